This is an optimization exercise on Yosys and OpenROAD, whose aim is small area and a short achievable clock period, not a production implementation. RTL that was checked went through simulation tests only; none was proved equivalent to the original. Runs are listed by start time; runs that overlapped did not see each other's results, and the first one shown may already differ from the original design. Not every run is shown, and edits may drop behaviour that the tests do not exercise. Function not checked in run 5: the RTL went through the layout flow alone.

==> flow/design.v <==
module Mul12_CS (
    input  [11:0] a,
    input  [11:0] b,
    output [23:0] x,
    output [23:0] y
);
    wire s1, c1, s2, c2, s3, c3, s4, c4, s5, c5, s6, c6, s7, c7, s8, c8;
    wire s9, c9, s10, c10, s11, c11, s12, c12, s13, c13, s14, c14, s15, c15, s16, c16;
    wire s17, c17, s18, c18, s19, c19, s20, c20, s21, c21, s22, c22, s23, c23, s24, c24;
    wire s25, c25, s26, c26, s27, c27, s28, c28, s29, c29, s30, c30, s31, c31, s32, c32;
    wire s33, c33, s34, c34, s35, c35, s36, c36, s37, c37, s38, c38, s39, c39, s40, c40;
    wire s41, c41, s42, c42, s43, c43, s44, c44, s45, c45, s46, c46, s47, c47, s48, c48;
    wire s49, c49, s50, c50, s51, c51, s52, c52, s53, c53, s54, c54, s55, c55, s56, c56;
    wire s57, c57, s58, c58, s59, c59, s60, c60, s61, c61, s62, c62, s63, c63, s64, c64;
    wire s65, c65, s66, c66, s67, c67, s68, c68, s69, c69, s70, c70, s71, c71, s72, c72;
    wire s73, c73, s74, c74, s75, c75, s76, c76, s77, c77, s78, c78, s79, c79, s80, c80;
    wire s81, c81, s82, c82, s83, c83, s84, c84, s85, c85, s86, c86, s87, c87, s88, c88;
    wire s89, c89, s90, c90, s91, c91, s92, c92, s93, c93, s94, c94, s95, c95, s96, c96;
    wire s97, c97, s98, c98, s99, c99, s100, c100, s101, c101, s102, c102, s103, c103, s104, c104;
    wire s105, c105, s106, c106, s107, c107, s108, c108, s109, c109, s110, c110;
    assign s1 = ~((~(a[0] & b[9])) ^ (~(a[1] & b[8])));
    assign c1 = (~(a[0] & b[9])) | (~(a[1] & b[8]));
    assign {c2, s2} = {1'b0, (~(a[0] & b[10]))} + {1'b0, (~(a[1] & b[9]))} + {1'b0, (~(a[2] & b[8]))};
    assign s3 = ~((~(a[3] & b[7])) ^ (~(a[4] & b[6])));
    assign c3 = (~(a[3] & b[7])) | (~(a[4] & b[6]));
    assign {c4, s4} = {1'b0, (~(a[0] & b[11]))} + {1'b0, (~(a[1] & b[10]))} + {1'b0, (~(a[2] & b[9]))};
    assign {c5, s5} = {1'b0, (~(a[3] & b[8]))} + {1'b0, (~(a[4] & b[7]))} + {1'b0, (~(a[5] & b[6]))};
    assign s6 = ~((~(a[6] & b[5])) ^ (~(a[7] & b[4])));
    assign c6 = (~(a[6] & b[5])) | (~(a[7] & b[4]));
    assign {c7, s7} = {1'b0, (~(a[1] & b[11]))} + {1'b0, (~(a[2] & b[10]))} + {1'b0, (~(a[3] & b[9]))};
    assign {c8, s8} = {1'b0, (~(a[4] & b[8]))} + {1'b0, (~(a[5] & b[7]))} + {1'b0, (~(a[6] & b[6]))};
    assign s9 = ~((~(a[7] & b[5])) ^ (~(a[8] & b[4])));
    assign c9 = (~(a[7] & b[5])) | (~(a[8] & b[4]));
    assign {c10, s10} = {1'b0, (~(a[2] & b[11]))} + {1'b0, (~(a[3] & b[10]))} + {1'b0, (~(a[4] & b[9]))};
    assign {c11, s11} = {1'b0, (~(a[5] & b[8]))} + {1'b0, (~(a[6] & b[7]))} + {1'b0, (~(a[7] & b[6]))};
    assign {c12, s12} = {1'b0, (~(a[3] & b[11]))} + {1'b0, (~(a[4] & b[10]))} + {1'b0, (~(a[5] & b[9]))};
    assign s13 = ~((~(a[0] & b[6])) ^ (~(a[1] & b[5])));
    assign c13 = (~(a[0] & b[6])) | (~(a[1] & b[5]));
    assign {c14, s14} = {1'b0, (~(a[0] & b[7]))} + {1'b0, (~(a[1] & b[6]))} + {1'b0, (~(a[2] & b[5]))};
    assign s15 = ~((~(a[3] & b[4])) ^ (~(a[4] & b[3])));
    assign c15 = (~(a[3] & b[4])) | (~(a[4] & b[3]));
    assign {c16, s16} = {1'b0, (~(a[0] & b[8]))} + {1'b0, (~(a[1] & b[7]))} + {1'b0, (~(a[2] & b[6]))};
    assign {c17, s17} = {1'b0, (~(a[3] & b[5]))} + {1'b0, (~(a[4] & b[4]))} + {1'b0, (~(a[5] & b[3]))};
    assign s18 = ~((~(a[6] & b[2])) ^ (~(a[7] & b[1])));
    assign c18 = (~(a[6] & b[2])) | (~(a[7] & b[1]));
    assign {c19, s19} = {1'b0, s1} + {1'b0, (~(a[2] & b[7]))} + {1'b0, (~(a[3] & b[6]))};
    assign {c20, s20} = {1'b0, (~(a[4] & b[5]))} + {1'b0, (~(a[5] & b[4]))} + {1'b0, (~(a[6] & b[3]))};
    assign {c21, s21} = {1'b0, (~(a[7] & b[2]))} + {1'b0, (~(a[8] & b[1]))} + {1'b0, (~(a[9] & b[0]))};
    assign {c22, s22} = {1'b0, s2} + {1'b0, s3} + {1'b0, (~(a[5] & b[5]))};
    assign {c23, s23} = {1'b0, (~(a[6] & b[4]))} + {1'b0, (~(a[7] & b[3]))} + {1'b0, (~(a[8] & b[2]))};
    assign {c24, s24} = {1'b0, (~(a[9] & b[1]))} + {1'b0, (~(a[10] & b[0]))} + {1'b0, c1};
    assign {c25, s25} = {1'b0, s4} + {1'b0, s5} + {1'b0, s6};
    assign {c26, s26} = {1'b0, (~(a[8] & b[3]))} + {1'b0, (~(a[9] & b[2]))} + {1'b0, (~(a[10] & b[1]))};
    assign {c27, s27} = {1'b0, (~(a[11] & b[0]))} + {1'b0, c2} + {1'b0, c3};
    assign {c28, s28} = {1'b0, s7} + {1'b0, s8} + {1'b0, s9};
    assign {c29, s29} = {1'b0, (~(a[9] & b[3]))} + {1'b0, (~(a[10] & b[2]))} + {1'b0, (~(a[11] & b[1]))};
    assign {c30, s30} = {1'b0, c4} + {1'b0, c5} + {1'b0, c6};
    assign {c31, s31} = {1'b0, s10} + {1'b0, s11} + {1'b0, (~(a[8] & b[5]))};
    assign {c32, s32} = {1'b0, (~(a[9] & b[4]))} + {1'b0, (~(a[10] & b[3]))} + {1'b0, (~(a[11] & b[2]))};
    assign {c33, s33} = {1'b0, c7} + {1'b0, c8} + {1'b0, c9};
    assign {c34, s34} = {1'b0, s12} + {1'b0, (~(a[6] & b[8]))} + {1'b0, (~(a[7] & b[7]))};
    assign {c35, s35} = {1'b0, (~(a[8] & b[6]))} + {1'b0, (~(a[9] & b[5]))} + {1'b0, (~(a[10] & b[4]))};
    assign {c36, s36} = {1'b0, (~(a[11] & b[3]))} + {1'b0, c10} + {1'b0, c11};
    assign {c37, s37} = {1'b0, (~(a[4] & b[11]))} + {1'b0, (~(a[5] & b[10]))} + {1'b0, (~(a[6] & b[9]))};
    assign {c38, s38} = {1'b0, (~(a[7] & b[8]))} + {1'b0, (~(a[8] & b[7]))} + {1'b0, (~(a[9] & b[6]))};
    assign {c39, s39} = {1'b0, (~(a[10] & b[5]))} + {1'b0, (~(a[11] & b[4]))} + {1'b0, c12};
    assign {c40, s40} = {1'b0, (~(a[5] & b[11]))} + {1'b0, (~(a[6] & b[10]))} + {1'b0, (~(a[7] & b[9]))};
    assign {c41, s41} = {1'b0, (~(a[8] & b[8]))} + {1'b0, (~(a[9] & b[7]))} + {1'b0, (~(a[10] & b[6]))};
    assign {c42, s42} = {1'b0, (~(a[6] & b[11]))} + {1'b0, (~(a[7] & b[10]))} + {1'b0, (~(a[8] & b[9]))};
    assign s43 = ~((~(a[0] & b[4])) ^ (~(a[1] & b[3])));
    assign c43 = (~(a[0] & b[4])) | (~(a[1] & b[3]));
    assign {c44, s44} = {1'b0, (~(a[0] & b[5]))} + {1'b0, (~(a[1] & b[4]))} + {1'b0, (~(a[2] & b[3]))};
    assign s45 = ~((~(a[3] & b[2])) ^ (~(a[4] & b[1])));
    assign c45 = (~(a[3] & b[2])) | (~(a[4] & b[1]));
    assign {c46, s46} = {1'b0, s13} + {1'b0, (~(a[2] & b[4]))} + {1'b0, (~(a[3] & b[3]))};
    assign {c47, s47} = {1'b0, (~(a[4] & b[2]))} + {1'b0, (~(a[5] & b[1]))} + {1'b0, (~(a[6] & b[0]))};
    assign {c48, s48} = {1'b0, s14} + {1'b0, s15} + {1'b0, (~(a[5] & b[2]))};
    assign {c49, s49} = {1'b0, (~(a[6] & b[1]))} + {1'b0, (~(a[7] & b[0]))} + {1'b0, c13};
    assign {c50, s50} = {1'b0, s16} + {1'b0, s17} + {1'b0, s18};
    assign {c51, s51} = {1'b0, (~(a[8] & b[0]))} + {1'b0, c14} + {1'b0, c15};
    assign {c52, s52} = {1'b0, s19} + {1'b0, s20} + {1'b0, s21};
    assign {c53, s53} = {1'b0, c16} + {1'b0, c17} + {1'b0, c18};
    assign {c54, s54} = {1'b0, s22} + {1'b0, s23} + {1'b0, s24};
    assign {c55, s55} = {1'b0, c19} + {1'b0, c20} + {1'b0, c21};
    assign {c56, s56} = {1'b0, s25} + {1'b0, s26} + {1'b0, s27};
    assign {c57, s57} = {1'b0, c22} + {1'b0, c23} + {1'b0, c24};
    assign {c58, s58} = {1'b0, s28} + {1'b0, s29} + {1'b0, s30};
    assign {c59, s59} = {1'b0, c25} + {1'b0, c26} + {1'b0, c27};
    assign {c60, s60} = {1'b0, s31} + {1'b0, s32} + {1'b0, s33};
    assign {c61, s61} = {1'b0, c28} + {1'b0, c29} + {1'b0, c30};
    assign {c62, s62} = {1'b0, s34} + {1'b0, s35} + {1'b0, s36};
    assign {c63, s63} = {1'b0, c31} + {1'b0, c32} + {1'b0, c33};
    assign {c64, s64} = {1'b0, s37} + {1'b0, s38} + {1'b0, s39};
    assign {c65, s65} = {1'b0, c34} + {1'b0, c35} + {1'b0, c36};
    assign {c66, s66} = {1'b0, s40} + {1'b0, s41} + {1'b0, (~(a[11] & b[5]))};
    assign {c67, s67} = {1'b0, c37} + {1'b0, c38} + {1'b0, c39};
    assign {c68, s68} = {1'b0, s42} + {1'b0, (~(a[9] & b[8]))} + {1'b0, (~(a[10] & b[7]))};
    assign {c69, s69} = {1'b0, (~(a[11] & b[6]))} + {1'b0, c40} + {1'b0, c41};
    assign {c70, s70} = {1'b0, (~(a[7] & b[11]))} + {1'b0, (~(a[8] & b[10]))} + {1'b0, (~(a[9] & b[9]))};
    assign {c71, s71} = {1'b0, (~(a[10] & b[8]))} + {1'b0, (~(a[11] & b[7]))} + {1'b0, c42};
    assign {c72, s72} = {1'b0, (~(a[8] & b[11]))} + {1'b0, (~(a[9] & b[10]))} + {1'b0, (~(a[10] & b[9]))};
    assign s73 = ~((~(a[0] & b[3])) ^ (~(a[1] & b[2])));
    assign c73 = (~(a[0] & b[3])) | (~(a[1] & b[2]));
    assign {c74, s74} = {1'b0, s43} + {1'b0, (~(a[2] & b[2]))} + {1'b0, (~(a[3] & b[1]))};
    assign {c75, s75} = {1'b0, s44} + {1'b0, s45} + {1'b0, (~(a[5] & b[0]))};
    assign {c76, s76} = {1'b0, s46} + {1'b0, s47} + {1'b0, c44};
    assign {c77, s77} = {1'b0, s48} + {1'b0, s49} + {1'b0, c46};
    assign {c78, s78} = {1'b0, s50} + {1'b0, s51} + {1'b0, c48};
    assign {c79, s79} = {1'b0, s52} + {1'b0, s53} + {1'b0, c50};
    assign {c80, s80} = {1'b0, s54} + {1'b0, s55} + {1'b0, c52};
    assign {c81, s81} = {1'b0, s56} + {1'b0, s57} + {1'b0, c54};
    assign {c82, s82} = {1'b0, s58} + {1'b0, s59} + {1'b0, c56};
    assign {c83, s83} = {1'b0, s60} + {1'b0, s61} + {1'b0, c58};
    assign {c84, s84} = {1'b0, s62} + {1'b0, s63} + {1'b0, c60};
    assign {c85, s85} = {1'b0, s64} + {1'b0, s65} + {1'b0, c62};
    assign {c86, s86} = {1'b0, s66} + {1'b0, s67} + {1'b0, c64};
    assign {c87, s87} = {1'b0, s68} + {1'b0, s69} + {1'b0, c66};
    assign {c88, s88} = {1'b0, s70} + {1'b0, s71} + {1'b0, c68};
    assign {c89, s89} = {1'b0, s72} + {1'b0, (~(a[11] & b[8]))} + {1'b0, c70};
    assign {c90, s90} = {1'b0, (~(a[9] & b[11]))} + {1'b0, (~(a[10] & b[10]))} + {1'b0, (~(a[11] & b[9]))};
    assign s91 = ~((~(a[0] & b[2])) ^ (~(a[1] & b[1])));
    assign c91 = (~(a[0] & b[2])) | (~(a[1] & b[1]));
    assign {c92, s92} = {1'b0, s73} + {1'b0, (~(a[2] & b[1]))} + {1'b0, (~(a[3] & b[0]))};
    assign {c93, s93} = {1'b0, s74} + {1'b0, (~(a[4] & b[0]))} + {1'b0, c73};
    assign {c94, s94} = {1'b0, s75} + {1'b0, c43} + {1'b0, c74};
    assign {c95, s95} = {1'b0, s76} + {1'b0, c45} + {1'b0, c75};
    assign {c96, s96} = {1'b0, s77} + {1'b0, c47} + {1'b0, c76};
    assign {c97, s97} = {1'b0, s78} + {1'b0, c49} + {1'b0, c77};
    assign {c98, s98} = {1'b0, s79} + {1'b0, c51} + {1'b0, c78};
    assign {c99, s99} = {1'b0, s80} + {1'b0, c53} + {1'b0, c79};
    assign {c100, s100} = {1'b0, s81} + {1'b0, c55} + {1'b0, c80};
    assign {c101, s101} = {1'b0, s82} + {1'b0, c57} + {1'b0, c81};
    assign {c102, s102} = {1'b0, s83} + {1'b0, c59} + {1'b0, c82};
    assign {c103, s103} = {1'b0, s84} + {1'b0, c61} + {1'b0, c83};
    assign {c104, s104} = {1'b0, s85} + {1'b0, c63} + {1'b0, c84};
    assign {c105, s105} = {1'b0, s86} + {1'b0, c65} + {1'b0, c85};
    assign {c106, s106} = {1'b0, s87} + {1'b0, c67} + {1'b0, c86};
    assign {c107, s107} = {1'b0, s88} + {1'b0, c69} + {1'b0, c87};
    assign {c108, s108} = {1'b0, s89} + {1'b0, c71} + {1'b0, c88};
    assign {c109, s109} = {1'b0, s90} + {1'b0, c72} + {1'b0, c89};
    assign {c110, s110} = {1'b0, (~(a[10] & b[11]))} + {1'b0, (~(a[11] & b[10]))} + {1'b0, c90};
    assign x = ~{1'b1, (~(a[11] & b[11])), s110, s109, s108, s107, s106, s105, s104, s103, s102, s101, s100, s99, s98, s97, s96, s95, s94, s93, s92, s91, (~(a[0] & b[1])), (~(a[0] & b[0]))};
    assign y = ~{1'b1, c110, c109, c108, c107, c106, c105, c104, c103, c102, c101, c100, c99, c98, c97, c96, c95, c94, c93, c92, c91, (~(a[2] & b[0])), (~(a[1] & b[0])), 1'b1};
endmodule
module Tab_P12 (input [3:0] h, output [12:0] t);
    assign t[0] = (~h[3] & ~h[2] & ~h[1] & ~h[0]) | (~h[3] & ~h[2] & h[1] & h[0]) | (~h[3] & h[2] & ~h[1] & h[0]) | (~h[3] & h[2] & h[1] & ~h[0]) | (h[3] & ~h[2] & ~h[1] & ~h[0]) | (h[3] & ~h[2] & h[1] & ~h[0]) | (h[3] & ~h[2] & h[1] & h[0]) | (h[3] & h[2] & ~h[1] & h[0]);
    assign t[1] = (~h[3] & ~h[2] & h[1] & ~h[0]) | (~h[3] & h[2] & ~h[1] & h[0]) | (h[3] & ~h[2] & ~h[1] & ~h[0]) | (h[3] & ~h[2] & ~h[1] & h[0]) | (h[3] & ~h[2] & h[1] & h[0]) | (h[3] & h[2] & ~h[1] & ~h[0]) | (h[3] & h[2] & h[1] & h[0]);
    assign t[2] = (~h[3] & ~h[2] & h[1] & ~h[0]) | (~h[3] & ~h[2] & h[1] & h[0]) | (~h[3] & h[2] & ~h[1] & ~h[0]) | (h[3] & ~h[2] & ~h[1] & ~h[0]) | (h[3] & ~h[2] & ~h[1] & h[0]) | (h[3] & ~h[2] & h[1] & ~h[0]) | (h[3] & h[2] & h[1] & h[0]);
    assign t[3] = (~h[3] & ~h[2] & h[1] & ~h[0]) | (~h[3] & ~h[2] & h[1] & h[0]) | (~h[3] & h[2] & ~h[1] & ~h[0]) | (~h[3] & h[2] & ~h[1] & h[0]) | (~h[3] & h[2] & h[1] & ~h[0]) | (~h[3] & h[2] & h[1] & h[0]) | (h[3] & h[2] & h[1] & h[0]);
    assign t[4] = (~h[3] & ~h[2] & h[1] & ~h[0]) | (~h[3] & ~h[2] & h[1] & h[0]) | (~h[3] & h[2] & ~h[1] & ~h[0]) | (~h[3] & h[2] & ~h[1] & h[0]) | (~h[3] & h[2] & h[1] & ~h[0]) | (~h[3] & h[2] & h[1] & h[0]) | (h[3] & ~h[2] & ~h[1] & ~h[0]) | (h[3] & ~h[2] & ~h[1] & h[0]) | (h[3] & ~h[2] & h[1] & ~h[0]) | (h[3] & ~h[2] & h[1] & h[0]) | (h[3] & h[2] & ~h[1] & ~h[0]) | (h[3] & h[2] & ~h[1] & h[0]) | (h[3] & h[2] & h[1] & ~h[0]);
    assign t[5] = (~h[3] & ~h[2] & h[1] & ~h[0]) | (~h[3] & ~h[2] & h[1] & h[0]) | (~h[3] & h[2] & ~h[1] & ~h[0]) | (~h[3] & h[2] & ~h[1] & h[0]) | (~h[3] & h[2] & h[1] & ~h[0]) | (~h[3] & h[2] & h[1] & h[0]) | (h[3] & ~h[2] & ~h[1] & ~h[0]) | (h[3] & ~h[2] & ~h[1] & h[0]) | (h[3] & ~h[2] & h[1] & ~h[0]) | (h[3] & ~h[2] & h[1] & h[0]) | (h[3] & h[2] & ~h[1] & ~h[0]) | (h[3] & h[2] & ~h[1] & h[0]) | (h[3] & h[2] & h[1] & ~h[0]) | (h[3] & h[2] & h[1] & h[0]);
    assign t[6] = (~h[3] & ~h[2] & h[1] & ~h[0]) | (~h[3] & ~h[2] & h[1] & h[0]) | (~h[3] & h[2] & ~h[1] & ~h[0]) | (~h[3] & h[2] & ~h[1] & h[0]) | (~h[3] & h[2] & h[1] & ~h[0]) | (~h[3] & h[2] & h[1] & h[0]) | (h[3] & ~h[2] & ~h[1] & ~h[0]) | (h[3] & ~h[2] & ~h[1] & h[0]) | (h[3] & ~h[2] & h[1] & ~h[0]) | (h[3] & ~h[2] & h[1] & h[0]) | (h[3] & h[2] & ~h[1] & ~h[0]) | (h[3] & h[2] & ~h[1] & h[0]) | (h[3] & h[2] & h[1] & ~h[0]) | (h[3] & h[2] & h[1] & h[0]);
    assign t[7] = (~h[3] & ~h[2] & h[1] & ~h[0]) | (~h[3] & ~h[2] & h[1] & h[0]) | (~h[3] & h[2] & ~h[1] & ~h[0]) | (~h[3] & h[2] & ~h[1] & h[0]) | (~h[3] & h[2] & h[1] & ~h[0]) | (~h[3] & h[2] & h[1] & h[0]) | (h[3] & ~h[2] & ~h[1] & ~h[0]) | (h[3] & ~h[2] & ~h[1] & h[0]) | (h[3] & ~h[2] & h[1] & ~h[0]) | (h[3] & ~h[2] & h[1] & h[0]) | (h[3] & h[2] & ~h[1] & ~h[0]) | (h[3] & h[2] & ~h[1] & h[0]) | (h[3] & h[2] & h[1] & ~h[0]) | (h[3] & h[2] & h[1] & h[0]);
    assign t[8] = (~h[3] & ~h[2] & ~h[1] & ~h[0]) | (~h[3] & ~h[2] & h[1] & ~h[0]) | (~h[3] & h[2] & ~h[1] & ~h[0]) | (~h[3] & h[2] & h[1] & h[0]) | (h[3] & ~h[2] & ~h[1] & h[0]) | (h[3] & h[2] & ~h[1] & ~h[0]) | (h[3] & h[2] & h[1] & ~h[0]) | (h[3] & h[2] & h[1] & h[0]);
    assign t[9] = (~h[3] & h[2] & ~h[1] & ~h[0]) | (~h[3] & h[2] & ~h[1] & h[0]) | (~h[3] & h[2] & h[1] & h[0]) | (h[3] & ~h[2] & ~h[1] & ~h[0]) | (h[3] & ~h[2] & h[1] & h[0]) | (h[3] & h[2] & h[1] & ~h[0]);
    assign t[10] = (~h[3] & ~h[2] & ~h[1] & ~h[0]) | (~h[3] & ~h[2] & h[1] & ~h[0]) | (~h[3] & h[2] & ~h[1] & h[0]) | (~h[3] & h[2] & h[1] & ~h[0]) | (~h[3] & h[2] & h[1] & h[0]) | (h[3] & ~h[2] & ~h[1] & h[0]) | (h[3] & ~h[2] & h[1] & h[0]) | (h[3] & h[2] & ~h[1] & h[0]) | (h[3] & h[2] & h[1] & ~h[0]) | (h[3] & h[2] & h[1] & h[0]);
    assign t[11] = (~h[3] & ~h[2] & ~h[1] & ~h[0]) | (~h[3] & ~h[2] & h[1] & h[0]) | (~h[3] & h[2] & ~h[1] & ~h[0]) | (~h[3] & h[2] & ~h[1] & h[0]) | (h[3] & ~h[2] & ~h[1] & ~h[0]) | (h[3] & ~h[2] & ~h[1] & h[0]) | (h[3] & h[2] & ~h[1] & ~h[0]) | (h[3] & h[2] & ~h[1] & h[0]) | (h[3] & h[2] & h[1] & ~h[0]);
    assign t[12] = (~h[3] & ~h[2] & ~h[1] & h[0]) | (h[3] & ~h[2] & h[1] & ~h[0]);
endmodule
module Tab_P16 (input [3:0] h, output [11:0] t);
    assign t[0] = (~h[3] & ~h[2] & ~h[1] & h[0]) | (~h[3] & ~h[2] & h[1] & ~h[0]) | (~h[3] & ~h[2] & h[1] & h[0]) | (~h[3] & h[2] & h[1] & h[0]) | (h[3] & ~h[2] & ~h[1] & ~h[0]) | (h[3] & ~h[2] & ~h[1] & h[0]) | (h[3] & h[2] & ~h[1] & h[0]) | (h[3] & h[2] & h[1] & ~h[0]) | (h[3] & h[2] & h[1] & h[0]);
    assign t[1] = (~h[3] & h[2] & ~h[1] & ~h[0]) | (~h[3] & h[2] & ~h[1] & h[0]) | (~h[3] & h[2] & h[1] & ~h[0]) | (~h[3] & h[2] & h[1] & h[0]) | (h[3] & ~h[2] & ~h[1] & ~h[0]) | (h[3] & ~h[2] & ~h[1] & h[0]);
    assign t[2] = (~h[3] & ~h[2] & ~h[1] & h[0]) | (~h[3] & ~h[2] & h[1] & h[0]) | (~h[3] & h[2] & ~h[1] & h[0]) | (~h[3] & h[2] & h[1] & h[0]) | (h[3] & ~h[2] & ~h[1] & h[0]) | (h[3] & ~h[2] & h[1] & ~h[0]) | (h[3] & h[2] & ~h[1] & ~h[0]) | (h[3] & h[2] & h[1] & ~h[0]);
    assign t[3] = (~h[3] & ~h[2] & ~h[1] & h[0]) | (~h[3] & ~h[2] & h[1] & ~h[0]) | (~h[3] & h[2] & ~h[1] & h[0]) | (~h[3] & h[2] & h[1] & ~h[0]) | (h[3] & ~h[2] & ~h[1] & h[0]) | (h[3] & ~h[2] & h[1] & ~h[0]) | (h[3] & ~h[2] & h[1] & h[0]) | (h[3] & h[2] & h[1] & ~h[0]) | (h[3] & h[2] & h[1] & h[0]);
    assign t[4] = (~h[3] & ~h[2] & h[1] & ~h[0]) | (~h[3] & h[2] & ~h[1] & ~h[0]) | (~h[3] & h[2] & ~h[1] & h[0]) | (~h[3] & h[2] & h[1] & h[0]) | (h[3] & ~h[2] & h[1] & ~h[0]) | (h[3] & h[2] & ~h[1] & ~h[0]) | (h[3] & h[2] & h[1] & h[0]);
    assign t[5] = (~h[3] & ~h[2] & ~h[1] & h[0]) | (~h[3] & h[2] & ~h[1] & ~h[0]) | (~h[3] & h[2] & h[1] & h[0]) | (h[3] & ~h[2] & ~h[1] & ~h[0]) | (h[3] & ~h[2] & h[1] & ~h[0]) | (h[3] & ~h[2] & h[1] & h[0]) | (h[3] & h[2] & h[1] & ~h[0]);
    assign t[6] = (~h[3] & ~h[2] & ~h[1] & h[0]) | (~h[3] & ~h[2] & h[1] & ~h[0]) | (~h[3] & ~h[2] & h[1] & h[0]) | (~h[3] & h[2] & h[1] & h[0]) | (h[3] & ~h[2] & ~h[1] & ~h[0]) | (h[3] & ~h[2] & ~h[1] & h[0]) | (h[3] & h[2] & h[1] & ~h[0]) | (h[3] & h[2] & h[1] & h[0]);
    assign t[7] = (~h[3] & ~h[2] & ~h[1] & h[0]) | (~h[3] & ~h[2] & h[1] & ~h[0]) | (~h[3] & ~h[2] & h[1] & h[0]) | (~h[3] & h[2] & ~h[1] & ~h[0]) | (~h[3] & h[2] & ~h[1] & h[0]) | (~h[3] & h[2] & h[1] & ~h[0]) | (h[3] & h[2] & h[1] & ~h[0]) | (h[3] & h[2] & h[1] & h[0]);
    assign t[8] = (~h[3] & h[2] & ~h[1] & ~h[0]) | (~h[3] & h[2] & ~h[1] & h[0]) | (~h[3] & h[2] & h[1] & ~h[0]) | (h[3] & ~h[2] & h[1] & ~h[0]) | (h[3] & ~h[2] & h[1] & h[0]) | (h[3] & h[2] & ~h[1] & ~h[0]) | (h[3] & h[2] & h[1] & ~h[0]) | (h[3] & h[2] & h[1] & h[0]);
    assign t[9] = (~h[3] & h[2] & h[1] & h[0]) | (h[3] & ~h[2] & ~h[1] & ~h[0]) | (h[3] & ~h[2] & ~h[1] & h[0]) | (h[3] & ~h[2] & h[1] & ~h[0]) | (h[3] & ~h[2] & h[1] & h[0]) | (h[3] & h[2] & ~h[1] & ~h[0]) | (h[3] & h[2] & h[1] & ~h[0]) | (h[3] & h[2] & h[1] & h[0]);
    assign t[10] = (~h[3] & ~h[2] & h[1] & ~h[0]) | (~h[3] & h[2] & ~h[1] & h[0]) | (h[3] & ~h[2] & ~h[1] & ~h[0]) | (h[3] & ~h[2] & h[1] & h[0]) | (h[3] & h[2] & ~h[1] & h[0]) | (h[3] & h[2] & h[1] & ~h[0]);
    assign t[11] = (~h[3] & ~h[2] & ~h[1] & h[0]) | (~h[3] & h[2] & ~h[1] & ~h[0]) | (~h[3] & h[2] & h[1] & h[0]) | (h[3] & ~h[2] & h[1] & ~h[0]) | (h[3] & h[2] & ~h[1] & h[0]);
endmodule
module Tab_P20 (input [3:0] h, output [14:0] t);
    assign t[0] = (~h[3] & ~h[2] & ~h[1] & h[0]) | (~h[3] & ~h[2] & h[1] & h[0]) | (~h[3] & h[2] & ~h[1] & h[0]) | (~h[3] & h[2] & h[1] & h[0]) | (h[3] & ~h[2] & ~h[1] & h[0]) | (h[3] & ~h[2] & h[1] & h[0]) | (h[3] & h[2] & ~h[1] & h[0]) | (h[3] & h[2] & h[1] & h[0]);
    assign t[1] = (~h[3] & ~h[2] & h[1] & ~h[0]) | (~h[3] & ~h[2] & h[1] & h[0]) | (~h[3] & h[2] & h[1] & ~h[0]) | (~h[3] & h[2] & h[1] & h[0]) | (h[3] & ~h[2] & h[1] & ~h[0]) | (h[3] & ~h[2] & h[1] & h[0]) | (h[3] & h[2] & h[1] & ~h[0]) | (h[3] & h[2] & h[1] & h[0]);
    assign t[2] = (~h[3] & ~h[2] & ~h[1] & h[0]) | (~h[3] & ~h[2] & h[1] & h[0]) | (~h[3] & h[2] & ~h[1] & ~h[0]) | (~h[3] & h[2] & h[1] & ~h[0]) | (h[3] & ~h[2] & ~h[1] & h[0]) | (h[3] & ~h[2] & h[1] & h[0]) | (h[3] & h[2] & ~h[1] & ~h[0]) | (h[3] & h[2] & h[1] & ~h[0]);
    assign t[3] = (~h[3] & ~h[2] & h[1] & ~h[0]) | (~h[3] & ~h[2] & h[1] & h[0]) | (~h[3] & h[2] & ~h[1] & h[0]) | (~h[3] & h[2] & h[1] & ~h[0]) | (h[3] & ~h[2] & ~h[1] & ~h[0]) | (h[3] & ~h[2] & ~h[1] & h[0]) | (h[3] & h[2] & ~h[1] & ~h[0]) | (h[3] & h[2] & h[1] & h[0]);
    assign t[4] = (~h[3] & h[2] & ~h[1] & ~h[0]) | (~h[3] & h[2] & ~h[1] & h[0]) | (~h[3] & h[2] & h[1] & ~h[0]) | (h[3] & ~h[2] & h[1] & ~h[0]) | (h[3] & ~h[2] & h[1] & h[0]) | (h[3] & h[2] & ~h[1] & ~h[0]);
    assign t[5] = (~h[3] & h[2] & h[1] & h[0]) | (h[3] & ~h[2] & ~h[1] & ~h[0]) | (h[3] & ~h[2] & ~h[1] & h[0]) | (h[3] & ~h[2] & h[1] & ~h[0]) | (h[3] & ~h[2] & h[1] & h[0]) | (h[3] & h[2] & ~h[1] & ~h[0]);
    assign t[6] = (~h[3] & ~h[2] & ~h[1] & h[0]) | (~h[3] & ~h[2] & h[1] & h[0]) | (~h[3] & h[2] & ~h[1] & h[0]) | (~h[3] & h[2] & h[1] & h[0]) | (h[3] & ~h[2] & ~h[1] & h[0]) | (h[3] & ~h[2] & h[1] & h[0]) | (h[3] & h[2] & h[1] & ~h[0]);
    assign t[7] = (~h[3] & ~h[2] & ~h[1] & h[0]) | (~h[3] & ~h[2] & h[1] & ~h[0]) | (~h[3] & h[2] & ~h[1] & h[0]) | (~h[3] & h[2] & h[1] & ~h[0]) | (h[3] & ~h[2] & ~h[1] & h[0]) | (h[3] & ~h[2] & h[1] & ~h[0]) | (h[3] & h[2] & h[1] & ~h[0]) | (h[3] & h[2] & h[1] & h[0]);
    assign t[8] = (~h[3] & ~h[2] & ~h[1] & h[0]) | (~h[3] & ~h[2] & h[1] & ~h[0]) | (~h[3] & ~h[2] & h[1] & h[0]) | (~h[3] & h[2] & ~h[1] & ~h[0]) | (h[3] & ~h[2] & ~h[1] & h[0]) | (h[3] & ~h[2] & h[1] & ~h[0]) | (h[3] & ~h[2] & h[1] & h[0]) | (h[3] & h[2] & ~h[1] & ~h[0]) | (h[3] & h[2] & ~h[1] & h[0]);
    assign t[9] = (~h[3] & ~h[2] & ~h[1] & h[0]) | (~h[3] & ~h[2] & h[1] & ~h[0]) | (~h[3] & ~h[2] & h[1] & h[0]) | (~h[3] & h[2] & ~h[1] & ~h[0]) | (~h[3] & h[2] & ~h[1] & h[0]) | (~h[3] & h[2] & h[1] & ~h[0]) | (~h[3] & h[2] & h[1] & h[0]) | (h[3] & ~h[2] & ~h[1] & ~h[0]);
    assign t[10] = (~h[3] & ~h[2] & ~h[1] & h[0]) | (~h[3] & ~h[2] & h[1] & ~h[0]) | (~h[3] & ~h[2] & h[1] & h[0]) | (~h[3] & h[2] & ~h[1] & ~h[0]) | (~h[3] & h[2] & ~h[1] & h[0]) | (~h[3] & h[2] & h[1] & ~h[0]) | (~h[3] & h[2] & h[1] & h[0]) | (h[3] & ~h[2] & ~h[1] & ~h[0]) | (h[3] & ~h[2] & ~h[1] & h[0]) | (h[3] & ~h[2] & h[1] & ~h[0]) | (h[3] & ~h[2] & h[1] & h[0]) | (h[3] & h[2] & ~h[1] & ~h[0]) | (h[3] & h[2] & ~h[1] & h[0]) | (h[3] & h[2] & h[1] & ~h[0]) | (h[3] & h[2] & h[1] & h[0]);
    assign t[11] = (~h[3] & ~h[2] & ~h[1] & h[0]) | (~h[3] & ~h[2] & h[1] & ~h[0]) | (~h[3] & ~h[2] & h[1] & h[0]) | (~h[3] & h[2] & ~h[1] & ~h[0]) | (~h[3] & h[2] & ~h[1] & h[0]) | (~h[3] & h[2] & h[1] & ~h[0]) | (~h[3] & h[2] & h[1] & h[0]) | (h[3] & ~h[2] & ~h[1] & ~h[0]) | (h[3] & ~h[2] & ~h[1] & h[0]) | (h[3] & ~h[2] & h[1] & ~h[0]) | (h[3] & ~h[2] & h[1] & h[0]) | (h[3] & h[2] & ~h[1] & ~h[0]) | (h[3] & h[2] & ~h[1] & h[0]) | (h[3] & h[2] & h[1] & ~h[0]) | (h[3] & h[2] & h[1] & h[0]);
    assign t[12] = (~h[3] & ~h[2] & ~h[1] & h[0]) | (~h[3] & ~h[2] & h[1] & ~h[0]) | (~h[3] & ~h[2] & h[1] & h[0]) | (~h[3] & h[2] & ~h[1] & ~h[0]) | (~h[3] & h[2] & ~h[1] & h[0]) | (~h[3] & h[2] & h[1] & ~h[0]) | (~h[3] & h[2] & h[1] & h[0]) | (h[3] & ~h[2] & ~h[1] & ~h[0]) | (h[3] & ~h[2] & ~h[1] & h[0]) | (h[3] & ~h[2] & h[1] & ~h[0]) | (h[3] & ~h[2] & h[1] & h[0]) | (h[3] & h[2] & ~h[1] & ~h[0]) | (h[3] & h[2] & ~h[1] & h[0]) | (h[3] & h[2] & h[1] & ~h[0]) | (h[3] & h[2] & h[1] & h[0]);
    assign t[13] = (~h[3] & ~h[2] & ~h[1] & h[0]) | (~h[3] & ~h[2] & h[1] & ~h[0]) | (~h[3] & ~h[2] & h[1] & h[0]) | (~h[3] & h[2] & ~h[1] & ~h[0]) | (~h[3] & h[2] & ~h[1] & h[0]) | (~h[3] & h[2] & h[1] & ~h[0]) | (~h[3] & h[2] & h[1] & h[0]) | (h[3] & ~h[2] & ~h[1] & ~h[0]) | (h[3] & ~h[2] & ~h[1] & h[0]) | (h[3] & ~h[2] & h[1] & ~h[0]) | (h[3] & ~h[2] & h[1] & h[0]) | (h[3] & h[2] & ~h[1] & ~h[0]) | (h[3] & h[2] & ~h[1] & h[0]) | (h[3] & h[2] & h[1] & ~h[0]) | (h[3] & h[2] & h[1] & h[0]);
    assign t[14] = (~h[3] & ~h[2] & ~h[1] & h[0]) | (~h[3] & ~h[2] & h[1] & ~h[0]) | (~h[3] & ~h[2] & h[1] & h[0]) | (~h[3] & h[2] & ~h[1] & ~h[0]) | (~h[3] & h[2] & ~h[1] & h[0]) | (~h[3] & h[2] & h[1] & ~h[0]) | (~h[3] & h[2] & h[1] & h[0]) | (h[3] & ~h[2] & ~h[1] & ~h[0]) | (h[3] & ~h[2] & ~h[1] & h[0]) | (h[3] & ~h[2] & h[1] & ~h[0]) | (h[3] & ~h[2] & h[1] & h[0]) | (h[3] & h[2] & ~h[1] & ~h[0]) | (h[3] & h[2] & ~h[1] & h[0]) | (h[3] & h[2] & h[1] & ~h[0]) | (h[3] & h[2] & h[1] & h[0]);
endmodule
module CSA #(parameter W = 8) (
    input  [W-1:0] a,
    input  [W-1:0] b,
    input  [W-1:0] c,
    output [W-1:0] s,
    output [W-1:0] y       
);
    wire [W-1:0] maj;
    genvar i;
    generate
        for (i = 0; i < W; i = i + 1) begin : bit_
            assign {maj[i], s[i]} = {1'b0, a[i]} + {1'b0, b[i]} + {1'b0, c[i]};
        end
    endgenerate
    assign y = {maj[W-2:0], 1'b0};
endmodule
module Butterfly_Unit (
    input clk,
    input reset,
    input [1:0] operation,   
    input valid_in,
    input [11:0] a_in,
    input [11:0] b_in,
    input [11:0] zeta,
    output reg [11:0] a_out,
    output reg [11:0] b_out,
    output reg valid_out
);
    localparam [12:0] Q = 13'd3329;
    wire        intt0 = operation[0];
    wire        zero0 = operation[1];
    wire [12:0] d0    = {1'b0, a_in} - {1'b0, b_in};
    wire [12:0] ds0, dc0;
    CSA #(13) csa_d (.a({1'b0, a_in}), .b({1'b1, ~b_in}), .c(13'd3330), .s(ds0), .y(dc0));
    wire [12:0] dq0   = ds0 + dc0;                                   
    wire [11:0] m0    = !intt0 ? b_in : (d0[12] ? dq0[11:0] : d0[11:0]);
    wire [12:0] s0    = {1'b0, a_in & {12{~zero0}}} + {1'b0, b_in & {12{intt0 & ~zero0}}};
    reg [11:0] m1, z1;
    reg [12:0] s1;
    reg        op1;
    reg        v1;
    always @(posedge clk) begin
        m1  <= m0;
        s1  <= s0;
        z1  <= zeta & {12{~zero0}};
        op1 <= intt0;
    end
    wire [23:0] px1, py1;
    Mul12_CS mul (.a(z1), .b(m1), .x(px1), .y(py1));
    reg [23:0] px2, py2;
    reg [12:0] s2;
    reg        op2;
    reg        v2;
    always @(posedge clk) begin
        px2 <= px1;
        py2 <= py1;
        s2  <= s1;
        op2 <= op1;
    end
    wire [11:0] h2 = px2[23:12] + py2[23:12];
    wire [12:0] t0;
    wire [11:0] t1;
    wire [14:0] t2;
    Tab_P12 tab0 (.h(h2[3:0]),  .t(t0));
    Tab_P16 tab1 (.h(h2[7:4]),  .t(t1));
    Tab_P20 tab2 (.h(h2[11:8]), .t(t2));
    wire [14:0] sa, ca, sb, cb, sc, cc;
    CSA #(15) csa_a (.a({3'b000, px2[11:0]}), .b({3'b000, py2[11:0]}), .c({2'b00, t0}), .s(sa), .y(ca));
    CSA #(15) csa_b (.a(sa), .b(ca), .c({3'b000, t1}), .s(sb), .y(cb));
    CSA #(15) csa_c (.a(sb), .b(cb), .c(t2), .s(sc), .y(cc));
    reg [14:0] xs3, xc3;
    reg [12:0] s3;
    reg        op3;
    reg        v3;
    always @(posedge clk) begin
        xs3 <= sc;
        xc3 <= cc;
        s3  <= s2;
        op3 <= op2;
    end
    wire [14:0] x3  = xs3 + xc3;
    wire        ge1 = x3 >= 15'd3329;
    wire        ge2 = x3 >= 15'd6658;
    wire        ge3 = x3 >= 15'd9987;
    wire        ge4 = x3 >= 15'd13316;
    wire [11:0] x31 = x3[11:0] + 12'd767;
    wire [11:0] x32 = x3[11:0] + 12'd1534;
    wire [11:0] x33 = x3[11:0] + 12'd2301;
    wire [11:0] x34 = x3[11:0] + 12'd3068;
    wire [11:0] r3  = ge4 ? x34 : ge3 ? x33 : ge2 ? x32 : ge1 ? x31 : x3[11:0];
    reg [11:0] r4;
    reg [12:0] s4;
    reg        op4;
    reg        v4;
    always @(posedge clk) begin
        r4  <= r3;
        s4  <= s3;
        op4 <= op3;
    end
    wire [11:0] rn4 = r4 & {12{~op4}};
    wire [12:0] t4  = s4 + {1'b0, rn4};                            
    wire        tg4 = t4 >= 13'd3329;
    wire [11:0] tm4 = t4[11:0] + 12'd767;
    wire [11:0] ao4 = tg4 ? tm4 : t4[11:0];
    wire [12:0] u4  = {1'b0, s4[11:0]} - {1'b0, r4};
    wire [11:0] uq4 = u4[11:0] + 12'd3329;
    wire [11:0] bo4 = op4 ? r4 : (u4[12] ? uq4 : u4[11:0]);
    always @(posedge clk) begin
        a_out <= ao4;
        b_out <= bo4;
    end
    always @(posedge clk) begin
        if (reset) begin
            v1 <= 1'b0; v2 <= 1'b0; v3 <= 1'b0; v4 <= 1'b0; valid_out <= 1'b0;
        end else begin
            v1 <= valid_in; v2 <= v1; v3 <= v2; v4 <= v3; valid_out <= v4;
        end
    end
endmodule
==> flow/run.sh <==
#!/bin/bash
# synth_recipe.tcl (not shown) runs the flow's synth.tcl, then flattens the netlist and writes it again
# the make line also repeats each setting of config.mk as NAME=value (left out here)
make -C /OpenROAD-flow-scripts/flow DESIGN_CONFIG=/design/flow/config.mk WORK_HOME=/design/flow/orfs CLKGATE_MAP_FILE= SYNTH_SCRIPT=/design/flow/synth_recipe.tcl finish
==> flow/config.mk <==
export PLATFORM = sky130hd
export DESIGN_NAME = Butterfly_Unit
export DESIGN_NICKNAME = Butterfly_Unit
export VERILOG_FILES = /design/flow/design.v
export SDC_FILE = /design/flow/constraint.sdc
export NUM_CORES = 4
export LEC_CHECK = 0
export CAP_MARGIN = 20
export CELL_PAD_IN_SITES_DETAIL_PLACEMENT = 0
export CELL_PAD_IN_SITES_GLOBAL_PLACEMENT = 0
export CORE_MARGIN = 2
export CORE_UTILIZATION = 55
export SETUP_SLACK_MARGIN = 3.15
export SLEW_MARGIN = 20
export TNS_END_PERCENT = 0
==> flow/constraint.sdc <==
create_clock -name core_clock -period 6.5 [get_ports {clk}]
set_input_delay 1.3000 -clock core_clock [delete_from_list [all_inputs] [get_ports {clk}]]
set_output_delay 1.3000 -clock core_clock [all_outputs]
set_load 0.01 [all_outputs]
==> flow_metrics.tcl, run 1 <==
set metrics [dict create \
    synth_compound_area_share_pct 15.0 \
    synthAdderAreaFrac_pct 29.9 \
    route.detailed.drc 0 \
    port_buffers 65 \
    syn_area_per_cell_um2 9.49 \
    synth-simple-area-share_pct 15.6 \
    synth_flop_cell "dfxtp_1" \
    antenna_found_initial 0 \
    cts_buffers 17 \
    use_met2_pct 42.9 \
    use_met3_pct 3.40 \
    synth-edff-count 0 \
    rr_worst_depth 13 \
    gr-total-overflow 0 \
    groute.usage.overall_pct 24.4 \
    synth_seq_cells 195 \
    worst_pin_slew_ns 1.01 \
    htreeDepth 4 \
    drtAntennaViolNets 0 \
    min_period_ns 3.66 \
    gp_congestion 0.851 \
    ff2ff_setup_slack_ns 2.84 \
    finalWirelength_um 33400 \
    final_cell_mix "dfxtp_1 (189), inv_1 (148), and2_1 (144)" \
    hp-class "reg -> reg" \
    hold_end "s2[9]$_DFF_P_" \
    io-pin-count 66 \
    use_met1_pct 31.8 \
    critPathLaunchType "flip-flop" \
    critical_path_class "reg -> reg" \
    layout_commonest_cell "dfxtp_1" \
    viasPerCell 5.54 \
    final-setup-viol-count 0 \
    drive_gt1_share_pct 15.2 \
    status "no timing/DRC/antenna violations" \
    grt_pass1_wl_um 54800 \
    max_freq_ghz 0.273 \
    clock_skew_ns 0.0135 \
    rsz0062_at_grt "yes" \
    critPathArrivalTime_ns 4.01 \
    crit_path_end_kind "flip-flop" \
    clockRootBuffer "clkbuf_16" \
    syn_inst 1546 \
    die_h_um 167 \
    first_iter_violations 660 \
    ys_seq_area_share_pct 26.6 \
    num_vias 11000 \
    yosys.cell_types.count 78 \
    ys.warnings.count 1 \
    syn_nets 1849 \
    dp_hpwl_um 24500 \
    finalCritPeriodShare_pct 56.3 \
    clk_path_buf_depth 2 \
    core_um2 26100 \
    r2r-start "xs3[1]$_DFF_P_" \
    maxSlewViolCount 0 \
    cts_hold_buffers 0 \
    muxShareOfSynthArea_pct 1.01 \
    grt_busiest_layer "met2" \
    dr.pass1.iters 16 \
    insertedDiodeCount 0 \
    synthToLayoutAreaGrowth_pct 20.3 \
    start_util_pct 56.2 \
    clock_sinks 195 \
    max_cap_violations 0 \
    die_area_um2 28000 \
    cts_tree "done" \
    netlist_area_um2 14700 \
    reg2reg_to "r4[4]$_DFF_P_" \
    synthArstFlopShare_pct 0 \
    cp_max_fo 6 \
    clk_pin_slew_ns 0.09 \
    die_w_um 167 \
    fin_nets 1948 \
    synth_top_family_by_area "adder cells" \
    synth_xor_xnor_area_share_pct 6.15 \
    worstPathRequired_ns 6.85 \
    rows 59 \
    relSlewSlack_pct 31.9 \
    routedWlPerCell_um 16.8 \
    grt_pass1_vias 11000 \
    min_from "s1[9]$_DFF_P_" \
    final_hold_viol_count 0 \
    tns_ns 0 \
    hold_path_depth 0 \
    grt_max_degree 22 \
    clkLatencyLatePin_ns 0.44 \
]
[metal layers]
metal,vias up,wire [um]
met5,-,0
met4,0,551
met3,51,1140
met2,236,16700
met1,5393,15000
li1,5368,-
[metrics by stage]
stage | std cells | hold WS [ns] | util, % | setup slack (ns) | cell area, um^2
CTS | 1969 | 0.318 | 65.4 | 2.91 | 17100
detailed placement | 1890 | 0.312 | 60.2 | 1.98 | 15700
global placement | 1890 | 0.311 | 60.2 | 2.04 | 15700
global route | 1993 | 0.326 | 67.6 | 2.76 | 17700
floorplan | 1546 | 0.310 | - | 3.01 | 14900
finish | 1993 | 0.318 | 67.6 | 2.84 | 17700
[worst max-delay path by stage]
| stage | slack (ns) | from | cells after the start | endpoint |
|---|---|---|---|---|
| detailed placement | 1.98 | operation[0] | 15 | s1[11]$_DFF_P_ |
| floorplan | 3.01 | xc3[1]$_DFF_P_ | 14 | r4[3]$_DFF_P_ |
| global placement | 2.04 | operation[0] | 15 | s1[11]$_DFF_P_ |
| CTS | 2.91 | xs3[1]$_DFF_P_ | 13 | r4[2]$_DFF_P_ |
| finish | 2.84 | xs3[1]$_DFF_P_ | 13 | r4[4]$_DFF_P_ |
| global route | 2.76 | xc3[1]$_DFF_P_ | 13 | r4[4]$_DFF_P_ |
[flip-flops by register name, summed over array words and instances (netlist names), 13 cells and up]
register  count
px2          23
py2          22
xs3          15
xc3          14
s1           13
s2           13
s3           13
s4           13
[synthesized netlist by cell type, types with 14 or more instances]
| library cell | instances | area share [%] |
|---|---|---|
| dfxtp_1 | 195 | 27 |
| inv_1 | 155 | 4.0 |
| fa_1 | 147 | 20 |
| and2_1 | 144 | 6.1 |
| ha_1 | 115 | 9.8 |
| nand2_1 | 89 | 2.3 |
| a21oi_1 | 79 | 2.7 |
| nor2_1 | 76 | 1.9 |
| o21ai_0 | 70 | 2.4 |
| xnor2_1 | 61 | 3.6 |
| clkbuf_1 | 48 | 1.2 |
| xor2_1 | 42 | 2.5 |
| a21o_1 | 28 | 1.4 |
| nor2b_1 | 27 | 1.2 |
| nor3_1 | 26 | 0.89 |
| nand3_1 | 18 | 0.61 |
| o21bai_1 | 16 | 0.82 |
| o211ai_1 | 15 | 0.77 |
| and3_1 | 14 | 0.60 |
[logic make-up (layout without fill, tap and decap cells)]
family          Yosys count  after routing
compound gates          322            324
xor+xnor                103            103
fa+ha+maj               263            263
buf+inv                 214            324
flops                   195            195
mux                      14             14
simple gates            435            435
[layout make-up]
cell class / count / area [um^2]
Inverter: 155 / 591
Clock inverter: 14 / 206
Fill cell: 2097 / 8470
Clock buffer: 18 / 439
Tap cell: 335 / 419
Multi-Input combinational cell: 1139 / 10800
Timing Repair Buffer: 137 / 1320
Sequential cell: 195 / 3910
[critical path, stage by stage, from the launching register on]
cell	delay (ns)
dfxtp_2	0.33
ha_4	0.16
buf_6	0.11
a211o_1	0.33
a2111o_1	0.54
and3b_1	0.23
or4_4	0.58
a211oi_4	0.31
a21oi_4	0.14
buf_6	0.14
buf_4	0.13
a211oi_1	0.23
o21ai_1	0.13
xnor2_1	0.20
[what timing repair did]
item                                   in CTS  in global routing
gates resized for setup                    75                 76
gates cloned                                5                  1
endpoints found under the hold margin       0                  0
setup buffers                              42                 23
setup endpoints to repair                  96                 95
pin swaps                                  35                 48
Power of run 1 is not shown: default switching activity piles up to over one toggle a cycle in this logic, so the estimate is an artifact.
==> inputs of run 2 (changes only) <==
--- a/flow/config.mk
+++ b/flow/config.mk
@@ -10,6 +10,6 @@
 export CELL_PAD_IN_SITES_GLOBAL_PLACEMENT = 0
 export CORE_MARGIN = 2
 export CORE_UTILIZATION = 55
-export SETUP_SLACK_MARGIN = 3.15
+export SETUP_SLACK_MARGIN = 2.85
 export SLEW_MARGIN = 20
 export TNS_END_PERCENT = 0
==> run 2 against run 1 <==
  * Utilization fell by 2.0 points
  * Fmax is 2.6% lower
  * Design area is 2.9% lower
  * Clock skew down 0.0014 ns
  * Clock-buffer cell count unchanged
  * Worst setup slack got worse by 0.096 ns
  * Critical path type unchanged
  * Register-to-register slack got worse by 0.096 ns
  * Area after synthesis did not move
  * Final cell count decreased by 0.85%
  * Sequential cell count stayed put
  * Highest routed layer unchanged
  * Critical path depth decreased by 1
  * Synthesized cell count unchanged
  * Still clean
  * Critical endpoint is now r4[11]$_DFF_P_
==> flow_metrics.tcl, run 2 <==
set metrics [dict create \
    layout_commonest_cell "dfxtp_1" \
    final_cell_mix "dfxtp_1 (194), inv_1 (150), and2_1 (144)" \
    syn_area_per_cell_um2 9.49 \
    cts_tree "done" \
    synth_compound_area_share_pct 15.0 \
    rsz0062_at_grt "yes" \
    synth_xor_xnor_area_share_pct 6.15 \
    finalCritPeriodShare_pct 57.7 \
    fill_cells 2171 \
    hold_end "s2[1]$_DFF_P_" \
    r2r-start "xs3[1]$_DFF_P_" \
    gp_congestion 0.882 \
    status "no timing/DRC/antenna violations" \
    clk_path_buf_depth 2 \
    relSlewSlack_pct 42.1 \
    hold_path_depth 0 \
    grt_max_degree 30 \
    grt_pass1_vias 10800 \
    antenna_found_initial 0 \
    drtAntennaViolNets 0 \
    finalWirelength_um 31800 \
    critical_path_class "reg -> reg" \
    synth-edff-count 0 \
    htreeDepth 4 \
    synth_top_area_cell "dfxtp_1" \
    die_area_um2 28000 \
    final_hold_viol_count 0 \
    clock_skew_ns 0.0121 \
    start_util_pct 56.2 \
    worstPathRequired_ns 6.79 \
    fin_nets 1932 \
    num_vias 10800 \
    netlist_area_um2 14700 \
    yosys.cell_types.count 78 \
    rr_worst_depth 12 \
    groute.usage.overall_pct 23.4 \
    max_cap_violations 0 \
    synth-simple-area-share_pct 15.6 \
    cts_buffers 17 \
    synth_top_cell_area_share_pct 26.6 \
    drive_gt1_share_pct 12.9 \
    ys_seq_area_share_pct 26.6 \
    clockRootBuffer "clkbuf_16" \
    syn_inst 1546 \
    synth_top_cells_by_count "dfxtp_1 (195), inv_1 (155), fa_1 (147), and2_1 (144), ha_1 (115)" \
    maxSlewViolCount 0 \
    top_regs "px2: 23 flops, py2: 22 flops, xs3: 15 flops" \
    routedWlPerCell_um 16.1 \
    synth_top_family_by_area "adder cells" \
    insertedDiodeCount 0 \
    tns_ns 0 \
    die_w_um 167 \
    largest_reg_flops 23 \
    ff2ff_setup_slack_ns 2.75 \
    grt_pass1_wl_um 53000 \
    core_um2 26100 \
    min_period_ns 3.75 \
    synth.most_common_cell "dfxtp_1" \
    route.detailed.drc 0 \
    rows 59 \
    synthArstFlopShare_pct 0 \
    hp-class "reg -> reg" \
    gr-total-overflow 0 \
    max_freq_ghz 0.266 \
    final-setup-viol-count 0 \
    synthAdderAreaFrac_pct 29.9 \
    critPathArrivalTime_ns 4.05 \
    crit_path_end_kind "flip-flop" \
    synth_seq_cells 195 \
    first_iter_violations 526 \
    port_buffers 65 \
    largest_register "px2" \
    reg2reg_to "r4[11]$_DFF_P_" \
    worst_pin_slew_ns 0.862 \
    critPathLaunchType "flip-flop" \
    cp_max_fo 6 \
    muxShareOfSynthArea_pct 1.01 \
    clock_sinks 195 \
    ys.warnings.count 1 \
    synthToLayoutAreaGrowth_pct 16.8 \
    io-pin-count 66 \
    synth.area.top_cells "dfxtp_1 (27%), fa_1 (20%), ha_1 (9.8%)" \
    min_from "s1[1]$_DFF_P_" \
    dr.pass1.iters 16 \
    clk_pin_slew_ns 0.07 \
    viasPerCell 5.48 \
    clkLatencyLatePin_ns 0.43 \
    synth_flop_cell "dfxtp_1" \
    syn_nets 1849 \
    die_h_um 167 \
    critical_path.startpoint "xs3[1]$_DFF_P_" \
    dp_hpwl_um 23900 \
]
## run 2: cell counts after synthesis
Identical to the previous run, type by type.
## run 2: stage by stage
step / util, % / hold slack, ns / area, um^2 / cells / worst slack [ns]
after floorplan: - / 0.310 / 14700 / 1546 / 2.77
after global placement: 59.3 / 0.310 / 15500 / 1889 / 1.37
after detailed placement: 59.3 / 0.312 / 15500 / 1889 / 1.31
after CTS: 63.8 / 0.320 / 16700 / 1953 / 2.80
after global routing: 65.6 / 0.329 / 17100 / 1976 / 2.73
final: 65.6 / 0.323 / 17100 / 1976 / 2.75
## run 2: worst max path at each step
stage / depth (start not counted) / endpoint
6_report: 12 / r4[11]$_DFF_P_
5_1_grt: 14 / s1[11]$_DFF_P_
4_1_cts: 12 / xs3[2]$_DFF_P_
3_5_place_dp: 14 / s1[11]$_DFF_P_
3_3_place_gp: 14 / s1[11]$_DFF_P_
2_1_floorplan: 14 / m1[8]$_DFF_P_
## run 2: what timing repair did
item	CTS	global route
endpoints found under the setup margin	73	79
hold buffers	0	0
pin swaps	25	41
gates cloned	1	0
gates resized for setup	82	76
setup buffers	32	23
## run 2: logic make-up (layout without fill, tap and decap cells)
logic type	Yosys count	count (layout)
fa+ha+maj	263	263
compound gates	322	322
flops	195	195
mux	14	14
buf+inv	214	309
simple gates	435	435
xor+xnor	103	103
## run 2: cell type report
cell class	instances	area (um^2)	area share, %
Sequential cell	195	3910	22.8
Inverter	155	586	3.42
Timing Repair Buffer	123	1120	6.51
Clock buffer	18	429	2.50
Clock inverter	13	141	0.825
Multi-Input combinational cell	1137	10500	61.5
Tap cell	335	419	2.44
## run 2: routing by layer
metal	vias to the layer above	global-route usage, %	share of wire (%)
met5	-	0	0
met4	0	5.82	1.4
met3	39	3.10	2.5
met2	169	40.5	49
met1	5324	31.1	47
li1	5299	-	-
## run 2: critical path, stage by stage (launching register included)
cell and delay (ns):
dfxtp_1 0.31, ha_2 0.21, fa_2 0.40, a211o_4 0.40, a21o_1 0.20, a311oi_4 0.37
o31ai_4 0.15, or4b_4 0.55, a21oi_4 0.24, buf_4 0.16, a211oi_1 0.07, o31ai_1 0.40
xnor2_1 0.17
Power of run 2 is not shown: the default activity estimate is doubtful for this run.
==> inputs of run 3 (changes only) <==
--- a/flow/config.mk
+++ b/flow/config.mk
@@ -10,6 +10,7 @@
 export CELL_PAD_IN_SITES_GLOBAL_PLACEMENT = 0
 export CORE_MARGIN = 2
 export CORE_UTILIZATION = 55
-export SETUP_SLACK_MARGIN = 2.85
+export GPL_TIMING_DRIVEN = 0
+export SETUP_SLACK_MARGIN = 3.0
 export SLEW_MARGIN = 20
 export TNS_END_PERCENT = 0
==> run 3 against run 2 <==
  * Critical path type unchanged
  * Fmax up 2.0%
  * Area after synthesis unchanged
  * Hold slack worse by 0.0015 ns
  * Worst setup slack better by 0.073 ns
  * Critical path depth up 1
  * Still clean on timing, DRC and antenna
  * Synthesized cell count unchanged
  * Via count up 3.4%
  * Routed wire length up 7.3%
  * Sequential cell count unchanged
==> flow_metrics.tcl, run 3 <==
set metrics [dict create \
    grt_max_degree 25 \
    muxShareOfSynthArea_pct 1.01 \
    critPathLaunchType "flip-flop" \
    critical_path_class "reg -> reg" \
    gr-total-overflow 0 \
    grt_pass1_wl_um 56000 \
    netlist_area_um2 14700 \
    tns_ns 0 \
    fin_nets 2004 \
    die_area_um2 28000 \
    drtAntennaViolNets 0 \
    grt_pass1_vias 11500 \
    worst_pin_slew_ns 0.789 \
    start_util_pct 56.2 \
    worstPathRequired_ns 6.84 \
    maxSlewViolCount 0 \
    yosys.cell_types.count 78 \
    hp-class "reg -> reg" \
    synth_compound_area_share_pct 15.0 \
    ys_seq_area_share_pct 26.6 \
    finalCritPeriodShare_pct 56.6 \
    min_period_ns 3.68 \
    die_w_um 167 \
    gp_congestion 0.892 \
    synth-simple-area-share_pct 15.6 \
    synth.most_common_cell "dfxtp_1" \
    critPathArrivalTime_ns 4.02 \
    die_h_um 167 \
    crit_path_cell_trace "ha_4, fa_2, buf_6, a211o_4, a211o_4, a31oi_4, xor2_4, or4b_4, o211ai_4, buf_6, a211oi_2, o31ai_2, xnor2_1" \
    largest_register "px2" \
    synth-edff-count 0 \
    clk_pin_slew_ns 0.09 \
    synthAdderAreaFrac_pct 29.9 \
    route.detailed.drc 0 \
    rsz0062_at_grt "yes" \
    syn_nets 1849 \
    finalWirelength_um 34100 \
    ys.warnings.count 1 \
    num_vias 11200 \
    drive_gt1_share_pct 17.6 \
    synth_flop_cell "dfxtp_1" \
    layout_commonest_cell "dfxtp_1" \
    clock_skew_ns 0.0132 \
    htreeDepth 4 \
    synthToLayoutAreaGrowth_pct 22.1 \
    final_hold_viol_count 0 \
    largest_reg_flops 23 \
    groute.usage.overall_pct 24.9 \
    syn_area_per_cell_um2 9.49 \
    synth_top_family_by_area "adder cells" \
    status "no timing/DRC/antenna violations" \
    first_iter_violations 708 \
    finalWorstSetupSlack_ns 2.82 \
    synth_top_area_cell "dfxtp_1" \
    max_stage_delay_ns 0.51 \
    antenna_found_initial 0 \
    synth.area.top_cells "dfxtp_1 (27%), fa_1 (20%), ha_1 (9.8%)" \
    port_buffers 64 \
    routedWlPerCell_um 16.6 \
    crit_path_end_kind "flip-flop" \
    max_cap_violations 0 \
    max_freq_ghz 0.272 \
    viasPerCell 5.47 \
    place_ws_ns 1.80 \
    syn_inst 1546 \
    synth_top_cells_by_count "dfxtp_1 (195), inv_1 (155), fa_1 (147), and2_1 (144), ha_1 (115)" \
    insertedDiodeCount 0 \
    clkLatencyLatePin_ns 0.44 \
    final-setup-viol-count 0 \
    critPathSlowestCell "or4b_4" \
    io-pin-count 66 \
    dr.pass1.iters 18 \
    dp_hpwl_um 25800 \
    clockRootBuffer "clkbuf_16" \
    core_um2 26100 \
    synthArstFlopShare_pct 0 \
    synth_top_cell_area_share_pct 26.6 \
    cp_max_fo 6 \
    clock_sinks 195 \
    synth_xor_xnor_area_share_pct 6.15 \
    relSlewSlack_pct 47.0 \
    top_regs "px2: 23 flops, py2: 22 flops, xs3: 15 flops" \
    cts_buffers 17 \
    cts_tree "done" \
    final_cell_mix "dfxtp_1 (190), inv_1 (147), and2_1 (144)" \
    rows 59 \
    clk_path_buf_depth 2 \
    synth_seq_cells 195 \
]
-- run 3: cell counts after synthesis --
No cell type changed its count.
-- run 3: what timing repair did --
item,in CTS,in global routing
setup buffers,32,37
endpoints found under the setup margin,92,96
pin swaps,43,81
cloned,3,0
hold buffers,0,0
gates resized for setup,101,157
-- run 3: worst max-delay path, delay by kind of cell (launching register included) --
family | cells | cell delay [ns]
AOI/OAI and AO/OA | 6 | 1.57
adders and majority gates | 2 | 0.51
and+or+nand+nor | 1 | 0.51
DFF | 1 | 0.33
xor gates and xnor gates | 2 | 0.33
buffers and inverters | 2 | 0.31
-- run 3: cell families after synthesis --
family / after synthesis
simple gates: 435
buf+inv: 214
mux: 14
xor+xnor: 103
fa+ha+maj: 263
flops: 195
compound gates: 322
-- run 3: final timing paths --
| path | startpoint | endpoint | slack (ns) | cells after the start |
|---|---|---|---|---|
| max | xs3[1]$_DFF_P_ | r4[11]$_DFF_P_ | 2.82 | 13 |
| min | s1[5]$_DFF_P_ | s2[5]$_DFF_P_ | 0.32 | 0 |
| max reg2reg | xs3[1]$_DFF_P_ | r4[11]$_DFF_P_ | 2.82 | 13 |
| min reg2reg | s1[5]$_DFF_P_ | s2[5]$_DFF_P_ | 0.32 | 0 |
-- run 3: cell type report --
class	count	area, um^2
plain buffers	59	362
clock buffers	17	425
clock inverters	15	225
fillers	2162	8210
inverters	155	582
multi-input cells	1138	10800
flip-flops and latches	195	3910
well taps	335	419
repair buffers	135	1210
-- run 3: layer usage --
layer	vias to the layer above	wire length (um)	GRT usage, %
met1	5441	15400	32.4
met3	61	926	3.24
met5	-	0	0
met4	0	938	8.32
li1	5473	-	-
met2	227	16800	43.2
-- run 3: per-stage QoR --
stage / util [%] / hold WS [ns] / std cells / area [um^2]
2_1_floorplan: - / 0.310 / 1546 / 14700
3_3_place_gp: 60.4 / 0.311 / 1945 / 15800
3_5_place_dp: 60.4 / 0.312 / 1945 / 15800
4_1_cts: 65.7 / 0.322 / 2012 / 17200
5_1_grt: 68.6 / 0.327 / 2049 / 17900
6_report: 68.6 / 0.322 / 2049 / 17900
Power of run 3 is not shown: default switching activity piles up to over one toggle a cycle in this logic, so the estimate is an artifact.
==> inputs of run 4 (changes only) <==
==> flow/config.mk (replaced) <==
export PLATFORM = sky130hd
export DESIGN_NAME = Butterfly_Unit
export DESIGN_NICKNAME = Butterfly_Unit
export VERILOG_FILES = /design/flow/design.v
export SDC_FILE = /design/flow/constraint.sdc
export NUM_CORES = 4
export LEC_CHECK = 0
export CAP_MARGIN = 5
export CELL_PAD_IN_SITES_DETAIL_PLACEMENT = 0
export CELL_PAD_IN_SITES_GLOBAL_PLACEMENT = 0
export CORE_MARGIN = 2
export CORE_UTILIZATION = 55
export SETUP_SLACK_MARGIN = 3.0
export SLEW_MARGIN = 5
export TNS_END_PERCENT = 0
==> run 4 against run 3 <==
  * Area after synthesis unchanged
  * Hold slack improved by 0.0015 ns
  * Register-to-register slack improved by 0.09 ns
  * Critical endpoint unchanged
==> flow_metrics.tcl, run 4 <==
set metrics [dict create \
    clockRootBuffer "clkbuf_16" \
    finalCritPeriodShare_pct 55.2 \
    finalWirelength_um 34400 \
    dp_hpwl_um 24700 \
    top_regs "px2: 23 flops, py2: 22 flops, xs3: 15 flops" \
    route.detailed.drc 0 \
    synth-edff-count 0 \
    fin_nets 1968 \
    layout_commonest_cell "dfxtp_1" \
    fill_cells 2108 \
    crit_path_cell_trace "ha_4, fa_2, a211o_4, a211o_4, a211oi_4, o211ai_1, buf_4, buf_4, buf_6, buf_6, buf_4, buf_4, o211ai_1, o31ai_2, xnor2_1" \
    yosys.cell_types.count 78 \
    rows 59 \
    syn_area_per_cell_um2 9.49 \
    clk_path_buf_depth 2 \
    synth_top_family_by_area "adder cells" \
    port_buffers 65 \
    path_buf_inv 6 \
    critPathLaunchType "flip-flop" \
    grt_pass1_vias 11400 \
    rsz0062_at_grt "yes" \
    synth_flop_cell "dfxtp_1" \
    max_freq_ghz 0.279 \
    cp_max_fo 5 \
    max_stage_delay_ns 0.42 \
    syn_nets 1849 \
    die_area_um2 28000 \
    die_h_um 167 \
    core_um2 26100 \
    wl_met3_um 1330 \
    place_ws_ns 1.89 \
    final_hold_viol_count 0 \
    htreeDepth 4 \
    drive_gt1_share_pct 17.0 \
    clock_sinks 195 \
    largest_register "px2" \
    gr-total-overflow 0 \
    register_area_um2 3920 \
    grt_pass1_wl_um 57000 \
    first_iter_violations 653 \
    min_period_ns 3.59 \
    synth_compound_area_share_pct 15.0 \
    critPathSlowestCell "fa_2" \
    multi_input_area_um2 10800 \
    worstPathRequired_ns 6.84 \
    cts_buffers 17 \
    routedWlPerCell_um 17.1 \
    final-setup-viol-count 0 \
    synth.area.top_cells "dfxtp_1 (27%), fa_1 (20%), ha_1 (9.8%)" \
    syn_inst 1546 \
    critical_path_class "reg -> reg" \
    synth_xor_xnor_area_share_pct 6.15 \
    grt_max_degree 23 \
    m1WireLength_um 15200 \
    synth_top_cell_area_share_pct 26.6 \
    cts_tree "done" \
    gp_congestion 0.890 \
    synth_top_cells_by_count "dfxtp_1 (195), inv_1 (155), fa_1 (147), and2_1 (144), ha_1 (115)" \
    critPathArrivalTime_ns 3.92 \
    clock_skew_ns 0.0210 \
    relSlewSlack_pct 47.4 \
    synthToLayoutAreaGrowth_pct 21.5 \
    synth_top_area_cell "dfxtp_1" \
    synthAdderAreaFrac_pct 29.9 \
    top_layer_used "met4" \
    synthArstFlopShare_pct 0 \
    max_cap_violations 0 \
    hp-class "reg -> reg" \
    num_vias 11100 \
    crit_path_end_kind "flip-flop" \
    clk_pin_slew_ns 0.09 \
    tns_ns 0 \
    met2_length_um 17300 \
    dr.pass1.iters 19 \
    die_w_um 167 \
    cts_hold_buffers 0 \
    viasPerCell 5.54 \
    synth_seq_cells 195 \
    status "no timing/DRC/antenna violations" \
    synth-simple-area-share_pct 15.6 \
    io-pin-count 66 \
    finalWorstSetupSlack_ns 2.91 \
    largest_reg_flops 23 \
    netlist_area_um2 14700 \
    final_cell_mix "dfxtp_1 (188), inv_1 (148), and2_1 (144)" \
    synth.most_common_cell "dfxtp_1" \
    antenna_found_initial 0 \
    clkLatencyLatePin_ns 0.44 \
    maxSlewViolCount 0 \
    insertedDiodeCount 0 \
    ys_seq_area_share_pct 26.6 \
    ys.warnings.count 1 \
    groute.usage.overall_pct 25.3 \
    crit_top_cell "buf_4" \
    worst_pin_slew_ns 0.789 \
    start_util_pct 56.2 \
    crit_family "compound AO/OA/AOI/OAI gates" \
    drtAntennaViolNets 0 \
    muxShareOfSynthArea_pct 1.01 \
]
[run 4: cell counts after synthesis]
Identical to the previous run, type by type.
[run 4: cell families (layout without fill, tap and decap cells)]
kind of cell / after synthesis / in the layout
adder cells (fa/ha/maj): 263 / 263
AND/OR/NAND/NOR: 435 / 435
buffers and inverters: 214 / 345
XOR/XNOR: 103 / 103
flip-flops: 195 / 195
AO/OA/AOI/OAI: 322 / 323
multiplexers: 14 / 14
[run 4: stage by stage]
step | hold WS (ns) | cell area [um^2] | std cells | util [%]
after floorplan | 0.310 | 14700 | 1546 | -
after global placement | 0.310 | 15500 | 1890 | 59.5
after detailed placement | 0.312 | 15500 | 1890 | 59.5
after CTS | 0.324 | 17300 | 1994 | 66.2
after global routing | 0.331 | 17800 | 2013 | 68.3
final | 0.323 | 17800 | 2013 | 68.3
[run 4: timing repair]
| item | in CTS | in global routing |
|---|---|---|
| cloned | 4 | 0 |
| pin swaps | 57 | 70 |
| setup endpoints to repair | 85 | 91 |
| resized for setup | 134 | 89 |
| setup buffers | 68 | 19 |
| endpoints found under the hold margin | 0 | 0 |
[run 4: layout make-up]
class                      instances  share of cell area (%)
timing repair buffer             158                    8.21
clock buffer                      18                    2.41
sequential                       195                    21.9
tap                              335                    2.35
multi-input combinational       1138                    60.7
inverter                         155                    3.28
clock inverter                    14                    1.07
[run 4: worst paths after layout]
check | slack (ns) | start | cells past startpoint | end
max | 2.91 | xc3[1]$_DFF_P_ | 15 | r4[11]$_DFF_P_
min | 0.32 | s2[0]$_DFF_P_ | 0 | s3[0]$_DFF_P_
max reg2reg | 2.91 | xc3[1]$_DFF_P_ | 15 | r4[11]$_DFF_P_
min reg2reg | 0.32 | s2[0]$_DFF_P_ | 0 | s3[0]$_DFF_P_
[run 4: layer usage]
| metal | track usage (%) | up-vias |
|---|---|---|
| li1 | - | 5383 |
| met1 | 32.8 | 5478 |
| met2 | 44.8 | 235 |
| met3 | 3.81 | 51 |
| met4 | 5.75 | 0 |
| met5 | 0 | - |
Power of run 4 is left out for the same reason.
==> inputs of run 5 (changes only) <==
==> flow/design.v (replaced) <==
module Mul12x13s_CS (
    input  [11:0] a,
    input  [12:0] b,
    output [24:0] x,
    output [24:0] y
);
    wire s1, c1, s2, c2, s3, c3, s4, c4, s5, c5, s6, c6, s7, c7, s8, c8;
    wire s9, c9, s10, c10, s11, c11, s12, c12, s13, c13, s14, c14, s15, c15, s16, c16;
    wire s17, c17, s18, c18, s19, c19, s20, c20, s21, c21, s22, c22, s23, c23, s24, c24;
    wire s25, c25, s26, c26, s27, c27, s28, c28, s29, c29, s30, c30, s31, c31, s32, c32;
    wire s33, c33, s34, c34, s35, c35, s36, c36, s37, c37, s38, c38, s39, c39, s40, c40;
    wire s41, c41, s42, c42, s43, c43, s44, c44, s45, c45, s46, c46, s47, c47, s48, c48;
    wire s49, c49, s50, c50, s51, c51, s52, c52, s53, c53, s54, c54, s55, c55, s56, c56;
    wire s57, c57, s58, c58, s59, c59, s60, c60, s61, c61, s62, c62, s63, c63, s64, c64;
    wire s65, c65, s66, c66, s67, c67, s68, c68, s69, c69, s70, c70, s71, c71, s72, c72;
    wire s73, c73, s74, c74, s75, c75, s76, c76, s77, c77, s78, c78, s79, c79, s80, c80;
    wire s81, c81, s82, c82, s83, c83, s84, c84, s85, c85, s86, c86, s87, c87, s88, c88;
    wire s89, c89, s90, c90, s91, c91, s92, c92, s93, c93, s94, c94, s95, c95, s96, c96;
    wire s97, c97, s98, c98, s99, c99, s100, c100, s101, c101, s102, c102, s103, c103, s104, c104;
    wire s105, c105, s106, c106, s107, c107, s108, c108, s109, c109, s110, c110, s111, c111, s112, c112;
    wire s113, c113, s114, c114, s115, c115, s116, c116, s117, c117, s118, c118, s119, c119, s120, c120;
    wire s121, c121;
    assign {c1, s1} = {1'b0, (a[0] & b[9])} + {1'b0, (a[1] & b[8])};
    assign {c2, s2} = {1'b0, (a[0] & b[10])} + {1'b0, (a[1] & b[9])} + {1'b0, (a[2] & b[8])};
    assign {c3, s3} = {1'b0, (a[3] & b[7])} + {1'b0, (a[4] & b[6])};
    assign {c4, s4} = {1'b0, (a[0] & b[11])} + {1'b0, (a[1] & b[10])} + {1'b0, (a[2] & b[9])};
    assign {c5, s5} = {1'b0, (a[3] & b[8])} + {1'b0, (a[4] & b[7])} + {1'b0, (a[5] & b[6])};
    assign {c6, s6} = {1'b0, (a[6] & b[5])} + {1'b0, (a[7] & b[4])};
    assign {c7, s7} = {1'b0, (a[1] & b[11])} + {1'b0, (a[2] & b[10])} + {1'b0, (a[3] & b[9])};
    assign {c8, s8} = {1'b0, (a[4] & b[8])} + {1'b0, (a[5] & b[7])} + {1'b0, (a[6] & b[6])};
    assign {c9, s9} = {1'b0, (a[7] & b[5])} + {1'b0, (a[8] & b[4])} + {1'b0, (a[9] & b[3])};
    assign {c10, s10} = {1'b0, (a[10] & b[2])} + {1'b0, (a[11] & b[1])};
    assign {c11, s11} = {1'b0, (a[2] & b[11])} + {1'b0, (a[3] & b[10])} + {1'b0, (a[4] & b[9])};
    assign {c12, s12} = {1'b0, (a[5] & b[8])} + {1'b0, (a[6] & b[7])} + {1'b0, (a[7] & b[6])};
    assign {c13, s13} = {1'b0, (a[8] & b[5])} + {1'b0, (a[9] & b[4])} + {1'b0, (a[10] & b[3])};
    assign {c14, s14} = {1'b0, (a[3] & b[11])} + {1'b0, (a[4] & b[10])} + {1'b0, (a[5] & b[9])};
    assign {c15, s15} = {1'b0, (a[6] & b[8])} + {1'b0, (a[7] & b[7])} + {1'b0, (a[8] & b[6])};
    assign {c16, s16} = {1'b0, (a[4] & b[11])} + {1'b0, (a[5] & b[10])} + {1'b0, (a[6] & b[9])};
    assign {c17, s17} = {1'b0, (a[0] & b[6])} + {1'b0, (a[1] & b[5])};
    assign {c18, s18} = {1'b0, (a[0] & b[7])} + {1'b0, (a[1] & b[6])} + {1'b0, (a[2] & b[5])};
    assign {c19, s19} = {1'b0, (a[3] & b[4])} + {1'b0, (a[4] & b[3])};
    assign {c20, s20} = {1'b0, (a[0] & b[8])} + {1'b0, (a[1] & b[7])} + {1'b0, (a[2] & b[6])};
    assign {c21, s21} = {1'b0, (a[3] & b[5])} + {1'b0, (a[4] & b[4])} + {1'b0, (a[5] & b[3])};
    assign {c22, s22} = {1'b0, (a[6] & b[2])} + {1'b0, (a[7] & b[1])};
    assign {c23, s23} = {1'b0, s1} + {1'b0, (a[2] & b[7])} + {1'b0, (a[3] & b[6])};
    assign {c24, s24} = {1'b0, (a[4] & b[5])} + {1'b0, (a[5] & b[4])} + {1'b0, (a[6] & b[3])};
    assign {c25, s25} = {1'b0, (a[7] & b[2])} + {1'b0, (a[8] & b[1])} + {1'b0, (a[9] & b[0])};
    assign {c26, s26} = {1'b0, s2} + {1'b0, s3} + {1'b0, (a[5] & b[5])};
    assign {c27, s27} = {1'b0, (a[6] & b[4])} + {1'b0, (a[7] & b[3])} + {1'b0, (a[8] & b[2])};
    assign {c28, s28} = {1'b0, (a[9] & b[1])} + {1'b0, (a[10] & b[0])} + {1'b0, c1};
    assign {c29, s29} = {1'b0, s4} + {1'b0, s5} + {1'b0, s6};
    assign {c30, s30} = {1'b0, (a[8] & b[3])} + {1'b0, (a[9] & b[2])} + {1'b0, (a[10] & b[1])};
    assign {c31, s31} = {1'b0, (a[11] & b[0])} + {1'b0, c2} + {1'b0, c3};
    assign {c32, s32} = {1'b0, s7} + {1'b0, s8} + {1'b0, s9};
    assign {c33, s33} = {1'b0, s10} + {1'b0, (~(a[0] & b[12]))} + {1'b0, 1'b1};
    assign {c34, s34} = {1'b0, c4} + {1'b0, c5} + {1'b0, c6};
    assign {c35, s35} = {1'b0, s11} + {1'b0, s12} + {1'b0, s13};
    assign {c36, s36} = {1'b0, (a[11] & b[2])} + {1'b0, (~(a[1] & b[12]))} + {1'b0, c7};
    assign {c37, s37} = {1'b0, c8} + {1'b0, c9} + {1'b0, c10};
    assign {c38, s38} = {1'b0, s14} + {1'b0, s15} + {1'b0, (a[9] & b[5])};
    assign {c39, s39} = {1'b0, (a[10] & b[4])} + {1'b0, (a[11] & b[3])} + {1'b0, (~(a[2] & b[12]))};
    assign {c40, s40} = {1'b0, c11} + {1'b0, c12} + {1'b0, c13};
    assign {c41, s41} = {1'b0, s16} + {1'b0, (a[7] & b[8])} + {1'b0, (a[8] & b[7])};
    assign {c42, s42} = {1'b0, (a[9] & b[6])} + {1'b0, (a[10] & b[5])} + {1'b0, (a[11] & b[4])};
    assign {c43, s43} = {1'b0, (~(a[3] & b[12]))} + {1'b0, c14} + {1'b0, c15};
    assign {c44, s44} = {1'b0, (a[5] & b[11])} + {1'b0, (a[6] & b[10])} + {1'b0, (a[7] & b[9])};
    assign {c45, s45} = {1'b0, (a[8] & b[8])} + {1'b0, (a[9] & b[7])} + {1'b0, (a[10] & b[6])};
    assign {c46, s46} = {1'b0, (a[11] & b[5])} + {1'b0, (~(a[4] & b[12]))} + {1'b0, c16};
    assign {c47, s47} = {1'b0, (a[6] & b[11])} + {1'b0, (a[7] & b[10])} + {1'b0, (a[8] & b[9])};
    assign {c48, s48} = {1'b0, (a[9] & b[8])} + {1'b0, (a[10] & b[7])} + {1'b0, (a[11] & b[6])};
    assign {c49, s49} = {1'b0, (a[7] & b[11])} + {1'b0, (a[8] & b[10])} + {1'b0, (a[9] & b[9])};
    assign {c50, s50} = {1'b0, (a[0] & b[4])} + {1'b0, (a[1] & b[3])};
    assign {c51, s51} = {1'b0, (a[0] & b[5])} + {1'b0, (a[1] & b[4])} + {1'b0, (a[2] & b[3])};
    assign {c52, s52} = {1'b0, (a[3] & b[2])} + {1'b0, (a[4] & b[1])};
    assign {c53, s53} = {1'b0, s17} + {1'b0, (a[2] & b[4])} + {1'b0, (a[3] & b[3])};
    assign {c54, s54} = {1'b0, (a[4] & b[2])} + {1'b0, (a[5] & b[1])} + {1'b0, (a[6] & b[0])};
    assign {c55, s55} = {1'b0, s18} + {1'b0, s19} + {1'b0, (a[5] & b[2])};
    assign {c56, s56} = {1'b0, (a[6] & b[1])} + {1'b0, (a[7] & b[0])} + {1'b0, c17};
    assign {c57, s57} = {1'b0, s20} + {1'b0, s21} + {1'b0, s22};
    assign {c58, s58} = {1'b0, (a[8] & b[0])} + {1'b0, c18} + {1'b0, c19};
    assign {c59, s59} = {1'b0, s23} + {1'b0, s24} + {1'b0, s25};
    assign {c60, s60} = {1'b0, c20} + {1'b0, c21} + {1'b0, c22};
    assign {c61, s61} = {1'b0, s26} + {1'b0, s27} + {1'b0, s28};
    assign {c62, s62} = {1'b0, c23} + {1'b0, c24} + {1'b0, c25};
    assign {c63, s63} = {1'b0, s29} + {1'b0, s30} + {1'b0, s31};
    assign {c64, s64} = {1'b0, c26} + {1'b0, c27} + {1'b0, c28};
    assign {c65, s65} = {1'b0, s32} + {1'b0, s33} + {1'b0, s34};
    assign {c66, s66} = {1'b0, c29} + {1'b0, c30} + {1'b0, c31};
    assign {c67, s67} = {1'b0, s35} + {1'b0, s36} + {1'b0, s37};
    assign {c68, s68} = {1'b0, c32} + {1'b0, c33} + {1'b0, c34};
    assign {c69, s69} = {1'b0, s38} + {1'b0, s39} + {1'b0, s40};
    assign {c70, s70} = {1'b0, c35} + {1'b0, c36} + {1'b0, c37};
    assign {c71, s71} = {1'b0, s41} + {1'b0, s42} + {1'b0, s43};
    assign {c72, s72} = {1'b0, c38} + {1'b0, c39} + {1'b0, c40};
    assign {c73, s73} = {1'b0, s44} + {1'b0, s45} + {1'b0, s46};
    assign {c74, s74} = {1'b0, c41} + {1'b0, c42} + {1'b0, c43};
    assign {c75, s75} = {1'b0, s47} + {1'b0, s48} + {1'b0, (~(a[5] & b[12]))};
    assign {c76, s76} = {1'b0, c44} + {1'b0, c45} + {1'b0, c46};
    assign {c77, s77} = {1'b0, s49} + {1'b0, (a[10] & b[8])} + {1'b0, (a[11] & b[7])};
    assign {c78, s78} = {1'b0, (~(a[6] & b[12]))} + {1'b0, c47} + {1'b0, c48};
    assign {c79, s79} = {1'b0, (a[8] & b[11])} + {1'b0, (a[9] & b[10])} + {1'b0, (a[10] & b[9])};
    assign {c80, s80} = {1'b0, (a[11] & b[8])} + {1'b0, (~(a[7] & b[12]))} + {1'b0, c49};
    assign {c81, s81} = {1'b0, (a[9] & b[11])} + {1'b0, (a[10] & b[10])} + {1'b0, (a[11] & b[9])};
    assign {c82, s82} = {1'b0, (a[0] & b[3])} + {1'b0, (a[1] & b[2])};
    assign {c83, s83} = {1'b0, s50} + {1'b0, (a[2] & b[2])} + {1'b0, (a[3] & b[1])};
    assign {c84, s84} = {1'b0, s51} + {1'b0, s52} + {1'b0, (a[5] & b[0])};
    assign {c85, s85} = {1'b0, s53} + {1'b0, s54} + {1'b0, c51};
    assign {c86, s86} = {1'b0, s55} + {1'b0, s56} + {1'b0, c53};
    assign {c87, s87} = {1'b0, s57} + {1'b0, s58} + {1'b0, c55};
    assign {c88, s88} = {1'b0, s59} + {1'b0, s60} + {1'b0, c57};
    assign {c89, s89} = {1'b0, s61} + {1'b0, s62} + {1'b0, c59};
    assign {c90, s90} = {1'b0, s63} + {1'b0, s64} + {1'b0, c61};
    assign {c91, s91} = {1'b0, s65} + {1'b0, s66} + {1'b0, c63};
    assign {c92, s92} = {1'b0, s67} + {1'b0, s68} + {1'b0, c65};
    assign {c93, s93} = {1'b0, s69} + {1'b0, s70} + {1'b0, c67};
    assign {c94, s94} = {1'b0, s71} + {1'b0, s72} + {1'b0, c69};
    assign {c95, s95} = {1'b0, s73} + {1'b0, s74} + {1'b0, c71};
    assign {c96, s96} = {1'b0, s75} + {1'b0, s76} + {1'b0, c73};
    assign {c97, s97} = {1'b0, s77} + {1'b0, s78} + {1'b0, c75};
    assign {c98, s98} = {1'b0, s79} + {1'b0, s80} + {1'b0, c77};
    assign {c99, s99} = {1'b0, s81} + {1'b0, (~(a[8] & b[12]))} + {1'b0, c79};
    assign {c100, s100} = {1'b0, (a[10] & b[11])} + {1'b0, (a[11] & b[10])} + {1'b0, (~(a[9] & b[12]))};
    assign {c101, s101} = {1'b0, (a[0] & b[2])} + {1'b0, (a[1] & b[1])};
    assign {c102, s102} = {1'b0, s82} + {1'b0, (a[2] & b[1])} + {1'b0, (a[3] & b[0])};
    assign {c103, s103} = {1'b0, s83} + {1'b0, (a[4] & b[0])} + {1'b0, c82};
    assign {c104, s104} = {1'b0, s84} + {1'b0, c50} + {1'b0, c83};
    assign {c105, s105} = {1'b0, s85} + {1'b0, c52} + {1'b0, c84};
    assign {c106, s106} = {1'b0, s86} + {1'b0, c54} + {1'b0, c85};
    assign {c107, s107} = {1'b0, s87} + {1'b0, c56} + {1'b0, c86};
    assign {c108, s108} = {1'b0, s88} + {1'b0, c58} + {1'b0, c87};
    assign {c109, s109} = {1'b0, s89} + {1'b0, c60} + {1'b0, c88};
    assign {c110, s110} = {1'b0, s90} + {1'b0, c62} + {1'b0, c89};
    assign {c111, s111} = {1'b0, s91} + {1'b0, c64} + {1'b0, c90};
    assign {c112, s112} = {1'b0, s92} + {1'b0, c66} + {1'b0, c91};
    assign {c113, s113} = {1'b0, s93} + {1'b0, c68} + {1'b0, c92};
    assign {c114, s114} = {1'b0, s94} + {1'b0, c70} + {1'b0, c93};
    assign {c115, s115} = {1'b0, s95} + {1'b0, c72} + {1'b0, c94};
    assign {c116, s116} = {1'b0, s96} + {1'b0, c74} + {1'b0, c95};
    assign {c117, s117} = {1'b0, s97} + {1'b0, c76} + {1'b0, c96};
    assign {c118, s118} = {1'b0, s98} + {1'b0, c78} + {1'b0, c97};
    assign {c119, s119} = {1'b0, s99} + {1'b0, c80} + {1'b0, c98};
    assign {c120, s120} = {1'b0, s100} + {1'b0, c81} + {1'b0, c99};
    assign {c121, s121} = {1'b0, (a[11] & b[11])} + {1'b0, (~(a[10] & b[12]))} + {1'b0, c100};
    assign x = {1'b1, (~(a[11] & b[12])), s121, s120, s119, s118, s117, s116, s115, s114, s113, s112, s111, s110, s109, s108, s107, s106, s105, s104, s103, s102, s101, (a[0] & b[1]), (a[0] & b[0])};
    assign y = {1'b0, c121, c120, c119, c118, c117, c116, c115, c114, c113, c112, c111, c110, c109, c108, c107, c106, c105, c104, c103, c102, c101, (a[2] & b[0]), (a[1] & b[0]), 1'b0};
endmodule
module Tab_P12 (input [3:0] h, output [12:0] t);
    assign t[0] = (~h[3] & ~h[2] & ~h[1] & ~h[0]) | (~h[3] & ~h[2] & ~h[1] & h[0]) | (~h[3] & ~h[2] & h[1] & h[0]) | (~h[3] & h[2] & h[1] & ~h[0]) | (h[3] & ~h[2] & ~h[1] & ~h[0]) | (h[3] & ~h[2] & ~h[1] & h[0]) | (h[3] & ~h[2] & h[1] & h[0]) | (h[3] & h[2] & ~h[1] & h[0]) | (h[3] & h[2] & h[1] & ~h[0]);
    assign t[1] = (~h[3] & ~h[2] & ~h[1] & h[0]) | (~h[3] & ~h[2] & h[1] & ~h[0]) | (~h[3] & h[2] & ~h[1] & h[0]) | (h[3] & ~h[2] & ~h[1] & ~h[0]) | (h[3] & ~h[2] & h[1] & h[0]) | (h[3] & h[2] & ~h[1] & ~h[0]) | (h[3] & h[2] & h[1] & ~h[0]) | (h[3] & h[2] & h[1] & h[0]);
    assign t[2] = (~h[3] & ~h[2] & ~h[1] & h[0]) | (~h[3] & ~h[2] & h[1] & ~h[0]) | (~h[3] & ~h[2] & h[1] & h[0]) | (~h[3] & h[2] & ~h[1] & ~h[0]) | (h[3] & ~h[2] & ~h[1] & ~h[0]) | (h[3] & ~h[2] & ~h[1] & h[0]) | (h[3] & ~h[2] & h[1] & ~h[0]) | (h[3] & h[2] & h[1] & ~h[0]) | (h[3] & h[2] & h[1] & h[0]);
    assign t[3] = (~h[3] & ~h[2] & ~h[1] & h[0]) | (~h[3] & ~h[2] & h[1] & ~h[0]) | (~h[3] & ~h[2] & h[1] & h[0]) | (~h[3] & h[2] & ~h[1] & ~h[0]) | (~h[3] & h[2] & ~h[1] & h[0]) | (~h[3] & h[2] & h[1] & ~h[0]) | (~h[3] & h[2] & h[1] & h[0]) | (h[3] & h[2] & h[1] & ~h[0]) | (h[3] & h[2] & h[1] & h[0]);
    assign t[4] = (~h[3] & ~h[2] & ~h[1] & h[0]) | (~h[3] & ~h[2] & h[1] & ~h[0]) | (~h[3] & ~h[2] & h[1] & h[0]) | (~h[3] & h[2] & ~h[1] & ~h[0]) | (~h[3] & h[2] & ~h[1] & h[0]) | (~h[3] & h[2] & h[1] & ~h[0]) | (~h[3] & h[2] & h[1] & h[0]) | (h[3] & ~h[2] & ~h[1] & ~h[0]) | (h[3] & ~h[2] & ~h[1] & h[0]) | (h[3] & ~h[2] & h[1] & ~h[0]) | (h[3] & ~h[2] & h[1] & h[0]) | (h[3] & h[2] & ~h[1] & ~h[0]) | (h[3] & h[2] & ~h[1] & h[0]);
    assign t[5] = (~h[3] & ~h[2] & ~h[1] & h[0]) | (~h[3] & ~h[2] & h[1] & ~h[0]) | (~h[3] & ~h[2] & h[1] & h[0]) | (~h[3] & h[2] & ~h[1] & ~h[0]) | (~h[3] & h[2] & ~h[1] & h[0]) | (~h[3] & h[2] & h[1] & ~h[0]) | (~h[3] & h[2] & h[1] & h[0]) | (h[3] & ~h[2] & ~h[1] & ~h[0]) | (h[3] & ~h[2] & ~h[1] & h[0]) | (h[3] & ~h[2] & h[1] & ~h[0]) | (h[3] & ~h[2] & h[1] & h[0]) | (h[3] & h[2] & ~h[1] & ~h[0]) | (h[3] & h[2] & ~h[1] & h[0]) | (h[3] & h[2] & h[1] & ~h[0]) | (h[3] & h[2] & h[1] & h[0]);
    assign t[6] = (~h[3] & ~h[2] & ~h[1] & h[0]) | (~h[3] & ~h[2] & h[1] & ~h[0]) | (~h[3] & ~h[2] & h[1] & h[0]) | (~h[3] & h[2] & ~h[1] & ~h[0]) | (~h[3] & h[2] & ~h[1] & h[0]) | (~h[3] & h[2] & h[1] & ~h[0]) | (~h[3] & h[2] & h[1] & h[0]) | (h[3] & ~h[2] & ~h[1] & ~h[0]) | (h[3] & ~h[2] & ~h[1] & h[0]) | (h[3] & ~h[2] & h[1] & ~h[0]) | (h[3] & ~h[2] & h[1] & h[0]) | (h[3] & h[2] & ~h[1] & ~h[0]) | (h[3] & h[2] & ~h[1] & h[0]) | (h[3] & h[2] & h[1] & ~h[0]) | (h[3] & h[2] & h[1] & h[0]);
    assign t[7] = (~h[3] & ~h[2] & ~h[1] & h[0]) | (~h[3] & ~h[2] & h[1] & ~h[0]) | (~h[3] & ~h[2] & h[1] & h[0]) | (~h[3] & h[2] & ~h[1] & ~h[0]) | (~h[3] & h[2] & ~h[1] & h[0]) | (~h[3] & h[2] & h[1] & ~h[0]) | (~h[3] & h[2] & h[1] & h[0]) | (h[3] & ~h[2] & ~h[1] & ~h[0]) | (h[3] & ~h[2] & ~h[1] & h[0]) | (h[3] & ~h[2] & h[1] & ~h[0]) | (h[3] & ~h[2] & h[1] & h[0]) | (h[3] & h[2] & ~h[1] & ~h[0]) | (h[3] & h[2] & ~h[1] & h[0]) | (h[3] & h[2] & h[1] & ~h[0]) | (h[3] & h[2] & h[1] & h[0]);
    assign t[8] = (~h[3] & ~h[2] & ~h[1] & ~h[0]) | (~h[3] & ~h[2] & h[1] & ~h[0]) | (~h[3] & h[2] & ~h[1] & ~h[0]) | (~h[3] & h[2] & ~h[1] & h[0]) | (~h[3] & h[2] & h[1] & h[0]) | (h[3] & ~h[2] & h[1] & ~h[0]) | (h[3] & h[2] & ~h[1] & ~h[0]) | (h[3] & h[2] & h[1] & h[0]);
    assign t[9] = (~h[3] & ~h[2] & ~h[1] & h[0]) | (~h[3] & h[2] & ~h[1] & ~h[0]) | (~h[3] & h[2] & h[1] & h[0]) | (h[3] & ~h[2] & ~h[1] & ~h[0]) | (h[3] & ~h[2] & h[1] & ~h[0]) | (h[3] & ~h[2] & h[1] & h[0]) | (h[3] & h[2] & h[1] & ~h[0]);
    assign t[10] = (~h[3] & ~h[2] & ~h[1] & ~h[0]) | (~h[3] & ~h[2] & h[1] & ~h[0]) | (~h[3] & h[2] & h[1] & ~h[0]) | (~h[3] & h[2] & h[1] & h[0]) | (h[3] & ~h[2] & h[1] & h[0]) | (h[3] & h[2] & ~h[1] & h[0]) | (h[3] & h[2] & h[1] & h[0]);
    assign t[11] = (~h[3] & ~h[2] & ~h[1] & ~h[0]) | (~h[3] & ~h[2] & h[1] & h[0]) | (~h[3] & h[2] & ~h[1] & ~h[0]) | (h[3] & ~h[2] & ~h[1] & ~h[0]) | (h[3] & h[2] & ~h[1] & ~h[0]) | (h[3] & h[2] & ~h[1] & h[0]);
    assign t[12] = 1'b0;
endmodule
module Tab_P16 (input [3:0] h, output [11:0] t);
    assign t[0] = (~h[3] & ~h[2] & ~h[1] & ~h[0]) | (~h[3] & ~h[2] & ~h[1] & h[0]) | (~h[3] & ~h[2] & h[1] & ~h[0]) | (~h[3] & h[2] & h[1] & h[0]) | (h[3] & ~h[2] & ~h[1] & ~h[0]) | (h[3] & ~h[2] & ~h[1] & h[0]) | (h[3] & h[2] & ~h[1] & h[0]) | (h[3] & h[2] & h[1] & ~h[0]) | (h[3] & h[2] & h[1] & h[0]);
    assign t[1] = (~h[3] & ~h[2] & h[1] & h[0]) | (~h[3] & h[2] & ~h[1] & ~h[0]) | (~h[3] & h[2] & ~h[1] & h[0]) | (~h[3] & h[2] & h[1] & ~h[0]) | (~h[3] & h[2] & h[1] & h[0]) | (h[3] & ~h[2] & ~h[1] & ~h[0]) | (h[3] & ~h[2] & ~h[1] & h[0]);
    assign t[2] = (~h[3] & ~h[2] & ~h[1] & h[0]) | (~h[3] & ~h[2] & h[1] & h[0]) | (~h[3] & h[2] & ~h[1] & h[0]) | (~h[3] & h[2] & h[1] & h[0]) | (h[3] & ~h[2] & ~h[1] & h[0]) | (h[3] & ~h[2] & h[1] & ~h[0]) | (h[3] & h[2] & ~h[1] & ~h[0]) | (h[3] & h[2] & h[1] & ~h[0]);
    assign t[3] = (~h[3] & ~h[2] & ~h[1] & h[0]) | (~h[3] & ~h[2] & h[1] & ~h[0]) | (~h[3] & h[2] & ~h[1] & h[0]) | (~h[3] & h[2] & h[1] & ~h[0]) | (h[3] & ~h[2] & ~h[1] & h[0]) | (h[3] & ~h[2] & h[1] & ~h[0]) | (h[3] & ~h[2] & h[1] & h[0]) | (h[3] & h[2] & h[1] & ~h[0]) | (h[3] & h[2] & h[1] & h[0]);
    assign t[4] = (~h[3] & ~h[2] & h[1] & ~h[0]) | (~h[3] & h[2] & ~h[1] & ~h[0]) | (~h[3] & h[2] & ~h[1] & h[0]) | (~h[3] & h[2] & h[1] & h[0]) | (h[3] & ~h[2] & h[1] & ~h[0]) | (h[3] & h[2] & ~h[1] & ~h[0]) | (h[3] & h[2] & h[1] & h[0]);
    assign t[5] = (~h[3] & ~h[2] & ~h[1] & h[0]) | (~h[3] & h[2] & ~h[1] & ~h[0]) | (~h[3] & h[2] & h[1] & h[0]) | (h[3] & ~h[2] & ~h[1] & ~h[0]) | (h[3] & ~h[2] & h[1] & ~h[0]) | (h[3] & ~h[2] & h[1] & h[0]) | (h[3] & h[2] & h[1] & ~h[0]);
    assign t[6] = (~h[3] & ~h[2] & ~h[1] & h[0]) | (~h[3] & ~h[2] & h[1] & ~h[0]) | (~h[3] & ~h[2] & h[1] & h[0]) | (~h[3] & h[2] & h[1] & h[0]) | (h[3] & ~h[2] & ~h[1] & ~h[0]) | (h[3] & ~h[2] & ~h[1] & h[0]) | (h[3] & h[2] & h[1] & ~h[0]) | (h[3] & h[2] & h[1] & h[0]);
    assign t[7] = (~h[3] & ~h[2] & ~h[1] & h[0]) | (~h[3] & ~h[2] & h[1] & ~h[0]) | (~h[3] & ~h[2] & h[1] & h[0]) | (~h[3] & h[2] & ~h[1] & ~h[0]) | (~h[3] & h[2] & ~h[1] & h[0]) | (~h[3] & h[2] & h[1] & ~h[0]) | (h[3] & h[2] & h[1] & ~h[0]) | (h[3] & h[2] & h[1] & h[0]);
    assign t[8] = (~h[3] & ~h[2] & ~h[1] & ~h[0]) | (~h[3] & ~h[2] & h[1] & h[0]) | (~h[3] & h[2] & ~h[1] & ~h[0]) | (~h[3] & h[2] & ~h[1] & h[0]) | (~h[3] & h[2] & h[1] & ~h[0]) | (h[3] & ~h[2] & h[1] & ~h[0]) | (h[3] & ~h[2] & h[1] & h[0]) | (h[3] & h[2] & ~h[1] & ~h[0]) | (h[3] & h[2] & h[1] & ~h[0]) | (h[3] & h[2] & h[1] & h[0]);
    assign t[9] = (~h[3] & h[2] & h[1] & h[0]) | (h[3] & ~h[2] & ~h[1] & ~h[0]) | (h[3] & ~h[2] & ~h[1] & h[0]) | (h[3] & ~h[2] & h[1] & ~h[0]) | (h[3] & ~h[2] & h[1] & h[0]) | (h[3] & h[2] & ~h[1] & ~h[0]) | (h[3] & h[2] & h[1] & ~h[0]) | (h[3] & h[2] & h[1] & h[0]);
    assign t[10] = (~h[3] & ~h[2] & ~h[1] & ~h[0]) | (~h[3] & ~h[2] & h[1] & ~h[0]) | (~h[3] & ~h[2] & h[1] & h[0]) | (~h[3] & h[2] & ~h[1] & h[0]) | (h[3] & ~h[2] & ~h[1] & ~h[0]) | (h[3] & ~h[2] & h[1] & h[0]) | (h[3] & h[2] & ~h[1] & h[0]) | (h[3] & h[2] & h[1] & ~h[0]);
    assign t[11] = (~h[3] & ~h[2] & ~h[1] & ~h[0]) | (~h[3] & ~h[2] & ~h[1] & h[0]) | (~h[3] & ~h[2] & h[1] & h[0]) | (~h[3] & h[2] & ~h[1] & ~h[0]) | (~h[3] & h[2] & h[1] & h[0]) | (h[3] & ~h[2] & h[1] & ~h[0]) | (h[3] & h[2] & ~h[1] & h[0]);
endmodule
module Tab_P20 (input [4:0] h, output [14:0] t);
    assign t[0] = (~h[4] & ~h[3] & ~h[2] & ~h[1] & h[0]) | (~h[4] & ~h[3] & ~h[2] & h[1] & h[0]) | (~h[4] & ~h[3] & h[2] & ~h[1] & h[0]) | (~h[4] & ~h[3] & h[2] & h[1] & h[0]) | (~h[4] & h[3] & ~h[2] & ~h[1] & h[0]) | (~h[4] & h[3] & ~h[2] & h[1] & h[0]) | (~h[4] & h[3] & h[2] & ~h[1] & h[0]) | (~h[4] & h[3] & h[2] & h[1] & h[0]) | (h[4] & ~h[3] & ~h[2] & ~h[1] & h[0]) | (h[4] & ~h[3] & ~h[2] & h[1] & h[0]) | (h[4] & ~h[3] & h[2] & ~h[1] & h[0]) | (h[4] & ~h[3] & h[2] & h[1] & h[0]) | (h[4] & h[3] & ~h[2] & ~h[1] & h[0]) | (h[4] & h[3] & ~h[2] & h[1] & h[0]) | (h[4] & h[3] & h[2] & ~h[1] & h[0]) | (h[4] & h[3] & h[2] & h[1] & h[0]);
    assign t[1] = (~h[4] & ~h[3] & ~h[2] & h[1] & ~h[0]) | (~h[4] & ~h[3] & ~h[2] & h[1] & h[0]) | (~h[4] & ~h[3] & h[2] & h[1] & ~h[0]) | (~h[4] & ~h[3] & h[2] & h[1] & h[0]) | (~h[4] & h[3] & ~h[2] & h[1] & ~h[0]) | (~h[4] & h[3] & ~h[2] & h[1] & h[0]) | (~h[4] & h[3] & h[2] & h[1] & ~h[0]) | (~h[4] & h[3] & h[2] & h[1] & h[0]) | (h[4] & ~h[3] & ~h[2] & h[1] & ~h[0]) | (h[4] & ~h[3] & ~h[2] & h[1] & h[0]) | (h[4] & ~h[3] & h[2] & h[1] & ~h[0]) | (h[4] & ~h[3] & h[2] & h[1] & h[0]) | (h[4] & h[3] & ~h[2] & h[1] & ~h[0]) | (h[4] & h[3] & ~h[2] & h[1] & h[0]) | (h[4] & h[3] & h[2] & h[1] & ~h[0]) | (h[4] & h[3] & h[2] & h[1] & h[0]);
    assign t[2] = (~h[4] & ~h[3] & ~h[2] & ~h[1] & h[0]) | (~h[4] & ~h[3] & ~h[2] & h[1] & h[0]) | (~h[4] & ~h[3] & h[2] & ~h[1] & ~h[0]) | (~h[4] & ~h[3] & h[2] & h[1] & ~h[0]) | (~h[4] & h[3] & ~h[2] & ~h[1] & h[0]) | (~h[4] & h[3] & ~h[2] & h[1] & h[0]) | (~h[4] & h[3] & h[2] & ~h[1] & ~h[0]) | (~h[4] & h[3] & h[2] & h[1] & ~h[0]) | (h[4] & ~h[3] & ~h[2] & ~h[1] & h[0]) | (h[4] & ~h[3] & ~h[2] & h[1] & h[0]) | (h[4] & ~h[3] & h[2] & ~h[1] & ~h[0]) | (h[4] & ~h[3] & h[2] & h[1] & ~h[0]) | (h[4] & h[3] & ~h[2] & ~h[1] & h[0]) | (h[4] & h[3] & ~h[2] & h[1] & h[0]) | (h[4] & h[3] & h[2] & ~h[1] & ~h[0]) | (h[4] & h[3] & h[2] & h[1] & ~h[0]);
    assign t[3] = (~h[4] & ~h[3] & ~h[2] & h[1] & ~h[0]) | (~h[4] & ~h[3] & ~h[2] & h[1] & h[0]) | (~h[4] & ~h[3] & h[2] & ~h[1] & h[0]) | (~h[4] & ~h[3] & h[2] & h[1] & ~h[0]) | (~h[4] & h[3] & ~h[2] & ~h[1] & ~h[0]) | (~h[4] & h[3] & ~h[2] & ~h[1] & h[0]) | (~h[4] & h[3] & h[2] & ~h[1] & ~h[0]) | (~h[4] & h[3] & h[2] & h[1] & h[0]) | (h[4] & ~h[3] & ~h[2] & h[1] & ~h[0]) | (h[4] & ~h[3] & ~h[2] & h[1] & h[0]) | (h[4] & ~h[3] & h[2] & ~h[1] & h[0]) | (h[4] & ~h[3] & h[2] & h[1] & ~h[0]) | (h[4] & h[3] & ~h[2] & ~h[1] & ~h[0]) | (h[4] & h[3] & ~h[2] & ~h[1] & h[0]) | (h[4] & h[3] & h[2] & ~h[1] & ~h[0]) | (h[4] & h[3] & h[2] & h[1] & h[0]);
    assign t[4] = (~h[4] & ~h[3] & h[2] & ~h[1] & ~h[0]) | (~h[4] & ~h[3] & h[2] & ~h[1] & h[0]) | (~h[4] & ~h[3] & h[2] & h[1] & ~h[0]) | (~h[4] & h[3] & ~h[2] & h[1] & ~h[0]) | (~h[4] & h[3] & ~h[2] & h[1] & h[0]) | (~h[4] & h[3] & h[2] & ~h[1] & ~h[0]) | (h[4] & ~h[3] & ~h[2] & ~h[1] & ~h[0]) | (h[4] & ~h[3] & ~h[2] & ~h[1] & h[0]) | (h[4] & ~h[3] & ~h[2] & h[1] & ~h[0]) | (h[4] & ~h[3] & ~h[2] & h[1] & h[0]) | (h[4] & ~h[3] & h[2] & h[1] & h[0]) | (h[4] & h[3] & ~h[2] & ~h[1] & ~h[0]) | (h[4] & h[3] & ~h[2] & ~h[1] & h[0]) | (h[4] & h[3] & h[2] & ~h[1] & h[0]) | (h[4] & h[3] & h[2] & h[1] & ~h[0]) | (h[4] & h[3] & h[2] & h[1] & h[0]);
    assign t[5] = (~h[4] & ~h[3] & h[2] & h[1] & h[0]) | (~h[4] & h[3] & ~h[2] & ~h[1] & ~h[0]) | (~h[4] & h[3] & ~h[2] & ~h[1] & h[0]) | (~h[4] & h[3] & ~h[2] & h[1] & ~h[0]) | (~h[4] & h[3] & ~h[2] & h[1] & h[0]) | (~h[4] & h[3] & h[2] & ~h[1] & ~h[0]) | (h[4] & ~h[3] & ~h[2] & ~h[1] & ~h[0]) | (h[4] & ~h[3] & ~h[2] & ~h[1] & h[0]) | (h[4] & ~h[3] & ~h[2] & h[1] & ~h[0]) | (h[4] & ~h[3] & ~h[2] & h[1] & h[0]) | (h[4] & h[3] & ~h[2] & h[1] & ~h[0]) | (h[4] & h[3] & ~h[2] & h[1] & h[0]) | (h[4] & h[3] & h[2] & ~h[1] & ~h[0]) | (h[4] & h[3] & h[2] & ~h[1] & h[0]) | (h[4] & h[3] & h[2] & h[1] & ~h[0]) | (h[4] & h[3] & h[2] & h[1] & h[0]);
    assign t[6] = (~h[4] & ~h[3] & ~h[2] & ~h[1] & h[0]) | (~h[4] & ~h[3] & ~h[2] & h[1] & h[0]) | (~h[4] & ~h[3] & h[2] & ~h[1] & h[0]) | (~h[4] & ~h[3] & h[2] & h[1] & h[0]) | (~h[4] & h[3] & ~h[2] & ~h[1] & h[0]) | (~h[4] & h[3] & ~h[2] & h[1] & h[0]) | (~h[4] & h[3] & h[2] & h[1] & ~h[0]) | (h[4] & ~h[3] & ~h[2] & ~h[1] & h[0]) | (h[4] & ~h[3] & ~h[2] & h[1] & h[0]) | (h[4] & ~h[3] & h[2] & ~h[1] & ~h[0]) | (h[4] & ~h[3] & h[2] & h[1] & ~h[0]) | (h[4] & h[3] & ~h[2] & ~h[1] & ~h[0]) | (h[4] & h[3] & ~h[2] & h[1] & ~h[0]) | (h[4] & h[3] & h[2] & ~h[1] & ~h[0]) | (h[4] & h[3] & h[2] & h[1] & ~h[0]);
    assign t[7] = (~h[4] & ~h[3] & ~h[2] & ~h[1] & h[0]) | (~h[4] & ~h[3] & ~h[2] & h[1] & ~h[0]) | (~h[4] & ~h[3] & h[2] & ~h[1] & h[0]) | (~h[4] & ~h[3] & h[2] & h[1] & ~h[0]) | (~h[4] & h[3] & ~h[2] & ~h[1] & h[0]) | (~h[4] & h[3] & ~h[2] & h[1] & ~h[0]) | (~h[4] & h[3] & h[2] & h[1] & ~h[0]) | (~h[4] & h[3] & h[2] & h[1] & h[0]) | (h[4] & ~h[3] & ~h[2] & ~h[1] & ~h[0]) | (h[4] & ~h[3] & ~h[2] & h[1] & h[0]) | (h[4] & ~h[3] & h[2] & ~h[1] & ~h[0]) | (h[4] & ~h[3] & h[2] & ~h[1] & h[0]) | (h[4] & h[3] & ~h[2] & ~h[1] & ~h[0]) | (h[4] & h[3] & ~h[2] & ~h[1] & h[0]) | (h[4] & h[3] & h[2] & ~h[1] & ~h[0]) | (h[4] & h[3] & h[2] & ~h[1] & h[0]);
    assign t[8] = (~h[4] & ~h[3] & ~h[2] & ~h[1] & h[0]) | (~h[4] & ~h[3] & ~h[2] & h[1] & ~h[0]) | (~h[4] & ~h[3] & ~h[2] & h[1] & h[0]) | (~h[4] & ~h[3] & h[2] & ~h[1] & ~h[0]) | (~h[4] & h[3] & ~h[2] & ~h[1] & h[0]) | (~h[4] & h[3] & ~h[2] & h[1] & ~h[0]) | (~h[4] & h[3] & ~h[2] & h[1] & h[0]) | (~h[4] & h[3] & h[2] & ~h[1] & ~h[0]) | (~h[4] & h[3] & h[2] & ~h[1] & h[0]) | (h[4] & ~h[3] & ~h[2] & ~h[1] & ~h[0]) | (h[4] & ~h[3] & ~h[2] & ~h[1] & h[0]) | (h[4] & ~h[3] & ~h[2] & h[1] & ~h[0]) | (h[4] & h[3] & ~h[2] & ~h[1] & ~h[0]) | (h[4] & h[3] & ~h[2] & ~h[1] & h[0]) | (h[4] & h[3] & ~h[2] & h[1] & ~h[0]) | (h[4] & h[3] & ~h[2] & h[1] & h[0]);
    assign t[9] = (~h[4] & ~h[3] & ~h[2] & ~h[1] & h[0]) | (~h[4] & ~h[3] & ~h[2] & h[1] & ~h[0]) | (~h[4] & ~h[3] & ~h[2] & h[1] & h[0]) | (~h[4] & ~h[3] & h[2] & ~h[1] & ~h[0]) | (~h[4] & ~h[3] & h[2] & ~h[1] & h[0]) | (~h[4] & ~h[3] & h[2] & h[1] & ~h[0]) | (~h[4] & ~h[3] & h[2] & h[1] & h[0]) | (~h[4] & h[3] & ~h[2] & ~h[1] & ~h[0]) | (h[4] & ~h[3] & ~h[2] & ~h[1] & ~h[0]) | (h[4] & ~h[3] & ~h[2] & ~h[1] & h[0]) | (h[4] & ~h[3] & ~h[2] & h[1] & ~h[0]) | (h[4] & ~h[3] & ~h[2] & h[1] & h[0]) | (h[4] & ~h[3] & h[2] & ~h[1] & ~h[0]) | (h[4] & ~h[3] & h[2] & ~h[1] & h[0]) | (h[4] & ~h[3] & h[2] & h[1] & ~h[0]) | (h[4] & ~h[3] & h[2] & h[1] & h[0]);
    assign t[10] = (~h[4] & ~h[3] & ~h[2] & ~h[1] & h[0]) | (~h[4] & ~h[3] & ~h[2] & h[1] & ~h[0]) | (~h[4] & ~h[3] & ~h[2] & h[1] & h[0]) | (~h[4] & ~h[3] & h[2] & ~h[1] & ~h[0]) | (~h[4] & ~h[3] & h[2] & ~h[1] & h[0]) | (~h[4] & ~h[3] & h[2] & h[1] & ~h[0]) | (~h[4] & ~h[3] & h[2] & h[1] & h[0]) | (~h[4] & h[3] & ~h[2] & ~h[1] & ~h[0]) | (~h[4] & h[3] & ~h[2] & ~h[1] & h[0]) | (~h[4] & h[3] & ~h[2] & h[1] & ~h[0]) | (~h[4] & h[3] & ~h[2] & h[1] & h[0]) | (~h[4] & h[3] & h[2] & ~h[1] & ~h[0]) | (~h[4] & h[3] & h[2] & ~h[1] & h[0]) | (~h[4] & h[3] & h[2] & h[1] & ~h[0]) | (~h[4] & h[3] & h[2] & h[1] & h[0]);
    assign t[11] = (~h[4] & ~h[3] & ~h[2] & ~h[1] & h[0]) | (~h[4] & ~h[3] & ~h[2] & h[1] & ~h[0]) | (~h[4] & ~h[3] & ~h[2] & h[1] & h[0]) | (~h[4] & ~h[3] & h[2] & ~h[1] & ~h[0]) | (~h[4] & ~h[3] & h[2] & ~h[1] & h[0]) | (~h[4] & ~h[3] & h[2] & h[1] & ~h[0]) | (~h[4] & ~h[3] & h[2] & h[1] & h[0]) | (~h[4] & h[3] & ~h[2] & ~h[1] & ~h[0]) | (~h[4] & h[3] & ~h[2] & ~h[1] & h[0]) | (~h[4] & h[3] & ~h[2] & h[1] & ~h[0]) | (~h[4] & h[3] & ~h[2] & h[1] & h[0]) | (~h[4] & h[3] & h[2] & ~h[1] & ~h[0]) | (~h[4] & h[3] & h[2] & ~h[1] & h[0]) | (~h[4] & h[3] & h[2] & h[1] & ~h[0]) | (~h[4] & h[3] & h[2] & h[1] & h[0]);
    assign t[12] = (~h[4] & ~h[3] & ~h[2] & ~h[1] & h[0]) | (~h[4] & ~h[3] & ~h[2] & h[1] & ~h[0]) | (~h[4] & ~h[3] & ~h[2] & h[1] & h[0]) | (~h[4] & ~h[3] & h[2] & ~h[1] & ~h[0]) | (~h[4] & ~h[3] & h[2] & ~h[1] & h[0]) | (~h[4] & ~h[3] & h[2] & h[1] & ~h[0]) | (~h[4] & ~h[3] & h[2] & h[1] & h[0]) | (~h[4] & h[3] & ~h[2] & ~h[1] & ~h[0]) | (~h[4] & h[3] & ~h[2] & ~h[1] & h[0]) | (~h[4] & h[3] & ~h[2] & h[1] & ~h[0]) | (~h[4] & h[3] & ~h[2] & h[1] & h[0]) | (~h[4] & h[3] & h[2] & ~h[1] & ~h[0]) | (~h[4] & h[3] & h[2] & ~h[1] & h[0]) | (~h[4] & h[3] & h[2] & h[1] & ~h[0]) | (~h[4] & h[3] & h[2] & h[1] & h[0]);
    assign t[13] = (~h[4] & ~h[3] & ~h[2] & ~h[1] & h[0]) | (~h[4] & ~h[3] & ~h[2] & h[1] & ~h[0]) | (~h[4] & ~h[3] & ~h[2] & h[1] & h[0]) | (~h[4] & ~h[3] & h[2] & ~h[1] & ~h[0]) | (~h[4] & ~h[3] & h[2] & ~h[1] & h[0]) | (~h[4] & ~h[3] & h[2] & h[1] & ~h[0]) | (~h[4] & ~h[3] & h[2] & h[1] & h[0]) | (~h[4] & h[3] & ~h[2] & ~h[1] & ~h[0]) | (~h[4] & h[3] & ~h[2] & ~h[1] & h[0]) | (~h[4] & h[3] & ~h[2] & h[1] & ~h[0]) | (~h[4] & h[3] & ~h[2] & h[1] & h[0]) | (~h[4] & h[3] & h[2] & ~h[1] & ~h[0]) | (~h[4] & h[3] & h[2] & ~h[1] & h[0]) | (~h[4] & h[3] & h[2] & h[1] & ~h[0]) | (~h[4] & h[3] & h[2] & h[1] & h[0]);
    assign t[14] = (~h[4] & ~h[3] & ~h[2] & ~h[1] & h[0]) | (~h[4] & ~h[3] & ~h[2] & h[1] & ~h[0]) | (~h[4] & ~h[3] & ~h[2] & h[1] & h[0]) | (~h[4] & ~h[3] & h[2] & ~h[1] & ~h[0]) | (~h[4] & ~h[3] & h[2] & ~h[1] & h[0]) | (~h[4] & ~h[3] & h[2] & h[1] & ~h[0]) | (~h[4] & ~h[3] & h[2] & h[1] & h[0]) | (~h[4] & h[3] & ~h[2] & ~h[1] & ~h[0]) | (~h[4] & h[3] & ~h[2] & ~h[1] & h[0]) | (~h[4] & h[3] & ~h[2] & h[1] & ~h[0]) | (~h[4] & h[3] & ~h[2] & h[1] & h[0]) | (~h[4] & h[3] & h[2] & ~h[1] & ~h[0]) | (~h[4] & h[3] & h[2] & ~h[1] & h[0]) | (~h[4] & h[3] & h[2] & h[1] & ~h[0]) | (~h[4] & h[3] & h[2] & h[1] & h[0]);
endmodule
module CSA #(parameter W = 8) (
    input  [W-1:0] a,
    input  [W-1:0] b,
    input  [W-1:0] c,
    output [W-1:0] s,
    output [W-1:0] y       
);
    wire [W-1:0] maj;
    genvar i;
    generate
        for (i = 0; i < W; i = i + 1) begin : bit_
            assign {maj[i], s[i]} = {1'b0, a[i]} + {1'b0, b[i]} + {1'b0, c[i]};
        end
    endgenerate
    assign y = {maj[W-2:0], 1'b0};
endmodule
module Butterfly_Unit (
    input clk,
    input reset,
    input [1:0] operation,   
    input valid_in,
    input [11:0] a_in,
    input [11:0] b_in,
    input [11:0] zeta,
    output reg [11:0] a_out,
    output reg [11:0] b_out,
    output reg valid_out
);
    localparam [12:0] Q = 13'd3329;
    wire        intt0 = operation[0];
    wire        zero0 = operation[1];
    wire [12:0] d0    = {1'b0, a_in} - {1'b0, b_in};
    wire [12:0] m0    = intt0 ? d0 : {1'b0, b_in};
    wire [12:0] s0    = {1'b0, a_in & {12{~zero0}}} + {1'b0, b_in & {12{intt0 & ~zero0}}};
    reg [12:0] m1;
    reg [11:0] z1;
    reg [12:0] s1;
    reg        op1;
    reg        v1;
    always @(posedge clk) begin
        m1  <= m0;
        s1  <= s0;
        z1  <= zeta & {12{~zero0}};
        op1 <= intt0;
    end
    wire [24:0] px1, py1;
    Mul12x13s_CS mul (.a(z1), .b(m1), .x(px1), .y(py1));
    reg [24:0] px2, py2;
    reg [12:0] s2;
    reg        op2;
    reg        v2;
    always @(posedge clk) begin
        px2 <= px1;
        py2 <= py1;
        s2  <= s1;
        op2 <= op1;
    end
    wire [12:0] h2 = px2[24:12] + py2[24:12];
    wire [12:0] t0;
    wire [11:0] t1;
    wire [14:0] t2;
    Tab_P12 tab0 (.h(h2[3:0]),  .t(t0));
    Tab_P16 tab1 (.h(h2[7:4]),  .t(t1));
    Tab_P20 tab2 (.h(h2[12:8]), .t(t2));
    wire [14:0] sa, ca, sb, cb, sc, cc;
    CSA #(15) csa_a (.a({3'b000, px2[11:0]}), .b({3'b000, py2[11:0]}), .c({2'b00, t0}), .s(sa), .y(ca));
    CSA #(15) csa_b (.a(sa), .b(ca), .c({3'b000, t1}), .s(sb), .y(cb));
    CSA #(15) csa_c (.a(sb), .b(cb), .c(t2), .s(sc), .y(cc));
    reg [14:0] xs3, xc3;
    reg [12:0] s3;
    reg        op3;
    reg        v3;
    always @(posedge clk) begin
        xs3 <= sc;
        xc3 <= cc;
        s3  <= s2;
        op3 <= op2;
    end
    wire [14:0] x3  = xs3 + xc3;
    wire        ge1 = x3 >= 15'd3329;
    wire        ge2 = x3 >= 15'd6658;
    wire        ge3 = x3 >= 15'd9987;
    wire        ge4 = x3 >= 15'd13316;
    wire [11:0] x31 = x3[11:0] + 12'd767;
    wire [11:0] x32 = x3[11:0] + 12'd1534;
    wire [11:0] x33 = x3[11:0] + 12'd2301;
    wire [11:0] x34 = x3[11:0] + 12'd3068;
    wire [11:0] r3  = ge4 ? x34 : ge3 ? x33 : ge2 ? x32 : ge1 ? x31 : x3[11:0];
    reg [11:0] r4;
    reg [12:0] s4;
    reg        op4;
    reg        v4;
    always @(posedge clk) begin
        r4  <= r3;
        s4  <= s3;
        op4 <= op3;
    end
    wire [11:0] rn4 = r4 & {12{~op4}};
    wire [12:0] t4  = s4 + {1'b0, rn4};                            
    wire        tg4 = t4 >= 13'd3329;
    wire [11:0] tm4 = t4[11:0] + 12'd767;
    wire [11:0] ao4 = tg4 ? tm4 : t4[11:0];
    wire [12:0] u4  = {1'b0, s4[11:0]} - {1'b0, r4};
    wire [11:0] uq4 = u4[11:0] + 12'd3329;
    wire [11:0] bo4 = op4 ? r4 : (u4[12] ? uq4 : u4[11:0]);
    always @(posedge clk) begin
        a_out <= ao4;
        b_out <= bo4;
    end
    always @(posedge clk) begin
        if (reset) begin
            v1 <= 1'b0; v2 <= 1'b0; v3 <= 1'b0; v4 <= 1'b0; valid_out <= 1'b0;
        end else begin
            v1 <= valid_in; v2 <= v1; v3 <= v2; v4 <= v3; valid_out <= v4;
        end
    end
endmodule
--- a/flow/config.mk
+++ b/flow/config.mk
@@ -5,11 +5,11 @@
 export SDC_FILE = /design/flow/constraint.sdc
 export NUM_CORES = 4
 export LEC_CHECK = 0
-export CAP_MARGIN = 5
+export CAP_MARGIN = 20
 export CELL_PAD_IN_SITES_DETAIL_PLACEMENT = 0
 export CELL_PAD_IN_SITES_GLOBAL_PLACEMENT = 0
 export CORE_MARGIN = 2
 export CORE_UTILIZATION = 55
 export SETUP_SLACK_MARGIN = 3.0
-export SLEW_MARGIN = 5
+export SLEW_MARGIN = 20
 export TNS_END_PERCENT = 0
==> run 5 against run 4 <==
  * Critical path type unchanged
  * Synthesized cell count up 4.7%
  * Sequential cell count up 1
  * Die area is 1.1% higher
  * Highest routed layer unchanged
  * First-iteration DRC count is 15% lower
  * Critical path depth decreased by 2
  * Clock-buffer cell count fell by 1
  * Critical endpoint is now r4[7]$_DFF_P_
  * Largest cell class unchanged
==> flow_metrics.tcl, run 5 <==
set metrics [dict create \
    finalCritPeriodShare_pct 55.6 \
    cp_max_fo 4 \
    grt_pass1_vias 10900 \
    synth_top_cells_by_count "inv_1 (232), dfxtp_1 (196), fa_1 (149), and2_1 (147), nand2_1 (110)" \
    ys.warnings.count 1 \
    clock_sinks 196 \
    maxSlewViolCount 0 \
    fin_nets 2001 \
    synth_seq_cells 196 \
    top_regs "px2: 24 flops, xs3: 14 flops" \
    critical_path_class "reg -> reg" \
    path_buf_inv 2 \
    grt_max_degree 35 \
    critPathSlowestCell "a2111oi_0" \
    yosys.cell_types.count 90 \
    largest_register "px2" \
    max_stage_delay_ns 0.62 \
    worstPathRequired_ns 6.85 \
    synthArstFlopShare_pct 0 \
    gr-total-overflow 0 \
    routedWlPerCell_um 16.2 \
    dr.pass1.iters 6 \
    clock_skew_ns 0.0125 \
    clk_path_buf_depth 2 \
    io-pin-count 66 \
    max_freq_ghz 0.277 \
    final_cell_mix "inv_1 (226), dfxtp_1 (177), and2_1 (147)" \
    final_hold_viol_count 0 \
    syn_nets 1909 \
    die_w_um 168 \
    viasPerCell 5.38 \
    synth_flop_cell "dfxtp_1" \
    min_period_ns 3.61 \
    critPathArrivalTime_ns 3.96 \
    fin_cells 2064 \
    port_buffers 65 \
    grt_pass1_wl_um 54300 \
    synth.most_common_cell "inv_1" \
    worst_pin_slew_ns 0.729 \
    synthToLayoutAreaGrowth_pct 18.6 \
    route.detailed.drc 0 \
    crit_path_end_kind "flip-flop" \
    critPathLaunchType "flip-flop" \
    htreeDepth 4 \
    finalWirelength_um 33400 \
    crit_top_cell "buf_4" \
    dp_hpwl_um 24800 \
    crit_path_cell_trace "ha_1, a21o_1, a2111oi_0, o311ai_2, a2111oi_2, o2111ai_1, a31oi_2, buf_4, buf_4, a221oi_1, o32ai_1, nand2_1, xnor2_1" \
    cts_tree "done" \
    crit_family "compound AO/OA/AOI/OAI gates" \
    antenna_found_initial 0 \
    synth.area.top_cells "dfxtp_1 (26%), fa_1 (20%), ha_1 (8.5%)" \
    clkLatencyLatePin_ns 0.44 \
    clockRootBuffer "clkbuf_16" \
    finalWorstSetupSlack_ns 2.89 \
    final-setup-viol-count 0 \
    hold_slack_ns 0.324 \
    gp_congestion 0.891 \
    syn_inst 1618 \
    drive_gt1_share_pct 14.3 \
    synth_top_area_cell "dfxtp_1" \
    clk_pin_slew_ns 0.08 \
    first_iter_violations 554 \
    ys_seq_area_share_pct 26.4 \
    tns_ns 0 \
    max_cap_violations 0 \
    syn_area_per_cell_um2 9.17 \
    synth-edff-count 0 \
    rsz0062_at_grt "yes" \
    rows 60 \
    relSlewSlack_pct 51.0 \
    netlist_area_um2 14800 \
    insertedDiodeCount 0 \
    largest_reg_flops 24 \
    synth_top_cell_area_share_pct 26.4 \
    die_area_um2 28300 \
    dpl.cell_count 1973 \
    status "no timing/DRC/antenna violations" \
    num_vias 11100 \
    drtAntennaViolNets 0 \
    core_um2 26700 \
    cts_hold_buffers 0 \
    hp-class "reg -> reg" \
    layout_commonest_cell "inv_1" \
    place_ws_ns 1.59 \
    groute.usage.overall_pct 24.0 \
    cts_buffers 17 \
    start_util_pct 55.5 \
    die_h_um 168 \
]
[run 5: worst paths after layout]
path	from	to	slack (ns)	cells after the start
setup / recovery	xc3[2]$_DFF_P_	r4[7]$_DFF_P_	2.89	13
hold / removal	s3[4]$_DFF_P_	s4[4]$_DFF_P_	0.32	0
setup reg to reg	xc3[2]$_DFF_P_	r4[7]$_DFF_P_	2.89	13
hold reg to reg	s3[4]$_DFF_P_	s4[4]$_DFF_P_	0.32	0
[run 5: what timing repair did]
item / 4_1_cts / 5_1_grt
gates cloned: 1 / 2
setup endpoints to repair: 67 / 85
buffers inserted: 14 / 42
gates resized for setup: 42 / 138
pin swaps: 10 / 70
[run 5: through the flow]
| step | util (%) | cell area [um^2] |
|---|---|---|
| floorplan | - | 14800 |
| global placement | 58.8 | 15700 |
| detailed placement | 58.8 | 15700 |
| CTS | 62.4 | 16700 |
| global route | 65.9 | 17600 |
| finish | 65.9 | 17600 |
[run 5: cell families after synthesis]
logic type | synth area share (%)
and+or+nand+nor | 16.8
xor gates and xnor gates | 5.36
adders and majority gates | 28.7
muxes | 0.717
DFF | 26.4
buffers and inverters | 7.55
AOI/OAI and AO/OA | 14.4
[run 5: final cells by class]
| type | count | area (um^2) |
|---|---|---|
| Multi-Input combinational cell | 1136 | 10500 |
| Clock buffer | 17 | 425 |
| Inverter | 232 | 871 |
| Clock inverter | 15 | 211 |
| Sequential cell | 196 | 3950 |
| Tap cell | 341 | 427 |
| Fill cell | 2186 | 9120 |
| Timing Repair Buffer | 127 | 1210 |
[run 5: routing by layer]
layer / part of all wire, % / GRT usage, % / up-vias / wire length (um)
met5: 0 / 0 / - / 0
met4: 2.2 / 7.27 / 0 / 729
met3: 3.4 / 3.08 / 60 / 1140
met2: 50 / 41.5 / 261 / 16600
met1: 45 / 31.6 / 5295 / 14900
li1: - / - / 5479 / -
Power of run 5 is left out for the same reason.
==> inputs of run 6 (changes only) <==
==> flow/design.v (replaced) <==
module Mul12_CS (
    input  [11:0] a,
    input  [11:0] b,
    output [23:0] x,
    output [23:0] y
);
    wire s1, c1, s2, c2, s3, c3, s4, c4, s5, c5, s6, c6, s7, c7, s8, c8;
    wire s9, c9, s10, c10, s11, c11, s12, c12, s13, c13, s14, c14, s15, c15, s16, c16;
    wire s17, c17, s18, c18, s19, c19, s20, c20, s21, c21, s22, c22, s23, c23, s24, c24;
    wire s25, c25, s26, c26, s27, c27, s28, c28, s29, c29, s30, c30, s31, c31, s32, c32;
    wire s33, c33, s34, c34, s35, c35, s36, c36, s37, c37, s38, c38, s39, c39, s40, c40;
    wire s41, c41, s42, c42, s43, c43, s44, c44, s45, c45, s46, c46, s47, c47, s48, c48;
    wire s49, c49, s50, c50, s51, c51, s52, c52, s53, c53, s54, c54, s55, c55, s56, c56;
    wire s57, c57, s58, c58, s59, c59, s60, c60, s61, c61, s62, c62, s63, c63, s64, c64;
    wire s65, c65, s66, c66, s67, c67, s68, c68, s69, c69, s70, c70, s71, c71, s72, c72;
    wire s73, c73, s74, c74, s75, c75, s76, c76, s77, c77, s78, c78, s79, c79, s80, c80;
    wire s81, c81, s82, c82, s83, c83, s84, c84, s85, c85, s86, c86, s87, c87, s88, c88;
    wire s89, c89, s90, c90, s91, c91, s92, c92, s93, c93, s94, c94, s95, c95, s96, c96;
    wire s97, c97, s98, c98, s99, c99, s100, c100, s101, c101, s102, c102, s103, c103, s104, c104;
    wire s105, c105, s106, c106, s107, c107, s108, c108, s109, c109, s110, c110;
    assign s1 = ~((~(a[0] & b[9])) ^ (~(a[1] & b[8])));
    assign c1 = (~(a[0] & b[9])) | (~(a[1] & b[8]));
    assign {c2, s2} = {1'b0, (~(a[0] & b[10]))} + {1'b0, (~(a[1] & b[9]))} + {1'b0, (~(a[2] & b[8]))};
    assign s3 = ~((~(a[3] & b[7])) ^ (~(a[4] & b[6])));
    assign c3 = (~(a[3] & b[7])) | (~(a[4] & b[6]));
    assign {c4, s4} = {1'b0, (~(a[0] & b[11]))} + {1'b0, (~(a[1] & b[10]))} + {1'b0, (~(a[2] & b[9]))};
    assign {c5, s5} = {1'b0, (~(a[3] & b[8]))} + {1'b0, (~(a[4] & b[7]))} + {1'b0, (~(a[5] & b[6]))};
    assign s6 = ~((~(a[6] & b[5])) ^ (~(a[7] & b[4])));
    assign c6 = (~(a[6] & b[5])) | (~(a[7] & b[4]));
    assign {c7, s7} = {1'b0, (~(a[1] & b[11]))} + {1'b0, (~(a[2] & b[10]))} + {1'b0, (~(a[3] & b[9]))};
    assign {c8, s8} = {1'b0, (~(a[4] & b[8]))} + {1'b0, (~(a[5] & b[7]))} + {1'b0, (~(a[6] & b[6]))};
    assign s9 = ~((~(a[7] & b[5])) ^ (~(a[8] & b[4])));
    assign c9 = (~(a[7] & b[5])) | (~(a[8] & b[4]));
    assign {c10, s10} = {1'b0, (~(a[2] & b[11]))} + {1'b0, (~(a[3] & b[10]))} + {1'b0, (~(a[4] & b[9]))};
    assign {c11, s11} = {1'b0, (~(a[5] & b[8]))} + {1'b0, (~(a[6] & b[7]))} + {1'b0, (~(a[7] & b[6]))};
    assign {c12, s12} = {1'b0, (~(a[3] & b[11]))} + {1'b0, (~(a[4] & b[10]))} + {1'b0, (~(a[5] & b[9]))};
    assign s13 = ~((~(a[0] & b[6])) ^ (~(a[1] & b[5])));
    assign c13 = (~(a[0] & b[6])) | (~(a[1] & b[5]));
    assign {c14, s14} = {1'b0, (~(a[0] & b[7]))} + {1'b0, (~(a[1] & b[6]))} + {1'b0, (~(a[2] & b[5]))};
    assign s15 = ~((~(a[3] & b[4])) ^ (~(a[4] & b[3])));
    assign c15 = (~(a[3] & b[4])) | (~(a[4] & b[3]));
    assign {c16, s16} = {1'b0, (~(a[0] & b[8]))} + {1'b0, (~(a[1] & b[7]))} + {1'b0, (~(a[2] & b[6]))};
    assign {c17, s17} = {1'b0, (~(a[3] & b[5]))} + {1'b0, (~(a[4] & b[4]))} + {1'b0, (~(a[5] & b[3]))};
    assign s18 = ~((~(a[6] & b[2])) ^ (~(a[7] & b[1])));
    assign c18 = (~(a[6] & b[2])) | (~(a[7] & b[1]));
    assign {c19, s19} = {1'b0, s1} + {1'b0, (~(a[2] & b[7]))} + {1'b0, (~(a[3] & b[6]))};
    assign {c20, s20} = {1'b0, (~(a[4] & b[5]))} + {1'b0, (~(a[5] & b[4]))} + {1'b0, (~(a[6] & b[3]))};
    assign {c21, s21} = {1'b0, (~(a[7] & b[2]))} + {1'b0, (~(a[8] & b[1]))} + {1'b0, (~(a[9] & b[0]))};
    assign {c22, s22} = {1'b0, s2} + {1'b0, s3} + {1'b0, (~(a[5] & b[5]))};
    assign {c23, s23} = {1'b0, (~(a[6] & b[4]))} + {1'b0, (~(a[7] & b[3]))} + {1'b0, (~(a[8] & b[2]))};
    assign {c24, s24} = {1'b0, (~(a[9] & b[1]))} + {1'b0, (~(a[10] & b[0]))} + {1'b0, c1};
    assign {c25, s25} = {1'b0, s4} + {1'b0, s5} + {1'b0, s6};
    assign {c26, s26} = {1'b0, (~(a[8] & b[3]))} + {1'b0, (~(a[9] & b[2]))} + {1'b0, (~(a[10] & b[1]))};
    assign {c27, s27} = {1'b0, (~(a[11] & b[0]))} + {1'b0, c2} + {1'b0, c3};
    assign {c28, s28} = {1'b0, s7} + {1'b0, s8} + {1'b0, s9};
    assign {c29, s29} = {1'b0, (~(a[9] & b[3]))} + {1'b0, (~(a[10] & b[2]))} + {1'b0, (~(a[11] & b[1]))};
    assign {c30, s30} = {1'b0, c4} + {1'b0, c5} + {1'b0, c6};
    assign {c31, s31} = {1'b0, s10} + {1'b0, s11} + {1'b0, (~(a[8] & b[5]))};
    assign {c32, s32} = {1'b0, (~(a[9] & b[4]))} + {1'b0, (~(a[10] & b[3]))} + {1'b0, (~(a[11] & b[2]))};
    assign {c33, s33} = {1'b0, c7} + {1'b0, c8} + {1'b0, c9};
    assign {c34, s34} = {1'b0, s12} + {1'b0, (~(a[6] & b[8]))} + {1'b0, (~(a[7] & b[7]))};
    assign {c35, s35} = {1'b0, (~(a[8] & b[6]))} + {1'b0, (~(a[9] & b[5]))} + {1'b0, (~(a[10] & b[4]))};
    assign {c36, s36} = {1'b0, (~(a[11] & b[3]))} + {1'b0, c10} + {1'b0, c11};
    assign {c37, s37} = {1'b0, (~(a[4] & b[11]))} + {1'b0, (~(a[5] & b[10]))} + {1'b0, (~(a[6] & b[9]))};
    assign {c38, s38} = {1'b0, (~(a[7] & b[8]))} + {1'b0, (~(a[8] & b[7]))} + {1'b0, (~(a[9] & b[6]))};
    assign {c39, s39} = {1'b0, (~(a[10] & b[5]))} + {1'b0, (~(a[11] & b[4]))} + {1'b0, c12};
    assign {c40, s40} = {1'b0, (~(a[5] & b[11]))} + {1'b0, (~(a[6] & b[10]))} + {1'b0, (~(a[7] & b[9]))};
    assign {c41, s41} = {1'b0, (~(a[8] & b[8]))} + {1'b0, (~(a[9] & b[7]))} + {1'b0, (~(a[10] & b[6]))};
    assign {c42, s42} = {1'b0, (~(a[6] & b[11]))} + {1'b0, (~(a[7] & b[10]))} + {1'b0, (~(a[8] & b[9]))};
    assign s43 = ~((~(a[0] & b[4])) ^ (~(a[1] & b[3])));
    assign c43 = (~(a[0] & b[4])) | (~(a[1] & b[3]));
    assign {c44, s44} = {1'b0, (~(a[0] & b[5]))} + {1'b0, (~(a[1] & b[4]))} + {1'b0, (~(a[2] & b[3]))};
    assign s45 = ~((~(a[3] & b[2])) ^ (~(a[4] & b[1])));
    assign c45 = (~(a[3] & b[2])) | (~(a[4] & b[1]));
    assign {c46, s46} = {1'b0, s13} + {1'b0, (~(a[2] & b[4]))} + {1'b0, (~(a[3] & b[3]))};
    assign {c47, s47} = {1'b0, (~(a[4] & b[2]))} + {1'b0, (~(a[5] & b[1]))} + {1'b0, (~(a[6] & b[0]))};
    assign {c48, s48} = {1'b0, s14} + {1'b0, s15} + {1'b0, (~(a[5] & b[2]))};
    assign {c49, s49} = {1'b0, (~(a[6] & b[1]))} + {1'b0, (~(a[7] & b[0]))} + {1'b0, c13};
    assign {c50, s50} = {1'b0, s16} + {1'b0, s17} + {1'b0, s18};
    assign {c51, s51} = {1'b0, (~(a[8] & b[0]))} + {1'b0, c14} + {1'b0, c15};
    assign {c52, s52} = {1'b0, s19} + {1'b0, s20} + {1'b0, s21};
    assign {c53, s53} = {1'b0, c16} + {1'b0, c17} + {1'b0, c18};
    assign {c54, s54} = {1'b0, s22} + {1'b0, s23} + {1'b0, s24};
    assign {c55, s55} = {1'b0, c19} + {1'b0, c20} + {1'b0, c21};
    assign {c56, s56} = {1'b0, s25} + {1'b0, s26} + {1'b0, s27};
    assign {c57, s57} = {1'b0, c22} + {1'b0, c23} + {1'b0, c24};
    assign {c58, s58} = {1'b0, s28} + {1'b0, s29} + {1'b0, s30};
    assign {c59, s59} = {1'b0, c25} + {1'b0, c26} + {1'b0, c27};
    assign {c60, s60} = {1'b0, s31} + {1'b0, s32} + {1'b0, s33};
    assign {c61, s61} = {1'b0, c28} + {1'b0, c29} + {1'b0, c30};
    assign {c62, s62} = {1'b0, s34} + {1'b0, s35} + {1'b0, s36};
    assign {c63, s63} = {1'b0, c31} + {1'b0, c32} + {1'b0, c33};
    assign {c64, s64} = {1'b0, s37} + {1'b0, s38} + {1'b0, s39};
    assign {c65, s65} = {1'b0, c34} + {1'b0, c35} + {1'b0, c36};
    assign {c66, s66} = {1'b0, s40} + {1'b0, s41} + {1'b0, (~(a[11] & b[5]))};
    assign {c67, s67} = {1'b0, c37} + {1'b0, c38} + {1'b0, c39};
    assign {c68, s68} = {1'b0, s42} + {1'b0, (~(a[9] & b[8]))} + {1'b0, (~(a[10] & b[7]))};
    assign {c69, s69} = {1'b0, (~(a[11] & b[6]))} + {1'b0, c40} + {1'b0, c41};
    assign {c70, s70} = {1'b0, (~(a[7] & b[11]))} + {1'b0, (~(a[8] & b[10]))} + {1'b0, (~(a[9] & b[9]))};
    assign {c71, s71} = {1'b0, (~(a[10] & b[8]))} + {1'b0, (~(a[11] & b[7]))} + {1'b0, c42};
    assign {c72, s72} = {1'b0, (~(a[8] & b[11]))} + {1'b0, (~(a[9] & b[10]))} + {1'b0, (~(a[10] & b[9]))};
    assign s73 = ~((~(a[0] & b[3])) ^ (~(a[1] & b[2])));
    assign c73 = (~(a[0] & b[3])) | (~(a[1] & b[2]));
    assign {c74, s74} = {1'b0, s43} + {1'b0, (~(a[2] & b[2]))} + {1'b0, (~(a[3] & b[1]))};
    assign {c75, s75} = {1'b0, s44} + {1'b0, s45} + {1'b0, (~(a[5] & b[0]))};
    assign {c76, s76} = {1'b0, s46} + {1'b0, s47} + {1'b0, c44};
    assign {c77, s77} = {1'b0, s48} + {1'b0, s49} + {1'b0, c46};
    assign {c78, s78} = {1'b0, s50} + {1'b0, s51} + {1'b0, c48};
    assign {c79, s79} = {1'b0, s52} + {1'b0, s53} + {1'b0, c50};
    assign {c80, s80} = {1'b0, s54} + {1'b0, s55} + {1'b0, c52};
    assign {c81, s81} = {1'b0, s56} + {1'b0, s57} + {1'b0, c54};
    assign {c82, s82} = {1'b0, s58} + {1'b0, s59} + {1'b0, c56};
    assign {c83, s83} = {1'b0, s60} + {1'b0, s61} + {1'b0, c58};
    assign {c84, s84} = {1'b0, s62} + {1'b0, s63} + {1'b0, c60};
    assign {c85, s85} = {1'b0, s64} + {1'b0, s65} + {1'b0, c62};
    assign {c86, s86} = {1'b0, s66} + {1'b0, s67} + {1'b0, c64};
    assign {c87, s87} = {1'b0, s68} + {1'b0, s69} + {1'b0, c66};
    assign {c88, s88} = {1'b0, s70} + {1'b0, s71} + {1'b0, c68};
    assign {c89, s89} = {1'b0, s72} + {1'b0, (~(a[11] & b[8]))} + {1'b0, c70};
    assign {c90, s90} = {1'b0, (~(a[9] & b[11]))} + {1'b0, (~(a[10] & b[10]))} + {1'b0, (~(a[11] & b[9]))};
    assign s91 = ~((~(a[0] & b[2])) ^ (~(a[1] & b[1])));
    assign c91 = (~(a[0] & b[2])) | (~(a[1] & b[1]));
    assign {c92, s92} = {1'b0, s73} + {1'b0, (~(a[2] & b[1]))} + {1'b0, (~(a[3] & b[0]))};
    assign {c93, s93} = {1'b0, s74} + {1'b0, (~(a[4] & b[0]))} + {1'b0, c73};
    assign {c94, s94} = {1'b0, s75} + {1'b0, c43} + {1'b0, c74};
    assign {c95, s95} = {1'b0, s76} + {1'b0, c45} + {1'b0, c75};
    assign {c96, s96} = {1'b0, s77} + {1'b0, c47} + {1'b0, c76};
    assign {c97, s97} = {1'b0, s78} + {1'b0, c49} + {1'b0, c77};
    assign {c98, s98} = {1'b0, s79} + {1'b0, c51} + {1'b0, c78};
    assign {c99, s99} = {1'b0, s80} + {1'b0, c53} + {1'b0, c79};
    assign {c100, s100} = {1'b0, s81} + {1'b0, c55} + {1'b0, c80};
    assign {c101, s101} = {1'b0, s82} + {1'b0, c57} + {1'b0, c81};
    assign {c102, s102} = {1'b0, s83} + {1'b0, c59} + {1'b0, c82};
    assign {c103, s103} = {1'b0, s84} + {1'b0, c61} + {1'b0, c83};
    assign {c104, s104} = {1'b0, s85} + {1'b0, c63} + {1'b0, c84};
    assign {c105, s105} = {1'b0, s86} + {1'b0, c65} + {1'b0, c85};
    assign {c106, s106} = {1'b0, s87} + {1'b0, c67} + {1'b0, c86};
    assign {c107, s107} = {1'b0, s88} + {1'b0, c69} + {1'b0, c87};
    assign {c108, s108} = {1'b0, s89} + {1'b0, c71} + {1'b0, c88};
    assign {c109, s109} = {1'b0, s90} + {1'b0, c72} + {1'b0, c89};
    assign {c110, s110} = {1'b0, (~(a[10] & b[11]))} + {1'b0, (~(a[11] & b[10]))} + {1'b0, c90};
    assign x = ~{1'b1, (~(a[11] & b[11])), s110, s109, s108, s107, s106, s105, s104, s103, s102, s101, s100, s99, s98, s97, s96, s95, s94, s93, s92, s91, (~(a[0] & b[1])), (~(a[0] & b[0]))};
    assign y = ~{1'b1, c110, c109, c108, c107, c106, c105, c104, c103, c102, c101, c100, c99, c98, c97, c96, c95, c94, c93, c92, c91, (~(a[2] & b[0])), (~(a[1] & b[0])), 1'b1};
endmodule
module Tab_P11 (input [3:0] h, output [12:0] t);
    assign t[0] = (~h[3] & ~h[2] & ~h[1] & ~h[0]) | (~h[3] & ~h[2] & ~h[1] & h[0]) | (~h[3] & ~h[2] & h[1] & h[0]) | (~h[3] & h[2] & ~h[1] & ~h[0]) | (~h[3] & h[2] & h[1] & h[0]) | (h[3] & ~h[2] & h[1] & ~h[0]) | (h[3] & ~h[2] & h[1] & h[0]) | (h[3] & h[2] & ~h[1] & h[0]) | (h[3] & h[2] & h[1] & ~h[0]);
    assign t[1] = (~h[3] & ~h[2] & h[1] & h[0]) | (~h[3] & h[2] & ~h[1] & ~h[0]) | (~h[3] & h[2] & ~h[1] & h[0]) | (~h[3] & h[2] & h[1] & ~h[0]) | (h[3] & ~h[2] & h[1] & ~h[0]) | (h[3] & ~h[2] & h[1] & h[0]) | (h[3] & h[2] & ~h[1] & ~h[0]);
    assign t[2] = (~h[3] & ~h[2] & h[1] & h[0]) | (~h[3] & h[2] & ~h[1] & ~h[0]) | (~h[3] & h[2] & ~h[1] & h[0]) | (~h[3] & h[2] & h[1] & ~h[0]) | (~h[3] & h[2] & h[1] & h[0]) | (h[3] & ~h[2] & ~h[1] & ~h[0]) | (h[3] & ~h[2] & ~h[1] & h[0]);
    assign t[3] = (~h[3] & ~h[2] & h[1] & h[0]) | (~h[3] & h[2] & ~h[1] & ~h[0]) | (~h[3] & h[2] & ~h[1] & h[0]) | (~h[3] & h[2] & h[1] & ~h[0]) | (~h[3] & h[2] & h[1] & h[0]) | (h[3] & ~h[2] & ~h[1] & ~h[0]) | (h[3] & ~h[2] & ~h[1] & h[0]) | (h[3] & ~h[2] & h[1] & ~h[0]) | (h[3] & ~h[2] & h[1] & h[0]) | (h[3] & h[2] & ~h[1] & ~h[0]) | (h[3] & h[2] & ~h[1] & h[0]) | (h[3] & h[2] & h[1] & ~h[0]) | (h[3] & h[2] & h[1] & h[0]);
    assign t[4] = (~h[3] & ~h[2] & h[1] & h[0]) | (~h[3] & h[2] & ~h[1] & ~h[0]) | (~h[3] & h[2] & ~h[1] & h[0]) | (~h[3] & h[2] & h[1] & ~h[0]) | (~h[3] & h[2] & h[1] & h[0]) | (h[3] & ~h[2] & ~h[1] & ~h[0]) | (h[3] & ~h[2] & ~h[1] & h[0]) | (h[3] & ~h[2] & h[1] & ~h[0]) | (h[3] & ~h[2] & h[1] & h[0]) | (h[3] & h[2] & ~h[1] & ~h[0]) | (h[3] & h[2] & ~h[1] & h[0]) | (h[3] & h[2] & h[1] & ~h[0]) | (h[3] & h[2] & h[1] & h[0]);
    assign t[5] = (~h[3] & ~h[2] & h[1] & h[0]) | (~h[3] & h[2] & ~h[1] & ~h[0]) | (~h[3] & h[2] & ~h[1] & h[0]) | (~h[3] & h[2] & h[1] & ~h[0]) | (~h[3] & h[2] & h[1] & h[0]) | (h[3] & ~h[2] & ~h[1] & ~h[0]) | (h[3] & ~h[2] & ~h[1] & h[0]) | (h[3] & ~h[2] & h[1] & ~h[0]) | (h[3] & ~h[2] & h[1] & h[0]) | (h[3] & h[2] & ~h[1] & ~h[0]) | (h[3] & h[2] & ~h[1] & h[0]) | (h[3] & h[2] & h[1] & ~h[0]) | (h[3] & h[2] & h[1] & h[0]);
    assign t[6] = (~h[3] & ~h[2] & h[1] & h[0]) | (~h[3] & h[2] & ~h[1] & ~h[0]) | (~h[3] & h[2] & ~h[1] & h[0]) | (~h[3] & h[2] & h[1] & ~h[0]) | (~h[3] & h[2] & h[1] & h[0]) | (h[3] & ~h[2] & ~h[1] & ~h[0]) | (h[3] & ~h[2] & ~h[1] & h[0]) | (h[3] & ~h[2] & h[1] & ~h[0]) | (h[3] & ~h[2] & h[1] & h[0]) | (h[3] & h[2] & ~h[1] & ~h[0]) | (h[3] & h[2] & ~h[1] & h[0]) | (h[3] & h[2] & h[1] & ~h[0]) | (h[3] & h[2] & h[1] & h[0]);
    assign t[7] = (~h[3] & ~h[2] & h[1] & h[0]) | (~h[3] & h[2] & ~h[1] & ~h[0]) | (~h[3] & h[2] & ~h[1] & h[0]) | (~h[3] & h[2] & h[1] & ~h[0]) | (~h[3] & h[2] & h[1] & h[0]) | (h[3] & ~h[2] & ~h[1] & ~h[0]) | (h[3] & ~h[2] & ~h[1] & h[0]) | (h[3] & ~h[2] & h[1] & ~h[0]) | (h[3] & ~h[2] & h[1] & h[0]) | (h[3] & h[2] & ~h[1] & ~h[0]) | (h[3] & h[2] & ~h[1] & h[0]) | (h[3] & h[2] & h[1] & ~h[0]) | (h[3] & h[2] & h[1] & h[0]);
    assign t[8] = (~h[3] & ~h[2] & ~h[1] & ~h[0]) | (~h[3] & ~h[2] & ~h[1] & h[0]) | (~h[3] & h[2] & ~h[1] & h[0]) | (~h[3] & h[2] & h[1] & ~h[0]) | (h[3] & ~h[2] & ~h[1] & ~h[0]) | (h[3] & ~h[2] & ~h[1] & h[0]) | (h[3] & h[2] & ~h[1] & ~h[0]) | (h[3] & h[2] & h[1] & h[0]);
    assign t[9] = (~h[3] & ~h[2] & h[1] & h[0]) | (~h[3] & h[2] & ~h[1] & ~h[0]) | (h[3] & ~h[2] & ~h[1] & ~h[0]) | (h[3] & ~h[2] & ~h[1] & h[0]) | (h[3] & ~h[2] & h[1] & ~h[0]) | (h[3] & ~h[2] & h[1] & h[0]) | (h[3] & h[2] & h[1] & h[0]);
    assign t[10] = (~h[3] & ~h[2] & ~h[1] & ~h[0]) | (~h[3] & ~h[2] & ~h[1] & h[0]) | (~h[3] & h[2] & ~h[1] & h[0]) | (~h[3] & h[2] & h[1] & ~h[0]) | (h[3] & ~h[2] & h[1] & ~h[0]) | (h[3] & ~h[2] & h[1] & h[0]) | (h[3] & h[2] & ~h[1] & h[0]) | (h[3] & h[2] & h[1] & ~h[0]) | (h[3] & h[2] & h[1] & h[0]);
    assign t[11] = (~h[3] & ~h[2] & ~h[1] & ~h[0]) | (~h[3] & ~h[2] & h[1] & h[0]) | (~h[3] & h[2] & ~h[1] & h[0]) | (h[3] & ~h[2] & ~h[1] & ~h[0]) | (h[3] & ~h[2] & h[1] & ~h[0]) | (h[3] & h[2] & ~h[1] & h[0]) | (h[3] & h[2] & h[1] & h[0]);
    assign t[12] = (~h[3] & ~h[2] & ~h[1] & h[0]) | (~h[3] & ~h[2] & h[1] & ~h[0]) | (~h[3] & h[2] & ~h[1] & ~h[0]) | (~h[3] & h[2] & h[1] & ~h[0]) | (~h[3] & h[2] & h[1] & h[0]) | (h[3] & ~h[2] & ~h[1] & h[0]) | (h[3] & ~h[2] & h[1] & h[0]) | (h[3] & h[2] & ~h[1] & ~h[0]) | (h[3] & h[2] & h[1] & ~h[0]);
endmodule
module Tab_P15 (input [3:0] h, output [12:0] t);
    assign t[0] = (~h[3] & ~h[2] & ~h[1] & ~h[0]) | (~h[3] & ~h[2] & ~h[1] & h[0]) | (~h[3] & ~h[2] & h[1] & ~h[0]) | (~h[3] & ~h[2] & h[1] & h[0]) | (~h[3] & h[2] & ~h[1] & ~h[0]) | (h[3] & ~h[2] & h[1] & h[0]) | (h[3] & h[2] & ~h[1] & ~h[0]) | (h[3] & h[2] & ~h[1] & h[0]) | (h[3] & h[2] & h[1] & ~h[0]) | (h[3] & h[2] & h[1] & h[0]);
    assign t[1] = (~h[3] & ~h[2] & ~h[1] & h[0]) | (~h[3] & ~h[2] & h[1] & h[0]) | (~h[3] & h[2] & h[1] & ~h[0]) | (h[3] & ~h[2] & ~h[1] & ~h[0]) | (h[3] & ~h[2] & h[1] & ~h[0]) | (h[3] & h[2] & ~h[1] & ~h[0]) | (h[3] & h[2] & h[1] & ~h[0]);
    assign t[2] = (~h[3] & ~h[2] & ~h[1] & h[0]) | (~h[3] & ~h[2] & h[1] & ~h[0]) | (~h[3] & h[2] & h[1] & ~h[0]) | (~h[3] & h[2] & h[1] & h[0]) | (h[3] & ~h[2] & h[1] & ~h[0]) | (h[3] & ~h[2] & h[1] & h[0]) | (h[3] & h[2] & h[1] & ~h[0]) | (h[3] & h[2] & h[1] & h[0]);
    assign t[3] = (~h[3] & ~h[2] & h[1] & ~h[0]) | (~h[3] & h[2] & ~h[1] & ~h[0]) | (~h[3] & h[2] & h[1] & h[0]) | (h[3] & ~h[2] & ~h[1] & h[0]) | (h[3] & ~h[2] & h[1] & ~h[0]) | (h[3] & h[2] & ~h[1] & ~h[0]) | (h[3] & h[2] & h[1] & h[0]);
    assign t[4] = (~h[3] & ~h[2] & ~h[1] & h[0]) | (~h[3] & h[2] & ~h[1] & ~h[0]) | (~h[3] & h[2] & ~h[1] & h[0]) | (~h[3] & h[2] & h[1] & h[0]) | (h[3] & ~h[2] & ~h[1] & ~h[0]) | (h[3] & ~h[2] & h[1] & ~h[0]) | (h[3] & ~h[2] & h[1] & h[0]) | (h[3] & h[2] & h[1] & ~h[0]);
    assign t[5] = (~h[3] & ~h[2] & ~h[1] & h[0]) | (~h[3] & ~h[2] & h[1] & ~h[0]) | (~h[3] & ~h[2] & h[1] & h[0]) | (~h[3] & h[2] & h[1] & h[0]) | (h[3] & ~h[2] & ~h[1] & ~h[0]) | (h[3] & ~h[2] & ~h[1] & h[0]) | (h[3] & h[2] & h[1] & ~h[0]) | (h[3] & h[2] & h[1] & h[0]);
    assign t[6] = (~h[3] & ~h[2] & ~h[1] & h[0]) | (~h[3] & ~h[2] & h[1] & ~h[0]) | (~h[3] & ~h[2] & h[1] & h[0]) | (~h[3] & h[2] & ~h[1] & ~h[0]) | (~h[3] & h[2] & ~h[1] & h[0]) | (~h[3] & h[2] & h[1] & ~h[0]) | (h[3] & h[2] & h[1] & ~h[0]) | (h[3] & h[2] & h[1] & h[0]);
    assign t[7] = (~h[3] & ~h[2] & ~h[1] & h[0]) | (~h[3] & ~h[2] & h[1] & ~h[0]) | (~h[3] & ~h[2] & h[1] & h[0]) | (~h[3] & h[2] & ~h[1] & ~h[0]) | (~h[3] & h[2] & ~h[1] & h[0]) | (~h[3] & h[2] & h[1] & ~h[0]) | (~h[3] & h[2] & h[1] & h[0]) | (h[3] & ~h[2] & ~h[1] & ~h[0]) | (h[3] & ~h[2] & ~h[1] & h[0]) | (h[3] & ~h[2] & h[1] & ~h[0]) | (h[3] & ~h[2] & h[1] & h[0]) | (h[3] & h[2] & ~h[1] & ~h[0]) | (h[3] & h[2] & ~h[1] & h[0]);
    assign t[8] = (~h[3] & ~h[2] & ~h[1] & ~h[0]) | (~h[3] & h[2] & ~h[1] & h[0]) | (~h[3] & h[2] & h[1] & ~h[0]) | (~h[3] & h[2] & h[1] & h[0]) | (h[3] & ~h[2] & ~h[1] & ~h[0]) | (h[3] & ~h[2] & ~h[1] & h[0]) | (h[3] & ~h[2] & h[1] & ~h[0]);
    assign t[9] = (~h[3] & ~h[2] & ~h[1] & h[0]) | (~h[3] & ~h[2] & h[1] & h[0]) | (~h[3] & h[2] & ~h[1] & h[0]) | (~h[3] & h[2] & h[1] & h[0]) | (h[3] & ~h[2] & ~h[1] & h[0]) | (h[3] & h[2] & ~h[1] & ~h[0]) | (h[3] & h[2] & h[1] & ~h[0]);
    assign t[10] = (~h[3] & ~h[2] & ~h[1] & ~h[0]) | (~h[3] & ~h[2] & h[1] & h[0]) | (~h[3] & h[2] & ~h[1] & ~h[0]) | (~h[3] & h[2] & ~h[1] & h[0]) | (~h[3] & h[2] & h[1] & ~h[0]) | (h[3] & ~h[2] & ~h[1] & h[0]) | (h[3] & ~h[2] & h[1] & ~h[0]) | (h[3] & h[2] & ~h[1] & ~h[0]) | (h[3] & h[2] & ~h[1] & h[0]);
    assign t[11] = (~h[3] & ~h[2] & ~h[1] & ~h[0]) | (~h[3] & ~h[2] & ~h[1] & h[0]) | (~h[3] & ~h[2] & h[1] & ~h[0]) | (~h[3] & h[2] & ~h[1] & h[0]) | (~h[3] & h[2] & h[1] & ~h[0]) | (~h[3] & h[2] & h[1] & h[0]) | (h[3] & ~h[2] & ~h[1] & ~h[0]) | (h[3] & h[2] & ~h[1] & ~h[0]) | (h[3] & h[2] & ~h[1] & h[0]) | (h[3] & h[2] & h[1] & ~h[0]) | (h[3] & h[2] & h[1] & h[0]);
    assign t[12] = (h[3] & ~h[2] & h[1] & h[0]);
endmodule
module Tab_P19 (input [4:0] h, output [13:0] t);
    assign t[0] = (~h[4] & ~h[3] & ~h[2] & ~h[1] & ~h[0]) | (~h[4] & ~h[3] & ~h[2] & h[1] & h[0]) | (~h[4] & ~h[3] & h[2] & ~h[1] & ~h[0]) | (~h[4] & ~h[3] & h[2] & h[1] & h[0]) | (~h[4] & h[3] & ~h[2] & ~h[1] & ~h[0]) | (~h[4] & h[3] & ~h[2] & h[1] & h[0]) | (~h[4] & h[3] & h[2] & ~h[1] & ~h[0]) | (~h[4] & h[3] & h[2] & h[1] & h[0]) | (h[4] & ~h[3] & ~h[2] & ~h[1] & ~h[0]) | (h[4] & ~h[3] & ~h[2] & h[1] & h[0]) | (h[4] & ~h[3] & h[2] & ~h[1] & ~h[0]) | (h[4] & ~h[3] & h[2] & h[1] & ~h[0]) | (h[4] & ~h[3] & h[2] & h[1] & h[0]) | (h[4] & h[3] & ~h[2] & h[1] & ~h[0]) | (h[4] & h[3] & ~h[2] & h[1] & h[0]) | (h[4] & h[3] & h[2] & h[1] & ~h[0]) | (h[4] & h[3] & h[2] & h[1] & h[0]);
    assign t[1] = (~h[4] & ~h[3] & ~h[2] & ~h[1] & ~h[0]) | (~h[4] & ~h[3] & ~h[2] & ~h[1] & h[0]) | (~h[4] & ~h[3] & ~h[2] & h[1] & h[0]) | (~h[4] & ~h[3] & h[2] & h[1] & ~h[0]) | (~h[4] & h[3] & ~h[2] & ~h[1] & ~h[0]) | (~h[4] & h[3] & ~h[2] & ~h[1] & h[0]) | (~h[4] & h[3] & ~h[2] & h[1] & h[0]) | (~h[4] & h[3] & h[2] & h[1] & ~h[0]) | (h[4] & ~h[3] & ~h[2] & ~h[1] & ~h[0]) | (h[4] & ~h[3] & ~h[2] & ~h[1] & h[0]) | (h[4] & ~h[3] & ~h[2] & h[1] & h[0]) | (h[4] & ~h[3] & h[2] & h[1] & ~h[0]) | (h[4] & h[3] & ~h[2] & ~h[1] & h[0]) | (h[4] & h[3] & ~h[2] & h[1] & h[0]) | (h[4] & h[3] & h[2] & ~h[1] & ~h[0]) | (h[4] & h[3] & h[2] & h[1] & ~h[0]);
    assign t[2] = (~h[4] & ~h[3] & ~h[2] & ~h[1] & ~h[0]) | (~h[4] & ~h[3] & ~h[2] & h[1] & ~h[0]) | (~h[4] & ~h[3] & ~h[2] & h[1] & h[0]) | (~h[4] & ~h[3] & h[2] & ~h[1] & h[0]) | (~h[4] & ~h[3] & h[2] & h[1] & ~h[0]) | (~h[4] & h[3] & ~h[2] & ~h[1] & h[0]) | (~h[4] & h[3] & h[2] & ~h[1] & ~h[0]) | (~h[4] & h[3] & h[2] & h[1] & h[0]) | (h[4] & ~h[3] & ~h[2] & ~h[1] & ~h[0]) | (h[4] & ~h[3] & ~h[2] & h[1] & ~h[0]) | (h[4] & ~h[3] & ~h[2] & h[1] & h[0]) | (h[4] & ~h[3] & h[2] & ~h[1] & h[0]) | (h[4] & ~h[3] & h[2] & h[1] & ~h[0]) | (h[4] & h[3] & ~h[2] & ~h[1] & ~h[0]) | (h[4] & h[3] & ~h[2] & ~h[1] & h[0]) | (h[4] & h[3] & h[2] & ~h[1] & ~h[0]) | (h[4] & h[3] & h[2] & h[1] & h[0]);
    assign t[3] = (~h[4] & ~h[3] & ~h[2] & ~h[1] & ~h[0]) | (~h[4] & ~h[3] & h[2] & ~h[1] & ~h[0]) | (~h[4] & ~h[3] & h[2] & ~h[1] & h[0]) | (~h[4] & ~h[3] & h[2] & h[1] & ~h[0]) | (~h[4] & h[3] & ~h[2] & h[1] & ~h[0]) | (~h[4] & h[3] & ~h[2] & h[1] & h[0]) | (~h[4] & h[3] & h[2] & ~h[1] & ~h[0]) | (h[4] & ~h[3] & ~h[2] & ~h[1] & h[0]) | (h[4] & ~h[3] & ~h[2] & h[1] & ~h[0]) | (h[4] & ~h[3] & ~h[2] & h[1] & h[0]) | (h[4] & ~h[3] & h[2] & h[1] & h[0]) | (h[4] & h[3] & ~h[2] & ~h[1] & ~h[0]) | (h[4] & h[3] & ~h[2] & ~h[1] & h[0]) | (h[4] & h[3] & h[2] & ~h[1] & h[0]) | (h[4] & h[3] & h[2] & h[1] & ~h[0]) | (h[4] & h[3] & h[2] & h[1] & h[0]);
    assign t[4] = (~h[4] & ~h[3] & ~h[2] & ~h[1] & ~h[0]) | (~h[4] & ~h[3] & h[2] & h[1] & h[0]) | (~h[4] & h[3] & ~h[2] & ~h[1] & ~h[0]) | (~h[4] & h[3] & ~h[2] & ~h[1] & h[0]) | (~h[4] & h[3] & ~h[2] & h[1] & ~h[0]) | (~h[4] & h[3] & ~h[2] & h[1] & h[0]) | (~h[4] & h[3] & h[2] & ~h[1] & ~h[0]) | (h[4] & ~h[3] & h[2] & ~h[1] & ~h[0]) | (h[4] & ~h[3] & h[2] & ~h[1] & h[0]) | (h[4] & ~h[3] & h[2] & h[1] & ~h[0]) | (h[4] & ~h[3] & h[2] & h[1] & h[0]) | (h[4] & h[3] & ~h[2] & ~h[1] & ~h[0]) | (h[4] & h[3] & ~h[2] & ~h[1] & h[0]);
    assign t[5] = (~h[4] & ~h[3] & ~h[2] & ~h[1] & ~h[0]) | (~h[4] & ~h[3] & ~h[2] & ~h[1] & h[0]) | (~h[4] & ~h[3] & ~h[2] & h[1] & h[0]) | (~h[4] & ~h[3] & h[2] & ~h[1] & h[0]) | (~h[4] & ~h[3] & h[2] & h[1] & h[0]) | (~h[4] & h[3] & ~h[2] & ~h[1] & h[0]) | (~h[4] & h[3] & ~h[2] & h[1] & h[0]) | (~h[4] & h[3] & h[2] & h[1] & ~h[0]) | (h[4] & ~h[3] & ~h[2] & ~h[1] & ~h[0]) | (h[4] & ~h[3] & ~h[2] & h[1] & ~h[0]) | (h[4] & ~h[3] & h[2] & ~h[1] & ~h[0]) | (h[4] & ~h[3] & h[2] & h[1] & ~h[0]) | (h[4] & h[3] & ~h[2] & ~h[1] & ~h[0]) | (h[4] & h[3] & ~h[2] & h[1] & h[0]) | (h[4] & h[3] & h[2] & ~h[1] & h[0]) | (h[4] & h[3] & h[2] & h[1] & h[0]);
    assign t[6] = (~h[4] & ~h[3] & ~h[2] & ~h[1] & ~h[0]) | (~h[4] & ~h[3] & ~h[2] & ~h[1] & h[0]) | (~h[4] & ~h[3] & ~h[2] & h[1] & ~h[0]) | (~h[4] & ~h[3] & h[2] & ~h[1] & h[0]) | (~h[4] & ~h[3] & h[2] & h[1] & ~h[0]) | (~h[4] & h[3] & ~h[2] & ~h[1] & h[0]) | (~h[4] & h[3] & ~h[2] & h[1] & ~h[0]) | (~h[4] & h[3] & h[2] & h[1] & ~h[0]) | (~h[4] & h[3] & h[2] & h[1] & h[0]) | (h[4] & ~h[3] & ~h[2] & h[1] & ~h[0]) | (h[4] & ~h[3] & ~h[2] & h[1] & h[0]) | (h[4] & ~h[3] & h[2] & h[1] & ~h[0]) | (h[4] & ~h[3] & h[2] & h[1] & h[0]) | (h[4] & h[3] & ~h[2] & h[1] & h[0]) | (h[4] & h[3] & h[2] & ~h[1] & ~h[0]) | (h[4] & h[3] & h[2] & h[1] & h[0]);
    assign t[7] = (~h[4] & ~h[3] & ~h[2] & ~h[1] & ~h[0]) | (~h[4] & ~h[3] & ~h[2] & h[1] & ~h[0]) | (~h[4] & ~h[3] & h[2] & ~h[1] & ~h[0]) | (~h[4] & ~h[3] & h[2] & ~h[1] & h[0]) | (~h[4] & ~h[3] & h[2] & h[1] & h[0]) | (~h[4] & h[3] & ~h[2] & h[1] & ~h[0]) | (~h[4] & h[3] & h[2] & ~h[1] & ~h[0]) | (~h[4] & h[3] & h[2] & h[1] & h[0]) | (h[4] & ~h[3] & ~h[2] & ~h[1] & h[0]) | (h[4] & ~h[3] & ~h[2] & h[1] & ~h[0]) | (h[4] & ~h[3] & h[2] & ~h[1] & ~h[0]) | (h[4] & ~h[3] & h[2] & h[1] & h[0]) | (h[4] & h[3] & ~h[2] & ~h[1] & h[0]) | (h[4] & h[3] & h[2] & ~h[1] & ~h[0]) | (h[4] & h[3] & h[2] & h[1] & ~h[0]) | (h[4] & h[3] & h[2] & h[1] & h[0]);
    assign t[8] = (~h[4] & ~h[3] & ~h[2] & ~h[1] & h[0]) | (~h[4] & ~h[3] & ~h[2] & h[1] & h[0]) | (~h[4] & h[3] & ~h[2] & h[1] & ~h[0]) | (~h[4] & h[3] & h[2] & ~h[1] & ~h[0]) | (~h[4] & h[3] & h[2] & h[1] & ~h[0]) | (~h[4] & h[3] & h[2] & h[1] & h[0]) | (h[4] & ~h[3] & ~h[2] & ~h[1] & ~h[0]) | (h[4] & ~h[3] & ~h[2] & ~h[1] & h[0]) | (h[4] & ~h[3] & ~h[2] & h[1] & h[0]) | (h[4] & ~h[3] & h[2] & ~h[1] & h[0]) | (h[4] & ~h[3] & h[2] & h[1] & ~h[0]) | (h[4] & h[3] & ~h[2] & ~h[1] & ~h[0]) | (h[4] & h[3] & ~h[2] & h[1] & ~h[0]) | (h[4] & h[3] & h[2] & h[1] & h[0]);
    assign t[9] = (~h[4] & ~h[3] & ~h[2] & ~h[1] & ~h[0]) | (~h[4] & ~h[3] & ~h[2] & h[1] & ~h[0]) | (~h[4] & ~h[3] & h[2] & ~h[1] & ~h[0]) | (~h[4] & ~h[3] & h[2] & h[1] & ~h[0]) | (~h[4] & h[3] & ~h[2] & ~h[1] & ~h[0]) | (~h[4] & h[3] & h[2] & h[1] & h[0]) | (h[4] & ~h[3] & ~h[2] & ~h[1] & h[0]) | (h[4] & ~h[3] & ~h[2] & h[1] & h[0]) | (h[4] & ~h[3] & h[2] & ~h[1] & h[0]) | (h[4] & ~h[3] & h[2] & h[1] & h[0]) | (h[4] & h[3] & ~h[2] & ~h[1] & h[0]) | (h[4] & h[3] & ~h[2] & h[1] & h[0]) | (h[4] & h[3] & h[2] & ~h[1] & h[0]);
    assign t[10] = (~h[4] & h[3] & h[2] & h[1] & h[0]) | (h[4] & ~h[3] & ~h[2] & ~h[1] & h[0]) | (h[4] & ~h[3] & ~h[2] & h[1] & h[0]) | (h[4] & ~h[3] & h[2] & ~h[1] & h[0]) | (h[4] & ~h[3] & h[2] & h[1] & ~h[0]) | (h[4] & ~h[3] & h[2] & h[1] & h[0]) | (h[4] & h[3] & ~h[2] & ~h[1] & ~h[0]) | (h[4] & h[3] & ~h[2] & ~h[1] & h[0]) | (h[4] & h[3] & ~h[2] & h[1] & ~h[0]) | (h[4] & h[3] & ~h[2] & h[1] & h[0]) | (h[4] & h[3] & h[2] & ~h[1] & ~h[0]) | (h[4] & h[3] & h[2] & ~h[1] & h[0]) | (h[4] & h[3] & h[2] & h[1] & ~h[0]) | (h[4] & h[3] & h[2] & h[1] & h[0]);
    assign t[11] = (~h[4] & ~h[3] & ~h[2] & ~h[1] & h[0]) | (~h[4] & ~h[3] & ~h[2] & h[1] & h[0]) | (~h[4] & ~h[3] & h[2] & ~h[1] & h[0]) | (~h[4] & ~h[3] & h[2] & h[1] & h[0]) | (~h[4] & h[3] & ~h[2] & ~h[1] & h[0]) | (~h[4] & h[3] & ~h[2] & h[1] & h[0]) | (~h[4] & h[3] & h[2] & ~h[1] & h[0]) | (h[4] & ~h[3] & h[2] & h[1] & ~h[0]) | (h[4] & h[3] & ~h[2] & ~h[1] & ~h[0]) | (h[4] & h[3] & ~h[2] & h[1] & ~h[0]) | (h[4] & h[3] & h[2] & ~h[1] & ~h[0]) | (h[4] & h[3] & h[2] & h[1] & ~h[0]);
    assign t[12] = (~h[4] & ~h[3] & ~h[2] & ~h[1] & ~h[0]) | (~h[4] & ~h[3] & ~h[2] & ~h[1] & h[0]) | (~h[4] & ~h[3] & ~h[2] & h[1] & ~h[0]) | (~h[4] & ~h[3] & ~h[2] & h[1] & h[0]) | (~h[4] & ~h[3] & h[2] & ~h[1] & ~h[0]) | (~h[4] & ~h[3] & h[2] & ~h[1] & h[0]) | (~h[4] & ~h[3] & h[2] & h[1] & ~h[0]) | (~h[4] & ~h[3] & h[2] & h[1] & h[0]) | (~h[4] & h[3] & ~h[2] & ~h[1] & ~h[0]) | (~h[4] & h[3] & ~h[2] & ~h[1] & h[0]) | (~h[4] & h[3] & ~h[2] & h[1] & ~h[0]) | (~h[4] & h[3] & ~h[2] & h[1] & h[0]) | (~h[4] & h[3] & h[2] & ~h[1] & ~h[0]) | (~h[4] & h[3] & h[2] & ~h[1] & h[0]) | (~h[4] & h[3] & h[2] & h[1] & ~h[0]) | (~h[4] & h[3] & h[2] & h[1] & h[0]) | (h[4] & ~h[3] & ~h[2] & ~h[1] & ~h[0]) | (h[4] & ~h[3] & ~h[2] & ~h[1] & h[0]) | (h[4] & ~h[3] & ~h[2] & h[1] & ~h[0]) | (h[4] & ~h[3] & ~h[2] & h[1] & h[0]) | (h[4] & ~h[3] & h[2] & ~h[1] & ~h[0]) | (h[4] & ~h[3] & h[2] & ~h[1] & h[0]) | (h[4] & ~h[3] & h[2] & h[1] & ~h[0]) | (h[4] & ~h[3] & h[2] & h[1] & h[0]) | (h[4] & h[3] & ~h[2] & ~h[1] & ~h[0]) | (h[4] & h[3] & ~h[2] & ~h[1] & h[0]) | (h[4] & h[3] & ~h[2] & h[1] & ~h[0]) | (h[4] & h[3] & ~h[2] & h[1] & h[0]) | (h[4] & h[3] & h[2] & ~h[1] & ~h[0]) | (h[4] & h[3] & h[2] & ~h[1] & h[0]) | (h[4] & h[3] & h[2] & h[1] & ~h[0]) | (h[4] & h[3] & h[2] & h[1] & h[0]);
    assign t[13] = (~h[4] & ~h[3] & ~h[2] & ~h[1] & ~h[0]) | (~h[4] & ~h[3] & ~h[2] & ~h[1] & h[0]) | (~h[4] & ~h[3] & ~h[2] & h[1] & ~h[0]) | (~h[4] & ~h[3] & ~h[2] & h[1] & h[0]) | (~h[4] & ~h[3] & h[2] & ~h[1] & ~h[0]) | (~h[4] & ~h[3] & h[2] & ~h[1] & h[0]) | (~h[4] & ~h[3] & h[2] & h[1] & ~h[0]) | (~h[4] & ~h[3] & h[2] & h[1] & h[0]) | (~h[4] & h[3] & ~h[2] & ~h[1] & ~h[0]) | (~h[4] & h[3] & ~h[2] & ~h[1] & h[0]) | (~h[4] & h[3] & ~h[2] & h[1] & ~h[0]) | (~h[4] & h[3] & ~h[2] & h[1] & h[0]) | (~h[4] & h[3] & h[2] & ~h[1] & ~h[0]) | (~h[4] & h[3] & h[2] & ~h[1] & h[0]) | (~h[4] & h[3] & h[2] & h[1] & ~h[0]) | (~h[4] & h[3] & h[2] & h[1] & h[0]) | (h[4] & ~h[3] & ~h[2] & ~h[1] & ~h[0]) | (h[4] & ~h[3] & ~h[2] & ~h[1] & h[0]) | (h[4] & ~h[3] & ~h[2] & h[1] & ~h[0]) | (h[4] & ~h[3] & ~h[2] & h[1] & h[0]) | (h[4] & ~h[3] & h[2] & ~h[1] & ~h[0]) | (h[4] & ~h[3] & h[2] & ~h[1] & h[0]) | (h[4] & ~h[3] & h[2] & h[1] & ~h[0]) | (h[4] & ~h[3] & h[2] & h[1] & h[0]) | (h[4] & h[3] & ~h[2] & ~h[1] & ~h[0]) | (h[4] & h[3] & ~h[2] & ~h[1] & h[0]) | (h[4] & h[3] & ~h[2] & h[1] & ~h[0]) | (h[4] & h[3] & ~h[2] & h[1] & h[0]) | (h[4] & h[3] & h[2] & ~h[1] & ~h[0]) | (h[4] & h[3] & h[2] & ~h[1] & h[0]) | (h[4] & h[3] & h[2] & h[1] & ~h[0]) | (h[4] & h[3] & h[2] & h[1] & h[0]);
endmodule
module CSA #(parameter W = 8) (
    input  [W-1:0] a,
    input  [W-1:0] b,
    input  [W-1:0] c,
    output [W-1:0] s,
    output [W-1:0] y       
);
    wire [W-1:0] maj;
    genvar i;
    generate
        for (i = 0; i < W; i = i + 1) begin : bit_
            assign {maj[i], s[i]} = {1'b0, a[i]} + {1'b0, b[i]} + {1'b0, c[i]};
        end
    endgenerate
    assign y = {maj[W-2:0], 1'b0};
endmodule
module Butterfly_Unit (
    input clk,
    input reset,
    input [1:0] operation,   
    input valid_in,
    input [11:0] a_in,
    input [11:0] b_in,
    input [11:0] zeta,
    output reg [11:0] a_out,
    output reg [11:0] b_out,
    output reg valid_out
);
    localparam [12:0] Q = 13'd3329;
    wire        intt0 = operation[0];
    wire        zero0 = operation[1];
    wire [12:0] d0    = {1'b0, a_in} - {1'b0, b_in};
    wire [12:0] ds0, dc0;
    CSA #(13) csa_d (.a({1'b0, a_in}), .b({1'b1, ~b_in}), .c(13'd3330), .s(ds0), .y(dc0));
    wire [12:0] dq0   = ds0 + dc0;                                   
    wire [11:0] m0    = !intt0 ? b_in : (d0[12] ? dq0[11:0] : d0[11:0]);
    wire [12:0] s0    = {1'b0, a_in & {12{~zero0}}} + {1'b0, b_in & {12{intt0 & ~zero0}}};
    reg [11:0] m1, z1;
    reg [12:0] s1;
    reg        op1;
    reg        v1;
    always @(posedge clk) begin
        m1  <= m0;
        s1  <= s0;
        z1  <= zeta & {12{~zero0}};
        op1 <= intt0;
    end
    wire [23:0] px1, py1;
    Mul12_CS mul (.a(z1), .b(m1), .x(px1), .y(py1));
    reg [23:0] px2, py2;
    reg [12:0] s2;
    reg        op2;
    reg        v2;
    always @(posedge clk) begin
        px2 <= px1;
        py2 <= py1;
        s2  <= s1;
        op2 <= op1;
    end
    wire [12:0] h2 = px2[23:11] + py2[23:11];
    wire [12:0] t0, t1;
    wire [13:0] t2;
    Tab_P11 tab0 (.h(h2[3:0]),  .t(t0));
    Tab_P15 tab1 (.h(h2[7:4]),  .t(t1));
    Tab_P19 tab2 (.h(h2[12:8]), .t(t2));
    wire [13:0] sa, ca, sb, cb, sc, cc;
    CSA #(14) csa_a (.a({3'b000, px2[10:0]}), .b({3'b000, py2[10:0]}), .c({1'b0, t0}), .s(sa), .y(ca));
    CSA #(14) csa_b (.a(sa), .b(ca), .c({1'b0, t1}), .s(sb), .y(cb));
    CSA #(14) csa_c (.a(sb), .b(cb), .c(t2), .s(sc), .y(cc));
    reg [13:0] xs3, xc3;
    reg [12:0] s3;
    reg        op3;
    reg        v3;
    always @(posedge clk) begin
        xs3 <= sc;
        xc3 <= cc;
        s3  <= s2;
        op3 <= op2;
    end
    wire [13:0] x3  = xs3 + xc3;
    wire        ge1 = x3 >= 14'd3329;
    wire        ge2 = x3 >= 14'd6658;
    wire        ge3 = x3 >= 14'd9987;
    wire [11:0] x31 = x3[11:0] + 12'd767;
    wire [11:0] x32 = x3[11:0] + 12'd1534;
    wire [11:0] x33 = x3[11:0] + 12'd2301;
    wire [11:0] r3  = ge3 ? x33 : ge2 ? x32 : ge1 ? x31 : x3[11:0];
    reg [11:0] r4;
    reg [12:0] s4;
    reg        op4;
    reg        v4;
    always @(posedge clk) begin
        r4  <= r3;
        s4  <= s3;
        op4 <= op3;
    end
    wire [11:0] rn4 = r4 & {12{~op4}};
    wire [12:0] t4  = s4 + {1'b0, rn4};                            
    wire        tg4 = t4 >= 13'd3329;
    wire [11:0] tm4 = t4[11:0] + 12'd767;
    wire [11:0] ao4 = tg4 ? tm4 : t4[11:0];
    wire [12:0] u4  = {1'b0, s4[11:0]} - {1'b0, r4};
    wire [11:0] uq4 = u4[11:0] + 12'd3329;
    wire [11:0] bo4 = op4 ? r4 : (u4[12] ? uq4 : u4[11:0]);
    always @(posedge clk) begin
        a_out <= ao4;
        b_out <= bo4;
    end
    always @(posedge clk) begin
        if (reset) begin
            v1 <= 1'b0; v2 <= 1'b0; v3 <= 1'b0; v4 <= 1'b0; valid_out <= 1'b0;
        end else begin
            v1 <= valid_in; v2 <= v1; v3 <= v2; v4 <= v3; valid_out <= v4;
        end
    end
endmodule
==> run 6 against run 5 <==
  * Still clean on timing, DRC and antenna
  * Design area down 2.6%
  * Worst setup slack better by 0.017 ns
  * Clock-buffer cell count unchanged
  * Clock skew rose by 0.0020 ns
  * Area after synthesis decreased by 2.4%
  * Global-route usage rose by 0.10 points
  * Utilization up 0.13 points
  * Die area is 2.4% lower
  * Register-to-register slack gained 0.07 ns
  * Critical path depth is 2 higher
  * Final cell count down 3.7%
  * Highest routed layer unchanged
==> flow_metrics.tcl, run 6 <==
set metrics [dict create \
    critPathLaunchType "input port" \
    top_regs "px2: 23 flops, py2: 22 flops, xs3: 14 flops" \
    fill_cells 2168 \
    core_um2 26000 \
    gr-total-overflow 0 \
    min_period_ns 3.59 \
    num_vias 10800 \
    syn_area_per_cell_um2 9.31 \
    synth.most_common_cell "dfxtp_1" \
    rows 59 \
    synth_seq_cells 193 \
    cts_tree "done" \
    place_ws_ns 1.35 \
    drtAntennaViolNets 0 \
    synth_flop_cell "dfxtp_1" \
    clock_skew_ns 0.0145 \
    worst_pin_slew_ns 0.781 \
    die_area_um2 27600 \
    synthArstFlopShare_pct 0 \
    syn_nets 1854 \
    crit_path_end_kind "flip-flop" \
    hold_slack_ns 0.319 \
    worstPathRequired_ns 6.88 \
    final_cell_mix "dfxtp_1 (189), inv_1 (145), fa_1 (140)" \
    largest_reg_flops 23 \
    critical_path_class "in -> reg" \
    synth_top_cell_area_share_pct 26.7 \
    clockRootBuffer "clkbuf_16" \
    synthAdderAreaFrac_pct 29.9 \
    route.detailed.drc 0 \
    ys.warnings.count 1 \
    yosys.cell_types.count 70 \
    critPathArrivalTime_ns 3.97 \
    tns_ns 0 \
    die_h_um 166 \
    clock_sinks 193 \
    final-setup-viol-count 0 \
    status "no timing/DRC/antenna violations" \
    viasPerCell 5.45 \
    max_cap_violations 0 \
    fin_nets 1939 \
    dp_hpwl_um 25100 \
    netlist_area_um2 14500 \
    antenna_found_initial 0 \
    hp-class "reg -> reg" \
    max_freq_ghz 0.278 \
    start_util_pct 55.7 \
    groute.usage.overall_pct 24.1 \
    finalWirelength_um 32800 \
    cts_buffers 17 \
    htreeDepth 4 \
    synth-edff-count 0 \
    dr.pass1.iters 6 \
    register_area_um2 3870 \
    synth_xor_xnor_area_share_pct 6.10 \
    gp_congestion 0.870 \
    cp_max_fo 3 \
    grt_max_degree 31 \
    relSlewSlack_pct 47.4 \
    largest_register "px2" \
    insertedDiodeCount 0 \
    clk_pin_slew_ns 0.09 \
    synth_top_area_cell "dfxtp_1" \
    layout_commonest_cell "dfxtp_1" \
    synthToLayoutAreaGrowth_pct 18.4 \
    maxSlewViolCount 0 \
    port_buffers 65 \
    synth_compound_area_share_pct 14.4 \
    synth_top_family_by_area "adder cells" \
    ff2ff_setup_slack_ns 2.96 \
    synth-simple-area-share_pct 16.6 \
    first_iter_violations 626 \
    synth.area.top_cells "dfxtp_1 (27%), fa_1 (20%), ha_1 (9.7%)" \
    multi_input_area_um2 10500 \
    routedWlPerCell_um 16.5 \
    finalCritPeriodShare_pct 55.3 \
    drive_gt1_share_pct 14.3 \
    grt_pass1_vias 11000 \
    grt_pass1_wl_um 54200 \
    synth_top_cells_by_count "dfxtp_1 (193), inv_1 (157), fa_1 (146), and2_1 (139), ha_1 (112)" \
    rsz0062_at_grt "yes" \
    die_w_um 166 \
    final_hold_viol_count 0 \
    clkLatencyLatePin_ns 0.44 \
    clk_path_buf_depth 2 \
    muxShareOfSynthArea_pct 0.847 \
    ys_seq_area_share_pct 26.7 \
    syn_inst 1555 \
    io-pin-count 66 \
    finalWorstSetupSlack_ns 2.91 \
]
==> run 6: cell families (layout without fill, tap and decap cells) <==
group	count (synthesis)	count (layout)
simple gates	460	460
compound gates	323	323
fa+ha+maj	258	258
buf+inv	208	306
flops	193	193
xor+xnor	100	100
mux	12	12
other cells	1	1
==> run 6: repair_timing <==
action,CTS,global route
buffers inserted,25,24
resized for setup,88,86
hold buffers,0,0
setup endpoints to repair,83,84
pin swaps,30,54
==> run 6: area by class of cell <==
type | instances | share of cell area (%)
well taps | 335 | 2.44
clock buffers | 17 | 2.48
flip-flops and latches | 193 | 22.6
inverters | 157 | 3.46
repair buffers | 117 | 6.31
multi-input cells | 1154 | 61.4
clock inverters | 15 | 1.30
==> run 6: final timing paths <==
check,startpoint,to,cells past startpoint
max,b_in[2],m1[11]$_DFF_P_,15
min,op2$_DFF_P_,op3$_DFF_P_,0
max reg2reg,py2[11]$_DFF_P_,xs3[9]$_DFF_P_,13
min reg2reg,op2$_DFF_P_,op3$_DFF_P_,0
==> run 6: metrics by stage <==
| stage | cell area (um^2) | instances | util (%) |
|---|---|---|---|
| finish | 17100 | 1988 | 66.0 |
| global route | 17100 | 1988 | 66.0 |
| CTS | 16600 | 1964 | 64.1 |
| detailed placement | 15500 | 1907 | 59.6 |
| global placement | 15500 | 1907 | 59.5 |
| floorplan | 14600 | 1555 | - |
==> run 6: metal layers <==
metal	wire length (um)	track usage [%]	vias to the layer above	part of all wire, %
met1	14900	33.2	5169	46
met4	722	7.65	0	2.2
met2	15600	39.7	262	48
met3	1480	3.38	58	4.5
met5	0	0	-	0
li1	-	-	5345	-
==> run 6: critical path: stages <==
cell and delay (ns):
dlygate4sd2_1 0.24, inv_2 0.08, ha_4 0.14, inv_2 0.05
fa_2 0.57, o21bai_1 0.10, a21oi_2 0.19, o21bai_1 0.12
a21oi_2 0.18, o21bai_2 0.12, a2111o_1 0.38, o211ai_1 0.10
mux2i_1 0.11, xor2_1 0.16, mux2i_1 0.13
Power of run 6 is not shown: the default activity estimate is doubtful for this run.
==> inputs of run 7 (changes only) <==
--- a/flow/config.mk
+++ b/flow/config.mk
@@ -10,6 +10,6 @@
 export CELL_PAD_IN_SITES_GLOBAL_PLACEMENT = 0
 export CORE_MARGIN = 2
 export CORE_UTILIZATION = 55
-export SETUP_SLACK_MARGIN = 3.0
+export SETUP_SLACK_MARGIN = 2.85
 export SLEW_MARGIN = 20
 export TNS_END_PERCENT = 0
==> run 7 against run 6 <==
  * Worst setup slack lost 0.018 ns
  * Via count grew 0.27%
  * Non-clock buffer count is the same
  * Die area is the same
  * Routed wire length shrank 0.78%
==> flow_metrics.tcl, run 7 <==
set metrics [dict create \
    status "no timing/DRC/antenna violations" \
    layout_commonest_cell "dfxtp_1" \
    largest_reg_flops 23 \
    cts_buffers 17 \
    max_stage_delay_ns 0.44 \
    muxShareOfSynthArea_pct 0.847 \
    gp_congestion 0.880 \
    synth-edff-count 0 \
    critPathLaunchType "input port" \
    final_cell_mix "dfxtp_1 (193), inv_1 (151), fa_1 (142)" \
    grt_pass1_wl_um 53700 \
    die_h_um 166 \
    insertedDiodeCount 0 \
    synth.area.top_cells "dfxtp_1 (27%), fa_1 (20%), ha_1 (9.7%)" \
    crit_top_cell "buf_4" \
    wl_met3_um 1160 \
    netlist_area_um2 14500 \
    critPathSlowestCell "clkdlybuf4s50_1" \
    worst_pin_slew_ns 0.698 \
    critical_path_class "in -> reg" \
    final_hold_viol_count 0 \
    met2_length_um 15600 \
    grt_max_degree 31 \
    synth_compound_area_share_pct 14.4 \
    relSlewSlack_pct 53.1 \
    io-pin-count 66 \
    fin_nets 1940 \
    cp_max_fo 4 \
    synth_top_cell_area_share_pct 26.7 \
    antenna_found_initial 0 \
    top_layer_used "met4" \
    synthAdderAreaFrac_pct 29.9 \
    synth_top_cells_by_count "dfxtp_1 (193), inv_1 (157), fa_1 (146), and2_1 (139), ha_1 (112)" \
    hp-class "reg -> reg" \
    top_regs "px2: 23 flops, py2: 22 flops, xs3: 14 flops" \
    crit_path_cell_trace "clkdlybuf4s50_1, inv_1, ha_4, nand2_1, a21oi_2, buf_4, buf_4, buf_4, buf_4, buf_4, buf_4, buf_4, buf_4, buf_4, nor2_1, xor2_1, nand2_1, o211ai_1, o21ai_0" \
    start_util_pct 55.7 \
    synth_seq_cells 193 \
    synth_top_area_cell "dfxtp_1" \
    die_area_um2 27600 \
    htreeDepth 4 \
    routedWlPerCell_um 16.4 \
    rows 59 \
    first_iter_violations 568 \
    ys_seq_area_share_pct 26.7 \
    port_buffers 65 \
    final-setup-viol-count 0 \
    cts_tree "done" \
    crit_path_end_kind "flip-flop" \
    clk_path_buf_depth 2 \
    die_w_um 166 \
    rsz0062_at_grt "yes" \
    syn_area_per_cell_um2 9.31 \
    drive_gt1_share_pct 11.3 \
    synth.most_common_cell "dfxtp_1" \
    largest_register "px2" \
    min_period_ns 3.61 \
    cts_hold_buffers 0 \
    syn_nets 1854 \
    route.detailed.drc 0 \
    dp_hpwl_um 25100 \
    critPathArrivalTime_ns 3.94 \
    clock_skew_ns 0.0191 \
    ff2ff_setup_slack_ns 2.94 \
    ys.warnings.count 1 \
    gr-total-overflow 0 \
    max_freq_ghz 0.277 \
    synth_flop_cell "dfxtp_1" \
    groute.usage.overall_pct 23.8 \
    synth-simple-area-share_pct 16.6 \
    tns_ns 0 \
    grt_pass1_vias 10800 \
    clk_pin_slew_ns 0.09 \
    num_vias 10900 \
    core_um2 26000 \
    drtAntennaViolNets 0 \
    viasPerCell 5.46 \
    max_cap_violations 0 \
    maxSlewViolCount 0 \
    clockRootBuffer "clkbuf_16" \
    finalWirelength_um 32500 \
    clkLatencyLatePin_ns 0.45 \
    synthToLayoutAreaGrowth_pct 17.1 \
    yosys.cell_types.count 70 \
    clock_sinks 193 \
    finalCritPeriodShare_pct 55.6 \
    synthArstFlopShare_pct 0 \
    synth_top_family_by_area "adder cells" \
    worstPathRequired_ns 6.83 \
    syn_inst 1555 \
    m1WireLength_um 15100 \
    dr.pass1.iters 5 \
    synth_xor_xnor_area_share_pct 6.10 \
]
[run 7: cell count changes in the layout (fill, tap and decap cells not counted), sizes merged]
cell and change:
buf -3, clkdlybuf4s50 +1, inv +2, clkdlybuf4s15 -1, dlygate4sd2 -1, bufinv -1
clkbuf +1, dlymetal6s2s +3, clkinv -1, a21boi +1
[run 7: worst max-delay path, delay by kind of cell]
kind,cells,cell delay (ns)
buf+inv,11,1.74
simple gates,3,0.27
xor+xnor,1,0.16
fa+ha+maj,1,0.25
compound gates,3,0.21
[run 7: cell type report]
cell class	instances	area [um^2]
multi-input combinational	1155	10300
tap	335	419
sequential	193	3860
clock buffer	17	425
timing repair buffer	117	1070
fill	2177	9040
clock inverter	15	240
inverter	157	593
[run 7: through the flow]
stage                     utilization, %  std cells  cell area (um^2)  setup slack [ns]  hold slack (ns)
after CTS                           63.4       1966             16500              2.74            0.325
final                               65.2       1989             16900              2.89            0.325
after global routing                65.2       1989             16900              2.74            0.329
after detailed placement            59.3       1908             15400              1.13            0.312
after floorplan                        -       1555             14500              2.78            0.310
after global placement              59.2       1908             15400              1.22            0.310
[run 7: routing by layer]
metal  up-vias  track usage, %
met5         -               0
li1       5353               -
met2       228            40.5
met4         0            6.67
met3        58            2.79
met1      5224            32.2
[run 7: cells by family (layout without fill, tap and decap cells)]
group                      count (synthesis)  after routing
adders and majority gates                258            258
AOI/OAI and AO/OA                        323            324
buffers and inverters                    208            306
xor gates and xnor gates                 100            100
DFF                                      193            193
other                                      1              1
and+or+nand+nor                          460            460
muxes                                     12             12
[run 7: timing repair]
| item | CTS | global route |
|---|---|---|
| pin swaps | 20 | 30 |
| cloned | 0 | 1 |
| setup endpoints to repair | 71 | 66 |
| gates resized for setup | 61 | 73 |
| setup buffers | 26 | 22 |
[run 7: final timing paths]
kind,start,end,depth (start not counted)
worst max-delay path,b_in[5],m1[6]$_DFF_P_,19
worst min register to register,s2[2]$_DFF_P_,s3[2]$_DFF_P_,0
worst min-delay path,s2[2]$_DFF_P_,s3[2]$_DFF_P_,0
worst max register to register,s4[0]$_DFF_P_,b_out[11]$_DFF_P_,14
Power of run 7 is not shown: the default activity estimate is doubtful for this run.
==> inputs of run 8 (changes only) <==
==> flow/flow/run.sh (new file) <==
#!/bin/bash
# The standard layout (standard.sh), except that the buffers buffer_ports puts on
# every input and output port are sky130_fd_sc_hd__buf_2 cells instead of its default pick.
# ORFS writes each step's log under orfs/logs/; standard.sh's own output goes to standard.log.
set -euo pipefail
export BUFFER_PORTS_ARGS="-buffer_cell sky130_fd_sc_hd__buf_2"
bash standard.sh finish > standard.log 2>&1
==> flow/standard.sh (new file) <==
#!/bin/bash
# synth_recipe.tcl (not shown) runs the flow's synth.tcl, then flattens the netlist and writes it again
# the make line also repeats each setting of config.mk as NAME=value (left out here)
make -C /OpenROAD-flow-scripts/flow DESIGN_CONFIG=/design/flow/config.mk WORK_HOME=/design/flow/orfs CLKGATE_MAP_FILE= SYNTH_SCRIPT=/design/flow/synth_recipe.tcl "${@:-finish}"
--- a/flow/config.mk
+++ b/flow/config.mk
@@ -10,6 +10,6 @@
 export CELL_PAD_IN_SITES_GLOBAL_PLACEMENT = 0
 export CORE_MARGIN = 2
 export CORE_UTILIZATION = 55
-export SETUP_SLACK_MARGIN = 2.85
+export SETUP_SLACK_MARGIN = 3.0
 export SLEW_MARGIN = 20
 export TNS_END_PERCENT = 0
removed: flow/run.sh
==> run 8 against run 7 <==
  * Critical path type unchanged
  * Sequential share of layout area rose by 0.40 points
  * Die area unchanged
  * Clock-buffer cell count stayed put
  * Register-to-register slack got worse by 0.02 ns
  * Worst setup slack better by 0.028 ns
  * Area after synthesis stayed put
  * Routed wire length shrank 0.57%
  * Critical path depth down 2
  * Utilization shrank 1.1 points
  * Final cell count is 0.80% lower
  * Synthesized cell count stayed put
  * Still clean on timing, DRC and antenna
==> flow_metrics.tcl, run 8 <==
set metrics [dict create \
    status "no timing/DRC/antenna violations" \
    gr-total-overflow 0 \
    dpl.cell_count 1907 \
    insertedDiodeCount 0 \
    clkLatencyLatePin_ns 0.44 \
    finalCritPeriodShare_pct 55.1 \
    worst_pin_slew_ns 0.691 \
    dp_hpwl_um 24800 \
    grt_pass1_wl_um 53200 \
    finalWirelength_um 32300 \
    first_iter_violations 586 \
    netlist_area_um2 14500 \
    synth.area.top_cells "dfxtp_1 (27%), fa_1 (20%), ha_1 (9.7%)" \
    largest_register "px2" \
    clock_sinks 193 \
    port_buffers 65 \
    synth_top_cells_by_count "dfxtp_1 (193), inv_1 (157), fa_1 (146), and2_1 (139), ha_1 (112)" \
    final-setup-viol-count 0 \
    synthToLayoutAreaGrowth_pct 15.0 \
    synth.most_common_cell "dfxtp_1" \
    max_cap_violations 0 \
    grt_max_degree 37 \
    die_w_um 166 \
    grt_pass1_vias 10500 \
    synthArstFlopShare_pct 0 \
    routedWlPerCell_um 16.4 \
    final_hold_viol_count 0 \
    die_h_um 166 \
    synth_top_area_cell "dfxtp_1" \
    groute.usage.overall_pct 23.6 \
    hold_slack_ns 0.315 \
    fin_cells 1973 \
    hold_end "s3[4]$_DFF_P_" \
    synth_compound_area_share_pct 14.4 \
    hold_path_depth 0 \
    hp-class "reg -> reg" \
    die_area_um2 27600 \
    syn_inst 1555 \
    antenna_found_initial 0 \
    worstPathRequired_ns 6.83 \
    max_freq_ghz 0.279 \
    rsz0062_at_grt "yes" \
    gp_congestion 0.893 \
    num_vias 10700 \
    critical_path_class "in -> reg" \
    min_from "s2[4]$_DFF_P_" \
    cts_hold_buffers 0 \
    r2r-start "py2[11]$_DFF_P_" \
    relSlewSlack_pct 53.7 \
    top_regs "px2: 23 flops, py2: 22 flops, xs3: 14 flops" \
    io-pin-count 66 \
    htreeDepth 4 \
    ys_seq_area_share_pct 26.7 \
    synth-edff-count 0 \
    ys.warnings.count 1 \
    ff2ff_setup_slack_ns 2.92 \
    core_um2 26000 \
    maxSlewViolCount 0 \
    synthAdderAreaFrac_pct 29.9 \
    yosys.cell_types.count 70 \
    clk_pin_slew_ns 0.09 \
    synth_top_family_by_area "adder cells" \
    cts_tree "done" \
    rr_worst_depth 14 \
    muxShareOfSynthArea_pct 0.847 \
    syn_nets 1854 \
    clk_path_buf_depth 2 \
    synth-simple-area-share_pct 16.6 \
    cp_max_fo 3 \
    clock_skew_ns 0.0139 \
    viasPerCell 5.43 \
    clockRootBuffer "clkbuf_16" \
    reg2reg_to "xs3[5]$_DFF_P_" \
    tns_ns 0 \
    drive_gt1_share_pct 15.2 \
    route.detailed.drc 0 \
    start_util_pct 55.7 \
    final_cell_mix "dfxtp_1 (193), inv_1 (152), fa_1 (140)" \
    dr.pass1.iters 5 \
    synth_top_cell_area_share_pct 26.7 \
    synth_seq_cells 193 \
    rows 59 \
    critPathArrivalTime_ns 3.91 \
    synth_xor_xnor_area_share_pct 6.10 \
    cts_buffers 17 \
    min_period_ns 3.58 \
    drtAntennaViolNets 0 \
    syn_area_per_cell_um2 9.31 \
    synth_flop_cell "dfxtp_1" \
    largest_reg_flops 23 \
    layout_commonest_cell "dfxtp_1" \
    crit_path_end_kind "flip-flop" \
    critPathLaunchType "input port" \
    fin_nets 1924 \
]
==> run 8: cell counts after synthesis <==
Identical to the previous run, type by type.
==> run 8: how the worst max path moves through the flow <==
stage                endpoint  slack, ns  depth (start not counted)             from
2_1_floorplan  s1[12]$_DFF_P_       2.95                         14     operation[1]
3_3_place_gp   s1[11]$_DFF_P_       2.25                         14     operation[0]
3_5_place_dp   s1[11]$_DFF_P_       2.22                         14     operation[0]
4_1_cts        m1[11]$_DFF_P_       2.87                         15          a_in[0]
5_1_grt        xs3[4]$_DFF_P_       2.76                         12  px2[11]$_DFF_P_
6_report       m1[11]$_DFF_P_       2.92                         17          a_in[1]
==> run 8: per-layer routing <==
metal	global-route usage (%)	vias up	part of all wire, %
li1	-	5325	-
met1	33.8	5112	48
met2	38.3	243	47
met3	3.05	25	3.8
met4	5.92	0	1.2
met5	0	-	0
==> run 8: area by class of cell <==
cell class                      count  area (um^2)
Inverter                          157          593
Timing Repair Buffer              102          682
Clock inverter                     15          244
Multi-Input combinational cell   1154        10400
Tap cell                          335          419
Sequential cell                   193         3860
Clock buffer                       17          425
Fill cell                        2229         9330
==> run 8: through the flow <==
stage	worst slack, ns	cell area (um^2)	util (%)
after floorplan	2.95	14600	-
after global placement	2.25	15100	58.3
after detailed placement	2.22	15100	58.3
after CTS	2.87	16100	62.0
after global routing	2.76	16700	64.1
final	2.92	16700	64.1
==> run 8: timing repair <==
item                       in CTS  in global routing
resized for setup              43                 65
gates cloned                    0                  1
setup buffers                   9                 24
pin swaps                      11                 38
setup endpoints to repair      69                 82
==> run 8: worst max-delay path, cell delays in order <==
cell and delay (ns):
buf_2 0.13, inv_2 0.09, ha_4 0.20, inv_1 0.05, ha_2 0.19, inv_2 0.04
fa_2 0.36, o21bai_1 0.20, a21oi_2 0.10, o21bai_1 0.20, a21oi_2 0.10, o21bai_1 0.21
a2111o_1 0.17, o211ai_1 0.11, mux2i_2 0.19, xor2_1 0.17, mux2i_1 0.09
==> run 8: kinds of logic after synthesis <==
kind of cell,after synthesis
AND/OR/NAND/NOR,460
AO/OA/AOI/OAI,323
adder cells (fa/ha/maj),258
buffers and inverters,208
flip-flops,193
XOR/XNOR,100
multiplexers,12
other,1
Power of run 8 is not shown: the default activity estimate is doubtful for this run.
==> inputs of run 9 (changes only) <==
==> flow/flow/run.sh (replaced) <==
#!/bin/bash
# The standard layout (standard.sh), except that the buffers buffer_ports puts on
# every input and output port are sky130_fd_sc_hd__buf_2 cells instead of its default pick,
# and the resizer may swap a cell for any other of the same function (MATCH_CELL_FOOTPRINT=0).
# ORFS writes each step's log under orfs/logs/; standard.sh's own output goes to standard.log.
set -euo pipefail
export BUFFER_PORTS_ARGS="-buffer_cell sky130_fd_sc_hd__buf_2"
bash standard.sh MATCH_CELL_FOOTPRINT=0 finish > standard.log 2>&1
--- a/flow/config.mk
+++ b/flow/config.mk
@@ -10,6 +10,6 @@
 export CELL_PAD_IN_SITES_GLOBAL_PLACEMENT = 0
 export CORE_MARGIN = 2
 export CORE_UTILIZATION = 55
-export SETUP_SLACK_MARGIN = 3.0
+export SETUP_SLACK_MARGIN = 2.85
 export SLEW_MARGIN = 20
 export TNS_END_PERCENT = 0
==> run 9 against run 8 <==
  * Area after synthesis did not move
  * Critical path type is now reg -> reg
  * Non-clock buffer count rose by 3
  * Sequential share of layout area rose by 0.43 points
  * Critical endpoint is now xs3[5]$_DFF_P_
  * Worst setup slack got worse by 0.031 ns
  * Utilization fell by 1.2 points
  * Largest cell class unchanged
  * Clock skew rose by 0.0039 ns
==> flow_metrics.tcl, run 9 <==
set metrics [dict create \
    syn_nets 1854 \
    synthToLayoutAreaGrowth_pct 12.9 \
    gr-total-overflow 0 \
    final_cell_area_um2 16400 \
    clk_path_buf_depth 2 \
    final_hold_viol_count 0 \
    synth.most_common_cell "dfxtp_1" \
    max_stage_delay_ns 0.54 \
    worst_pin_slew_ns 0.767 \
    finalCritPeriodShare_pct 55.6 \
    syn_inst 1555 \
    htreeDepth 4 \
    worstPathRequired_ns 6.85 \
    clkLatencyLatePin_ns 0.45 \
    path_buf_inv 2 \
    syn_area_per_cell_um2 9.31 \
    synth-edff-count 0 \
    largest_register "px2" \
    groute.usage.overall_pct 23.2 \
    clockRootBuffer "clkbuf_16" \
    critPathArrivalTime_ns 3.96 \
    dpl_cell_area_um2 15100 \
    port_buffers 65 \
    crit_path_end_kind "flip-flop" \
    critPathSlowestCell "fa_1" \
    antenna_found_initial 0 \
    routedWlPerCell_um 16.3 \
    synth_top_cell_area_share_pct 26.7 \
    grt_max_degree 37 \
    die_h_um 166 \
    crit_family "adder cells" \
    core_um2 26000 \
    gp_congestion 0.896 \
    drive_gt1_share_pct 13.5 \
    crit_top_cell "fa_1" \
    critPathLaunchType "flip-flop" \
    clock_skew_ns 0.0178 \
    cts_hold_buffers 0 \
    hp-class "reg -> reg" \
    status "no timing/DRC/antenna violations" \
    synth_top_area_cell "dfxtp_1" \
    fill_cells 2246 \
    num_vias 10800 \
    min_period_ns 3.61 \
    dp_hpwl_um 24700 \
    io-pin-count 66 \
    ys.warnings.count 1 \
    ys_seq_area_share_pct 26.7 \
    cts_buffers 17 \
    netlist_area_um2 14500 \
    hold_slack_ns 0.327 \
    synth.area.top_cells "dfxtp_1 (27%), fa_1 (20%), ha_1 (9.7%)" \
    grt_pass1_vias 10500 \
    fin_util_pct 62.9 \
    dr.pass1.iters 5 \
    die_area_um2 27600 \
    drtAntennaViolNets 0 \
    max_freq_ghz 0.277 \
    yosys.cell_types.count 70 \
    tns_ns 0 \
    critical_path_class "reg -> reg" \
    layout_commonest_cell "dfxtp_1" \
    largest_reg_flops 23 \
    first_iter_violations 612 \
    route.detailed.drc 0 \
    synthArstFlopShare_pct 0 \
    cp_max_fo 8 \
    max_cap_violations 0 \
    insertedDiodeCount 0 \
    die_w_um 166 \
    fin_nets 1927 \
    grt_pass1_wl_um 52100 \
    maxSlewViolCount 0 \
    multi_input_area_um2 10200 \
    synth_seq_cells 193 \
    relSlewSlack_pct 48.5 \
    crit_path_cell_trace "ha_1, fa_2, a21o_1, a21oi_4, nor2_1, o21a_1, nor2_4, xor2_2, buf_4, nand2_1, o22ai_1, or2_2, fa_1, fa_1, inv_1" \
    top_regs "px2: 23 flops, py2: 22 flops, xs3: 14 flops" \
    final_cell_mix "dfxtp_1 (193), inv_1 (155), fa_1 (142)" \
    finalWirelength_um 32200 \
    rows 59 \
    clk_pin_slew_ns 0.08 \
    synth_flop_cell "dfxtp_1" \
    final-setup-viol-count 0 \
    cts_tree "done" \
    start_util_pct 55.7 \
    viasPerCell 5.44 \
    register_area_um2 3860 \
    clock_sinks 193 \
    synth_top_cells_by_count "dfxtp_1 (193), inv_1 (157), fa_1 (146), and2_1 (139), ha_1 (112)" \
    rsz0062_at_grt "yes" \
]
run 9: area by class of cell:
type / count / share of cell area (%)
multi-input cells: 1154 / 62.2
well taps: 335 / 2.56
flip-flops and latches: 193 / 23.6
clock buffers: 17 / 2.60
clock inverters: 15 / 1.39
repair buffers: 105 / 3.95
inverters: 157 / 3.63
run 9: path summary, 6_finish.rpt:
kind	startpoint	end	slack, ns	cells after the start
max	px2[11]$_DFF_P_	xs3[5]$_DFF_P_	2.89	15
max reg2reg	px2[11]$_DFF_P_	xs3[5]$_DFF_P_	2.89	15
min	s2[4]$_DFF_P_	s3[4]$_DFF_P_	0.33	0
min reg2reg	s2[4]$_DFF_P_	s3[4]$_DFF_P_	0.33	0
run 9: worst register-to-register path, stage by stage (launching register included):
cell	delay [ns]
dfxtp_1	0.31
ha_1	0.22
fa_2	0.39
a21o_1	0.21
a21oi_4	0.14
nor2_1	0.06
o21a_1	0.21
nor2_4	0.18
xor2_2	0.08
buf_4	0.17
nand2_1	0.10
o22ai_1	0.09
or2_2	0.33
fa_1	0.47
fa_1	0.54
inv_1	0.04
run 9: what timing repair did:
| item | CTS | global route |
|---|---|---|
| setup endpoints to repair | 58 | 67 |
| pin swaps | 8 | 34 |
| gates resized for setup | 33 | 53 |
| hold endpoints to repair | 0 | 0 |
| cloned | 1 | 0 |
| buffers inserted | 11 | 25 |
run 9: per-layer routing:
layer | up-vias | wire length (um) | part of all wire, % | global-route usage, %
li1 | 5323 | - | - | -
met1 | 5201 | 15300 | 47 | 31.7
met2 | 204 | 15500 | 48 | 39.3
met3 | 27 | 1100 | 3.4 | 3.38
met4 | 0 | 327 | 1.0 | 4.99
met5 | - | 0 | 0 | 0
run 9: logic make-up (layout without fill, tap and decap cells):
| logic type | after synthesis | after routing | synth area share, % |
|---|---|---|---|
| and+or+nand+nor | 460 | 460 | 16.6 |
| AOI/OAI and AO/OA | 323 | 323 | 14.5 |
| adders and majority gates | 258 | 258 | 29.9 |
| buffers and inverters | 208 | 294 | 5.44 |
| DFF | 193 | 193 | 26.7 |
| xor gates and xnor gates | 100 | 100 | 6.10 |
| muxes | 12 | 12 | 0.847 |
| other | 1 | 1 | 0.0259 |
run 9: metrics by stage:
step / std cells / setup slack [ns]
after global routing: 1976 / 2.73
after detailed placement: 1907 / 1.98
after CTS: 1951 / 2.80
after floorplan: 1555 / 2.78
after global placement: 1906 / 2.09
final: 1976 / 2.89
Power of run 9 is not shown: the default activity estimate is doubtful for this run.
==> inputs of run 10 (changes only) <==
==> flow/flow/run.sh (replaced) <==
#!/bin/bash
# The standard layout (standard.sh), except that the buffers buffer_ports puts on
# every input and output port are sky130_fd_sc_hd__buf_2 cells instead of its default pick.
# ORFS writes each step's log under orfs/logs/; standard.sh's own output goes to standard.log.
set -euo pipefail
export BUFFER_PORTS_ARGS="-buffer_cell sky130_fd_sc_hd__buf_2"
bash standard.sh finish > standard.log 2>&1
==> run 10 against run 9 <==
  * Still clean on timing, DRC and antenna
  * Via count grew 0.51%
  * Global-route usage shrank 0.068 points
  * Die area unchanged
  * Design area barely moved
  * Critical endpoint unchanged
  * Highest routed layer unchanged
==> flow_metrics.tcl, run 10 <==
set metrics [dict create \
    status "no timing/DRC/antenna violations" \
    groute.usage.overall_pct 23.1 \
    synth.area.top_cells "dfxtp_1 (27%), fa_1 (20%), ha_1 (9.7%)" \
    htreeDepth 4 \
    die_h_um 166 \
    hp-class "reg -> reg" \
    critPathSlowestCell "fa_1" \
    critPathLaunchType "flip-flop" \
    crit_path_end_kind "flip-flop" \
    critical_path_class "reg -> reg" \
    fill_cells 2243 \
    ys.warnings.count 1 \
    die_area_um2 27600 \
    routedWlPerCell_um 16.3 \
    final_cell_mix "dfxtp_1 (193), inv_1 (155), fa_1 (142)" \
    rr_worst_depth 15 \
    rows 59 \
    final-setup-viol-count 0 \
    synth_top_cells_by_count "dfxtp_1 (193), inv_1 (157), fa_1 (146), and2_1 (139), ha_1 (112)" \
    clock_skew_ns 0.0179 \
    synthToLayoutAreaGrowth_pct 13.0 \
    port_buffers 65 \
    largest_register "px2" \
    first_iter_violations 565 \
    drtAntennaViolNets 0 \
    syn_area_per_cell_um2 9.31 \
    syn_nets 1854 \
    core_um2 26000 \
    worstPathRequired_ns 6.85 \
    viasPerCell 5.47 \
    maxSlewViolCount 0 \
    register_area_um2 3860 \
    synthArstFlopShare_pct 0 \
    grt_pass1_vias 10500 \
    finalWirelength_um 32200 \
    cp_max_fo 8 \
    num_vias 10800 \
    start_util_pct 55.7 \
    ff2ff_setup_slack_ns 2.88 \
    clkLatencyLatePin_ns 0.45 \
    max_cap_violations 0 \
    relSlewSlack_pct 49.0 \
    route.detailed.drc 0 \
    dp_hpwl_um 24700 \
    r2r-start "px2[11]$_DFF_P_" \
    multi_input_area_um2 10200 \
    max_freq_ghz 0.277 \
    path_buf_inv 2 \
    critPathArrivalTime_ns 3.96 \
    largest_reg_flops 23 \
    cts_tree "done" \
    clock_sinks 193 \
    synth_top_area_cell "dfxtp_1" \
    crit_top_cell "fa_1" \
    syn_inst 1555 \
    min_from "s2[4]$_DFF_P_" \
    synth_flop_cell "dfxtp_1" \
    grt_pass1_wl_um 52000 \
    layout_commonest_cell "dfxtp_1" \
    hold_end "s3[4]$_DFF_P_" \
    antenna_found_initial 0 \
    fin_nets 1926 \
    synth_seq_cells 193 \
    clk_path_buf_depth 2 \
    tns_ns 0 \
    hold_path_depth 0 \
    crit_family "adder cells" \
    clockRootBuffer "clkbuf_16" \
    top_regs "px2: 23 flops, py2: 22 flops, xs3: 14 flops" \
    cts_buffers 17 \
    crit_path_cell_trace "ha_1, fa_2, a21o_1, a21oi_4, nor2_1, o21a_1, nor2_4, xor2_2, buf_4, nand2_1, o22ai_1, or2_2, fa_1, fa_1, inv_1" \
    min_period_ns 3.62 \
    cts_hold_buffers 0 \
    die_w_um 166 \
    insertedDiodeCount 0 \
    grt_max_degree 37 \
    clk_pin_slew_ns 0.08 \
    final_hold_viol_count 0 \
    dr.pass1.iters 8 \
    yosys.cell_types.count 70 \
    rsz0062_at_grt "yes" \
    worst_pin_slew_ns 0.759 \
    gr-total-overflow 0 \
    ys_seq_area_share_pct 26.7 \
    max_stage_delay_ns 0.54 \
    synth_top_cell_area_share_pct 26.7 \
    synth.most_common_cell "dfxtp_1" \
    reg2reg_to "xs3[5]$_DFF_P_" \
    finalCritPeriodShare_pct 55.6 \
    io-pin-count 66 \
    netlist_area_um2 14500 \
    gp_congestion 0.896 \
    drive_gt1_share_pct 13.5 \
    synth-edff-count 0 \
]
run 10: cell counts after synthesis:
No cell type changed its count.
run 10: routing by layer:
metal | vias to the layer above | share of wire (%) | GRT usage (%)
li1 | 5322 | - | -
met1 | 5233 | 47 | 31.6
met2 | 225 | 48 | 39.0
met3 | 30 | 3.7 | 3.38
met4 | 0 | 1.1 | 5.28
met5 | - | 0 | 0
run 10: worst max path at each step:
| stage | to | cells past startpoint | startpoint | slack [ns] |
|---|---|---|---|---|
| 2_1_floorplan | m1[1]$_DFF_P_ | 14 | a_in[0] | 2.78 |
| 3_3_place_gp | s1[11]$_DFF_P_ | 14 | operation[0] | 2.09 |
| 3_5_place_dp | s1[11]$_DFF_P_ | 14 | operation[0] | 1.98 |
| 4_1_cts | m1[11]$_DFF_P_ | 15 | a_in[0] | 2.78 |
| 5_1_grt | xs3[2]$_DFF_P_ | 16 | px2[11]$_DFF_P_ | 2.73 |
| 6_report | xs3[5]$_DFF_P_ | 15 | px2[11]$_DFF_P_ | 2.88 |
run 10: kinds of logic after synthesis:
kind of cell	Yosys count	synth area share [%]
xor+xnor	100	6.10
fa+ha+maj	258	29.9
flops	193	26.7
other cells	1	0.0259
simple gates	460	16.6
mux	12	0.847
buf+inv	208	5.44
compound gates	323	14.5
run 10: layout make-up:
cell class                      instances  area share, %
Clock inverter                         15           1.38
Timing Repair Buffer                  104           3.95
Clock buffer                           17           2.60
Multi-Input combinational cell       1154           62.3
Sequential cell                       193           23.6
Inverter                              157           3.63
Tap cell                              335           2.56
run 10: repair_timing:
action | 4_1_cts | 5_1_grt
endpoints found under the setup margin | 58 | 67
gates resized for setup | 30 | 57
cloned | 0 | 1
setup buffers | 9 | 26
pin swaps | 7 | 35
run 10: stage by stage:
stage                     hold WS, ns  util, %  cell area [um^2]  std cells  setup WS (ns)
after detailed placement        0.312     57.9             15100       1907           1.98
after floorplan                 0.310        -             14500       1555           2.78
final                           0.327     62.9             16400       1975           2.88
after global placement          0.311     57.9             15100       1906           2.09
after CTS                       0.328     61.3             15900       1948           2.78
after global routing            0.331     62.9             16400       1975           2.73
Power of run 10 is not shown: the default activity estimate is doubtful for this run.
==> inputs of run 11 (changes only) <==
--- a/flow/config.mk
+++ b/flow/config.mk
@@ -10,6 +10,6 @@
 export CELL_PAD_IN_SITES_GLOBAL_PLACEMENT = 0
 export CORE_MARGIN = 2
 export CORE_UTILIZATION = 55
-export SETUP_SLACK_MARGIN = 2.85
+export SETUP_SLACK_MARGIN = 2.7
 export SLEW_MARGIN = 20
 export TNS_END_PERCENT = 0
==> run 11 against run 10 <==
  * First-iteration DRC count shrank 5.0%
  * Non-clock buffer count shrank 20
  * Via count shrank 1.5%
  * Sequential share of layout area grew 0.22 points
  * Hold slack lost 0.0085 ns
  * Worst setup slack lost 0.093 ns
  * Fmax shrank 2.5%
  * Final cell count shrank 0.96%
  * Still clean
  * Critical path type unchanged
  * Clock skew grew 0.0017 ns
  * Highest routed layer unchanged
  * Design area shrank 0.94%
  * Global-route usage grew 0.21 points
  * Utilization shrank 0.59 points
==> flow_metrics.tcl, run 11 <==
set metrics [dict create \
    start_util_pct 55.7 \
    synth_top_cell_area_share_pct 26.7 \
    largest_register "px2" \
    grt_pass1_wl_um 52200 \
    syn_area_per_cell_um2 9.31 \
    maxSlewViolCount 0 \
    die_w_um 166 \
    antenna_found_initial 0 \
    synth_top_cells_by_count "dfxtp_1 (193), inv_1 (157), fa_1 (146), and2_1 (139), ha_1 (112)" \
    synth_flop_cell "dfxtp_1" \
    final-setup-viol-count 0 \
    min_from "s2[1]$_DFF_P_" \
    port_buffers 65 \
    critPathArrivalTime_ns 4.07 \
    max_cap_violations 0 \
    relSlewSlack_pct 38.9 \
    htreeDepth 4 \
    clockRootBuffer "clkbuf_16" \
    rows 59 \
    routedWlPerCell_um 16.4 \
    critical_path.startpoint "xs3[1]$_DFF_P_" \
    insertedDiodeCount 0 \
    finalWirelength_um 32000 \
    ys_seq_area_share_pct 26.7 \
    dp_hpwl_um 24900 \
    finalCritPeriodShare_pct 57.1 \
    tns_ns 0 \
    cts_buffers 17 \
    ys.warnings.count 1 \
    cp_max_fo 6 \
    synthArstFlopShare_pct 0 \
    place_ws_ns 2.03 \
    gr-total-overflow 0 \
    synth.most_common_cell "dfxtp_1" \
    clkLatencyLatePin_ns 0.45 \
    syn_nets 1854 \
    clk_pin_slew_ns 0.09 \
    viasPerCell 5.44 \
    r2r-start "xs3[1]$_DFF_P_" \
    die_area_um2 27600 \
    cts_tree "done" \
    drive_gt1_share_pct 12.0 \
    clock_skew_ns 0.0196 \
    io-pin-count 66 \
    synth_top_area_cell "dfxtp_1" \
    final_cell_mix "dfxtp_1 (193), inv_1 (156), fa_1 (143)" \
    status "no timing/DRC/antenna violations" \
    dr.pass1.iters 6 \
    die_h_um 166 \
    hp-class "reg -> reg" \
    syn_inst 1555 \
    synth_seq_cells 193 \
    fin_nets 1907 \
    yosys.cell_types.count 70 \
    drtAntennaViolNets 0 \
    max_freq_ghz 0.270 \
    fill_cells 2270 \
    grt_pass1_vias 10400 \
    fin_util_pct 62.4 \
    synth.area.top_cells "dfxtp_1 (27%), fa_1 (20%), ha_1 (9.7%)" \
    clk_path_buf_depth 2 \
    top_regs "px2: 23 flops, py2: 22 flops, xs3: 14 flops" \
    finalWorstSetupSlack_ns 2.79 \
    rsz0062_at_grt "yes" \
    layout_commonest_cell "dfxtp_1" \
    critPathLaunchType "flip-flop" \
    crit_path_end_kind "flip-flop" \
    worst_pin_slew_ns 0.911 \
    gp_congestion 0.882 \
    num_vias 10600 \
    core_um2 26000 \
    worstPathRequired_ns 6.86 \
    critical_path_class "reg -> reg" \
    largest_reg_flops 23 \
    clock_sinks 193 \
    final_hold_viol_count 0 \
    grt_max_degree 37 \
    first_iter_violations 537 \
    min_period_ns 3.71 \
    netlist_area_um2 14500 \
    synth-edff-count 0 \
    groute.usage.overall_pct 23.3 \
    route.detailed.drc 0 \
    synthToLayoutAreaGrowth_pct 11.9 \
]
## run 11: changes by cell type in the layout (fill, tap and decap cells not counted), moves of 3 or more
| cell | previous run | this run |
|---|---|---|
| nor2_1 | 101 | 98 |
| o21ai_0 | 55 | 58 |
| inv_16 | 0 | 3 |
| buf_4 | 38 | 16 |
| a21oi_2 | 12 | 8 |
| nor2_2 | 1 | 5 |
| o21ai_1 | 10 | 6 |
| a21oi_1 | 77 | 82 |
| clkinv_8 | 6 | 1 |
## run 11: final timing paths
kind | to | slack (ns) | cells past startpoint
worst max-delay path | r4[10]$_DFF_P_ | 2.79 | 12
worst min register to register | s3[1]$_DFF_P_ | 0.32 | 0
worst min-delay path | s3[1]$_DFF_P_ | 0.32 | 0
worst max register to register | r4[10]$_DFF_P_ | 2.79 | 12
## run 11: worst max-delay path, stage by stage (launching register included)
cell      delay [ns]
dfxtp_1         0.31
ha_1            0.24
fa_2            0.44
a211oi_4        0.30
o21ba_2         0.21
o221ai_2        0.13
or4_4           0.60
nor4_4          0.39
o31ai_2         0.17
nand2_1         0.22
o311ai_1        0.13
a41oi_1         0.31
xnor2_1         0.18
## run 11: per-stage QoR
step	instance area (um^2)	cells	hold slack [ns]
finish	16200	1956	0.319
global route	16200	1956	0.321
CTS	15800	1941	0.317
global placement	15000	1906	0.311
floorplan	14500	1555	0.310
detailed placement	15000	1906	0.312
## run 11: repair_timing
action	CTS	global route
cloned	0	2
gates resized for setup	11	63
hold buffers	0	0
pin swaps	1	18
endpoints found under the setup margin	47	71
setup buffers	3	13
## run 11: kinds of logic after synthesis
family                     synth area share, %
xor gates and xnor gates                  6.10
other                                   0.0259
buffers and inverters                     5.44
muxes                                    0.847
DFF                                       26.7
adders and majority gates                 29.9
and+or+nand+nor                           16.6
AOI/OAI and AO/OA                         14.5
## run 11: layer usage
layer | vias up | routed length, um | GRT usage, %
li1 | 5286 | - | -
met5 | - | 0 | 0
met2 | 214 | 15200 | 38.6
met4 | 0 | 376 | 5.62
met3 | 24 | 1190 | 3.41
met1 | 5119 | 15200 | 32.4
## run 11: area by class of cell
| class | count | area, um^2 | share of cell area (%) |
|---|---|---|---|
| repair buffers | 84 | 478 | 2.95 |
| clock inverters | 15 | 233 | 1.44 |
| clock buffers | 17 | 425 | 2.63 |
| well taps | 335 | 419 | 2.59 |
| flip-flops and latches | 193 | 3860 | 23.8 |
| inverters | 157 | 593 | 3.66 |
| multi-input cells | 1155 | 10200 | 62.9 |
Power of run 11 is not shown: the default activity estimate is doubtful for this run.
==> inputs of run 12 (changes only) <==
--- a/flow/config.mk
+++ b/flow/config.mk
@@ -10,6 +10,7 @@
 export CELL_PAD_IN_SITES_GLOBAL_PLACEMENT = 0
 export CORE_MARGIN = 2
 export CORE_UTILIZATION = 55
-export SETUP_SLACK_MARGIN = 2.7
+export CTS_BUF_LIST = sky130_fd_sc_hd__clkbuf_4 sky130_fd_sc_hd__clkbuf_8 sky130_fd_sc_hd__clkbuf_16
+export SETUP_SLACK_MARGIN = 2.85
 export SLEW_MARGIN = 20
 export TNS_END_PERCENT = 0
==> run 12 against run 11 <==
  * Design area increased by 0.95%
  * Die area unchanged
  * Final cell count increased by 0.97%
  * Critical endpoint is now xs3[5]$_DFF_P_
  * Synthesized cell count unchanged
  * Sequential cell count unchanged
  * Area after synthesis unchanged
==> flow_metrics.tcl, run 12 <==
set metrics [dict create \
    syn_nets 1854 \
    hold_slack_ns 0.327 \
    r2r-start "px2[11]$_DFF_P_" \
    maxSlewViolCount 0 \
    max_cap_violations 0 \
    synth.area.top_cells "dfxtp_1 (27%), fa_1 (20%), ha_1 (9.7%)" \
    layout_commonest_cell "dfxtp_1" \
    hp-class "reg -> reg" \
    first_iter_violations 565 \
    die_w_um 166 \
    start_util_pct 55.7 \
    relSlewSlack_pct 49.0 \
    final_cell_mix "dfxtp_1 (193), inv_1 (155), fa_1 (142)" \
    groute.usage.overall_pct 23.1 \
    crit_top_cell "fa_1" \
    netlist_area_um2 14500 \
    ff2ff_setup_slack_ns 2.88 \
    ys.warnings.count 1 \
    max_freq_ghz 0.277 \
    cp-endpoint "xs3[5]$_DFF_P_" \
    final-setup-viol-count 0 \
    synth_top_cells_by_count "dfxtp_1 (193), inv_1 (157), fa_1 (146), and2_1 (139), ha_1 (112)" \
    syn_area_per_cell_um2 9.31 \
    cts_hold_buffers 0 \
    gr-total-overflow 0 \
    synth-edff-count 0 \
    critPathArrivalTime_ns 3.96 \
    viasPerCell 5.47 \
    die_h_um 166 \
    cts_tree "done" \
    gp_congestion 0.896 \
    fin_util_pct 62.9 \
    finalWorstSetupSlack_ns 2.88 \
    cts_buffers 17 \
    port_buffers 65 \
    final_hold_viol_count 0 \
    largest_reg_flops 23 \
    crit_path_end_kind "flip-flop" \
    rows 59 \
    ys_seq_area_share_pct 26.7 \
    clkLatencyLatePin_ns 0.45 \
    top_regs "px2: 23 flops, py2: 22 flops, xs3: 14 flops" \
    die_area_um2 27600 \
    max_stage_delay_ns 0.54 \
    clockRootBuffer "clkbuf_16" \
    drtAntennaViolNets 0 \
    grt_pass1_vias 10500 \
    critical_path.startpoint "px2[11]$_DFF_P_" \
    place_ws_ns 1.98 \
    clk_path_buf_depth 2 \
    worst_pin_slew_ns 0.759 \
    synthArstFlopShare_pct 0 \
    grt_max_degree 37 \
    reg2reg_to "xs3[5]$_DFF_P_" \
    clock_skew_ns 0.0179 \
    tns_ns 0 \
    worstPathRequired_ns 6.85 \
    synthToLayoutAreaGrowth_pct 13.0 \
    finalWirelength_um 32200 \
    dr.pass1.iters 8 \
    insertedDiodeCount 0 \
    critical_path_class "reg -> reg" \
    htreeDepth 4 \
    antenna_found_initial 0 \
    synth_top_area_cell "dfxtp_1" \
    dp_hpwl_um 24700 \
    crit_path_cell_trace "ha_1, fa_2, a21o_1, a21oi_4, nor2_1, o21a_1, nor2_4, xor2_2, buf_4, nand2_1, o22ai_1, or2_2, fa_1, fa_1, inv_1" \
    hold_path_depth 0 \
    rr_worst_depth 15 \
    drive_gt1_share_pct 13.5 \
    synth_flop_cell "dfxtp_1" \
    num_vias 10800 \
    cp_max_fo 8 \
    io-pin-count 66 \
    grt_pass1_wl_um 52000 \
    yosys.cell_types.count 70 \
    synth.most_common_cell "dfxtp_1" \
    min_period_ns 3.62 \
    critPathSlowestCell "fa_1" \
    finalCritPeriodShare_pct 55.6 \
    synth_top_cell_area_share_pct 26.7 \
    routedWlPerCell_um 16.3 \
    fin_nets 1926 \
    syn_inst 1555 \
    route.detailed.drc 0 \
    status "no timing/DRC/antenna violations" \
    core_um2 26000 \
    clock_sinks 193 \
    largest_register "px2" \
    synth_seq_cells 193 \
    critPathLaunchType "flip-flop" \
    rsz0062_at_grt "yes" \
    clk_pin_slew_ns 0.08 \
]
## run 12: how the worst min path moves through the flow
stage | to | start | slack (ns)
6_report | s3[4]$_DFF_P_ | s2[4]$_DFF_P_ | 0.33
5_1_grt | s2[12]$_DFF_P_ | s1[12]$_DFF_P_ | 0.33
4_1_cts | s4[0]$_DFF_P_ | s3[0]$_DFF_P_ | 0.33
3_5_place_dp | s3[3]$_DFF_P_ | s2[3]$_DFF_P_ | 0.31
3_3_place_gp | s3[8]$_DFF_P_ | s2[8]$_DFF_P_ | 0.31
2_1_floorplan | op2$_DFF_P_ | op1$_DFF_P_ | 0.31
## run 12: critical path, delay by kind of cell (launching register included)
kind,cells,cell delay (ns)
compound gates,4,0.65
fa+ha+maj,4,1.62
simple gates,4,0.67
flops,1,0.31
xor+xnor,1,0.08
buf+inv,2,0.21
## run 12: metrics by stage
step	cell area [um^2]	std cells
after floorplan	14500	1555
after global placement	15100	1906
after detailed placement	15100	1907
after CTS	15900	1948
after global routing	16400	1975
final	16400	1975
## run 12: what timing repair did
item                                    CTS  global route
gates cloned                              0             1
pin swaps                                 7            35
setup buffers                             9            26
endpoints found under the setup margin   58            67
resized for setup                        30            57
## run 12: cells by family after synthesis
group	Yosys count	synth area share [%]
AO/OA/AOI/OAI	323	14.5
other	1	0.0259
AND/OR/NAND/NOR	460	16.6
adder cells (fa/ha/maj)	258	29.9
flip-flops	193	26.7
XOR/XNOR	100	6.10
multiplexers	12	0.847
buffers and inverters	208	5.44
## run 12: routing by layer
metal  up-vias  GRT usage (%)  wire length, um
li1       5322              -                -
met1      5233           31.6            15300
met2       225           39.0            15400
met3        30           3.38             1180
met4         0           5.28              359
met5         -              0                0
## run 12: layout make-up
class / count / area, um^2
fill: 2243 / 9630
clock inverter: 15 / 226
timing repair buffer: 104 / 647
sequential: 193 / 3860
tap: 335 / 419
multi-input combinational: 1154 / 10200
clock buffer: 17 / 425
inverter: 157 / 593
Power of run 12 is not shown: the default activity estimate is doubtful for this run.
==> inputs of run 13 (changes only) <==
--- a/flow/config.mk
+++ b/flow/config.mk
@@ -9,8 +9,7 @@
 export CELL_PAD_IN_SITES_DETAIL_PLACEMENT = 0
 export CELL_PAD_IN_SITES_GLOBAL_PLACEMENT = 0
 export CORE_MARGIN = 2
-export CORE_UTILIZATION = 55
-export CTS_BUF_LIST = sky130_fd_sc_hd__clkbuf_4 sky130_fd_sc_hd__clkbuf_8 sky130_fd_sc_hd__clkbuf_16
+export CORE_UTILIZATION = 62
 export SETUP_SLACK_MARGIN = 2.85
 export SLEW_MARGIN = 20
 export TNS_END_PERCENT = 0
==> run 13 against run 12 <==
  * Hold slack lost 0.0021 ns
  * Sequential cell count unchanged
  * Worst setup slack got worse by 0.0017 ns
  * Synthesized cell count did not move
  * Sequential share of layout area fell by 0.051 points
  * Die area is 11% lower
  * Non-clock buffer count rose by 1
  * Via count increased by 0.22%
  * Register-to-register slack hardly changed
  * Clock skew up 0.00061 ns
  * Final cell count decreased by 1.1%
  * Clock-buffer cell count unchanged
==> flow_metrics.tcl, run 13 <==
set metrics [dict create \
    worstPathRequired_ns 6.80 \
    synth_top_family_by_area "adder cells" \
    r2r-start "xs3[2]$_DFF_P_" \
    synth-edff-count 0 \
    cts_tree "done" \
    cp_max_fo 8 \
    routedWlPerCell_um 16.2 \
    htreeDepth 4 \
    synth_top_cells_by_count "dfxtp_1 (193), inv_1 (157), fa_1 (146), and2_1 (139), ha_1 (112)" \
    netlist_area_um2 14500 \
    crit_family "compound AO/OA/AOI/OAI gates" \
    crit_path_cell_trace "ha_1, a211o_1, and2_4, a311o_1, or4_4, nor4_4, o31ai_4, a211o_1, a31oi_1, o21ai_1, xnor2_1" \
    dr.pass1.iters 5 \
    core_um2 22800 \
    clkLatencyLatePin_ns 0.45 \
    dp_hpwl_um 24100 \
    final-setup-viol-count 0 \
    critical_path.startpoint "xs3[2]$_DFF_P_" \
    synthArstFlopShare_pct 0 \
    insertedDiodeCount 0 \
    tns_ns 0 \
    drive_gt1_share_pct 13.3 \
    viasPerCell 5.54 \
    synth_top_area_cell "dfxtp_1" \
    synthToLayoutAreaGrowth_pct 13.2 \
    num_vias 10800 \
    ys_seq_area_share_pct 26.7 \
    fin_nets 1927 \
    crit_top_cell "a211o_1" \
    min_from "s1[7]$_DFF_P_" \
    critical_path_class "reg -> reg" \
    rsz0062_at_grt "yes" \
    min_period_ns 3.62 \
    grt_pass1_vias 10500 \
    finalWirelength_um 31600 \
    top_regs "px2: 23 flops, py2: 22 flops, xs3: 14 flops" \
    status "no timing/DRC/antenna violations" \
    syn_inst 1555 \
    synth.most_common_cell "dfxtp_1" \
    syn_area_per_cell_um2 9.31 \
    antenna_found_initial 0 \
    start_util_pct 63.6 \
    hp-class "reg -> reg" \
    max_stage_delay_ns 0.61 \
    gr-total-overflow 0 \
    grt_max_degree 37 \
    synth_top_cell_area_share_pct 26.7 \
    die_area_um2 24600 \
    die_w_um 157 \
    drtAntennaViolNets 0 \
    synth.area.top_cells "dfxtp_1 (27%), fa_1 (20%), ha_1 (9.7%)" \
    max_cap_violations 0 \
    layout_commonest_cell "dfxtp_1" \
    groute.usage.overall_pct 26.7 \
    synth_xor_xnor_area_share_pct 6.10 \
    clk_path_buf_depth 2 \
    ys.warnings.count 1 \
    final_hold_viol_count 0 \
    critPathLaunchType "flip-flop" \
    die_h_um 157 \
    path_buf_inv 0 \
    relSlewSlack_pct 56.1 \
    rows 55 \
    final_cell_mix "dfxtp_1 (193), inv_1 (156), fa_1 (143)" \
    port_buffers 65 \
    finalCritPeriodShare_pct 55.7 \
    max_freq_ghz 0.276 \
    clk_pin_slew_ns 0.09 \
    critPathArrivalTime_ns 3.92 \
    synth_flop_cell "dfxtp_1" \
    finalWorstSetupSlack_ns 2.88 \
    cts_buffers 17 \
    critPathSlowestCell "or4_4" \
    route.detailed.drc 0 \
    muxShareOfSynthArea_pct 0.847 \
    maxSlewViolCount 0 \
    ff2ff_setup_slack_ns 2.88 \
    fill_cells 1755 \
    clockRootBuffer "clkbuf_16" \
    worst_pin_slew_ns 0.652 \
    synth_compound_area_share_pct 14.4 \
    largest_register "px2" \
    crit_path_end_kind "flip-flop" \
    grt_pass1_wl_um 51800 \
    io-pin-count 66 \
    synth_seq_cells 193 \
    clock_skew_ns 0.0185 \
    gp_congestion 0.931 \
    first_iter_violations 654 \
    largest_reg_flops 23 \
    synthAdderAreaFrac_pct 29.9 \
    synth-simple-area-share_pct 16.6 \
    clock_sinks 193 \
    syn_nets 1854 \
    place_ws_ns 2.04 \
    yosys.cell_types.count 70 \
]
==> run 13: cell counts after synthesis <==
Identical to the previous run, type by type.
==> run 13: layout make-up <==
cell class	instances	area (um^2)	area share (%)
clock buffers	17	425	2.60
clock inverters	15	244	1.49
inverters	157	593	3.62
multi-input cells	1154	10200	62.4
flip-flops and latches	193	3860	23.6
well taps	313	392	2.39
repair buffers	105	643	3.92
==> run 13: worst paths after layout <==
| path | end | cells past startpoint |
|---|---|---|
| worst max-delay path | r4[11]$_DFF_P_ | 11 |
| worst min-delay path | s2[7]$_DFF_P_ | 0 |
| worst max register to register | r4[11]$_DFF_P_ | 11 |
| worst min register to register | s2[7]$_DFF_P_ | 0 |
==> run 13: metrics by stage <==
step                      utilization (%)  area [um^2]  hold WS (ns)  std cells
after floorplan                         -        14500         0.310       1555
after global placement               66.0        15000         0.310       1885
after detailed placement             66.0        15000         0.312       1885
after CTS                            69.8        15900         0.324       1924
after global routing                 72.0        16400         0.329       1954
final                                72.0        16400         0.325       1954
==> run 13: worst register-to-register path: stages, from the launching register on <==
cell and delay [ns]:
dfxtp_1 0.34, ha_1 0.32, a211o_1 0.34, and2_4 0.17
a311o_1 0.40, or4_4 0.62, nor4_4 0.45, o31ai_4 0.15
a211o_1 0.30, a31oi_1 0.15, o21ai_1 0.10, xnor2_1 0.15
==> run 13: kinds of logic (layout without fill, tap and decap cells) <==
kind of cell,Yosys count,after routing
other,1,1
xor gates and xnor gates,100,100
AOI/OAI and AO/OA,323,323
DFF,193,193
buffers and inverters,208,294
adders and majority gates,258,258
and+or+nand+nor,460,460
muxes,12,12
==> run 13: layer usage <==
metal  track usage, %  wire, um  vias to the layer above
met1             37.0     14400                     5140
met5                0         0                        -
met2             43.6     14900                      325
met3             4.18      1800                       43
li1                 -         -                     5326
met4             7.08       480                        0
==> run 13: repair_timing <==
action,CTS,global route
gates cloned,0,1
hold buffers,0,0
setup endpoints to repair,69,68
gates resized for setup,26,60
setup buffers,7,29
pin swaps,3,33
Power of run 13 is not shown: the default activity estimate is doubtful for this run.
==> inputs of run 14 (changes only) <==
--- a/flow/config.mk
+++ b/flow/config.mk
@@ -9,7 +9,7 @@
 export CELL_PAD_IN_SITES_DETAIL_PLACEMENT = 0
 export CELL_PAD_IN_SITES_GLOBAL_PLACEMENT = 0
 export CORE_MARGIN = 2
-export CORE_UTILIZATION = 62
-export SETUP_SLACK_MARGIN = 2.85
+export CORE_UTILIZATION = 50
+export SETUP_SLACK_MARGIN = 2.95
 export SLEW_MARGIN = 20
 export TNS_END_PERCENT = 0
==> run 14 against run 13 <==
  * Still clean on timing, DRC and antenna
  * Clock-buffer cell count stayed put
  * Register-to-register slack hardly changed
  * Sequential cell count stayed put
  * Worst setup slack better by 0.010 ns
  * First-iteration DRC count is 7.3% lower
  * Largest cell class unchanged
  * Highest routed layer unchanged
  * Critical endpoint is now xs3[1]$_DFF_P_
  * Area after synthesis stayed put
==> flow_metrics.tcl, run 14 <==
set metrics [dict create \
    status "no timing/DRC/antenna violations" \
    clkLatencyLatePin_ns 0.45 \
    viasPerCell 5.29 \
    finalWirelength_um 31400 \
    die_w_um 174 \
    synth.most_common_cell "dfxtp_1" \
    gp_congestion 0.870 \
    clockRootBuffer "clkbuf_16" \
    port_buffers 65 \
    synth_top_area_cell "dfxtp_1" \
    groute.usage.overall_pct 21.8 \
    synth_top_cells_by_count "dfxtp_1 (193), inv_1 (157), fa_1 (146), and2_1 (139), ha_1 (112)" \
    clock_skew_ns 0.0141 \
    worst_pin_slew_ns 0.682 \
    synth-edff-count 0 \
    critical_path_class "reg -> reg" \
    crit_path_cell_trace "ha_2, fa_2, a21o_1, a21oi_4, nor2_1, o21a_2, nor2_4, xnor2_2, nand2_1, a21oi_1, or2_2, fa_1, fa_1" \
    antenna_found_initial 0 \
    syn_area_per_cell_um2 9.31 \
    fin_util_pct 57.1 \
    crit_top_cell "fa_1" \
    htreeDepth 4 \
    grt_max_degree 37 \
    path_buf_inv 0 \
    fin_nets 1913 \
    hp-class "reg -> reg" \
    synth_flop_cell "dfxtp_1" \
    io-pin-count 66 \
    cts_buffers 17 \
    final_cell_area_um2 16300 \
    netlist_area_um2 14500 \
    min_from "s1[5]$_DFF_P_" \
    start_util_pct 50.6 \
    core_um2 28600 \
    synthToLayoutAreaGrowth_pct 12.9 \
    cp_max_fo 7 \
    maxSlewViolCount 0 \
    route.detailed.drc 0 \
    num_vias 10600 \
    dr.pass1.iters 5 \
    ys_seq_area_share_pct 26.7 \
    clk_path_buf_depth 2 \
    largest_reg_flops 23 \
    finalCritPeriodShare_pct 55.5 \
    rsz0062_at_grt "yes" \
    crit_path_end_kind "flip-flop" \
    ys.warnings.count 1 \
    cts_hold_buffers 0 \
    relSlewSlack_pct 54.2 \
    syn_inst 1555 \
    max_freq_ghz 0.277 \
    max_stage_delay_ns 0.49 \
    critPathArrivalTime_ns 3.92 \
    synth_top_cell_area_share_pct 26.7 \
    final_cell_mix "dfxtp_1 (192), inv_1 (156), fa_1 (144)" \
    critPathSlowestCell "fa_1" \
    fill_cells 2551 \
    synth_seq_cells 193 \
    grt_pass1_vias 10800 \
    worstPathRequired_ns 6.82 \
    synthArstFlopShare_pct 0 \
    synth.area.top_cells "dfxtp_1 (27%), fa_1 (20%), ha_1 (9.7%)" \
    final_hold_viol_count 0 \
    drtAntennaViolNets 0 \
    die_h_um 174 \
    clock_sinks 193 \
    gr-total-overflow 0 \
    layout_commonest_cell "dfxtp_1" \
    tns_ns 0 \
    die_area_um2 30300 \
    syn_nets 1854 \
    rows 62 \
    first_iter_violations 606 \
    fin_cells 2011 \
    clk_pin_slew_ns 0.08 \
    drive_gt1_share_pct 13.1 \
    critPathLaunchType "flip-flop" \
    grt_pass1_wl_um 53100 \
    r2r-start "px2[11]$_DFF_P_" \
    crit_family "adder cells" \
    yosys.cell_types.count 70 \
    insertedDiodeCount 0 \
    critical_path.startpoint "px2[11]$_DFF_P_" \
    routedWlPerCell_um 15.6 \
    max_cap_violations 0 \
    min_period_ns 3.61 \
    dp_hpwl_um 24500 \
    cts_tree "done" \
    final-setup-viol-count 0 \
    dpl_cell_area_um2 15200 \
    largest_register "px2" \
    top_regs "px2: 23 flops, py2: 22 flops, xs3: 14 flops" \
    dpl.cell_count 1955 \
]
-- run 14: cell types whose count changed in the layout (fill, tap and decap cells not counted), sizes merged --
cell / delta
buf: -14
clkinv: +5
inv: -5
-- run 14: what timing repair did --
item / in CTS / in global routing
resized for setup: 33 / 47
endpoints found under the setup margin: 58 / 76
pin swaps: 7 / 26
buffers inserted: 9 / 15
cloned: 0 / 0
-- run 14: worst paths after layout --
path	cells after the start	slack [ns]	to
setup / recovery	13	2.89	xs3[1]$_DFF_P_
hold / removal	0	0.32	s2[5]$_DFF_P_
setup reg to reg	13	2.89	xs3[1]$_DFF_P_
hold reg to reg	0	0.32	s2[5]$_DFF_P_
-- run 14: layout make-up --
type,instances,area (um^2),area share [%]
Clock buffer,17,425,2.60
Multi-Input combinational cell,1154,10200,62.6
Sequential cell,193,3870,23.7
Tap cell,384,480,2.94
Inverter,157,593,3.63
Timing Repair Buffer,91,544,3.33
Clock inverter,15,204,1.25
-- run 14: worst register-to-register path, stage by stage (launching register included) --
cell and delay (ns):
dfxtp_1 0.31, ha_2 0.19, fa_2 0.43, a21o_1 0.23, a21oi_4 0.17, nor2_1 0.06, o21a_2 0.24, nor2_4 0.17
xnor2_2 0.16, nand2_1 0.14, a21oi_1 0.08, or2_2 0.32, fa_1 0.49, fa_1 0.49
-- run 14: cell families (layout without fill, tap and decap cells) --
kind of cell / after synthesis / after routing / synth area share (%)
adder cells (fa/ha/maj): 258 / 258 / 29.9
XOR/XNOR: 100 / 100 / 6.10
multiplexers: 12 / 12 / 0.847
AND/OR/NAND/NOR: 460 / 460 / 16.6
buffers and inverters: 208 / 280 / 5.44
AO/OA/AOI/OAI: 323 / 323 / 14.5
flip-flops: 193 / 193 / 26.7
other: 1 / 1 / 0.0259
-- run 14: layer usage --
metal / vias up / wire length [um] / GRT usage, %
met5: - / 0 / 0
met4: 0 / 476 / 5.71
met3: 31 / 1400 / 3.96
met2: 234 / 14300 / 34.9
met1: 5067 / 15100 / 30.4
li1: 5304 / - / -
-- run 14: stage by stage --
step	setup WS, ns	hold WS [ns]
after floorplan	2.88	0.310
after global placement	2.21	0.310
after detailed placement	2.13	0.312
after CTS	2.81	0.322
after global routing	2.70	0.320
final	2.89	0.321
Power of run 14 is not shown: the default activity estimate is doubtful for this run.

[port drivers added, routing unchanged]
The results above use ideal ports. As a check the final layouts listed here were re-extracted and re-timed, cells and wires unchanged. Step 1 sets driving cells, clkbuf_16 on the clock port and buf_2 on the other inputs (assumed; they add their load-dependent delay and slew). Step 2 moves the port delays by t, midway between the first and last clock arrival at a register: inputs arrive t later, outputs are due t later. That takes back most of the time a late clock gives input paths. a / b / c = ideal / step 1 / step 2; a / b = the first two.
run | t (ns) | setup slack, ns | worst register clock-pin slew, ns | worst data-port slew with drivers (ns)
run 1 | 0.486 | 2.843 / 2.843 / 2.493 | 0.09 / 0.09 | 0.04
run 2 | 0.477 | 2.747 / 2.747 / 2.414 | 0.08 / 0.08 | 0.04
run 3 | 0.487 | 2.820 / 2.820 / 2.474 | 0.09 / 0.09 | 0.03
run 4 | 0.482 | 2.913 / 2.913 / 2.520 | 0.09 / 0.09 | 0.03
run 5 | 0.483 | 2.889 / 2.889 / 2.615 | 0.09 / 0.09 | 0.04
run 6 | 0.485 | 2.907 / 2.940 / 2.454 | 0.09 / 0.09 | 0.05
run 7 | 0.485 | 2.889 / 2.916 / 2.431 | 0.09 / 0.09 | 0.05
run 8 | 0.484 | 2.917 / 2.921 / 2.455 | 0.09 / 0.09 | 0.05
run 9 | 0.486 | 2.886 / 2.886 / 2.458 | 0.09 / 0.09 | 0.05
run 10 | 0.486 | 2.884 / 2.884 / 2.430 | 0.09 / 0.09 | 0.05
run 11 | 0.489 | 2.791 / 2.791 / 2.368 | 0.09 / 0.09 | 0.05
run 12 | 0.486 | 2.884 / 2.884 / 2.430 | 0.09 / 0.09 | 0.05
run 13 | 0.490 | 2.882 / 2.882 / 2.423 | 0.09 / 0.09 | 0.05
run 14 | 0.489 | 2.893 / 2.893 / 2.510 | 0.09 / 0.09 | 0.04
After both steps setup and hold are still met in every run listed. The setup slack of run 8, which loses most, moves by +0.004 ns with the drivers and by -0.462 ns with both steps.
